From an optimization exercise on the open Yosys and OpenROAD flow, aimed at small area and a short achievable clock period; shortcuts taken in it are not production practice. Only simulation tests tie the RTL to the original design; equivalence was not proved. Runs are listed by start time; runs that overlapped did not see each other's results, and the first one shown may already differ from the original design. The series may have gaps, and a smaller design here may also do less where the tests do not look.

==> flow/design.v <==
module imm(
  input  [15:0] imm16,
  input  c_imm_zse,
  output [31:0] imm32,
  output [1:0]  lbu_byte
  );
parameter SPR_JRA   = 5'd31;  
parameter SPR_Z     = 5'd0;
parameter ZERO_DATA =   32'd0;
parameter DMEM_READ  = 2'b10;
parameter DMEM_WRITE = 2'b01;
parameter DMEM_NOP   = 2'b00;
parameter MUX_JADDR = 1'd0;
parameter MUX_JRA   = 1'd1;
parameter MUX_RD = 2'd0;
parameter MUX_RT = 2'd1;
parameter MUX_RA = 2'd2;
parameter MUX_DBYTE = 2'd3;
parameter MUX_JALRA = 2'd2;
parameter MUX_DWORD = 2'd1;
parameter MUX_ALU_R = 2'd0;
parameter MUX_IMM = 1'd1;
parameter MUX_RFB = 1'd0;
parameter MUX_ZE = 1'd0;
parameter MUX_SE = 1'd1;
parameter R_TYPE = 6'h00;
parameter J      = 6'h02;
parameter JAL    = 6'h03;
parameter BEQ    = 6'h04;
parameter BNE    = 6'h05;
parameter ADDIU  = 6'h09;
parameter SLTI   = 6'h0a;
parameter SLTIU  = 6'h0b;
parameter ANDI   = 6'h0c;
parameter ORI    = 6'h0d;
parameter LUI    = 6'h0f;
parameter LW     = 6'h23;
parameter LBU    = 6'h24;
parameter SW     = 6'h2b;
parameter SLL    = 6'h00;
parameter SRL    = 6'h02;
parameter SLLV   = 6'h04;
parameter SRLV   = 6'h06;
parameter JR     = 6'h08;
parameter JALR   = 6'h09;
parameter MOVZ   = 6'h0a;
parameter MULLO  = 6'h10;
parameter MULHI  = 6'h11;
parameter ADDU   = 6'h21;
parameter SUBU   = 6'h23;
parameter AND    = 6'h24;
parameter OR     = 6'h25;
parameter XOR    = 6'h26;
parameter NOR    = 6'h27;
parameter SLT    = 6'h2a;
parameter SLTU   = 6'h2b;
parameter F_LSHIFT  = 6'h00;
parameter F_RSHIFT  = 6'h02;
parameter F_LSHIFTV = 6'h04;
parameter F_RSHIFTV = 6'h06;
parameter F_MULLO   = 6'h10;  
parameter F_MULHI   = 6'h11;  
parameter F_ADD     = 6'h21;
parameter F_SUB     = 6'h23;
parameter F_AND     = 6'h24;
parameter F_OR      = 6'h25;
parameter F_XOR     = 6'h26;
parameter F_NOR     = 6'h27;
parameter F_CMP_S   = 6'h2a;  
parameter F_CMP_U   = 6'h2b;  
parameter F_NEQ     = 6'h3a;  
parameter F_EQ      = 6'h3b;  
wire [15:0] extension;
assign extension = (c_imm_zse == MUX_SE) ? {16{imm16[15]}} : 16'b0;
assign imm32 = { extension, imm16 };
assign lbu_byte = imm16[1:0];  
endmodule
module control(
  input       stall,
  input [5:0] opcode,
  input [4:0] shamt,
  input [5:0] func,
  input [4:0] shamtv,
  output       func_movz,
  output [5:0] alu_func,
  output [4:0] alu_shamt,
  output       c_imm_zse, 
  output       c_jjr,     
  output       c_b,       
  output       c_j,       
  output       c_rf_we,   
  output       c_aluy_src,
  output [1:0] c_wb_dest, 
  output [1:0] c_wb_src,  
  output [1:0] c_dmem_rw 
  );
parameter SPR_JRA   = 5'd31;  
parameter SPR_Z     = 5'd0;
parameter ZERO_DATA =   32'd0;
parameter DMEM_READ  = 2'b10;
parameter DMEM_WRITE = 2'b01;
parameter DMEM_NOP   = 2'b00;
parameter MUX_JADDR = 1'd0;
parameter MUX_JRA   = 1'd1;
parameter MUX_RD = 2'd0;
parameter MUX_RT = 2'd1;
parameter MUX_RA = 2'd2;
parameter MUX_DBYTE = 2'd3;
parameter MUX_JALRA = 2'd2;
parameter MUX_DWORD = 2'd1;
parameter MUX_ALU_R = 2'd0;
parameter MUX_IMM = 1'd1;
parameter MUX_RFB = 1'd0;
parameter MUX_ZE = 1'd0;
parameter MUX_SE = 1'd1;
parameter R_TYPE = 6'h00;
parameter J      = 6'h02;
parameter JAL    = 6'h03;
parameter BEQ    = 6'h04;
parameter BNE    = 6'h05;
parameter ADDIU  = 6'h09;
parameter SLTI   = 6'h0a;
parameter SLTIU  = 6'h0b;
parameter ANDI   = 6'h0c;
parameter ORI    = 6'h0d;
parameter LUI    = 6'h0f;
parameter LW     = 6'h23;
parameter LBU    = 6'h24;
parameter SW     = 6'h2b;
parameter SLL    = 6'h00;
parameter SRL    = 6'h02;
parameter SLLV   = 6'h04;
parameter SRLV   = 6'h06;
parameter JR     = 6'h08;
parameter JALR   = 6'h09;
parameter MOVZ   = 6'h0a;
parameter MULLO  = 6'h10;
parameter MULHI  = 6'h11;
parameter ADDU   = 6'h21;
parameter SUBU   = 6'h23;
parameter AND    = 6'h24;
parameter OR     = 6'h25;
parameter XOR    = 6'h26;
parameter NOR    = 6'h27;
parameter SLT    = 6'h2a;
parameter SLTU   = 6'h2b;
parameter F_LSHIFT  = 6'h00;
parameter F_RSHIFT  = 6'h02;
parameter F_LSHIFTV = 6'h04;
parameter F_RSHIFTV = 6'h06;
parameter F_MULLO   = 6'h10;  
parameter F_MULHI   = 6'h11;  
parameter F_ADD     = 6'h21;
parameter F_SUB     = 6'h23;
parameter F_AND     = 6'h24;
parameter F_OR      = 6'h25;
parameter F_XOR     = 6'h26;
parameter F_NOR     = 6'h27;
parameter F_CMP_S   = 6'h2a;  
parameter F_CMP_U   = 6'h2b;  
parameter F_NEQ     = 6'h3a;  
parameter F_EQ      = 6'h3b;  
assign alu_func =
  (opcode==R_TYPE) ?
    ( (func==MOVZ) ? F_OR : func ) :
  (opcode==BEQ   ) ? F_NEQ :
  (opcode==BNE   ) ? F_EQ  :
  (opcode==ADDIU ) ? F_ADD :
  (opcode==SLTI  ) ? F_CMP_S :
  (opcode==SLTIU ) ? F_CMP_U :
  (opcode==ANDI  ) ? F_AND :
  (opcode==ORI   ) ? F_OR :
  (opcode==LUI   ) ? F_LSHIFT :
  (opcode==LW    ) ? F_ADD :
  (opcode==LBU   ) ? F_ADD :
  (opcode==SW    ) ? F_ADD : 
                     F_LSHIFT;
assign alu_shamt =
  (opcode==R_TYPE &&
    (func == SRLV || func == SLLV)) ? shamtv :
  (opcode==LUI) ? 5'd16 :
                  shamt;
assign func_movz = (opcode == R_TYPE && func == MOVZ);
assign c_rf_we =
  ( opcode==J   ||
    opcode==BEQ || 
    opcode==BNE ||
    opcode==SW  || 
    stall ) ? 1'b0
            : 1'b1;
assign c_wb_dest =
  (opcode==JAL   ) ? MUX_RA :
  (opcode==R_TYPE) ? MUX_RD :
                     MUX_RT ;
assign c_imm_zse =
  (opcode==ANDI || 
   opcode==ORI) ? 1'b0 :
                  1'b1 ;
assign c_aluy_src =
  (opcode==R_TYPE || 
   opcode==BEQ   || 
   opcode==BNE)  ? MUX_RFB :
                   MUX_SE  ;
assign c_dmem_rw = 
  (opcode==SW )               ? DMEM_WRITE:
  (opcode==LW || opcode==LBU) ? DMEM_READ:
                                DMEM_NOP;
assign c_wb_src = 
  (opcode==LW   ) ? MUX_DWORD:
  (opcode==JAL || 
    (opcode==R_TYPE && func==JALR)
                ) ? MUX_JALRA:
  (opcode==LBU  ) ? MUX_DBYTE:
                    MUX_ALU_R;
assign c_b = (opcode==BEQ || opcode==BNE);
assign c_j = 
  (opcode==J    ||
   opcode==JAL  || 
    (opcode== R_TYPE && 
      (func==JR || func==JALR)
    )
  );
assign c_jjr =
 (opcode== R_TYPE && 
      (func==JR || func==JALR) ) ? MUX_JRA:
  (opcode==J || opcode==JAL) ? MUX_JADDR : MUX_JADDR; 
endmodule
module alu(
  input  [32-1:0] rfa,
  input  [32-1:0] rfb,
  input  [31:0]        imm32,
  input                c_aluy_src,
  input  [5:0]         alu_func,
  input  [4:0]         alu_shamt,
  output               alu_r_z,
  output [32-1:0] alu_r
  );
parameter SPR_JRA   = 5'd31;  
parameter SPR_Z     = 5'd0;
parameter ZERO_DATA =   32'd0;
parameter DMEM_READ  = 2'b10;
parameter DMEM_WRITE = 2'b01;
parameter DMEM_NOP   = 2'b00;
parameter MUX_JADDR = 1'd0;
parameter MUX_JRA   = 1'd1;
parameter MUX_RD = 2'd0;
parameter MUX_RT = 2'd1;
parameter MUX_RA = 2'd2;
parameter MUX_DBYTE = 2'd3;
parameter MUX_JALRA = 2'd2;
parameter MUX_DWORD = 2'd1;
parameter MUX_ALU_R = 2'd0;
parameter MUX_IMM = 1'd1;
parameter MUX_RFB = 1'd0;
parameter MUX_ZE = 1'd0;
parameter MUX_SE = 1'd1;
parameter R_TYPE = 6'h00;
parameter J      = 6'h02;
parameter JAL    = 6'h03;
parameter BEQ    = 6'h04;
parameter BNE    = 6'h05;
parameter ADDIU  = 6'h09;
parameter SLTI   = 6'h0a;
parameter SLTIU  = 6'h0b;
parameter ANDI   = 6'h0c;
parameter ORI    = 6'h0d;
parameter LUI    = 6'h0f;
parameter LW     = 6'h23;
parameter LBU    = 6'h24;
parameter SW     = 6'h2b;
parameter SLL    = 6'h00;
parameter SRL    = 6'h02;
parameter SLLV   = 6'h04;
parameter SRLV   = 6'h06;
parameter JR     = 6'h08;
parameter JALR   = 6'h09;
parameter MOVZ   = 6'h0a;
parameter MULLO  = 6'h10;
parameter MULHI  = 6'h11;
parameter ADDU   = 6'h21;
parameter SUBU   = 6'h23;
parameter AND    = 6'h24;
parameter OR     = 6'h25;
parameter XOR    = 6'h26;
parameter NOR    = 6'h27;
parameter SLT    = 6'h2a;
parameter SLTU   = 6'h2b;
parameter F_LSHIFT  = 6'h00;
parameter F_RSHIFT  = 6'h02;
parameter F_LSHIFTV = 6'h04;
parameter F_RSHIFTV = 6'h06;
parameter F_MULLO   = 6'h10;  
parameter F_MULHI   = 6'h11;  
parameter F_ADD     = 6'h21;
parameter F_SUB     = 6'h23;
parameter F_AND     = 6'h24;
parameter F_OR      = 6'h25;
parameter F_XOR     = 6'h26;
parameter F_NOR     = 6'h27;
parameter F_CMP_S   = 6'h2a;  
parameter F_CMP_U   = 6'h2b;  
parameter F_NEQ     = 6'h3a;  
parameter F_EQ      = 6'h3b;  
wire  [32-1:0] y;
wire  [32-1:0] x;
wire  signed [63:0] mul64;
assign y = (c_aluy_src==MUX_RFB) ? rfb : imm32;
assign x = rfa;
assign mul64 = $signed(x) * $signed(y);
assign alu_r =
(alu_func==F_LSHIFT ||
 alu_func==F_LSHIFTV) ? y << alu_shamt:
(alu_func==F_RSHIFT ||
 alu_func==F_RSHIFTV) ? y >> alu_shamt:
(alu_func==F_MULLO  ) ? mul64[32-1:0]:
(alu_func==F_MULHI  ) ? mul64[32*2-1:32]:
(alu_func==F_ADD    ) ? x + y:
(alu_func==F_SUB    ) ? x - y:
(alu_func==F_AND    ) ? x & y: 
(alu_func==F_OR     ) ? x | y:
(alu_func==F_XOR    ) ? x ^ y:
(alu_func==F_NOR    ) ? ~( x | y ):
(alu_func==F_CMP_S  ) ? $signed(x) < $signed(y):
(alu_func==F_CMP_U  ) ? x < y:
(alu_func==F_NEQ    ) ? x != y:
(alu_func==F_EQ     ) ? x == y:
                        ZERO_DATA;  
assign alu_r_z = ~|alu_r;
endmodule
module rf(
  input  clk,
  input  func_movz,
  input  [1:0] c_wb_dest,
  input  c_rf_we,
  input  [5-1:0]  rs,
  input  [5-1:0]  rt,
  input  [5-1:0]  rd,
  input  [32-1:0]  wb_data,
  output [32-1:0]  rfa,
  output [32-1:0]  rfb
  );
parameter SPR_JRA   = 5'd31;  
parameter SPR_Z     = 5'd0;
parameter ZERO_DATA =   32'd0;
parameter DMEM_READ  = 2'b10;
parameter DMEM_WRITE = 2'b01;
parameter DMEM_NOP   = 2'b00;
parameter MUX_JADDR = 1'd0;
parameter MUX_JRA   = 1'd1;
parameter MUX_RD = 2'd0;
parameter MUX_RT = 2'd1;
parameter MUX_RA = 2'd2;
parameter MUX_DBYTE = 2'd3;
parameter MUX_JALRA = 2'd2;
parameter MUX_DWORD = 2'd1;
parameter MUX_ALU_R = 2'd0;
parameter MUX_IMM = 1'd1;
parameter MUX_RFB = 1'd0;
parameter MUX_ZE = 1'd0;
parameter MUX_SE = 1'd1;
parameter R_TYPE = 6'h00;
parameter J      = 6'h02;
parameter JAL    = 6'h03;
parameter BEQ    = 6'h04;
parameter BNE    = 6'h05;
parameter ADDIU  = 6'h09;
parameter SLTI   = 6'h0a;
parameter SLTIU  = 6'h0b;
parameter ANDI   = 6'h0c;
parameter ORI    = 6'h0d;
parameter LUI    = 6'h0f;
parameter LW     = 6'h23;
parameter LBU    = 6'h24;
parameter SW     = 6'h2b;
parameter SLL    = 6'h00;
parameter SRL    = 6'h02;
parameter SLLV   = 6'h04;
parameter SRLV   = 6'h06;
parameter JR     = 6'h08;
parameter JALR   = 6'h09;
parameter MOVZ   = 6'h0a;
parameter MULLO  = 6'h10;
parameter MULHI  = 6'h11;
parameter ADDU   = 6'h21;
parameter SUBU   = 6'h23;
parameter AND    = 6'h24;
parameter OR     = 6'h25;
parameter XOR    = 6'h26;
parameter NOR    = 6'h27;
parameter SLT    = 6'h2a;
parameter SLTU   = 6'h2b;
parameter F_LSHIFT  = 6'h00;
parameter F_RSHIFT  = 6'h02;
parameter F_LSHIFTV = 6'h04;
parameter F_RSHIFTV = 6'h06;
parameter F_MULLO   = 6'h10;  
parameter F_MULHI   = 6'h11;  
parameter F_ADD     = 6'h21;
parameter F_SUB     = 6'h23;
parameter F_AND     = 6'h24;
parameter F_OR      = 6'h25;
parameter F_XOR     = 6'h26;
parameter F_NOR     = 6'h27;
parameter F_CMP_S   = 6'h2a;  
parameter F_CMP_U   = 6'h2b;  
parameter F_NEQ     = 6'h3a;  
parameter F_EQ      = 6'h3b;  
reg  [32-1:0] rf [32-1:1];
wire we;                                              
wire [5-1:0] wr;                              
wire rfb_z; 
assign rfb_z = (rt == SPR_Z) ? 1'b1 : ~|rf[rt];                              
assign we = (func_movz ? (rfb_z) : 1) && c_rf_we;     
assign wr =                                           
  (c_wb_dest == MUX_RD) ? rd :                        
  (c_wb_dest == MUX_RT) ? rt :                        
  (c_wb_dest == MUX_RA) ? SPR_JRA :
                          SPR_Z;
assign rfa = (rs == SPR_Z) ? ZERO_DATA : rf[rs];      
assign rfb = (rt == SPR_Z) ? ZERO_DATA : rf[rt];      
always @(negedge clk)
begin
  if (we && wr != SPR_Z)   
  begin                    
    rf[wr] <= wb_data;
  end
end
endmodule
module pc(
  input  clk,
  input                 stall,
  input  [29:0]         imm30,
  input  [32-1:0]  jra,
  input  [26-1:0] jaddr26,
  input  c_jjr,
  input  c_b,
  input  c_j,
  input  alu_r_z,
  output [32-1:0] imem_addr,
  output [32-1:0] jalra,
  input  rst
  );
parameter SPR_JRA   = 5'd31;  
parameter SPR_Z     = 5'd0;
parameter ZERO_DATA =   32'd0;
parameter DMEM_READ  = 2'b10;
parameter DMEM_WRITE = 2'b01;
parameter DMEM_NOP   = 2'b00;
parameter MUX_JADDR = 1'd0;
parameter MUX_JRA   = 1'd1;
parameter MUX_RD = 2'd0;
parameter MUX_RT = 2'd1;
parameter MUX_RA = 2'd2;
parameter MUX_DBYTE = 2'd3;
parameter MUX_JALRA = 2'd2;
parameter MUX_DWORD = 2'd1;
parameter MUX_ALU_R = 2'd0;
parameter MUX_IMM = 1'd1;
parameter MUX_RFB = 1'd0;
parameter MUX_ZE = 1'd0;
parameter MUX_SE = 1'd1;
parameter R_TYPE = 6'h00;
parameter J      = 6'h02;
parameter JAL    = 6'h03;
parameter BEQ    = 6'h04;
parameter BNE    = 6'h05;
parameter ADDIU  = 6'h09;
parameter SLTI   = 6'h0a;
parameter SLTIU  = 6'h0b;
parameter ANDI   = 6'h0c;
parameter ORI    = 6'h0d;
parameter LUI    = 6'h0f;
parameter LW     = 6'h23;
parameter LBU    = 6'h24;
parameter SW     = 6'h2b;
parameter SLL    = 6'h00;
parameter SRL    = 6'h02;
parameter SLLV   = 6'h04;
parameter SRLV   = 6'h06;
parameter JR     = 6'h08;
parameter JALR   = 6'h09;
parameter MOVZ   = 6'h0a;
parameter MULLO  = 6'h10;
parameter MULHI  = 6'h11;
parameter ADDU   = 6'h21;
parameter SUBU   = 6'h23;
parameter AND    = 6'h24;
parameter OR     = 6'h25;
parameter XOR    = 6'h26;
parameter NOR    = 6'h27;
parameter SLT    = 6'h2a;
parameter SLTU   = 6'h2b;
parameter F_LSHIFT  = 6'h00;
parameter F_RSHIFT  = 6'h02;
parameter F_LSHIFTV = 6'h04;
parameter F_RSHIFTV = 6'h06;
parameter F_MULLO   = 6'h10;  
parameter F_MULHI   = 6'h11;  
parameter F_ADD     = 6'h21;
parameter F_SUB     = 6'h23;
parameter F_AND     = 6'h24;
parameter F_OR      = 6'h25;
parameter F_XOR     = 6'h26;
parameter F_NOR     = 6'h27;
parameter F_CMP_S   = 6'h2a;  
parameter F_CMP_U   = 6'h2b;  
parameter F_NEQ     = 6'h3a;  
parameter F_EQ      = 6'h3b;  
reg  [32-1:0] pc;
wire [32-1:0] next_pc;
wire [32-1:0] pc_4;
wire [32-1:0] baddr;
wire [32-1:0] jaddr;
wire [32-1:0] jaddr_concat;
assign pc_4  = pc + 4;
assign jalra = pc + 8;
assign baddr = {imm30, 2'b00} + pc_4;
assign jaddr_concat = {pc_4[31:28], jaddr26, 2'b00};
assign jaddr =
  (c_jjr == MUX_JADDR) ? jaddr_concat:
  (c_jjr == MUX_JRA  ) ? jra :
                         jaddr_concat;
assign next_pc =
  (c_b && alu_r_z) ? baddr :
  (c_j) ? jaddr :
          pc_4  ;
assign imem_addr = pc;
always @(posedge clk or posedge rst)
begin
  if (rst) begin
    pc <= 0;
	 end else if (!stall) begin
    pc <= next_pc;
  end
end
endmodule
module wb(
 input        [32-1:0]     data_word,
 input        [32-1:0]     jalra,
 input        [32-1:0]     alu_r,
 input        [1:0]             lbu_byte,
 input        [1:0]             c_wb_src,
 output        [32-1:0]    wb_data
);
parameter SPR_JRA   = 5'd31;  
parameter SPR_Z     = 5'd0;
parameter ZERO_DATA =   32'd0;
parameter DMEM_READ  = 2'b10;
parameter DMEM_WRITE = 2'b01;
parameter DMEM_NOP   = 2'b00;
parameter MUX_JADDR = 1'd0;
parameter MUX_JRA   = 1'd1;
parameter MUX_RD = 2'd0;
parameter MUX_RT = 2'd1;
parameter MUX_RA = 2'd2;
parameter MUX_DBYTE = 2'd3;
parameter MUX_JALRA = 2'd2;
parameter MUX_DWORD = 2'd1;
parameter MUX_ALU_R = 2'd0;
parameter MUX_IMM = 1'd1;
parameter MUX_RFB = 1'd0;
parameter MUX_ZE = 1'd0;
parameter MUX_SE = 1'd1;
parameter R_TYPE = 6'h00;
parameter J      = 6'h02;
parameter JAL    = 6'h03;
parameter BEQ    = 6'h04;
parameter BNE    = 6'h05;
parameter ADDIU  = 6'h09;
parameter SLTI   = 6'h0a;
parameter SLTIU  = 6'h0b;
parameter ANDI   = 6'h0c;
parameter ORI    = 6'h0d;
parameter LUI    = 6'h0f;
parameter LW     = 6'h23;
parameter LBU    = 6'h24;
parameter SW     = 6'h2b;
parameter SLL    = 6'h00;
parameter SRL    = 6'h02;
parameter SLLV   = 6'h04;
parameter SRLV   = 6'h06;
parameter JR     = 6'h08;
parameter JALR   = 6'h09;
parameter MOVZ   = 6'h0a;
parameter MULLO  = 6'h10;
parameter MULHI  = 6'h11;
parameter ADDU   = 6'h21;
parameter SUBU   = 6'h23;
parameter AND    = 6'h24;
parameter OR     = 6'h25;
parameter XOR    = 6'h26;
parameter NOR    = 6'h27;
parameter SLT    = 6'h2a;
parameter SLTU   = 6'h2b;
parameter F_LSHIFT  = 6'h00;
parameter F_RSHIFT  = 6'h02;
parameter F_LSHIFTV = 6'h04;
parameter F_RSHIFTV = 6'h06;
parameter F_MULLO   = 6'h10;  
parameter F_MULHI   = 6'h11;  
parameter F_ADD     = 6'h21;
parameter F_SUB     = 6'h23;
parameter F_AND     = 6'h24;
parameter F_OR      = 6'h25;
parameter F_XOR     = 6'h26;
parameter F_NOR     = 6'h27;
parameter F_CMP_S   = 6'h2a;  
parameter F_CMP_U   = 6'h2b;  
parameter F_NEQ     = 6'h3a;  
parameter F_EQ      = 6'h3b;  
wire [7:0] data_byte;
wire [32-1:0] data_byte_ze;
assign data_byte =
  (lbu_byte== 2'd0) ? data_word[7:0]:
  (lbu_byte== 2'd1) ? data_word[15:8]:
  (lbu_byte== 2'd2) ? data_word[23:16]:
  (lbu_byte== 2'd3) ? data_word[31:24]:
                      data_word[7:0];
assign data_byte_ze = {24'b0, data_byte};  
assign wb_data =
 (c_wb_src== MUX_DBYTE) ? data_byte_ze:
 (c_wb_src== MUX_JALRA) ? jalra:
 (c_wb_src== MUX_DWORD) ? data_word:
 (c_wb_src== MUX_ALU_R) ? alu_r:
                          ZERO_DATA;
endmodule
module cpu(
  input                clk,
  input                i_cpu_stall,   
  output [32-1:0] o_data_addr,   
  output [32-1:0] o_data,        
  input  [32-1:0] i_data,        
  output [1:0]         o_data_rw,     
  output [32-1:0] o_inst_addr,   
  input  [32-1:0] i_inst,        
  input                rst            
  );
parameter SPR_JRA   = 5'd31;  
parameter SPR_Z     = 5'd0;
parameter ZERO_DATA =   32'd0;
parameter DMEM_READ  = 2'b10;
parameter DMEM_WRITE = 2'b01;
parameter DMEM_NOP   = 2'b00;
parameter MUX_JADDR = 1'd0;
parameter MUX_JRA   = 1'd1;
parameter MUX_RD = 2'd0;
parameter MUX_RT = 2'd1;
parameter MUX_RA = 2'd2;
parameter MUX_DBYTE = 2'd3;
parameter MUX_JALRA = 2'd2;
parameter MUX_DWORD = 2'd1;
parameter MUX_ALU_R = 2'd0;
parameter MUX_IMM = 1'd1;
parameter MUX_RFB = 1'd0;
parameter MUX_ZE = 1'd0;
parameter MUX_SE = 1'd1;
parameter R_TYPE = 6'h00;
parameter J      = 6'h02;
parameter JAL    = 6'h03;
parameter BEQ    = 6'h04;
parameter BNE    = 6'h05;
parameter ADDIU  = 6'h09;
parameter SLTI   = 6'h0a;
parameter SLTIU  = 6'h0b;
parameter ANDI   = 6'h0c;
parameter ORI    = 6'h0d;
parameter LUI    = 6'h0f;
parameter LW     = 6'h23;
parameter LBU    = 6'h24;
parameter SW     = 6'h2b;
parameter SLL    = 6'h00;
parameter SRL    = 6'h02;
parameter SLLV   = 6'h04;
parameter SRLV   = 6'h06;
parameter JR     = 6'h08;
parameter JALR   = 6'h09;
parameter MOVZ   = 6'h0a;
parameter MULLO  = 6'h10;
parameter MULHI  = 6'h11;
parameter ADDU   = 6'h21;
parameter SUBU   = 6'h23;
parameter AND    = 6'h24;
parameter OR     = 6'h25;
parameter XOR    = 6'h26;
parameter NOR    = 6'h27;
parameter SLT    = 6'h2a;
parameter SLTU   = 6'h2b;
parameter F_LSHIFT  = 6'h00;
parameter F_RSHIFT  = 6'h02;
parameter F_LSHIFTV = 6'h04;
parameter F_RSHIFTV = 6'h06;
parameter F_MULLO   = 6'h10;  
parameter F_MULHI   = 6'h11;  
parameter F_ADD     = 6'h21;
parameter F_SUB     = 6'h23;
parameter F_AND     = 6'h24;
parameter F_OR      = 6'h25;
parameter F_XOR     = 6'h26;
parameter F_NOR     = 6'h27;
parameter F_CMP_S   = 6'h2a;  
parameter F_CMP_U   = 6'h2b;  
parameter F_NEQ     = 6'h3a;  
parameter F_EQ      = 6'h3b;  
wire               stall = i_cpu_stall;
wire [32-1:0] dmem_in = i_data;
wire [32-1:0] imem_addr;
wire [31:0]        imm32;
wire [1:0]         lbu_byte;
wire [32-1:0] rfa;
wire [32-1:0] rfb;
wire [32-1:0] alu_r;
wire [4:0]         shamtv;
wire [5:0]         alu_func;
wire [4:0]         alu_shamt;
wire [32-1:0] wb_data;
wire               func_movz;
wire               alu_r_z;
wire [32-1:0] jalra;
wire [5:0]  opcode = i_inst[31:26];
wire [4:0]  rs     = i_inst[25:21];
wire [4:0]  rt     = i_inst[20:16];
wire [4:0]  rd     = i_inst[15:11];
wire [4:0]  shamt  = i_inst[10: 6];
wire [5:0]  func   = i_inst[ 5: 0];
wire [15:0] imm16  = i_inst[15: 0];
wire [25:0] jaddr  = i_inst[25: 0];
wire       c_rf_we;       
wire [1:0] c_wb_dest;     
wire       c_imm_zse;     
wire       c_aluy_src;    
wire [1:0] c_dmem_rw;     
wire       c_jjr;         
wire       c_b;           
wire       c_j;           
wire [1:0] c_wb_src;      
assign shamtv = rfa[4:0];
assign o_inst_addr = imem_addr;
assign o_data_addr = {alu_r[31:2],2'b00};  
assign o_data      = rfb;
assign o_data_rw   = c_dmem_rw;
imm imm(
  .imm16(imm16),
  .c_imm_zse(c_imm_zse),
  .imm32(imm32),
  .lbu_byte(lbu_byte)
  );
control control(
  .stall(stall),
  .opcode(opcode),
  .shamt(shamt),
  .func(func),
  .shamtv(shamtv),
  .alu_func(alu_func),
  .alu_shamt(alu_shamt),
  .func_movz(func_movz),
  .c_rf_we(c_rf_we),
  .c_wb_dest(c_wb_dest),
  .c_imm_zse(c_imm_zse),
  .c_aluy_src(c_aluy_src),
  .c_dmem_rw(c_dmem_rw),
  .c_jjr(c_jjr),
  .c_b(c_b),
  .c_j(c_j),
  .c_wb_src(c_wb_src)
  );
alu alu(
  .rfa(rfa),
  .rfb(rfb),
  .imm32(imm32),
  .c_aluy_src(c_aluy_src),
  .alu_func(alu_func),
  .alu_shamt(alu_shamt),
  .alu_r_z(alu_r_z),
  .alu_r(alu_r)
  );
rf rf(
  .clk(clk),
  .rs(rs),
  .rt(rt),
  .rd(rd),
  .wb_data(wb_data),
  .func_movz(func_movz),
  .c_wb_dest(c_wb_dest),
  .c_rf_we(c_rf_we),
  .rfa(rfa),
  .rfb(rfb)
  );
pc pc(
  .clk(clk),
  .imm30(imm32[29:0]),
  .jra(rfa),
  .jaddr26(jaddr),
  .stall(stall),
  .c_jjr(c_jjr),
  .c_b(c_b),
  .c_j(c_j),
  .alu_r_z(alu_r_z),
  .imem_addr(imem_addr),
  .jalra(jalra),
  .rst(rst)
  );
wb wb(
  .data_word(dmem_in),
  .jalra(jalra),
  .alu_r(alu_r),
  .lbu_byte(lbu_byte),
  .c_wb_src(c_wb_src),
  .wb_data(wb_data)
  );
endmodule
==> flow/run.sh <==
#!/bin/bash
# synth_recipe.tcl (not shown) runs the flow's synth.tcl, then flattens the netlist and writes it again
# the make line also repeats each setting of config.mk as NAME=value (left out here)
make -C /OpenROAD-flow-scripts/flow DESIGN_CONFIG=/design/flow/config.mk WORK_HOME=/design/flow/orfs CLKGATE_MAP_FILE= SYNTH_SCRIPT=/design/flow/synth_recipe.tcl finish
==> flow/config.mk <==
export PLATFORM = sky130hd
export DESIGN_NAME = cpu
export DESIGN_NICKNAME = cpu
export VERILOG_FILES = /design/flow/design.v
export SDC_FILE = /design/flow/constraint.sdc
export NUM_CORES = 4
export LEC_CHECK = 0
export CAP_MARGIN = 20
export CORE_MARGIN = 2
export CORE_UTILIZATION = 40
export SETUP_SLACK_MARGIN = 0.5
export SLEW_MARGIN = 20
==> flow/constraint.sdc <==
create_clock -name core_clock -period 42.0 [get_ports {clk}]
set_input_delay 8.4000 -clock core_clock [delete_from_list [all_inputs] [get_ports {clk}]]
set_output_delay 8.4000 -clock core_clock [all_outputs]
set_load 0.01 [all_outputs]
==> summary.txt, run 1 <==
- The clock tree from TritonCTS is done.
- The aggregate global routing overflow is 0.
- Compared with the post-synthesis result, the final layout area differs by 16.2%.
- Yosys printed 2 warnings.
- The library cell with the largest summed area after synthesis is sky130_fd_sc_hd__edfxtp_1.
- The number of vias in the routed layout is 82100.
- The number of enable-type register cells in the synthesized netlist is 992.
- Setup repair after global routing could not meet its margin everywhere.
- After routing the design area is between 100000 and 150000 um^2.
- STA classifies the critical path endpoint as an output pin.
- The count of port buffers added during placement is 162.
- Dividing the detail-routed via count by the number of cells gives 6.13.
- The worst max-slew margin expressed relative to the limit is 0.168.
- The die outline height is 499 um.
- The setup skew after layout is 86.4 ps.
- The starting utilization of the core area is 0.402.
- The maximum root-to-sink buffer count is 3.
- The overall die area is 249000 um^2.
- Synthesis inferred 1024 register bits.
- Setup violations remaining at the end of the flow were counted as 0.
- After clock tree synthesis, the clock-pin slew on the worst setup and hold paths is 60 ps.
- From left edge to right edge, the die measures 499 um.
- The number of antenna violations at the first check in global routing is 15.
- The proportion of layout cells with a drive suffix above 1 is 0.135.
- For this run, the slowest stage of the critical path takes roughly 600 ps.
- Across the run, the number of max-cap violations was 0.
- The final-report max-slew violation count is 0.
- The fraction of registers with async set/reset is 0.0313.
- The H-tree was split into 3 levels.
- The worst hold path class is register to register.
- Buffers inserted during clock tree synthesis total 110.
- For this design, the slowest cell found on the critical path is sky130_fd_sc_hd__fa_1.
- The floorplan step defined a core boundary enclosing 243000 um^2.
- The share of synthesized area occupied by flip-flops and latches is 0.313.
- Of all nets on the critical path, the largest fanout is 14.
- The number of hold-slack violations in the final timing report is 0.
- The first routing iteration left between 10000 and 15000 violations.
- The critical path in this run is classified as register to output pin.
- The weighted congestion reported at the end of routability-driven placement is 1.10.
- The count of nets left with antenna violations once routing finished came out at 0.
- During I/O placement, the number of pins put on the boundary was 165.
- The combined area of the multi-input logic cells is 60900 um^2.
- The most frequent cell on the critical path is sky130_fd_sc_hd__fa_1.
- The overall track demand over capacity in global routing is 0.349.
- The wire length reported by the detailed router is 440000 um.
- The clock latency reported for the late side of the worst-skew pair is 780 ps.
- The run finished with no timing, DRC or antenna violations.
- Clock tree synthesis selected as its root buffer the cell sky130_fd_sc_hd__clkbuf_16.
- The first global-routing pass estimated 617000 um of wire.
- For the worst setup path, the data arrival time is 32990 ps.
- The filler cell count is roughly 23000.
- The area of all sequential standard cells is 30600 um^2.
- In this run the cell area measured after placement is 106000 um^2.
- Yosys attributes the largest share of cell area to sky130_fd_sc_hd__edfxtp_1 30%, sky130_fd_sc_hd__fa_1 22%, sky130_fd_sc_hd__mux4_2 9.0%, sky130_fd_sc_hd__inv_1 4.4%, sky130_fd_sc_hd__ha_1 3.8%.
- The row count is between 150 and 200.
- The top flip-flop cell by instance count after synthesis is sky130_fd_sc_hd__edfxtp_1.
- A synthesized cell averages 11.0 um^2.
- The half-perimeter wire length after detailed placement is approximately 320000 um.
- The transition time at the pin with the least slew margin is 1250 ps.
- The synthesized area is 97900 um^2.
- The count of nets after finishing is ~12000.
- Once layout is complete, the utilization of the core stands at 0.468.
- The via count of the first global-routing pass was 84800.
- The number of optimization iterations in the first detailed-route pass is 6.
- The area share of the largest cell type after synthesis is 0.304.
- The synthesized netlist contains roughly 120 unique library cells.
- The gate count of the mapped netlist is 8873.
- In the final routed layout, each cell accounts on average for 32.9 um.
- The worst setup path is launched from a register.
- The clock sink count is 1024.
- The pin count of the biggest net entering global routing is 75.
- The required time of the critical path is approximately 34000 ps.
- The residual DRC count is 0.
[worst max-delay path, delay by kind of cell (launching register included)]
family / cells / cell delay [ps]
AO/OA/AOI/OAI: 7 / 1630
adder cells (fa/ha/maj): 9 / 4530
buffers and inverters: 6 / 1740
flip-flops: 1 / 380
multiplexers: 3 / 1550
AND/OR/NAND/NOR: 6 / 1330
[registers in the layout (all words and copies together) (netlist names)]
signal and cells:
pc.pc 32, rf.rf 992
[layout by cell type, fill, tap and decap left out, types with 64 or more instances in the layout]
cell type / instances
sky130_fd_sc_hd__ha_1: 301
sky130_fd_sc_hd__a211oi_1: 110
sky130_fd_sc_hd__clkbuf_16: 110
sky130_fd_sc_hd__buf_4: 490
sky130_fd_sc_hd__nand3_1: 95
sky130_fd_sc_hd__o21ai_0: 175
sky130_fd_sc_hd__inv_1: 2162
sky130_fd_sc_hd__nor3_1: 80
sky130_fd_sc_hd__fa_1: 1085
sky130_fd_sc_hd__xnor2_1: 132
sky130_fd_sc_hd__mux2i_1: 358
sky130_fd_sc_hd__clkdlybuf4s50_1: 152
sky130_fd_sc_hd__a21oi_1: 285
sky130_fd_sc_hd__nor2_1: 895
sky130_fd_sc_hd__a22oi_1: 114
sky130_fd_sc_hd__mux4_2: 390
sky130_fd_sc_hd__o211ai_1: 64
sky130_fd_sc_hd__nand2_1: 838
sky130_fd_sc_hd__o22ai_1: 84
sky130_fd_sc_hd__edfxtp_1: 992
[cell usage after synthesis (26+ instances only)]
cell,n
sky130_fd_sc_hd__a21oi_1,297
sky130_fd_sc_hd__fa_1,1085
sky130_fd_sc_hd__buf_4,55
sky130_fd_sc_hd__o21a_1,30
sky130_fd_sc_hd__o21bai_1,27
sky130_fd_sc_hd__and3_1,38
sky130_fd_sc_hd__a211o_1,34
sky130_fd_sc_hd__nor2_1,953
sky130_fd_sc_hd__nand2_1,839
sky130_fd_sc_hd__nand3_1,95
sky130_fd_sc_hd__nor4_1,27
sky130_fd_sc_hd__inv_1,1147
sky130_fd_sc_hd__buf_1,65
sky130_fd_sc_hd__a22oi_1,114
sky130_fd_sc_hd__nand4_1,51
sky130_fd_sc_hd__mux4_2,390
sky130_fd_sc_hd__a211oi_1,110
sky130_fd_sc_hd__nor3_1,87
sky130_fd_sc_hd__buf_2,88
sky130_fd_sc_hd__or3_1,49
sky130_fd_sc_hd__o22ai_1,85
sky130_fd_sc_hd__xor2_1,49
sky130_fd_sc_hd__o21ai_0,179
sky130_fd_sc_hd__mux2_2,38
sky130_fd_sc_hd__a21o_1,47
sky130_fd_sc_hd__buf_6,31
sky130_fd_sc_hd__a31oi_1,33
sky130_fd_sc_hd__o211ai_1,64
sky130_fd_sc_hd__a221oi_1,33
sky130_fd_sc_hd__or2_2,26
sky130_fd_sc_hd__ha_1,301
sky130_fd_sc_hd__clkbuf_1,345
sky130_fd_sc_hd__dfrtp_1,32
sky130_fd_sc_hd__edfxtp_1,992
sky130_fd_sc_hd__xnor2_1,132
sky130_fd_sc_hd__mux2i_1,360
sky130_fd_sc_hd__a221o_1,37
[worst paths after layout]
path / from / endpoint / slack [ps] / cells past startpoint
worst max-delay path: rf.rf[24][18] / o_data_addr[28] / 610 / 31
worst min-delay path: pc.pc[1] / pc.pc[1] / 650 / 2
worst max register to register: rf.rf[10][11] / pc.pc[25] / 9800 / 35
worst min register to register: pc.pc[1] / pc.pc[1] / 650 / 2
max in group asynchronous: rst / pc.pc[18] / 33560 / 3
min in group asynchronous: rst / pc.pc[16] / 8090 / 3
[cells by family after synthesis]
logic type / after synthesis / synth area share
AOI/OAI and AO/OA: 1373 / 0.0977
and+or+nand+nor: 2340 / 0.104
muxes: 804 / 0.135
xor gates and xnor gates: 181 / 0.0162
buffers and inverters: 1764 / 0.0742
other: 1 / 0.0000383
DFF: 1024 / 0.313
adders and majority gates: 1386 / 0.260
[stage by stage]
stage / hold slack, ps / instances / worst slack [ps] / setup TNS, ps
floorplan: 573 / 8874 / 989 / 0
global placement: 640 / 12200 / -314 / -9700
detailed placement: 659 / 12200 / -327 / -10090
CTS: 662 / 13400 / 621 / 0
global route: 696 / 13400 / 401 / 0
finish: 652 / 13400 / 610 / 0
[final cells by class]
cell class                      count  area share
Clock buffer                      110      0.0242
Tap cell                         3202      0.0352
Inverter                         1173      0.0388
Timing Repair Buffer              705      0.0562
Antenna cell                       14    0.000308
Clock inverter                   1083      0.0414
Multi-Input combinational cell   6086       0.535
Sequential cell                  1024       0.269
[layer usage]
metal | wire (um) | global-route usage | up-vias | part of all wire
met3 | 42700 | 0.0854 | 1188 | 0.097
met2 | 201000 | 0.544 | 5174 | 0.46
met5 | 34 | 0 | - | 0.000077
met1 | 162000 | 0.427 | 42300 | 0.37
met4 | 34500 | 0.244 | 6 | 0.078
li1 | - | - | 33400 | -
[timing repair]
item / in CTS / in global routing
pin swaps: 0 / 1
hold buffers: 0 / 0
setup buffers: 0 / 3
endpoints found under the setup margin: 32 / 43
gates resized for setup: 3 / 15
Power of run 1 is not shown: default switching activity piles up to over one toggle a cycle in this logic, so the estimate is an artifact.
==> run 2: changes to the inputs <==
==> flow/design.v (replaced) <==
module add32(
  input  [31:0] a,
  input  [31:0] b,
  output [31:0] s
  );
assign s = a + b;
endmodule
module add64(
  input  [63:0] a,
  input  [63:0] b,
  output [63:0] s
  );
assign s = a + b;
endmodule
module fa(input a, input b, input c, output s, output co);
assign s = a ^ b ^ c;
assign co = (a & b) | (a & c) | (b & c);
endmodule
module ha(input a, input b, output s, output co);
assign s = a ^ b;
assign co = a & b;
endmodule
module cpu(
  input         clk,
  input         i_cpu_stall,
  output [31:0] o_data_addr,
  output [31:0] o_data,
  input  [31:0] i_data,
  output [1:0]  o_data_rw,
  output [31:0] o_inst_addr,
  input  [31:0] i_inst,
  input         rst
  );
wire [5:0]  opcode = i_inst[31:26];
wire [4:0]  rs     = i_inst[25:21];
wire [4:0]  rt     = i_inst[20:16];
wire [4:0]  rd     = i_inst[15:11];
wire [4:0]  shamt  = i_inst[10:6];
wire [5:0]  func   = i_inst[5:0];
wire [15:0] imm16  = i_inst[15:0];
wire        stall  = i_cpu_stall;
wire r        = (opcode == 6'h00);
wire op_j     = (opcode == 6'h02);
wire op_jal   = (opcode == 6'h03);
wire op_beq   = (opcode == 6'h04);
wire op_bne   = (opcode == 6'h05);
wire op_addiu = (opcode == 6'h09);
wire op_slti  = (opcode == 6'h0a);
wire op_sltiu = (opcode == 6'h0b);
wire op_andi  = (opcode == 6'h0c);
wire op_ori   = (opcode == 6'h0d);
wire op_lui   = (opcode == 6'h0f);
wire op_lw    = (opcode == 6'h23);
wire op_lbu   = (opcode == 6'h24);
wire op_sw    = (opcode == 6'h2b);
wire f_jr   = (func == 6'h08);
wire f_jalr = (func == 6'h09);
wire c_rt_imm  = ~(r | op_beq | op_bne);    
wire c_imm_ze  = op_andi | op_ori;          
wire c_lui     = op_lui;
wire c_shift   = r & (func[5:3] == 3'b000) & ~func[0];
wire c_shift_r = func[1];
wire c_shift_v = func[2];
wire c_mul     = r & (func[5:1] == 5'b01000);
wire c_mul_hi  = func[0];
wire c_add     = op_addiu;
wire c_addu    = r & (func == 6'h21);
wire c_sub     = r & (func == 6'h23);
wire c_slt     = (r & (func == 6'h2a)) | op_slti;
wire c_sltu    = (r & (func == 6'h2b)) | op_sltiu;
wire c_and     = (r & (func == 6'h24)) | op_andi;
wire c_or      = (r & ((func == 6'h25) | (func == 6'h0a))) | op_ori;
wire c_xor     = r & (func == 6'h26);
wire c_nor     = r & (func == 6'h27);
wire c_b       = op_beq | op_bne;
wire c_jr      = r & (f_jr | f_jalr);
wire c_j       = op_j | op_jal;
wire c_jalr    = r & f_jalr;
wire c_movz    = r & (func == 6'h0a);
wire c_we      = ~(op_j | op_beq | op_bne | op_sw | stall);
wire c_wb_link = op_jal | (r & f_jalr);
assign o_data_rw = op_sw ? 2'b01 : (op_lw | op_lbu) ? 2'b10 : 2'b00;
wire [31:0] imm32 = {{16{imm16[15] & ~c_imm_ze}}, imm16};
wire [31:0] rfa, rfb, wb_data;
wire [4:0]  wr = op_jal ? 5'd31 : r ? rd : rt;
wire        we = c_we & (~c_movz | ~|rfb);
wire [32*32-1:0] ta, tb;
assign ta[31:0] = 32'd0;
assign tb[31:0] = 32'd0;
genvar g;
generate for (g = 1; g < 32; g = g + 1) begin : rg
  reg [31:0] q;
  always @(posedge clk)
    if (we && wr == g)
      q <= wb_data;
  assign ta[32*g+31:32*g] = ta[32*g-1:32*g-32] | ({32{rs == g}} & q);
  assign tb[32*g+31:32*g] = tb[32*g-1:32*g-32] | ({32{rt == g}} & q);
end endgenerate
assign rfa = ta[32*31+31:32*31];
assign rfb = tb[32*31+31:32*31];
wire [31:0] addr_sum;
add32 addr_add(.a(rfa), .b(imm32), .s(addr_sum));
assign o_data_addr = {addr_sum[31:2], 2'b00};
assign o_data      = rfb;
wire [31:0] x  = rfa;
wire [31:0] y  = c_rt_imm ? imm32 : rfb;
wire [31:0] xy = x ^ y;
wire        eq = ~|xy;
wire [4:0]  sa = c_shift_v ? x[4:0] : shamt;
reg  [31:0] y_rev, sh_rev;
integer i;
always @* begin
  for (i = 0; i < 32; i = i + 1) y_rev[i] = y[31-i];
end
wire [31:0] sh_in  = c_shift_r ? y_rev : y;
wire [31:0] sh_out = sh_in << sa;
always @* begin
  for (i = 0; i < 32; i = i + 1) sh_rev[i] = sh_out[31-i];
end
wire [31:0] shift_r = c_shift_r ? sh_rev : sh_out;
wire [63:0] mul64;
wire [32:0] m_xe = {x[31], x};
wire [32:0] m_xn = ~m_xe;
wire m_one0 = rfb[0] ^ 1'b0;
wire m_two0 = (rfb[1] & ~rfb[0] & ~1'b0) | (~rfb[1] & rfb[0] & 1'b0);
wire m_neg0 = rfb[1] & ~(rfb[0] & 1'b0);
wire m_p1_0 = m_one0 & ~m_neg0;
wire m_n1_0 = m_one0 & m_neg0;
wire m_p2_0 = m_two0 & ~m_neg0;
wire m_n2_0 = m_two0 & m_neg0;
wire [32:0] m_pp0 = ({33{m_p1_0}} & m_xe) | ({33{m_n1_0}} & m_xn) | ({33{m_p2_0}} & {m_xe[31:0], 1'b0}) | ({33{m_n2_0}} & {m_xn[31:0], 1'b1});
wire m_one1 = rfb[2] ^ rfb[1];
wire m_two1 = (rfb[3] & ~rfb[2] & ~rfb[1]) | (~rfb[3] & rfb[2] & rfb[1]);
wire m_neg1 = rfb[3] & ~(rfb[2] & rfb[1]);
wire m_p1_1 = m_one1 & ~m_neg1;
wire m_n1_1 = m_one1 & m_neg1;
wire m_p2_1 = m_two1 & ~m_neg1;
wire m_n2_1 = m_two1 & m_neg1;
wire [32:0] m_pp1 = ({33{m_p1_1}} & m_xe) | ({33{m_n1_1}} & m_xn) | ({33{m_p2_1}} & {m_xe[31:0], 1'b0}) | ({33{m_n2_1}} & {m_xn[31:0], 1'b1});
wire m_one2 = rfb[4] ^ rfb[3];
wire m_two2 = (rfb[5] & ~rfb[4] & ~rfb[3]) | (~rfb[5] & rfb[4] & rfb[3]);
wire m_neg2 = rfb[5] & ~(rfb[4] & rfb[3]);
wire m_p1_2 = m_one2 & ~m_neg2;
wire m_n1_2 = m_one2 & m_neg2;
wire m_p2_2 = m_two2 & ~m_neg2;
wire m_n2_2 = m_two2 & m_neg2;
wire [32:0] m_pp2 = ({33{m_p1_2}} & m_xe) | ({33{m_n1_2}} & m_xn) | ({33{m_p2_2}} & {m_xe[31:0], 1'b0}) | ({33{m_n2_2}} & {m_xn[31:0], 1'b1});
wire m_one3 = rfb[6] ^ rfb[5];
wire m_two3 = (rfb[7] & ~rfb[6] & ~rfb[5]) | (~rfb[7] & rfb[6] & rfb[5]);
wire m_neg3 = rfb[7] & ~(rfb[6] & rfb[5]);
wire m_p1_3 = m_one3 & ~m_neg3;
wire m_n1_3 = m_one3 & m_neg3;
wire m_p2_3 = m_two3 & ~m_neg3;
wire m_n2_3 = m_two3 & m_neg3;
wire [32:0] m_pp3 = ({33{m_p1_3}} & m_xe) | ({33{m_n1_3}} & m_xn) | ({33{m_p2_3}} & {m_xe[31:0], 1'b0}) | ({33{m_n2_3}} & {m_xn[31:0], 1'b1});
wire m_one4 = rfb[8] ^ rfb[7];
wire m_two4 = (rfb[9] & ~rfb[8] & ~rfb[7]) | (~rfb[9] & rfb[8] & rfb[7]);
wire m_neg4 = rfb[9] & ~(rfb[8] & rfb[7]);
wire m_p1_4 = m_one4 & ~m_neg4;
wire m_n1_4 = m_one4 & m_neg4;
wire m_p2_4 = m_two4 & ~m_neg4;
wire m_n2_4 = m_two4 & m_neg4;
wire [32:0] m_pp4 = ({33{m_p1_4}} & m_xe) | ({33{m_n1_4}} & m_xn) | ({33{m_p2_4}} & {m_xe[31:0], 1'b0}) | ({33{m_n2_4}} & {m_xn[31:0], 1'b1});
wire m_one5 = rfb[10] ^ rfb[9];
wire m_two5 = (rfb[11] & ~rfb[10] & ~rfb[9]) | (~rfb[11] & rfb[10] & rfb[9]);
wire m_neg5 = rfb[11] & ~(rfb[10] & rfb[9]);
wire m_p1_5 = m_one5 & ~m_neg5;
wire m_n1_5 = m_one5 & m_neg5;
wire m_p2_5 = m_two5 & ~m_neg5;
wire m_n2_5 = m_two5 & m_neg5;
wire [32:0] m_pp5 = ({33{m_p1_5}} & m_xe) | ({33{m_n1_5}} & m_xn) | ({33{m_p2_5}} & {m_xe[31:0], 1'b0}) | ({33{m_n2_5}} & {m_xn[31:0], 1'b1});
wire m_one6 = rfb[12] ^ rfb[11];
wire m_two6 = (rfb[13] & ~rfb[12] & ~rfb[11]) | (~rfb[13] & rfb[12] & rfb[11]);
wire m_neg6 = rfb[13] & ~(rfb[12] & rfb[11]);
wire m_p1_6 = m_one6 & ~m_neg6;
wire m_n1_6 = m_one6 & m_neg6;
wire m_p2_6 = m_two6 & ~m_neg6;
wire m_n2_6 = m_two6 & m_neg6;
wire [32:0] m_pp6 = ({33{m_p1_6}} & m_xe) | ({33{m_n1_6}} & m_xn) | ({33{m_p2_6}} & {m_xe[31:0], 1'b0}) | ({33{m_n2_6}} & {m_xn[31:0], 1'b1});
wire m_one7 = rfb[14] ^ rfb[13];
wire m_two7 = (rfb[15] & ~rfb[14] & ~rfb[13]) | (~rfb[15] & rfb[14] & rfb[13]);
wire m_neg7 = rfb[15] & ~(rfb[14] & rfb[13]);
wire m_p1_7 = m_one7 & ~m_neg7;
wire m_n1_7 = m_one7 & m_neg7;
wire m_p2_7 = m_two7 & ~m_neg7;
wire m_n2_7 = m_two7 & m_neg7;
wire [32:0] m_pp7 = ({33{m_p1_7}} & m_xe) | ({33{m_n1_7}} & m_xn) | ({33{m_p2_7}} & {m_xe[31:0], 1'b0}) | ({33{m_n2_7}} & {m_xn[31:0], 1'b1});
wire m_one8 = rfb[16] ^ rfb[15];
wire m_two8 = (rfb[17] & ~rfb[16] & ~rfb[15]) | (~rfb[17] & rfb[16] & rfb[15]);
wire m_neg8 = rfb[17] & ~(rfb[16] & rfb[15]);
wire m_p1_8 = m_one8 & ~m_neg8;
wire m_n1_8 = m_one8 & m_neg8;
wire m_p2_8 = m_two8 & ~m_neg8;
wire m_n2_8 = m_two8 & m_neg8;
wire [32:0] m_pp8 = ({33{m_p1_8}} & m_xe) | ({33{m_n1_8}} & m_xn) | ({33{m_p2_8}} & {m_xe[31:0], 1'b0}) | ({33{m_n2_8}} & {m_xn[31:0], 1'b1});
wire m_one9 = rfb[18] ^ rfb[17];
wire m_two9 = (rfb[19] & ~rfb[18] & ~rfb[17]) | (~rfb[19] & rfb[18] & rfb[17]);
wire m_neg9 = rfb[19] & ~(rfb[18] & rfb[17]);
wire m_p1_9 = m_one9 & ~m_neg9;
wire m_n1_9 = m_one9 & m_neg9;
wire m_p2_9 = m_two9 & ~m_neg9;
wire m_n2_9 = m_two9 & m_neg9;
wire [32:0] m_pp9 = ({33{m_p1_9}} & m_xe) | ({33{m_n1_9}} & m_xn) | ({33{m_p2_9}} & {m_xe[31:0], 1'b0}) | ({33{m_n2_9}} & {m_xn[31:0], 1'b1});
wire m_one10 = rfb[20] ^ rfb[19];
wire m_two10 = (rfb[21] & ~rfb[20] & ~rfb[19]) | (~rfb[21] & rfb[20] & rfb[19]);
wire m_neg10 = rfb[21] & ~(rfb[20] & rfb[19]);
wire m_p1_10 = m_one10 & ~m_neg10;
wire m_n1_10 = m_one10 & m_neg10;
wire m_p2_10 = m_two10 & ~m_neg10;
wire m_n2_10 = m_two10 & m_neg10;
wire [32:0] m_pp10 = ({33{m_p1_10}} & m_xe) | ({33{m_n1_10}} & m_xn) | ({33{m_p2_10}} & {m_xe[31:0], 1'b0}) | ({33{m_n2_10}} & {m_xn[31:0], 1'b1});
wire m_one11 = rfb[22] ^ rfb[21];
wire m_two11 = (rfb[23] & ~rfb[22] & ~rfb[21]) | (~rfb[23] & rfb[22] & rfb[21]);
wire m_neg11 = rfb[23] & ~(rfb[22] & rfb[21]);
wire m_p1_11 = m_one11 & ~m_neg11;
wire m_n1_11 = m_one11 & m_neg11;
wire m_p2_11 = m_two11 & ~m_neg11;
wire m_n2_11 = m_two11 & m_neg11;
wire [32:0] m_pp11 = ({33{m_p1_11}} & m_xe) | ({33{m_n1_11}} & m_xn) | ({33{m_p2_11}} & {m_xe[31:0], 1'b0}) | ({33{m_n2_11}} & {m_xn[31:0], 1'b1});
wire m_one12 = rfb[24] ^ rfb[23];
wire m_two12 = (rfb[25] & ~rfb[24] & ~rfb[23]) | (~rfb[25] & rfb[24] & rfb[23]);
wire m_neg12 = rfb[25] & ~(rfb[24] & rfb[23]);
wire m_p1_12 = m_one12 & ~m_neg12;
wire m_n1_12 = m_one12 & m_neg12;
wire m_p2_12 = m_two12 & ~m_neg12;
wire m_n2_12 = m_two12 & m_neg12;
wire [32:0] m_pp12 = ({33{m_p1_12}} & m_xe) | ({33{m_n1_12}} & m_xn) | ({33{m_p2_12}} & {m_xe[31:0], 1'b0}) | ({33{m_n2_12}} & {m_xn[31:0], 1'b1});
wire m_one13 = rfb[26] ^ rfb[25];
wire m_two13 = (rfb[27] & ~rfb[26] & ~rfb[25]) | (~rfb[27] & rfb[26] & rfb[25]);
wire m_neg13 = rfb[27] & ~(rfb[26] & rfb[25]);
wire m_p1_13 = m_one13 & ~m_neg13;
wire m_n1_13 = m_one13 & m_neg13;
wire m_p2_13 = m_two13 & ~m_neg13;
wire m_n2_13 = m_two13 & m_neg13;
wire [32:0] m_pp13 = ({33{m_p1_13}} & m_xe) | ({33{m_n1_13}} & m_xn) | ({33{m_p2_13}} & {m_xe[31:0], 1'b0}) | ({33{m_n2_13}} & {m_xn[31:0], 1'b1});
wire m_one14 = rfb[28] ^ rfb[27];
wire m_two14 = (rfb[29] & ~rfb[28] & ~rfb[27]) | (~rfb[29] & rfb[28] & rfb[27]);
wire m_neg14 = rfb[29] & ~(rfb[28] & rfb[27]);
wire m_p1_14 = m_one14 & ~m_neg14;
wire m_n1_14 = m_one14 & m_neg14;
wire m_p2_14 = m_two14 & ~m_neg14;
wire m_n2_14 = m_two14 & m_neg14;
wire [32:0] m_pp14 = ({33{m_p1_14}} & m_xe) | ({33{m_n1_14}} & m_xn) | ({33{m_p2_14}} & {m_xe[31:0], 1'b0}) | ({33{m_n2_14}} & {m_xn[31:0], 1'b1});
wire m_one15 = rfb[30] ^ rfb[29];
wire m_two15 = (rfb[31] & ~rfb[30] & ~rfb[29]) | (~rfb[31] & rfb[30] & rfb[29]);
wire m_neg15 = rfb[31] & ~(rfb[30] & rfb[29]);
wire m_p1_15 = m_one15 & ~m_neg15;
wire m_n1_15 = m_one15 & m_neg15;
wire m_p2_15 = m_two15 & ~m_neg15;
wire m_n2_15 = m_two15 & m_neg15;
wire [32:0] m_pp15 = ({33{m_p1_15}} & m_xe) | ({33{m_n1_15}} & m_xn) | ({33{m_p2_15}} & {m_xe[31:0], 1'b0}) | ({33{m_n2_15}} & {m_xn[31:0], 1'b1});
wire m_k1 = ~m_pp10[12];
wire m_k2 = ~m_pp10[12];
wire m_k3 = ~m_pp10[15];
wire m_k4 = ~m_pp10[17];
wire m_k5 = ~m_pp10[19];
wire m_k6 = ~m_pp10[21];
wire m_k7 = ~m_pp10[23];
wire m_k8 = ~m_pp10[25];
wire m_k9 = ~m_pp10[27];
wire m_k10 = ~m_pp10[29];
wire m_k11 = ~m_pp10[31];
wire m_k12 = ~m_pp11[31];
wire m_k13 = ~m_pp12[31];
wire m_k14 = ~m_pp13[31];
wire m_k15 = ~m_pp14[31];
wire m_k16 = ~m_pp15[31];
wire m_s17, m_c18;
ha u_s17 (.a(m_neg12), .b(m_pp0[24]), .s(m_s17), .co(m_c18));
wire m_s19, m_c20;
ha u_s19 (.a(m_pp0[25]), .b(m_pp10[5]), .s(m_s19), .co(m_c20));
wire m_s21, m_c22;
fa u_s21 (.a(m_neg13), .b(m_pp0[26]), .c(m_pp10[6]), .s(m_s21), .co(m_c22));
wire m_s23, m_c24;
ha u_s23 (.a(m_pp11[4]), .b(m_pp12[2]), .s(m_s23), .co(m_c24));
wire m_s25, m_c26;
fa u_s25 (.a(m_pp0[27]), .b(m_pp10[7]), .c(m_pp11[5]), .s(m_s25), .co(m_c26));
wire m_s27, m_c28;
ha u_s27 (.a(m_pp12[3]), .b(m_pp13[1]), .s(m_s27), .co(m_c28));
wire m_s29, m_c30;
fa u_s29 (.a(m_neg14), .b(m_pp0[28]), .c(m_pp10[8]), .s(m_s29), .co(m_c30));
wire m_s31, m_c32;
fa u_s31 (.a(m_pp11[6]), .b(m_pp12[4]), .c(m_pp13[2]), .s(m_s31), .co(m_c32));
wire m_s33, m_c34;
ha u_s33 (.a(m_pp14[0]), .b(m_pp1[26]), .s(m_s33), .co(m_c34));
wire m_s35, m_c36;
fa u_s35 (.a(m_pp0[29]), .b(m_pp10[9]), .c(m_pp11[7]), .s(m_s35), .co(m_c36));
wire m_s37, m_c38;
fa u_s37 (.a(m_pp12[5]), .b(m_pp13[3]), .c(m_pp14[1]), .s(m_s37), .co(m_c38));
wire m_s39, m_c40;
ha u_s39 (.a(m_pp1[27]), .b(m_pp2[25]), .s(m_s39), .co(m_c40));
wire m_s41, m_c42;
fa u_s41 (.a(m_neg15), .b(m_pp0[30]), .c(m_pp10[10]), .s(m_s41), .co(m_c42));
wire m_s43, m_c44;
fa u_s43 (.a(m_pp11[8]), .b(m_pp12[6]), .c(m_pp13[4]), .s(m_s43), .co(m_c44));
wire m_s45, m_c46;
fa u_s45 (.a(m_pp14[2]), .b(m_pp15[0]), .c(m_pp1[28]), .s(m_s45), .co(m_c46));
wire m_s47, m_c48;
ha u_s47 (.a(m_pp2[26]), .b(m_pp3[24]), .s(m_s47), .co(m_c48));
wire m_s49, m_c50;
fa u_s49 (.a(m_pp0[31]), .b(m_pp10[11]), .c(m_pp11[9]), .s(m_s49), .co(m_c50));
wire m_s51, m_c52;
fa u_s51 (.a(m_pp12[7]), .b(m_pp13[5]), .c(m_pp14[3]), .s(m_s51), .co(m_c52));
wire m_s53, m_c54;
fa u_s53 (.a(m_pp15[1]), .b(m_pp1[29]), .c(m_pp2[27]), .s(m_s53), .co(m_c54));
wire m_s55, m_c56;
ha u_s55 (.a(m_pp3[25]), .b(m_pp4[23]), .s(m_s55), .co(m_c56));
wire m_s57, m_c58;
fa u_s57 (.a(m_pp11[10]), .b(m_pp12[8]), .c(m_pp13[6]), .s(m_s57), .co(m_c58));
wire m_s59, m_c60;
fa u_s59 (.a(m_pp14[4]), .b(m_pp15[2]), .c(m_pp1[30]), .s(m_s59), .co(m_c60));
wire m_s61, m_c62;
fa u_s61 (.a(m_pp2[28]), .b(m_pp3[26]), .c(m_pp4[24]), .s(m_s61), .co(m_c62));
wire m_s63, m_c64;
ha u_s63 (.a(m_pp5[22]), .b(m_pp6[20]), .s(m_s63), .co(m_c64));
wire m_s65, m_c66;
fa u_s65 (.a(m_pp10[13]), .b(m_pp11[11]), .c(m_pp12[9]), .s(m_s65), .co(m_c66));
wire m_s67, m_c68;
fa u_s67 (.a(m_pp13[7]), .b(m_pp14[5]), .c(m_pp15[3]), .s(m_s67), .co(m_c68));
wire m_s69, m_c70;
fa u_s69 (.a(m_pp1[31]), .b(m_pp2[29]), .c(m_pp3[27]), .s(m_s69), .co(m_c70));
wire m_s71, m_c72;
ha u_s71 (.a(m_pp4[25]), .b(m_pp5[23]), .s(m_s71), .co(m_c72));
wire m_s73, m_c74;
fa u_s73 (.a(m_pp10[12]), .b(m_pp10[14]), .c(m_pp11[12]), .s(m_s73), .co(m_c74));
wire m_s75, m_c76;
fa u_s75 (.a(m_pp12[10]), .b(m_pp13[8]), .c(m_pp14[6]), .s(m_s75), .co(m_c76));
wire m_s77, m_c78;
fa u_s77 (.a(m_pp15[4]), .b(m_pp2[30]), .c(m_pp3[28]), .s(m_s77), .co(m_c78));
wire m_s79, m_c80;
ha u_s79 (.a(m_pp4[26]), .b(m_pp5[24]), .s(m_s79), .co(m_c80));
wire m_s81, m_c82;
fa u_s81 (.a(m_pp11[13]), .b(m_pp12[11]), .c(m_pp13[9]), .s(m_s81), .co(m_c82));
wire m_s83, m_c84;
fa u_s83 (.a(m_pp14[7]), .b(m_pp15[5]), .c(m_pp2[31]), .s(m_s83), .co(m_c84));
wire m_s85, m_c86;
ha u_s85 (.a(m_pp3[29]), .b(m_pp4[27]), .s(m_s85), .co(m_c86));
wire m_s87, m_c88;
fa u_s87 (.a(m_pp10[15]), .b(m_pp10[16]), .c(m_pp11[14]), .s(m_s87), .co(m_c88));
wire m_s89, m_c90;
fa u_s89 (.a(m_pp12[12]), .b(m_pp13[10]), .c(m_pp14[8]), .s(m_s89), .co(m_c90));
wire m_s91, m_c92;
ha u_s91 (.a(m_pp15[6]), .b(m_pp3[30]), .s(m_s91), .co(m_c92));
wire m_s93, m_c94;
fa u_s93 (.a(m_pp11[15]), .b(m_pp12[13]), .c(m_pp13[11]), .s(m_s93), .co(m_c94));
wire m_s95, m_c96;
ha u_s95 (.a(m_pp14[9]), .b(m_pp15[7]), .s(m_s95), .co(m_c96));
wire m_s97, m_c98;
fa u_s97 (.a(m_pp10[17]), .b(m_pp10[18]), .c(m_pp11[16]), .s(m_s97), .co(m_c98));
wire m_s99, m_c100;
ha u_s99 (.a(m_pp12[14]), .b(m_pp13[12]), .s(m_s99), .co(m_c100));
wire m_s101, m_c102;
ha u_s101 (.a(m_pp11[17]), .b(m_pp12[15]), .s(m_s101), .co(m_c102));
wire m_s103, m_c104;
ha u_s103 (.a(m_pp10[19]), .b(m_pp10[20]), .s(m_s103), .co(m_c104));
wire m_s105, m_c106;
ha u_s105 (.a(m_neg8), .b(m_pp0[16]), .s(m_s105), .co(m_c106));
wire m_s107, m_c108;
ha u_s107 (.a(m_pp0[17]), .b(m_pp1[15]), .s(m_s107), .co(m_c108));
wire m_s109, m_c110;
fa u_s109 (.a(m_neg9), .b(m_pp0[18]), .c(m_pp1[16]), .s(m_s109), .co(m_c110));
wire m_s111, m_c112;
ha u_s111 (.a(m_pp2[14]), .b(m_pp3[12]), .s(m_s111), .co(m_c112));
wire m_s113, m_c114;
fa u_s113 (.a(m_pp0[19]), .b(m_pp1[17]), .c(m_pp2[15]), .s(m_s113), .co(m_c114));
wire m_s115, m_c116;
ha u_s115 (.a(m_pp3[13]), .b(m_pp4[11]), .s(m_s115), .co(m_c116));
wire m_s117, m_c118;
fa u_s117 (.a(m_neg10), .b(m_pp0[20]), .c(m_pp10[0]), .s(m_s117), .co(m_c118));
wire m_s119, m_c120;
fa u_s119 (.a(m_pp1[18]), .b(m_pp2[16]), .c(m_pp3[14]), .s(m_s119), .co(m_c120));
wire m_s121, m_c122;
ha u_s121 (.a(m_pp4[12]), .b(m_pp5[10]), .s(m_s121), .co(m_c122));
wire m_s123, m_c124;
fa u_s123 (.a(m_pp0[21]), .b(m_pp10[1]), .c(m_pp1[19]), .s(m_s123), .co(m_c124));
wire m_s125, m_c126;
fa u_s125 (.a(m_pp2[17]), .b(m_pp3[15]), .c(m_pp4[13]), .s(m_s125), .co(m_c126));
wire m_s127, m_c128;
ha u_s127 (.a(m_pp5[11]), .b(m_pp6[9]), .s(m_s127), .co(m_c128));
wire m_s129, m_c130;
fa u_s129 (.a(m_neg11), .b(m_pp0[22]), .c(m_pp10[2]), .s(m_s129), .co(m_c130));
wire m_s131, m_c132;
fa u_s131 (.a(m_pp11[0]), .b(m_pp1[20]), .c(m_pp2[18]), .s(m_s131), .co(m_c132));
wire m_s133, m_c134;
fa u_s133 (.a(m_pp3[16]), .b(m_pp4[14]), .c(m_pp5[12]), .s(m_s133), .co(m_c134));
wire m_s135, m_c136;
ha u_s135 (.a(m_pp6[10]), .b(m_pp7[8]), .s(m_s135), .co(m_c136));
wire m_s137, m_c138;
fa u_s137 (.a(m_pp0[23]), .b(m_pp10[3]), .c(m_pp11[1]), .s(m_s137), .co(m_c138));
wire m_s139, m_c140;
fa u_s139 (.a(m_pp1[21]), .b(m_pp2[19]), .c(m_pp3[17]), .s(m_s139), .co(m_c140));
wire m_s141, m_c142;
fa u_s141 (.a(m_pp4[15]), .b(m_pp5[13]), .c(m_pp6[11]), .s(m_s141), .co(m_c142));
wire m_s143, m_c144;
ha u_s143 (.a(m_pp7[9]), .b(m_pp8[7]), .s(m_s143), .co(m_c144));
wire m_s145, m_c146;
fa u_s145 (.a(m_pp10[4]), .b(m_pp11[2]), .c(m_pp12[0]), .s(m_s145), .co(m_c146));
wire m_s147, m_c148;
fa u_s147 (.a(m_pp1[22]), .b(m_pp2[20]), .c(m_pp3[18]), .s(m_s147), .co(m_c148));
wire m_s149, m_c150;
fa u_s149 (.a(m_pp4[16]), .b(m_pp5[14]), .c(m_pp6[12]), .s(m_s149), .co(m_c150));
wire m_s151, m_c152;
fa u_s151 (.a(m_pp7[10]), .b(m_pp8[8]), .c(m_pp9[6]), .s(m_s151), .co(m_c152));
wire m_s153, m_c154;
fa u_s153 (.a(m_pp11[3]), .b(m_pp12[1]), .c(m_pp1[23]), .s(m_s153), .co(m_c154));
wire m_s155, m_c156;
fa u_s155 (.a(m_pp2[21]), .b(m_pp3[19]), .c(m_pp4[17]), .s(m_s155), .co(m_c156));
wire m_s157, m_c158;
fa u_s157 (.a(m_pp5[15]), .b(m_pp6[13]), .c(m_pp7[11]), .s(m_s157), .co(m_c158));
wire m_s159, m_c160;
fa u_s159 (.a(m_pp8[9]), .b(m_pp9[7]), .c(m_c18), .s(m_s159), .co(m_c160));
wire m_s161, m_c162;
fa u_s161 (.a(m_pp13[0]), .b(m_pp1[24]), .c(m_pp2[22]), .s(m_s161), .co(m_c162));
wire m_s163, m_c164;
fa u_s163 (.a(m_pp3[20]), .b(m_pp4[18]), .c(m_pp5[16]), .s(m_s163), .co(m_c164));
wire m_s165, m_c166;
fa u_s165 (.a(m_pp6[14]), .b(m_pp7[12]), .c(m_pp8[10]), .s(m_s165), .co(m_c166));
wire m_s167, m_c168;
fa u_s167 (.a(m_pp9[8]), .b(m_c20), .c(m_s23), .s(m_s167), .co(m_c168));
wire m_s169, m_c170;
fa u_s169 (.a(m_pp1[25]), .b(m_pp2[23]), .c(m_pp3[21]), .s(m_s169), .co(m_c170));
wire m_s171, m_c172;
fa u_s171 (.a(m_pp4[19]), .b(m_pp5[17]), .c(m_pp6[15]), .s(m_s171), .co(m_c172));
wire m_s173, m_c174;
fa u_s173 (.a(m_pp7[13]), .b(m_pp8[11]), .c(m_pp9[9]), .s(m_s173), .co(m_c174));
wire m_s175, m_c176;
fa u_s175 (.a(m_c24), .b(m_s27), .c(m_c22), .s(m_s175), .co(m_c176));
wire m_s177, m_c178;
fa u_s177 (.a(m_pp2[24]), .b(m_pp3[22]), .c(m_pp4[20]), .s(m_s177), .co(m_c178));
wire m_s179, m_c180;
fa u_s179 (.a(m_pp5[18]), .b(m_pp6[16]), .c(m_pp7[14]), .s(m_s179), .co(m_c180));
wire m_s181, m_c182;
fa u_s181 (.a(m_pp8[12]), .b(m_pp9[10]), .c(m_c28), .s(m_s181), .co(m_c182));
wire m_s183, m_c184;
fa u_s183 (.a(m_s33), .b(m_c26), .c(m_s29), .s(m_s183), .co(m_c184));
wire m_s185, m_c186;
fa u_s185 (.a(m_pp3[23]), .b(m_pp4[21]), .c(m_pp5[19]), .s(m_s185), .co(m_c186));
wire m_s187, m_c188;
fa u_s187 (.a(m_pp6[17]), .b(m_pp7[15]), .c(m_pp8[13]), .s(m_s187), .co(m_c188));
wire m_s189, m_c190;
fa u_s189 (.a(m_pp9[11]), .b(m_c34), .c(m_s39), .s(m_s189), .co(m_c190));
wire m_s191, m_c192;
fa u_s191 (.a(m_c30), .b(m_c32), .c(m_s35), .s(m_s191), .co(m_c192));
wire m_s193, m_c194;
fa u_s193 (.a(m_pp4[22]), .b(m_pp5[20]), .c(m_pp6[18]), .s(m_s193), .co(m_c194));
wire m_s195, m_c196;
fa u_s195 (.a(m_pp7[16]), .b(m_pp8[14]), .c(m_pp9[12]), .s(m_s195), .co(m_c196));
wire m_s197, m_c198;
fa u_s197 (.a(m_c40), .b(m_s47), .c(m_c36), .s(m_s197), .co(m_c198));
wire m_s199, m_c200;
fa u_s199 (.a(m_c38), .b(m_s41), .c(m_s43), .s(m_s199), .co(m_c200));
wire m_s201, m_c202;
fa u_s201 (.a(m_pp5[21]), .b(m_pp6[19]), .c(m_pp7[17]), .s(m_s201), .co(m_c202));
wire m_s203, m_c204;
fa u_s203 (.a(m_pp8[15]), .b(m_pp9[13]), .c(m_c48), .s(m_s203), .co(m_c204));
wire m_s205, m_c206;
fa u_s205 (.a(m_s55), .b(m_c42), .c(m_c44), .s(m_s205), .co(m_c206));
wire m_s207, m_c208;
fa u_s207 (.a(m_c46), .b(m_s49), .c(m_s51), .s(m_s207), .co(m_c208));
wire m_s209, m_c210;
fa u_s209 (.a(m_pp7[18]), .b(m_pp8[16]), .c(m_pp9[14]), .s(m_s209), .co(m_c210));
wire m_s211, m_c212;
fa u_s211 (.a(~m_pp0[32]), .b(m_k1), .c(m_c56), .s(m_s211), .co(m_c212));
wire m_s213, m_c214;
fa u_s213 (.a(m_s63), .b(m_c50), .c(m_c52), .s(m_s213), .co(m_c214));
wire m_s215, m_c216;
fa u_s215 (.a(m_c54), .b(m_s57), .c(m_s59), .s(m_s215), .co(m_c216));
wire m_s217, m_c218;
fa u_s217 (.a(m_pp6[21]), .b(m_pp7[19]), .c(m_pp8[17]), .s(m_s217), .co(m_c218));
wire m_s219, m_c220;
fa u_s219 (.a(m_pp9[15]), .b(m_k2), .c(m_c64), .s(m_s219), .co(m_c220));
wire m_s221, m_c222;
fa u_s221 (.a(m_s71), .b(m_c58), .c(m_c60), .s(m_s221), .co(m_c222));
wire m_s223, m_c224;
fa u_s223 (.a(m_c62), .b(m_s65), .c(m_s67), .s(m_s223), .co(m_c224));
wire m_s225, m_c226;
fa u_s225 (.a(m_pp6[22]), .b(m_pp7[20]), .c(m_pp8[18]), .s(m_s225), .co(m_c226));
wire m_s227, m_c228;
fa u_s227 (.a(m_pp9[16]), .b(~m_pp1[32]), .c(m_c72), .s(m_s227), .co(m_c228));
wire m_s229, m_c230;
fa u_s229 (.a(m_s79), .b(m_c66), .c(m_c68), .s(m_s229), .co(m_c230));
wire m_s231, m_c232;
fa u_s231 (.a(m_c70), .b(m_s73), .c(m_s75), .s(m_s231), .co(m_c232));
wire m_s233, m_c234;
fa u_s233 (.a(m_pp5[25]), .b(m_pp6[23]), .c(m_pp7[21]), .s(m_s233), .co(m_c234));
wire m_s235, m_c236;
fa u_s235 (.a(m_pp8[19]), .b(m_pp9[17]), .c(m_k3), .s(m_s235), .co(m_c236));
wire m_s237, m_c238;
fa u_s237 (.a(m_c80), .b(m_s85), .c(m_c74), .s(m_s237), .co(m_c238));
wire m_s239, m_c240;
fa u_s239 (.a(m_c76), .b(m_c78), .c(m_s81), .s(m_s239), .co(m_c240));
wire m_s241, m_c242;
fa u_s241 (.a(m_pp4[28]), .b(m_pp5[26]), .c(m_pp6[24]), .s(m_s241), .co(m_c242));
wire m_s243, m_c244;
fa u_s243 (.a(m_pp7[22]), .b(m_pp8[20]), .c(m_pp9[18]), .s(m_s243), .co(m_c244));
wire m_s245, m_c246;
fa u_s245 (.a(~m_pp2[32]), .b(m_c86), .c(m_s91), .s(m_s245), .co(m_c246));
wire m_s247, m_c248;
fa u_s247 (.a(m_c82), .b(m_c84), .c(m_s87), .s(m_s247), .co(m_c248));
wire m_s249, m_c250;
fa u_s249 (.a(m_pp3[31]), .b(m_pp4[29]), .c(m_pp5[27]), .s(m_s249), .co(m_c250));
wire m_s251, m_c252;
fa u_s251 (.a(m_pp6[25]), .b(m_pp7[23]), .c(m_pp8[21]), .s(m_s251), .co(m_c252));
wire m_s253, m_c254;
fa u_s253 (.a(m_pp9[19]), .b(m_k4), .c(m_c92), .s(m_s253), .co(m_c254));
wire m_s255, m_c256;
fa u_s255 (.a(m_s95), .b(m_c88), .c(m_c90), .s(m_s255), .co(m_c256));
wire m_s257, m_c258;
fa u_s257 (.a(m_pp14[10]), .b(m_pp15[8]), .c(m_pp4[30]), .s(m_s257), .co(m_c258));
wire m_s259, m_c260;
fa u_s259 (.a(m_pp5[28]), .b(m_pp6[26]), .c(m_pp7[24]), .s(m_s259), .co(m_c260));
wire m_s261, m_c262;
fa u_s261 (.a(m_pp8[22]), .b(m_pp9[20]), .c(~m_pp3[32]), .s(m_s261), .co(m_c262));
wire m_s263, m_c264;
fa u_s263 (.a(m_c96), .b(m_s99), .c(m_c94), .s(m_s263), .co(m_c264));
wire m_s265, m_c266;
fa u_s265 (.a(m_pp13[13]), .b(m_pp14[11]), .c(m_pp15[9]), .s(m_s265), .co(m_c266));
wire m_s267, m_c268;
fa u_s267 (.a(m_pp4[31]), .b(m_pp5[29]), .c(m_pp6[27]), .s(m_s267), .co(m_c268));
wire m_s269, m_c270;
fa u_s269 (.a(m_pp7[25]), .b(m_pp8[23]), .c(m_pp9[21]), .s(m_s269), .co(m_c270));
wire m_s271, m_c272;
fa u_s271 (.a(m_k5), .b(m_c100), .c(m_s101), .s(m_s271), .co(m_c272));
wire m_s273, m_c274;
fa u_s273 (.a(m_pp11[18]), .b(m_pp12[16]), .c(m_pp13[14]), .s(m_s273), .co(m_c274));
wire m_s275, m_c276;
fa u_s275 (.a(m_pp14[12]), .b(m_pp15[10]), .c(m_pp5[30]), .s(m_s275), .co(m_c276));
wire m_s277, m_c278;
fa u_s277 (.a(m_pp6[28]), .b(m_pp7[26]), .c(m_pp8[24]), .s(m_s277), .co(m_c278));
wire m_s279, m_c280;
fa u_s279 (.a(m_pp9[22]), .b(~m_pp4[32]), .c(m_c102), .s(m_s279), .co(m_c280));
wire m_s281, m_c282;
fa u_s281 (.a(m_pp11[19]), .b(m_pp12[17]), .c(m_pp13[15]), .s(m_s281), .co(m_c282));
wire m_s283, m_c284;
fa u_s283 (.a(m_pp14[13]), .b(m_pp15[11]), .c(m_pp5[31]), .s(m_s283), .co(m_c284));
wire m_s285, m_c286;
fa u_s285 (.a(m_pp6[29]), .b(m_pp7[27]), .c(m_pp8[25]), .s(m_s285), .co(m_c286));
wire m_s287, m_c288;
ha u_s287 (.a(m_pp9[23]), .b(m_k6), .s(m_s287), .co(m_c288));
wire m_s289, m_c290;
fa u_s289 (.a(m_pp10[21]), .b(m_pp10[22]), .c(m_pp11[20]), .s(m_s289), .co(m_c290));
wire m_s291, m_c292;
fa u_s291 (.a(m_pp12[18]), .b(m_pp13[16]), .c(m_pp14[14]), .s(m_s291), .co(m_c292));
wire m_s293, m_c294;
fa u_s293 (.a(m_pp15[12]), .b(m_pp6[30]), .c(m_pp7[28]), .s(m_s293), .co(m_c294));
wire m_s295, m_c296;
ha u_s295 (.a(m_pp8[26]), .b(m_pp9[24]), .s(m_s295), .co(m_c296));
wire m_s297, m_c298;
fa u_s297 (.a(m_pp11[21]), .b(m_pp12[19]), .c(m_pp13[17]), .s(m_s297), .co(m_c298));
wire m_s299, m_c300;
fa u_s299 (.a(m_pp14[15]), .b(m_pp15[13]), .c(m_pp6[31]), .s(m_s299), .co(m_c300));
wire m_s301, m_c302;
ha u_s301 (.a(m_pp7[29]), .b(m_pp8[27]), .s(m_s301), .co(m_c302));
wire m_s303, m_c304;
fa u_s303 (.a(m_pp10[23]), .b(m_pp10[24]), .c(m_pp11[22]), .s(m_s303), .co(m_c304));
wire m_s305, m_c306;
fa u_s305 (.a(m_pp12[20]), .b(m_pp13[18]), .c(m_pp14[16]), .s(m_s305), .co(m_c306));
wire m_s307, m_c308;
ha u_s307 (.a(m_pp15[14]), .b(m_pp7[30]), .s(m_s307), .co(m_c308));
wire m_s309, m_c310;
fa u_s309 (.a(m_pp11[23]), .b(m_pp12[21]), .c(m_pp13[19]), .s(m_s309), .co(m_c310));
wire m_s311, m_c312;
ha u_s311 (.a(m_pp14[17]), .b(m_pp15[15]), .s(m_s311), .co(m_c312));
wire m_s313, m_c314;
fa u_s313 (.a(m_pp10[25]), .b(m_pp10[26]), .c(m_pp11[24]), .s(m_s313), .co(m_c314));
wire m_s315, m_c316;
ha u_s315 (.a(m_pp12[22]), .b(m_pp13[20]), .s(m_s315), .co(m_c316));
wire m_s317, m_c318;
ha u_s317 (.a(m_pp11[25]), .b(m_pp12[23]), .s(m_s317), .co(m_c318));
wire m_s319, m_c320;
ha u_s319 (.a(m_pp10[27]), .b(m_pp10[28]), .s(m_s319), .co(m_c320));
wire m_s321, m_c322;
ha u_s321 (.a(m_neg5), .b(m_pp0[10]), .s(m_s321), .co(m_c322));
wire m_s323, m_c324;
ha u_s323 (.a(m_pp0[11]), .b(m_pp1[9]), .s(m_s323), .co(m_c324));
wire m_s325, m_c326;
fa u_s325 (.a(m_neg6), .b(m_pp0[12]), .c(m_pp1[10]), .s(m_s325), .co(m_c326));
wire m_s327, m_c328;
ha u_s327 (.a(m_pp2[8]), .b(m_pp3[6]), .s(m_s327), .co(m_c328));
wire m_s329, m_c330;
fa u_s329 (.a(m_pp0[13]), .b(m_pp1[11]), .c(m_pp2[9]), .s(m_s329), .co(m_c330));
wire m_s331, m_c332;
ha u_s331 (.a(m_pp3[7]), .b(m_pp4[5]), .s(m_s331), .co(m_c332));
wire m_s333, m_c334;
fa u_s333 (.a(m_neg7), .b(m_pp0[14]), .c(m_pp1[12]), .s(m_s333), .co(m_c334));
wire m_s335, m_c336;
fa u_s335 (.a(m_pp2[10]), .b(m_pp3[8]), .c(m_pp4[6]), .s(m_s335), .co(m_c336));
wire m_s337, m_c338;
ha u_s337 (.a(m_pp5[4]), .b(m_pp6[2]), .s(m_s337), .co(m_c338));
wire m_s339, m_c340;
fa u_s339 (.a(m_pp0[15]), .b(m_pp1[13]), .c(m_pp2[11]), .s(m_s339), .co(m_c340));
wire m_s341, m_c342;
fa u_s341 (.a(m_pp3[9]), .b(m_pp4[7]), .c(m_pp5[5]), .s(m_s341), .co(m_c342));
wire m_s343, m_c344;
ha u_s343 (.a(m_pp6[3]), .b(m_pp7[1]), .s(m_s343), .co(m_c344));
wire m_s345, m_c346;
fa u_s345 (.a(m_pp1[14]), .b(m_pp2[12]), .c(m_pp3[10]), .s(m_s345), .co(m_c346));
wire m_s347, m_c348;
fa u_s347 (.a(m_pp4[8]), .b(m_pp5[6]), .c(m_pp6[4]), .s(m_s347), .co(m_c348));
wire m_s349, m_c350;
fa u_s349 (.a(m_pp7[2]), .b(m_pp8[0]), .c(m_s105), .s(m_s349), .co(m_c350));
wire m_s351, m_c352;
fa u_s351 (.a(m_pp2[13]), .b(m_pp3[11]), .c(m_pp4[9]), .s(m_s351), .co(m_c352));
wire m_s353, m_c354;
fa u_s353 (.a(m_pp5[7]), .b(m_pp6[5]), .c(m_pp7[3]), .s(m_s353), .co(m_c354));
wire m_s355, m_c356;
fa u_s355 (.a(m_pp8[1]), .b(m_c106), .c(m_s107), .s(m_s355), .co(m_c356));
wire m_s357, m_c358;
fa u_s357 (.a(m_pp4[10]), .b(m_pp5[8]), .c(m_pp6[6]), .s(m_s357), .co(m_c358));
wire m_s359, m_c360;
fa u_s359 (.a(m_pp7[4]), .b(m_pp8[2]), .c(m_pp9[0]), .s(m_s359), .co(m_c360));
wire m_s361, m_c362;
fa u_s361 (.a(m_c108), .b(m_s111), .c(m_s109), .s(m_s361), .co(m_c362));
wire m_s363, m_c364;
fa u_s363 (.a(m_pp5[9]), .b(m_pp6[7]), .c(m_pp7[5]), .s(m_s363), .co(m_c364));
wire m_s365, m_c366;
fa u_s365 (.a(m_pp8[3]), .b(m_pp9[1]), .c(m_c112), .s(m_s365), .co(m_c366));
wire m_s367, m_c368;
fa u_s367 (.a(m_s115), .b(m_c110), .c(m_s113), .s(m_s367), .co(m_c368));
wire m_s369, m_c370;
fa u_s369 (.a(m_pp6[8]), .b(m_pp7[6]), .c(m_pp8[4]), .s(m_s369), .co(m_c370));
wire m_s371, m_c372;
fa u_s371 (.a(m_pp9[2]), .b(m_c116), .c(m_s121), .s(m_s371), .co(m_c372));
wire m_s373, m_c374;
fa u_s373 (.a(m_c114), .b(m_s117), .c(m_s119), .s(m_s373), .co(m_c374));
wire m_s375, m_c376;
fa u_s375 (.a(m_pp7[7]), .b(m_pp8[5]), .c(m_pp9[3]), .s(m_s375), .co(m_c376));
wire m_s377, m_c378;
fa u_s377 (.a(m_c122), .b(m_s127), .c(m_c118), .s(m_s377), .co(m_c378));
wire m_s379, m_c380;
fa u_s379 (.a(m_c120), .b(m_s123), .c(m_s125), .s(m_s379), .co(m_c380));
wire m_s381, m_c382;
fa u_s381 (.a(m_pp8[6]), .b(m_pp9[4]), .c(m_c128), .s(m_s381), .co(m_c382));
wire m_s383, m_c384;
fa u_s383 (.a(m_s135), .b(m_c124), .c(m_c126), .s(m_s383), .co(m_c384));
wire m_s385, m_c386;
fa u_s385 (.a(m_s129), .b(m_s131), .c(m_s133), .s(m_s385), .co(m_c386));
wire m_s387, m_c388;
fa u_s387 (.a(m_pp9[5]), .b(m_c136), .c(m_s143), .s(m_s387), .co(m_c388));
wire m_s389, m_c390;
fa u_s389 (.a(m_c130), .b(m_c132), .c(m_c134), .s(m_s389), .co(m_c390));
wire m_s391, m_c392;
fa u_s391 (.a(m_s137), .b(m_s139), .c(m_s141), .s(m_s391), .co(m_c392));
wire m_s393, m_c394;
fa u_s393 (.a(m_c144), .b(m_s17), .c(m_c138), .s(m_s393), .co(m_c394));
wire m_s395, m_c396;
fa u_s395 (.a(m_c140), .b(m_c142), .c(m_s145), .s(m_s395), .co(m_c396));
wire m_s397, m_c398;
fa u_s397 (.a(m_s147), .b(m_s149), .c(m_s151), .s(m_s397), .co(m_c398));
wire m_s399, m_c400;
fa u_s399 (.a(m_s19), .b(m_c146), .c(m_c148), .s(m_s399), .co(m_c400));
wire m_s401, m_c402;
fa u_s401 (.a(m_c150), .b(m_c152), .c(m_s153), .s(m_s401), .co(m_c402));
wire m_s403, m_c404;
fa u_s403 (.a(m_s155), .b(m_s157), .c(m_s159), .s(m_s403), .co(m_c404));
wire m_s405, m_c406;
fa u_s405 (.a(m_c154), .b(m_c156), .c(m_c158), .s(m_s405), .co(m_c406));
wire m_s407, m_c408;
fa u_s407 (.a(m_s161), .b(m_s163), .c(m_s165), .s(m_s407), .co(m_c408));
wire m_s409, m_c410;
fa u_s409 (.a(m_s21), .b(m_c160), .c(m_s167), .s(m_s409), .co(m_c410));
wire m_s411, m_c412;
fa u_s411 (.a(m_c162), .b(m_c164), .c(m_c166), .s(m_s411), .co(m_c412));
wire m_s413, m_c414;
fa u_s413 (.a(m_s169), .b(m_s171), .c(m_s173), .s(m_s413), .co(m_c414));
wire m_s415, m_c416;
fa u_s415 (.a(m_s25), .b(m_c168), .c(m_s175), .s(m_s415), .co(m_c416));
wire m_s417, m_c418;
fa u_s417 (.a(m_c170), .b(m_c172), .c(m_c174), .s(m_s417), .co(m_c418));
wire m_s419, m_c420;
fa u_s419 (.a(m_s177), .b(m_s179), .c(m_s31), .s(m_s419), .co(m_c420));
wire m_s421, m_c422;
fa u_s421 (.a(m_s181), .b(m_c176), .c(m_s183), .s(m_s421), .co(m_c422));
wire m_s423, m_c424;
fa u_s423 (.a(m_c178), .b(m_c180), .c(m_s185), .s(m_s423), .co(m_c424));
wire m_s425, m_c426;
fa u_s425 (.a(m_s187), .b(m_s37), .c(m_c182), .s(m_s425), .co(m_c426));
wire m_s427, m_c428;
fa u_s427 (.a(m_s189), .b(m_c184), .c(m_s191), .s(m_s427), .co(m_c428));
wire m_s429, m_c430;
fa u_s429 (.a(m_c186), .b(m_c188), .c(m_s193), .s(m_s429), .co(m_c430));
wire m_s431, m_c432;
fa u_s431 (.a(m_s195), .b(m_s45), .c(m_c190), .s(m_s431), .co(m_c432));
wire m_s433, m_c434;
fa u_s433 (.a(m_c192), .b(m_s197), .c(m_s199), .s(m_s433), .co(m_c434));
wire m_s435, m_c436;
fa u_s435 (.a(m_c194), .b(m_c196), .c(m_s201), .s(m_s435), .co(m_c436));
wire m_s437, m_c438;
fa u_s437 (.a(m_s53), .b(m_s203), .c(m_c198), .s(m_s437), .co(m_c438));
wire m_s439, m_c440;
fa u_s439 (.a(m_c200), .b(m_s205), .c(m_s207), .s(m_s439), .co(m_c440));
wire m_s441, m_c442;
fa u_s441 (.a(m_c202), .b(m_s209), .c(m_s61), .s(m_s441), .co(m_c442));
wire m_s443, m_c444;
fa u_s443 (.a(m_c204), .b(m_s211), .c(m_c206), .s(m_s443), .co(m_c444));
wire m_s445, m_c446;
fa u_s445 (.a(m_c208), .b(m_s213), .c(m_s215), .s(m_s445), .co(m_c446));
wire m_s447, m_c448;
fa u_s447 (.a(m_c210), .b(m_s217), .c(m_s69), .s(m_s447), .co(m_c448));
wire m_s449, m_c450;
fa u_s449 (.a(m_c212), .b(m_s219), .c(m_c214), .s(m_s449), .co(m_c450));
wire m_s451, m_c452;
fa u_s451 (.a(m_c216), .b(m_s221), .c(m_s223), .s(m_s451), .co(m_c452));
wire m_s453, m_c454;
fa u_s453 (.a(m_c218), .b(m_s225), .c(m_s77), .s(m_s453), .co(m_c454));
wire m_s455, m_c456;
fa u_s455 (.a(m_c220), .b(m_s227), .c(m_c222), .s(m_s455), .co(m_c456));
wire m_s457, m_c458;
fa u_s457 (.a(m_c224), .b(m_s229), .c(m_s231), .s(m_s457), .co(m_c458));
wire m_s459, m_c460;
fa u_s459 (.a(m_c226), .b(m_s233), .c(m_s83), .s(m_s459), .co(m_c460));
wire m_s461, m_c462;
fa u_s461 (.a(m_s235), .b(m_c228), .c(m_c230), .s(m_s461), .co(m_c462));
wire m_s463, m_c464;
fa u_s463 (.a(m_c232), .b(m_s237), .c(m_s239), .s(m_s463), .co(m_c464));
wire m_s465, m_c466;
fa u_s465 (.a(m_c234), .b(m_c236), .c(m_s241), .s(m_s465), .co(m_c466));
wire m_s467, m_c468;
fa u_s467 (.a(m_s243), .b(m_s89), .c(m_s245), .s(m_s467), .co(m_c468));
wire m_s469, m_c470;
fa u_s469 (.a(m_c238), .b(m_c240), .c(m_s247), .s(m_s469), .co(m_c470));
wire m_s471, m_c472;
fa u_s471 (.a(m_c242), .b(m_c244), .c(m_s249), .s(m_s471), .co(m_c472));
wire m_s473, m_c474;
fa u_s473 (.a(m_s251), .b(m_s93), .c(m_c246), .s(m_s473), .co(m_c474));
wire m_s475, m_c476;
fa u_s475 (.a(m_s253), .b(m_c248), .c(m_s255), .s(m_s475), .co(m_c476));
wire m_s477, m_c478;
fa u_s477 (.a(m_c250), .b(m_c252), .c(m_s257), .s(m_s477), .co(m_c478));
wire m_s479, m_c480;
fa u_s479 (.a(m_s259), .b(m_s261), .c(m_s97), .s(m_s479), .co(m_c480));
wire m_s481, m_c482;
fa u_s481 (.a(m_c254), .b(m_c256), .c(m_s263), .s(m_s481), .co(m_c482));
wire m_s483, m_c484;
fa u_s483 (.a(m_c258), .b(m_c260), .c(m_c262), .s(m_s483), .co(m_c484));
wire m_s485, m_c486;
fa u_s485 (.a(m_c98), .b(m_s265), .c(m_s267), .s(m_s485), .co(m_c486));
wire m_s487, m_c488;
fa u_s487 (.a(m_s269), .b(m_s271), .c(m_c264), .s(m_s487), .co(m_c488));
wire m_s489, m_c490;
fa u_s489 (.a(m_s103), .b(m_c266), .c(m_c268), .s(m_s489), .co(m_c490));
wire m_s491, m_c492;
fa u_s491 (.a(m_c270), .b(m_s273), .c(m_s275), .s(m_s491), .co(m_c492));
wire m_s493, m_c494;
fa u_s493 (.a(m_s277), .b(m_c272), .c(m_s279), .s(m_s493), .co(m_c494));
wire m_s495, m_c496;
fa u_s495 (.a(m_c104), .b(m_s287), .c(m_c274), .s(m_s495), .co(m_c496));
wire m_s497, m_c498;
fa u_s497 (.a(m_c276), .b(m_c278), .c(m_s281), .s(m_s497), .co(m_c498));
wire m_s499, m_c500;
fa u_s499 (.a(m_s283), .b(m_s285), .c(m_c280), .s(m_s499), .co(m_c500));
wire m_s501, m_c502;
fa u_s501 (.a(~m_pp5[32]), .b(m_s295), .c(m_c288), .s(m_s501), .co(m_c502));
wire m_s503, m_c504;
fa u_s503 (.a(m_c282), .b(m_c284), .c(m_c286), .s(m_s503), .co(m_c504));
wire m_s505, m_c506;
fa u_s505 (.a(m_s289), .b(m_s291), .c(m_s293), .s(m_s505), .co(m_c506));
wire m_s507, m_c508;
fa u_s507 (.a(m_pp9[25]), .b(m_k7), .c(m_c296), .s(m_s507), .co(m_c508));
wire m_s509, m_c510;
fa u_s509 (.a(m_s301), .b(m_c290), .c(m_c292), .s(m_s509), .co(m_c510));
wire m_s511, m_c512;
fa u_s511 (.a(m_c294), .b(m_s297), .c(m_s299), .s(m_s511), .co(m_c512));
wire m_s513, m_c514;
fa u_s513 (.a(m_pp8[28]), .b(m_pp9[26]), .c(~m_pp6[32]), .s(m_s513), .co(m_c514));
wire m_s515, m_c516;
fa u_s515 (.a(m_c302), .b(m_s307), .c(m_c298), .s(m_s515), .co(m_c516));
wire m_s517, m_c518;
fa u_s517 (.a(m_c300), .b(m_s303), .c(m_s305), .s(m_s517), .co(m_c518));
wire m_s519, m_c520;
fa u_s519 (.a(m_pp7[31]), .b(m_pp8[29]), .c(m_pp9[27]), .s(m_s519), .co(m_c520));
wire m_s521, m_c522;
fa u_s521 (.a(m_k8), .b(m_c308), .c(m_s311), .s(m_s521), .co(m_c522));
wire m_s523, m_c524;
fa u_s523 (.a(m_c304), .b(m_c306), .c(m_s309), .s(m_s523), .co(m_c524));
wire m_s525, m_c526;
fa u_s525 (.a(m_pp14[18]), .b(m_pp15[16]), .c(m_pp8[30]), .s(m_s525), .co(m_c526));
wire m_s527, m_c528;
fa u_s527 (.a(m_pp9[28]), .b(~m_pp7[32]), .c(m_c312), .s(m_s527), .co(m_c528));
wire m_s529, m_c530;
fa u_s529 (.a(m_s315), .b(m_c310), .c(m_s313), .s(m_s529), .co(m_c530));
wire m_s531, m_c532;
fa u_s531 (.a(m_pp13[21]), .b(m_pp14[19]), .c(m_pp15[17]), .s(m_s531), .co(m_c532));
wire m_s533, m_c534;
fa u_s533 (.a(m_pp8[31]), .b(m_pp9[29]), .c(m_k9), .s(m_s533), .co(m_c534));
wire m_s535, m_c536;
fa u_s535 (.a(m_c316), .b(m_s317), .c(m_c314), .s(m_s535), .co(m_c536));
wire m_s537, m_c538;
fa u_s537 (.a(m_pp11[26]), .b(m_pp12[24]), .c(m_pp13[22]), .s(m_s537), .co(m_c538));
wire m_s539, m_c540;
fa u_s539 (.a(m_pp14[20]), .b(m_pp15[18]), .c(m_pp9[30]), .s(m_s539), .co(m_c540));
wire m_s541, m_c542;
fa u_s541 (.a(~m_pp8[32]), .b(m_c318), .c(m_s319), .s(m_s541), .co(m_c542));
wire m_s543, m_c544;
fa u_s543 (.a(m_pp11[27]), .b(m_pp12[25]), .c(m_pp13[23]), .s(m_s543), .co(m_c544));
wire m_s545, m_c546;
fa u_s545 (.a(m_pp14[21]), .b(m_pp15[19]), .c(m_pp9[31]), .s(m_s545), .co(m_c546));
wire m_s547, m_c548;
ha u_s547 (.a(m_k10), .b(m_c320), .s(m_s547), .co(m_c548));
wire m_s549, m_c550;
fa u_s549 (.a(m_pp10[29]), .b(m_pp10[30]), .c(m_pp11[28]), .s(m_s549), .co(m_c550));
wire m_s551, m_c552;
fa u_s551 (.a(m_pp12[26]), .b(m_pp13[24]), .c(m_pp14[22]), .s(m_s551), .co(m_c552));
wire m_s553, m_c554;
ha u_s553 (.a(m_pp15[20]), .b(~m_pp9[32]), .s(m_s553), .co(m_c554));
wire m_s555, m_c556;
fa u_s555 (.a(m_pp11[29]), .b(m_pp12[27]), .c(m_pp13[25]), .s(m_s555), .co(m_c556));
wire m_s557, m_c558;
ha u_s557 (.a(m_pp14[23]), .b(m_pp15[21]), .s(m_s557), .co(m_c558));
wire m_s559, m_c560;
fa u_s559 (.a(m_pp10[31]), .b(m_pp11[30]), .c(m_pp12[28]), .s(m_s559), .co(m_c560));
wire m_s561, m_c562;
ha u_s561 (.a(m_pp13[26]), .b(m_pp14[24]), .s(m_s561), .co(m_c562));
wire m_s563, m_c564;
ha u_s563 (.a(m_pp12[29]), .b(m_pp13[27]), .s(m_s563), .co(m_c564));
wire m_s565, m_c566;
ha u_s565 (.a(m_pp11[31]), .b(m_pp12[30]), .s(m_s565), .co(m_c566));
wire m_s567, m_c568;
ha u_s567 (.a(m_neg3), .b(m_pp0[6]), .s(m_s567), .co(m_c568));
wire m_s569, m_c570;
ha u_s569 (.a(m_pp0[7]), .b(m_pp1[5]), .s(m_s569), .co(m_c570));
wire m_s571, m_c572;
fa u_s571 (.a(m_neg4), .b(m_pp0[8]), .c(m_pp1[6]), .s(m_s571), .co(m_c572));
wire m_s573, m_c574;
ha u_s573 (.a(m_pp2[4]), .b(m_pp3[2]), .s(m_s573), .co(m_c574));
wire m_s575, m_c576;
fa u_s575 (.a(m_pp0[9]), .b(m_pp1[7]), .c(m_pp2[5]), .s(m_s575), .co(m_c576));
wire m_s577, m_c578;
ha u_s577 (.a(m_pp3[3]), .b(m_pp4[1]), .s(m_s577), .co(m_c578));
wire m_s579, m_c580;
fa u_s579 (.a(m_pp1[8]), .b(m_pp2[6]), .c(m_pp3[4]), .s(m_s579), .co(m_c580));
wire m_s581, m_c582;
fa u_s581 (.a(m_pp4[2]), .b(m_pp5[0]), .c(m_s321), .s(m_s581), .co(m_c582));
wire m_s583, m_c584;
fa u_s583 (.a(m_pp2[7]), .b(m_pp3[5]), .c(m_pp4[3]), .s(m_s583), .co(m_c584));
wire m_s585, m_c586;
fa u_s585 (.a(m_pp5[1]), .b(m_c322), .c(m_s323), .s(m_s585), .co(m_c586));
wire m_s587, m_c588;
fa u_s587 (.a(m_pp4[4]), .b(m_pp5[2]), .c(m_pp6[0]), .s(m_s587), .co(m_c588));
wire m_s589, m_c590;
fa u_s589 (.a(m_c324), .b(m_s327), .c(m_s325), .s(m_s589), .co(m_c590));
wire m_s591, m_c592;
fa u_s591 (.a(m_pp5[3]), .b(m_pp6[1]), .c(m_c328), .s(m_s591), .co(m_c592));
wire m_s593, m_c594;
fa u_s593 (.a(m_s331), .b(m_c326), .c(m_s329), .s(m_s593), .co(m_c594));
wire m_s595, m_c596;
fa u_s595 (.a(m_pp7[0]), .b(m_c332), .c(m_s337), .s(m_s595), .co(m_c596));
wire m_s597, m_c598;
fa u_s597 (.a(m_c330), .b(m_s333), .c(m_s335), .s(m_s597), .co(m_c598));
wire m_s599, m_c600;
fa u_s599 (.a(m_c338), .b(m_s343), .c(m_c334), .s(m_s599), .co(m_c600));
wire m_s601, m_c602;
fa u_s601 (.a(m_c336), .b(m_s339), .c(m_s341), .s(m_s601), .co(m_c602));
wire m_s603, m_c604;
fa u_s603 (.a(m_c344), .b(m_c340), .c(m_c342), .s(m_s603), .co(m_c604));
wire m_s605, m_c606;
fa u_s605 (.a(m_s345), .b(m_s347), .c(m_s349), .s(m_s605), .co(m_c606));
wire m_s607, m_c608;
fa u_s607 (.a(m_c346), .b(m_c348), .c(m_s351), .s(m_s607), .co(m_c608));
wire m_s609, m_c610;
fa u_s609 (.a(m_s353), .b(m_c350), .c(m_s355), .s(m_s609), .co(m_c610));
wire m_s611, m_c612;
fa u_s611 (.a(m_c352), .b(m_c354), .c(m_s357), .s(m_s611), .co(m_c612));
wire m_s613, m_c614;
fa u_s613 (.a(m_s359), .b(m_c356), .c(m_s361), .s(m_s613), .co(m_c614));
wire m_s615, m_c616;
fa u_s615 (.a(m_c358), .b(m_c360), .c(m_s363), .s(m_s615), .co(m_c616));
wire m_s617, m_c618;
fa u_s617 (.a(m_s365), .b(m_c362), .c(m_s367), .s(m_s617), .co(m_c618));
wire m_s619, m_c620;
fa u_s619 (.a(m_c364), .b(m_s369), .c(m_c366), .s(m_s619), .co(m_c620));
wire m_s621, m_c622;
fa u_s621 (.a(m_s371), .b(m_c368), .c(m_s373), .s(m_s621), .co(m_c622));
wire m_s623, m_c624;
fa u_s623 (.a(m_c370), .b(m_s375), .c(m_c372), .s(m_s623), .co(m_c624));
wire m_s625, m_c626;
fa u_s625 (.a(m_c374), .b(m_s377), .c(m_s379), .s(m_s625), .co(m_c626));
wire m_s627, m_c628;
fa u_s627 (.a(m_c376), .b(m_s381), .c(m_c378), .s(m_s627), .co(m_c628));
wire m_s629, m_c630;
fa u_s629 (.a(m_c380), .b(m_s383), .c(m_s385), .s(m_s629), .co(m_c630));
wire m_s631, m_c632;
fa u_s631 (.a(m_c382), .b(m_s387), .c(m_c384), .s(m_s631), .co(m_c632));
wire m_s633, m_c634;
fa u_s633 (.a(m_c386), .b(m_s389), .c(m_s391), .s(m_s633), .co(m_c634));
wire m_s635, m_c636;
fa u_s635 (.a(m_c388), .b(m_c390), .c(m_c392), .s(m_s635), .co(m_c636));
wire m_s637, m_c638;
fa u_s637 (.a(m_s393), .b(m_s395), .c(m_s397), .s(m_s637), .co(m_c638));
wire m_s639, m_c640;
fa u_s639 (.a(m_c394), .b(m_c396), .c(m_c398), .s(m_s639), .co(m_c640));
wire m_s641, m_c642;
fa u_s641 (.a(m_s399), .b(m_s401), .c(m_s403), .s(m_s641), .co(m_c642));
wire m_s643, m_c644;
fa u_s643 (.a(m_c400), .b(m_c402), .c(m_s405), .s(m_s643), .co(m_c644));
wire m_s645, m_c646;
fa u_s645 (.a(m_s407), .b(m_c404), .c(m_s409), .s(m_s645), .co(m_c646));
wire m_s647, m_c648;
fa u_s647 (.a(m_c406), .b(m_c408), .c(m_s411), .s(m_s647), .co(m_c648));
wire m_s649, m_c650;
fa u_s649 (.a(m_s413), .b(m_c410), .c(m_s415), .s(m_s649), .co(m_c650));
wire m_s651, m_c652;
fa u_s651 (.a(m_c412), .b(m_c414), .c(m_s417), .s(m_s651), .co(m_c652));
wire m_s653, m_c654;
fa u_s653 (.a(m_s419), .b(m_c416), .c(m_s421), .s(m_s653), .co(m_c654));
wire m_s655, m_c656;
fa u_s655 (.a(m_c418), .b(m_c420), .c(m_s423), .s(m_s655), .co(m_c656));
wire m_s657, m_c658;
fa u_s657 (.a(m_s425), .b(m_c422), .c(m_s427), .s(m_s657), .co(m_c658));
wire m_s659, m_c660;
fa u_s659 (.a(m_c424), .b(m_c426), .c(m_s429), .s(m_s659), .co(m_c660));
wire m_s661, m_c662;
fa u_s661 (.a(m_s431), .b(m_c428), .c(m_s433), .s(m_s661), .co(m_c662));
wire m_s663, m_c664;
fa u_s663 (.a(m_c430), .b(m_s435), .c(m_c432), .s(m_s663), .co(m_c664));
wire m_s665, m_c666;
fa u_s665 (.a(m_s437), .b(m_c434), .c(m_s439), .s(m_s665), .co(m_c666));
wire m_s667, m_c668;
fa u_s667 (.a(m_c436), .b(m_s441), .c(m_c438), .s(m_s667), .co(m_c668));
wire m_s669, m_c670;
fa u_s669 (.a(m_s443), .b(m_c440), .c(m_s445), .s(m_s669), .co(m_c670));
wire m_s671, m_c672;
fa u_s671 (.a(m_c442), .b(m_s447), .c(m_c444), .s(m_s671), .co(m_c672));
wire m_s673, m_c674;
fa u_s673 (.a(m_s449), .b(m_c446), .c(m_s451), .s(m_s673), .co(m_c674));
wire m_s675, m_c676;
fa u_s675 (.a(m_c448), .b(m_s453), .c(m_c450), .s(m_s675), .co(m_c676));
wire m_s677, m_c678;
fa u_s677 (.a(m_s455), .b(m_c452), .c(m_s457), .s(m_s677), .co(m_c678));
wire m_s679, m_c680;
fa u_s679 (.a(m_c454), .b(m_s459), .c(m_c456), .s(m_s679), .co(m_c680));
wire m_s681, m_c682;
fa u_s681 (.a(m_s461), .b(m_c458), .c(m_s463), .s(m_s681), .co(m_c682));
wire m_s683, m_c684;
fa u_s683 (.a(m_c460), .b(m_s465), .c(m_c462), .s(m_s683), .co(m_c684));
wire m_s685, m_c686;
fa u_s685 (.a(m_s467), .b(m_c464), .c(m_s469), .s(m_s685), .co(m_c686));
wire m_s687, m_c688;
fa u_s687 (.a(m_c466), .b(m_s471), .c(m_c468), .s(m_s687), .co(m_c688));
wire m_s689, m_c690;
fa u_s689 (.a(m_s473), .b(m_c470), .c(m_s475), .s(m_s689), .co(m_c690));
wire m_s691, m_c692;
fa u_s691 (.a(m_c472), .b(m_s477), .c(m_s479), .s(m_s691), .co(m_c692));
wire m_s693, m_c694;
fa u_s693 (.a(m_c474), .b(m_c476), .c(m_s481), .s(m_s693), .co(m_c694));
wire m_s695, m_c696;
fa u_s695 (.a(m_c478), .b(m_c480), .c(m_s483), .s(m_s695), .co(m_c696));
wire m_s697, m_c698;
fa u_s697 (.a(m_s485), .b(m_c482), .c(m_s487), .s(m_s697), .co(m_c698));
wire m_s699, m_c700;
fa u_s699 (.a(m_c484), .b(m_c486), .c(m_s489), .s(m_s699), .co(m_c700));
wire m_s701, m_c702;
fa u_s701 (.a(m_s491), .b(m_s493), .c(m_c488), .s(m_s701), .co(m_c702));
wire m_s703, m_c704;
fa u_s703 (.a(m_c490), .b(m_c492), .c(m_s495), .s(m_s703), .co(m_c704));
wire m_s705, m_c706;
fa u_s705 (.a(m_s497), .b(m_c494), .c(m_s499), .s(m_s705), .co(m_c706));
wire m_s707, m_c708;
fa u_s707 (.a(m_s501), .b(m_c496), .c(m_c498), .s(m_s707), .co(m_c708));
wire m_s709, m_c710;
fa u_s709 (.a(m_s503), .b(m_c500), .c(m_s505), .s(m_s709), .co(m_c710));
wire m_s711, m_c712;
fa u_s711 (.a(m_c502), .b(m_s507), .c(m_c504), .s(m_s711), .co(m_c712));
wire m_s713, m_c714;
fa u_s713 (.a(m_c506), .b(m_s509), .c(m_s511), .s(m_s713), .co(m_c714));
wire m_s715, m_c716;
fa u_s715 (.a(m_s513), .b(m_c508), .c(m_c510), .s(m_s715), .co(m_c716));
wire m_s717, m_c718;
fa u_s717 (.a(m_c512), .b(m_s515), .c(m_s517), .s(m_s717), .co(m_c718));
wire m_s719, m_c720;
fa u_s719 (.a(m_c514), .b(m_s519), .c(m_s521), .s(m_s719), .co(m_c720));
wire m_s721, m_c722;
fa u_s721 (.a(m_c516), .b(m_c518), .c(m_s523), .s(m_s721), .co(m_c722));
wire m_s723, m_c724;
fa u_s723 (.a(m_c520), .b(m_s525), .c(m_c522), .s(m_s723), .co(m_c724));
wire m_s725, m_c726;
fa u_s725 (.a(m_s527), .b(m_c524), .c(m_s529), .s(m_s725), .co(m_c726));
wire m_s727, m_c728;
fa u_s727 (.a(m_c526), .b(m_s531), .c(m_s533), .s(m_s727), .co(m_c728));
wire m_s729, m_c730;
fa u_s729 (.a(m_c528), .b(m_c530), .c(m_s535), .s(m_s729), .co(m_c730));
wire m_s731, m_c732;
fa u_s731 (.a(m_c532), .b(m_c534), .c(m_s537), .s(m_s731), .co(m_c732));
wire m_s733, m_c734;
fa u_s733 (.a(m_s539), .b(m_s541), .c(m_c536), .s(m_s733), .co(m_c734));
wire m_s735, m_c736;
fa u_s735 (.a(m_c538), .b(m_c540), .c(m_s547), .s(m_s735), .co(m_c736));
wire m_s737, m_c738;
fa u_s737 (.a(m_s543), .b(m_s545), .c(m_c542), .s(m_s737), .co(m_c738));
wire m_s739, m_c740;
fa u_s739 (.a(m_s553), .b(m_c544), .c(m_c546), .s(m_s739), .co(m_c740));
wire m_s741, m_c742;
fa u_s741 (.a(m_c548), .b(m_s549), .c(m_s551), .s(m_s741), .co(m_c742));
wire m_s743, m_c744;
fa u_s743 (.a(m_k11), .b(m_c554), .c(m_s557), .s(m_s743), .co(m_c744));
wire m_s745, m_c746;
fa u_s745 (.a(m_c550), .b(m_c552), .c(m_s555), .s(m_s745), .co(m_c746));
wire m_s747, m_c748;
fa u_s747 (.a(m_pp15[22]), .b(~m_pp10[32]), .c(m_c558), .s(m_s747), .co(m_c748));
wire m_s749, m_c750;
fa u_s749 (.a(m_s561), .b(m_c556), .c(m_s559), .s(m_s749), .co(m_c750));
wire m_s751, m_c752;
fa u_s751 (.a(m_pp14[25]), .b(m_pp15[23]), .c(m_k12), .s(m_s751), .co(m_c752));
wire m_s753, m_c754;
fa u_s753 (.a(m_c562), .b(m_s563), .c(m_c560), .s(m_s753), .co(m_c754));
wire m_s755, m_c756;
fa u_s755 (.a(m_pp13[28]), .b(m_pp14[26]), .c(m_pp15[24]), .s(m_s755), .co(m_c756));
wire m_s757, m_c758;
fa u_s757 (.a(~m_pp11[32]), .b(m_c564), .c(m_s565), .s(m_s757), .co(m_c758));
wire m_s759, m_c760;
fa u_s759 (.a(m_pp13[29]), .b(m_pp14[27]), .c(m_pp15[25]), .s(m_s759), .co(m_c760));
wire m_s761, m_c762;
ha u_s761 (.a(m_k13), .b(m_c566), .s(m_s761), .co(m_c762));
wire m_s763, m_c764;
fa u_s763 (.a(m_pp12[31]), .b(m_pp13[30]), .c(m_pp14[28]), .s(m_s763), .co(m_c764));
wire m_s765, m_c766;
ha u_s765 (.a(m_pp15[26]), .b(~m_pp12[32]), .s(m_s765), .co(m_c766));
wire m_s767, m_c768;
ha u_s767 (.a(m_pp14[29]), .b(m_pp15[27]), .s(m_s767), .co(m_c768));
wire m_s769, m_c770;
ha u_s769 (.a(m_pp13[31]), .b(m_pp14[30]), .s(m_s769), .co(m_c770));
wire m_s771, m_c772;
ha u_s771 (.a(m_neg2), .b(m_pp0[4]), .s(m_s771), .co(m_c772));
wire m_s773, m_c774;
ha u_s773 (.a(m_pp0[5]), .b(m_pp1[3]), .s(m_s773), .co(m_c774));
wire m_s775, m_c776;
fa u_s775 (.a(m_pp1[4]), .b(m_pp2[2]), .c(m_pp3[0]), .s(m_s775), .co(m_c776));
wire m_s777, m_c778;
fa u_s777 (.a(m_pp2[3]), .b(m_pp3[1]), .c(m_c568), .s(m_s777), .co(m_c778));
wire m_s779, m_c780;
fa u_s779 (.a(m_pp4[0]), .b(m_c570), .c(m_s573), .s(m_s779), .co(m_c780));
wire m_s781, m_c782;
fa u_s781 (.a(m_c574), .b(m_s577), .c(m_c572), .s(m_s781), .co(m_c782));
wire m_s783, m_c784;
fa u_s783 (.a(m_c578), .b(m_c576), .c(m_s579), .s(m_s783), .co(m_c784));
wire m_s785, m_c786;
fa u_s785 (.a(m_c580), .b(m_s583), .c(m_c582), .s(m_s785), .co(m_c786));
wire m_s787, m_c788;
fa u_s787 (.a(m_c584), .b(m_s587), .c(m_c586), .s(m_s787), .co(m_c788));
wire m_s789, m_c790;
fa u_s789 (.a(m_c588), .b(m_s591), .c(m_c590), .s(m_s789), .co(m_c790));
wire m_s791, m_c792;
fa u_s791 (.a(m_c592), .b(m_s595), .c(m_c594), .s(m_s791), .co(m_c792));
wire m_s793, m_c794;
fa u_s793 (.a(m_c596), .b(m_c598), .c(m_s599), .s(m_s793), .co(m_c794));
wire m_s795, m_c796;
fa u_s795 (.a(m_c600), .b(m_c602), .c(m_s603), .s(m_s795), .co(m_c796));
wire m_s797, m_c798;
fa u_s797 (.a(m_c604), .b(m_s607), .c(m_c606), .s(m_s797), .co(m_c798));
wire m_s799, m_c800;
fa u_s799 (.a(m_c608), .b(m_s611), .c(m_c610), .s(m_s799), .co(m_c800));
wire m_s801, m_c802;
fa u_s801 (.a(m_c612), .b(m_s615), .c(m_c614), .s(m_s801), .co(m_c802));
wire m_s803, m_c804;
fa u_s803 (.a(m_c616), .b(m_s619), .c(m_c618), .s(m_s803), .co(m_c804));
wire m_s805, m_c806;
fa u_s805 (.a(m_c620), .b(m_s623), .c(m_c622), .s(m_s805), .co(m_c806));
wire m_s807, m_c808;
fa u_s807 (.a(m_c624), .b(m_s627), .c(m_c626), .s(m_s807), .co(m_c808));
wire m_s809, m_c810;
fa u_s809 (.a(m_c628), .b(m_s631), .c(m_c630), .s(m_s809), .co(m_c810));
wire m_s811, m_c812;
fa u_s811 (.a(m_c632), .b(m_c634), .c(m_s635), .s(m_s811), .co(m_c812));
wire m_s813, m_c814;
fa u_s813 (.a(m_c636), .b(m_c638), .c(m_s639), .s(m_s813), .co(m_c814));
wire m_s815, m_c816;
fa u_s815 (.a(m_c640), .b(m_s643), .c(m_c642), .s(m_s815), .co(m_c816));
wire m_s817, m_c818;
fa u_s817 (.a(m_c644), .b(m_s647), .c(m_c646), .s(m_s817), .co(m_c818));
wire m_s819, m_c820;
fa u_s819 (.a(m_c648), .b(m_s651), .c(m_c650), .s(m_s819), .co(m_c820));
wire m_s821, m_c822;
fa u_s821 (.a(m_c652), .b(m_s655), .c(m_c654), .s(m_s821), .co(m_c822));
wire m_s823, m_c824;
fa u_s823 (.a(m_c656), .b(m_s659), .c(m_c658), .s(m_s823), .co(m_c824));
wire m_s825, m_c826;
fa u_s825 (.a(m_c660), .b(m_s663), .c(m_c662), .s(m_s825), .co(m_c826));
wire m_s827, m_c828;
fa u_s827 (.a(m_c664), .b(m_s667), .c(m_c666), .s(m_s827), .co(m_c828));
wire m_s829, m_c830;
fa u_s829 (.a(m_c668), .b(m_s671), .c(m_c670), .s(m_s829), .co(m_c830));
wire m_s831, m_c832;
fa u_s831 (.a(m_c672), .b(m_s675), .c(m_c674), .s(m_s831), .co(m_c832));
wire m_s833, m_c834;
fa u_s833 (.a(m_c676), .b(m_s679), .c(m_c678), .s(m_s833), .co(m_c834));
wire m_s835, m_c836;
fa u_s835 (.a(m_c680), .b(m_s683), .c(m_c682), .s(m_s835), .co(m_c836));
wire m_s837, m_c838;
fa u_s837 (.a(m_c684), .b(m_s687), .c(m_c686), .s(m_s837), .co(m_c838));
wire m_s839, m_c840;
fa u_s839 (.a(m_s691), .b(m_c688), .c(m_c690), .s(m_s839), .co(m_c840));
wire m_s841, m_c842;
fa u_s841 (.a(m_c692), .b(m_s695), .c(m_c694), .s(m_s841), .co(m_c842));
wire m_s843, m_c844;
fa u_s843 (.a(m_c696), .b(m_s699), .c(m_c698), .s(m_s843), .co(m_c844));
wire m_s845, m_c846;
fa u_s845 (.a(m_c700), .b(m_s703), .c(m_c702), .s(m_s845), .co(m_c846));
wire m_s847, m_c848;
fa u_s847 (.a(m_c704), .b(m_s707), .c(m_c706), .s(m_s847), .co(m_c848));
wire m_s849, m_c850;
fa u_s849 (.a(m_c708), .b(m_s711), .c(m_c710), .s(m_s849), .co(m_c850));
wire m_s851, m_c852;
fa u_s851 (.a(m_c712), .b(m_s715), .c(m_c714), .s(m_s851), .co(m_c852));
wire m_s853, m_c854;
fa u_s853 (.a(m_c716), .b(m_s719), .c(m_c718), .s(m_s853), .co(m_c854));
wire m_s855, m_c856;
fa u_s855 (.a(m_c720), .b(m_s723), .c(m_c722), .s(m_s855), .co(m_c856));
wire m_s857, m_c858;
fa u_s857 (.a(m_c724), .b(m_s727), .c(m_c726), .s(m_s857), .co(m_c858));
wire m_s859, m_c860;
fa u_s859 (.a(m_c728), .b(m_s731), .c(m_c730), .s(m_s859), .co(m_c860));
wire m_s861, m_c862;
fa u_s861 (.a(m_c732), .b(m_s735), .c(m_s737), .s(m_s861), .co(m_c862));
wire m_s863, m_c864;
fa u_s863 (.a(m_c736), .b(m_s739), .c(m_s741), .s(m_s863), .co(m_c864));
wire m_s865, m_c866;
fa u_s865 (.a(m_s743), .b(m_c740), .c(m_c742), .s(m_s865), .co(m_c866));
wire m_s867, m_c868;
fa u_s867 (.a(m_c744), .b(m_s747), .c(m_c746), .s(m_s867), .co(m_c868));
wire m_s869, m_c870;
fa u_s869 (.a(m_s751), .b(m_c748), .c(m_c750), .s(m_s869), .co(m_c870));
wire m_s871, m_c872;
fa u_s871 (.a(m_c752), .b(m_s755), .c(m_s757), .s(m_s871), .co(m_c872));
wire m_s873, m_c874;
fa u_s873 (.a(m_c756), .b(m_s761), .c(m_s759), .s(m_s873), .co(m_c874));
wire m_s875, m_c876;
fa u_s875 (.a(m_s765), .b(m_c760), .c(m_c762), .s(m_s875), .co(m_c876));
wire m_s877, m_c878;
fa u_s877 (.a(m_k14), .b(m_c766), .c(m_s767), .s(m_s877), .co(m_c878));
wire m_s879, m_c880;
fa u_s879 (.a(m_pp15[28]), .b(~m_pp13[32]), .c(m_c768), .s(m_s879), .co(m_c880));
wire m_s881, m_c882;
ha u_s881 (.a(m_pp15[29]), .b(m_k15), .s(m_s881), .co(m_c882));
wire m_s883, m_c884;
ha u_s883 (.a(m_pp14[31]), .b(m_pp15[30]), .s(m_s883), .co(m_c884));
wire m_s885, m_c886;
ha u_s885 (.a(m_neg1), .b(m_pp0[2]), .s(m_s885), .co(m_c886));
wire m_s887, m_c888;
ha u_s887 (.a(m_pp0[3]), .b(m_pp1[1]), .s(m_s887), .co(m_c888));
wire m_s889, m_c890;
fa u_s889 (.a(m_pp1[2]), .b(m_pp2[0]), .c(m_s771), .s(m_s889), .co(m_c890));
wire m_s891, m_c892;
fa u_s891 (.a(m_pp2[1]), .b(m_c772), .c(m_s773), .s(m_s891), .co(m_c892));
wire m_s893, m_c894;
fa u_s893 (.a(m_c774), .b(m_s567), .c(m_s775), .s(m_s893), .co(m_c894));
wire m_s895, m_c896;
fa u_s895 (.a(m_s569), .b(m_c776), .c(m_s777), .s(m_s895), .co(m_c896));
wire m_s897, m_c898;
fa u_s897 (.a(m_s571), .b(m_c778), .c(m_s779), .s(m_s897), .co(m_c898));
wire m_s899, m_c900;
fa u_s899 (.a(m_s575), .b(m_c780), .c(m_s781), .s(m_s899), .co(m_c900));
wire m_s901, m_c902;
fa u_s901 (.a(m_s581), .b(m_c782), .c(m_s783), .s(m_s901), .co(m_c902));
wire m_s903, m_c904;
fa u_s903 (.a(m_s585), .b(m_c784), .c(m_s785), .s(m_s903), .co(m_c904));
wire m_s905, m_c906;
fa u_s905 (.a(m_s589), .b(m_c786), .c(m_s787), .s(m_s905), .co(m_c906));
wire m_s907, m_c908;
fa u_s907 (.a(m_s593), .b(m_c788), .c(m_s789), .s(m_s907), .co(m_c908));
wire m_s909, m_c910;
fa u_s909 (.a(m_s597), .b(m_c790), .c(m_s791), .s(m_s909), .co(m_c910));
wire m_s911, m_c912;
fa u_s911 (.a(m_s601), .b(m_c792), .c(m_s793), .s(m_s911), .co(m_c912));
wire m_s913, m_c914;
fa u_s913 (.a(m_s605), .b(m_c794), .c(m_s795), .s(m_s913), .co(m_c914));
wire m_s915, m_c916;
fa u_s915 (.a(m_s609), .b(m_c796), .c(m_s797), .s(m_s915), .co(m_c916));
wire m_s917, m_c918;
fa u_s917 (.a(m_s613), .b(m_c798), .c(m_s799), .s(m_s917), .co(m_c918));
wire m_s919, m_c920;
fa u_s919 (.a(m_s617), .b(m_c800), .c(m_s801), .s(m_s919), .co(m_c920));
wire m_s921, m_c922;
fa u_s921 (.a(m_s621), .b(m_c802), .c(m_s803), .s(m_s921), .co(m_c922));
wire m_s923, m_c924;
fa u_s923 (.a(m_s625), .b(m_c804), .c(m_s805), .s(m_s923), .co(m_c924));
wire m_s925, m_c926;
fa u_s925 (.a(m_s629), .b(m_c806), .c(m_s807), .s(m_s925), .co(m_c926));
wire m_s927, m_c928;
fa u_s927 (.a(m_s633), .b(m_c808), .c(m_s809), .s(m_s927), .co(m_c928));
wire m_s929, m_c930;
fa u_s929 (.a(m_s637), .b(m_c810), .c(m_s811), .s(m_s929), .co(m_c930));
wire m_s931, m_c932;
fa u_s931 (.a(m_s641), .b(m_c812), .c(m_s813), .s(m_s931), .co(m_c932));
wire m_s933, m_c934;
fa u_s933 (.a(m_s645), .b(m_c814), .c(m_s815), .s(m_s933), .co(m_c934));
wire m_s935, m_c936;
fa u_s935 (.a(m_s649), .b(m_c816), .c(m_s817), .s(m_s935), .co(m_c936));
wire m_s937, m_c938;
fa u_s937 (.a(m_s653), .b(m_c818), .c(m_s819), .s(m_s937), .co(m_c938));
wire m_s939, m_c940;
fa u_s939 (.a(m_s657), .b(m_c820), .c(m_s821), .s(m_s939), .co(m_c940));
wire m_s941, m_c942;
fa u_s941 (.a(m_s661), .b(m_c822), .c(m_s823), .s(m_s941), .co(m_c942));
wire m_s943, m_c944;
fa u_s943 (.a(m_s665), .b(m_c824), .c(m_s825), .s(m_s943), .co(m_c944));
wire m_s945, m_c946;
fa u_s945 (.a(m_s669), .b(m_c826), .c(m_s827), .s(m_s945), .co(m_c946));
wire m_s947, m_c948;
fa u_s947 (.a(m_s673), .b(m_c828), .c(m_s829), .s(m_s947), .co(m_c948));
wire m_s949, m_c950;
fa u_s949 (.a(m_s677), .b(m_c830), .c(m_s831), .s(m_s949), .co(m_c950));
wire m_s951, m_c952;
fa u_s951 (.a(m_s681), .b(m_c832), .c(m_s833), .s(m_s951), .co(m_c952));
wire m_s953, m_c954;
fa u_s953 (.a(m_s685), .b(m_c834), .c(m_s835), .s(m_s953), .co(m_c954));
wire m_s955, m_c956;
fa u_s955 (.a(m_s689), .b(m_c836), .c(m_s837), .s(m_s955), .co(m_c956));
wire m_s957, m_c958;
fa u_s957 (.a(m_s693), .b(m_c838), .c(m_s839), .s(m_s957), .co(m_c958));
wire m_s959, m_c960;
fa u_s959 (.a(m_s697), .b(m_c840), .c(m_s841), .s(m_s959), .co(m_c960));
wire m_s961, m_c962;
fa u_s961 (.a(m_s701), .b(m_c842), .c(m_s843), .s(m_s961), .co(m_c962));
wire m_s963, m_c964;
fa u_s963 (.a(m_s705), .b(m_c844), .c(m_s845), .s(m_s963), .co(m_c964));
wire m_s965, m_c966;
fa u_s965 (.a(m_s709), .b(m_c846), .c(m_s847), .s(m_s965), .co(m_c966));
wire m_s967, m_c968;
fa u_s967 (.a(m_s713), .b(m_c848), .c(m_s849), .s(m_s967), .co(m_c968));
wire m_s969, m_c970;
fa u_s969 (.a(m_s717), .b(m_c850), .c(m_s851), .s(m_s969), .co(m_c970));
wire m_s971, m_c972;
fa u_s971 (.a(m_s721), .b(m_c852), .c(m_s853), .s(m_s971), .co(m_c972));
wire m_s973, m_c974;
fa u_s973 (.a(m_s725), .b(m_c854), .c(m_s855), .s(m_s973), .co(m_c974));
wire m_s975, m_c976;
fa u_s975 (.a(m_s729), .b(m_c856), .c(m_s857), .s(m_s975), .co(m_c976));
wire m_s977, m_c978;
fa u_s977 (.a(m_s733), .b(m_c858), .c(m_s859), .s(m_s977), .co(m_c978));
wire m_s979, m_c980;
fa u_s979 (.a(m_c734), .b(m_s861), .c(m_c860), .s(m_s979), .co(m_c980));
wire m_s981, m_c982;
fa u_s981 (.a(m_c738), .b(m_s863), .c(m_c862), .s(m_s981), .co(m_c982));
wire m_s983, m_c984;
fa u_s983 (.a(m_s745), .b(m_c864), .c(m_s865), .s(m_s983), .co(m_c984));
wire m_s985, m_c986;
fa u_s985 (.a(m_s749), .b(m_c866), .c(m_s867), .s(m_s985), .co(m_c986));
wire m_s987, m_c988;
fa u_s987 (.a(m_s753), .b(m_c868), .c(m_s869), .s(m_s987), .co(m_c988));
wire m_s989, m_c990;
fa u_s989 (.a(m_c754), .b(m_s871), .c(m_c870), .s(m_s989), .co(m_c990));
wire m_s991, m_c992;
fa u_s991 (.a(m_c758), .b(m_s873), .c(m_c872), .s(m_s991), .co(m_c992));
wire m_s993, m_c994;
fa u_s993 (.a(m_s763), .b(m_c874), .c(m_s875), .s(m_s993), .co(m_c994));
wire m_s995, m_c996;
fa u_s995 (.a(m_c764), .b(m_s877), .c(m_c876), .s(m_s995), .co(m_c996));
wire m_s997, m_c998;
fa u_s997 (.a(m_s769), .b(m_c878), .c(m_s879), .s(m_s997), .co(m_c998));
wire m_s999, m_c1000;
fa u_s999 (.a(m_c770), .b(m_s881), .c(m_c880), .s(m_s999), .co(m_c1000));
wire m_s1001, m_c1002;
fa u_s1001 (.a(~m_pp14[32]), .b(m_s883), .c(m_c882), .s(m_s1001), .co(m_c1002));
wire m_s1003, m_c1004;
ha u_s1003 (.a(m_k16), .b(m_c884), .s(m_s1003), .co(m_c1004));
wire m_s1005, m_c1006;
ha u_s1005 (.a(m_pp15[31]), .b(~m_pp15[32]), .s(m_s1005), .co(m_c1006));
wire [63:0] m_r0;
wire [63:0] m_r1;
assign m_r0[0] = m_neg0;
assign m_r1[0] = m_pp0[0];
assign m_r0[1] = m_pp0[1];
assign m_r1[1] = 1'b0;
assign m_r0[2] = m_pp1[0];
assign m_r1[2] = m_s885;
assign m_r0[3] = m_s887;
assign m_r1[3] = m_c886;
assign m_r0[4] = m_s889;
assign m_r1[4] = m_c888;
assign m_r0[5] = m_s891;
assign m_r1[5] = m_c890;
assign m_r0[6] = m_s893;
assign m_r1[6] = m_c892;
assign m_r0[7] = m_s895;
assign m_r1[7] = m_c894;
assign m_r0[8] = m_s897;
assign m_r1[8] = m_c896;
assign m_r0[9] = m_s899;
assign m_r1[9] = m_c898;
assign m_r0[10] = m_s901;
assign m_r1[10] = m_c900;
assign m_r0[11] = m_s903;
assign m_r1[11] = m_c902;
assign m_r0[12] = m_s905;
assign m_r1[12] = m_c904;
assign m_r0[13] = m_s907;
assign m_r1[13] = m_c906;
assign m_r0[14] = m_s909;
assign m_r1[14] = m_c908;
assign m_r0[15] = m_s911;
assign m_r1[15] = m_c910;
assign m_r0[16] = m_s913;
assign m_r1[16] = m_c912;
assign m_r0[17] = m_s915;
assign m_r1[17] = m_c914;
assign m_r0[18] = m_s917;
assign m_r1[18] = m_c916;
assign m_r0[19] = m_s919;
assign m_r1[19] = m_c918;
assign m_r0[20] = m_s921;
assign m_r1[20] = m_c920;
assign m_r0[21] = m_s923;
assign m_r1[21] = m_c922;
assign m_r0[22] = m_s925;
assign m_r1[22] = m_c924;
assign m_r0[23] = m_s927;
assign m_r1[23] = m_c926;
assign m_r0[24] = m_s929;
assign m_r1[24] = m_c928;
assign m_r0[25] = m_s931;
assign m_r1[25] = m_c930;
assign m_r0[26] = m_s933;
assign m_r1[26] = m_c932;
assign m_r0[27] = m_s935;
assign m_r1[27] = m_c934;
assign m_r0[28] = m_s937;
assign m_r1[28] = m_c936;
assign m_r0[29] = m_s939;
assign m_r1[29] = m_c938;
assign m_r0[30] = m_s941;
assign m_r1[30] = m_c940;
assign m_r0[31] = m_s943;
assign m_r1[31] = m_c942;
assign m_r0[32] = m_s945;
assign m_r1[32] = m_c944;
assign m_r0[33] = m_s947;
assign m_r1[33] = m_c946;
assign m_r0[34] = m_s949;
assign m_r1[34] = m_c948;
assign m_r0[35] = m_s951;
assign m_r1[35] = m_c950;
assign m_r0[36] = m_s953;
assign m_r1[36] = m_c952;
assign m_r0[37] = m_s955;
assign m_r1[37] = m_c954;
assign m_r0[38] = m_s957;
assign m_r1[38] = m_c956;
assign m_r0[39] = m_s959;
assign m_r1[39] = m_c958;
assign m_r0[40] = m_s961;
assign m_r1[40] = m_c960;
assign m_r0[41] = m_s963;
assign m_r1[41] = m_c962;
assign m_r0[42] = m_s965;
assign m_r1[42] = m_c964;
assign m_r0[43] = m_s967;
assign m_r1[43] = m_c966;
assign m_r0[44] = m_s969;
assign m_r1[44] = m_c968;
assign m_r0[45] = m_s971;
assign m_r1[45] = m_c970;
assign m_r0[46] = m_s973;
assign m_r1[46] = m_c972;
assign m_r0[47] = m_s975;
assign m_r1[47] = m_c974;
assign m_r0[48] = m_s977;
assign m_r1[48] = m_c976;
assign m_r0[49] = m_s979;
assign m_r1[49] = m_c978;
assign m_r0[50] = m_s981;
assign m_r1[50] = m_c980;
assign m_r0[51] = m_s983;
assign m_r1[51] = m_c982;
assign m_r0[52] = m_s985;
assign m_r1[52] = m_c984;
assign m_r0[53] = m_s987;
assign m_r1[53] = m_c986;
assign m_r0[54] = m_s989;
assign m_r1[54] = m_c988;
assign m_r0[55] = m_s991;
assign m_r1[55] = m_c990;
assign m_r0[56] = m_s993;
assign m_r1[56] = m_c992;
assign m_r0[57] = m_s995;
assign m_r1[57] = m_c994;
assign m_r0[58] = m_s997;
assign m_r1[58] = m_c996;
assign m_r0[59] = m_s999;
assign m_r1[59] = m_c998;
assign m_r0[60] = m_s1001;
assign m_r1[60] = m_c1000;
assign m_r0[61] = m_s1003;
assign m_r1[61] = m_c1002;
assign m_r0[62] = m_s1005;
assign m_r1[62] = m_c1004;
assign m_r0[63] = 1'b1;
assign m_r1[63] = m_c1006;
add64 mul_add(.a(m_r0), .b(m_r1), .s(mul64));
wire [31:0] mul_r = c_mul_hi ? mul64[63:32] : mul64[31:0];
wire        neg  = c_sub | c_slt | c_sltu;
wire [32:0] diff = {1'b0, x} + {1'b0, y ^ {32{neg}}} + {32'b0, neg};
wire lt_u = ~diff[32];
wire lt_s = (x[31] ^ y[31]) ? x[31] : diff[31];
wire [31:0] alu_r =
  ({32{c_shift}}         & shift_r) |
  ({32{c_mul}}           & mul_r) |
  ({32{c_add}}           & addr_sum) |
  ({32{c_addu | c_sub}}  & diff[31:0]) |
  ({32{c_slt}}           & {31'b0, lt_s}) |
  ({32{c_sltu}}          & {31'b0, lt_u}) |
  ({32{c_and}}           & (x & y)) |
  ({32{c_or}}            & (x | y)) |
  ({32{c_xor}}           & xy) |
  ({32{c_nor}}           & ~(x | y)) |
  ({32{c_lui}}           & {imm16, 16'b0});
reg  [31:0] pc_r;
wire [31:0] pc4, pc8;
wire [28:0] inc3;
wire [29:0] ic;
assign ic[0] = 1'b1;
generate for (g = 0; g < 29; g = g + 1) begin : g_inc
  assign inc3[g]  = pc_r[g+3] ^ ic[g];
  assign ic[g+1]  = pc_r[g+3] & ic[g];
end endgenerate
assign pc4 = pc_r[2] ? {inc3, 1'b0, pc_r[1:0]} : {pc_r[31:3], 1'b1, pc_r[1:0]};
assign pc8 = {inc3, pc_r[2:0]};
wire [15:0] bl;
wire [16:0] bc;
assign bc[0] = 1'b1;
generate for (g = 0; g < 16; g = g + 1) begin : g_bl
  assign bl[g]   = pc_r[g+2] ^ imm16[g] ^ bc[g];
  assign bc[g+1] = (pc_r[g+2] & imm16[g]) | (pc_r[g+2] & bc[g]) | (imm16[g] & bc[g]);
end endgenerate
wire [13:0] hp, hm;
wire [14:0] hpc, hmc;
assign hpc[0] = 1'b1;
assign hmc[0] = 1'b1;
generate for (g = 0; g < 14; g = g + 1) begin : g_bh
  assign hp[g]    = pc_r[g+18] ^ hpc[g];
  assign hpc[g+1] = pc_r[g+18] & hpc[g];
  assign hm[g]    = pc_r[g+18] ^ hmc[g];
  assign hmc[g+1] = ~pc_r[g+18] & hmc[g];
end endgenerate
wire [13:0] bh = (bc[16] == imm16[15]) ? pc_r[31:18] :
                 bc[16]                ? hp : hm;
wire [31:0] baddr = {bh, bl, pc_r[1:0]};
wire taken     = c_b & (eq ^ op_bne);
wire jalr_self = c_jalr & (rd == rs) & (rd != 5'd0);
wire [31:0] next_pc =
  taken     ? baddr :
  c_j       ? {pc4[31:28], i_inst[25:0], 2'b00} :
  jalr_self ? pc8 :
  c_jr      ? rfa :
              pc4;
assign o_inst_addr = pc_r;
always @(posedge clk or posedge rst)
begin
  if (rst)
    pc_r <= 32'd0;
  else if (!stall)
    pc_r <= next_pc;
end
wire [7:0] data_byte = i_data >> {imm16[1:0], 3'b000};
assign wb_data = op_lw     ? i_data :
                 op_lbu    ? {24'b0, data_byte} :
                 c_wb_link ? pc8 :
                             alu_r;
endmodule
==> flow/flow/run.sh (new file) <==
#!/bin/bash
set -euo pipefail
bash standard.sh SETUP_SLACK_MARGIN=21 "BUFFER_PORTS_ARGS=-buffer_cell sky130_fd_sc_hd__buf_4" finish > standard_finish.log 2>&1
==> flow/standard.sh (new file) <==
#!/bin/bash
# synth_recipe.tcl (not shown) runs the flow's synth.tcl, then flattens the netlist and writes it again
# the make line also repeats each setting of config.mk as NAME=value (left out here)
make -C /OpenROAD-flow-scripts/flow DESIGN_CONFIG=/design/flow/config.mk WORK_HOME=/design/flow/orfs CLKGATE_MAP_FILE= SYNTH_SCRIPT=/design/flow/synth_recipe.tcl "${@:-finish}"
==> flow/config.mk (replaced) <==
export PLATFORM = sky130hd
export DESIGN_NAME = cpu
export DESIGN_NICKNAME = cpu
export VERILOG_FILES = /design/flow/design.v
export SDC_FILE = /design/flow/constraint.sdc
export NUM_CORES = 4
export LEC_CHECK = 0
export CAP_MARGIN = 35
export CORE_MARGIN = 2
export CORE_UTILIZATION = 50
export CTS_BUF_LIST = sky130_fd_sc_hd__clkbuf_8
export CTS_CLUSTER_SIZE = 24
export SLEW_MARGIN = 35
export SYNTH_HIERARCHICAL = 1
export SYNTH_MINIMUM_KEEP_SIZE = 0
removed: flow/run.sh
==> run 2 against run 1 <==
Critical path depth increased by 6. Clock skew is 15 ps lower. Global-route usage increased by 19 points. Core utilization is 9.8 points higher. Sequential share of layout area rose by 6.4 points. Critical path type is now input port to register. Critical endpoint is now rg[5].q[8]. Largest cell class unchanged. Highest routed layer unchanged.
==> summary.txt, run 2 <==
- STA classifies the critical path startpoint as an input port.
- The TritonCTS buffer count is 160 (+45%).
- The overall track demand over capacity in global routing is 0.538 (+0.188).
- The die outline height is 408 um (-18%).
- The number of enable-type register cells in the synthesized netlist is 992 (unchanged).
- The worst register-to-register path ends at rg[5].q[8].
- The residual DRC count was 0 (unchanged).
- The cell depth of the worst setup path was 37 (+19%).
- The most frequent cell on the critical path is sky130_fd_sc_hd__fa_1.
- The starting utilization of the core area is 0.502 (+0.0999).
- By area the synthesized netlist is led by sky130_fd_sc_hd__edfxtp_1 37%, sky130_fd_sc_hd__fa_1 11%, sky130_fd_sc_hd__xnor2_1 6.0%, sky130_fd_sc_hd__a22oi_1 5.5%, sky130_fd_sc_hd__ha_1 4.5%.
- sky130_fd_sc_hd__edfxtp_1 takes more of the synthesized area than any other cell.
- The filler cell count was 14000 (-38%).
- The arithmetic-cell share of the synthesized area counting full adders, half adders and majority gates is 0.156 (-0.104).
- The overall die area is 166000 um^2 (-33%).
- The via count of the first global-routing pass is 75800 (-11%).
- The chip width is 408 um (-18%).
- The proportion of layout cells with a drive suffix above 1 is 0.159 (+0.0241).
- The synthesized area was 81500 um^2 (-17%).
- The run finished with no timing, DRC or antenna violations.
- The post-synthesis compound-gate area fraction is 0.203 (+0.106).
- The count of cells along the worst register-to-register path was 32 (-8.6%).
- The average size of a mapped cell is 10.5 um^2 (-4.4%).
- The library cell used most frequently in the layout, excluding fill and tap cells, is sky130_fd_sc_hd__edfxtp_1.
- The cell at the slowest stage of the critical path is sky130_fd_sc_hd__o21ai_0.
- The number of antenna violations at the first check in global routing is 46 (+31).
- The finished layout cell area was 91800 um^2 (-19%).
- The combined area of the multi-input logic cells is 49300 um^2 (-19%).
- Setup repair after global routing could not meet its margin everywhere.
- The number of hold-slack violations in the final timing report was 0 (unchanged).
- The transition time at the pin with the least slew margin was 1090 ps (-160 ps).
- In the layout the commonest cells are 992 x sky130_fd_sc_hd__edfxtp_1, 580 x sky130_fd_sc_hd__a22oi_1, 554 x sky130_fd_sc_hd__xnor2_1.
- The number of vias in the routed layout came to 81100 (-1.2%).
- The global-route wire length before repair was 620000 um (+0.52%).
- The number of placed cells counting well taps came to 9724 (-20%).
- The aggregate global routing overflow came to 0 (unchanged).
- The number of ports placed on the die boundary is 165 (unchanged).
- The weighted congestion reported at the end of routability-driven placement was 1.05 (-4.4%).
- The final-report max-slew violation count is 0 (unchanged).
- By area, the combinational part of the netlist is dominated by compound AO/OA/AOI/OAI gates.
- The most critical setup path has its startpoint at i_inst[17].
- The number of nets with antenna violations after detailed routing is 0 (unchanged).
- The number of non-filler instances in the completed layout is 10100 (-24%).
- The clock transition at the register clock pins on the worst setup and hold paths after CTS was 60 ps (about the same).
- The fraction of registers with async set/reset was 0.0313 (unchanged).
- Ranked by instance count, the synthesized netlist is headed by 992 x sky130_fd_sc_hd__edfxtp_1, 592 x sky130_fd_sc_hd__a22oi_1, 556 x sky130_fd_sc_hd__xnor2_1.
- The unique cell type count in the Yosys netlist is 130 (+6.6%).
- Static timing analysis puts the maximum clock frequency at 47.0 MHz.
- rg.q holds more flip-flops than any other register.
- The total negative setup slack came to 0 ps (unchanged).
- The xor and xnor area share after synthesis was 0.0682 (+0.0521).
- The setup skew after layout came to 71.3 ps (-15.1 ps).
- The standard cell core area is 162000 um^2 (-33%).
- The count of maximum capacitance violations is 0 (unchanged).
- The row count is 148 (-18%).
- The largest registers in the layout are rg.q x992, pc_r x32.
- The fraction of synthesized area in multiplexers is 0.0277 (-0.107).
- The pin count of the biggest net entering global routing is 64 (-15%).
- The wire length reported by the detailed router was 462000 um (+5.0%).
- The count of nets after finishing was 8613 (-25%).
- The DRC violation total after the first TritonRoute iteration is 17300 (+65%).
- Among all flip-flop cells after synthesis, the most frequent one is sky130_fd_sc_hd__edfxtp_1.
- From synthesis to final layout, the design area changed by 12.7%.
- The most frequently used cell type in the post-synthesis netlist is sky130_fd_sc_hd__edfxtp_1.
- The half-perimeter wire length after detailed placement came to 299000 um (-7.8%).
- The area share of the largest cell type after synthesis is 0.366 (+0.0612).
- The kind of capture point of the worst setup path is a register.
- The total of endpoints with negative setup slack in the final report is 0 (unchanged).
- The period utilization is 0.506.
- The flip-flop and latch count after synthesis was 1024 (unchanged).
- The share of synthesized area occupied by flip-flops and latches is 0.375 (+0.0629).
- The startpoint of the worst register-to-register path is rg[6].q[1].
- The simple-gate area share of the yosys netlist was 0.125 (+0.0204).
- The number of optimization iterations in the first detailed-route pass is 11 (+5).
- The worst max-slew margin expressed relative to the limit is 0.270 (+0.101).
- The count of port buffers added during placement is 162 (unchanged).
- The critical path in this run is classified as input port to register.
- The slack of the worst reg-to-reg path is 29780 ps (+19980 ps).
- The data arrival time of the worst path is 21870 ps (-11120 ps).
- The area of all sequential standard cells is 30600 um^2 (unchanged).
- The required time of the critical path came to 42600 ps (+9000 ps).
- The biggest fanout along the worst timing path is 40 (+26).
- The flip-flop count of the largest register, all copies and words added is 992 (unchanged).
- The clock tree from TritonCTS is done.
- The number of warnings printed during yosys synthesis was 7 (+5).
- The clock sink count is 1024 (unchanged).
- The count of H-tree levels built during CTS is 4 (+1).
- The number of vias per cell after detailed routing is 7.99 (+30%).
- The count of buffering cells on the critical path with inverters included is 7 (+1).
- The worst hold path begins at pc_r[6].
- The post-detailed-placement cell area was 86300 um^2 (-19%).
- The clock latency reported for the late side of the worst-skew pair is 950 ps (+170 ps).
- In this run the worst hold path is classified as register to register.
- Broken down by cell family, the worst path's largest delay share belongs to compound AO/OA/AOI/OAI gates.
- Counting I/O delays and the setup requirement, the final critical path takes between 20000 and 25000 ps.
- The critical path ends at rg[5].q[8].
- The root buffer selected by CTS is sky130_fd_sc_hd__clkbuf_8.
- The maximum root-to-sink buffer count is 3 (unchanged).
- The routed wire length per instance is 45.6 um (+39%).
- The gate count of the mapped netlist came to 7730 (-13%).
- The largest stage delay on the critical path is 750 ps (+160 ps).
==> run 2: cell count changes after synthesis, sizes merged, moves of 381 or more <==
cell,before,now
inv,1158,206
fa,1085,452
nor2,956,355
a22oi,114,593
nand2,840,416
xnor2,132,556
o22ai,85,466
==> run 2: final cells by class <==
cell class | instances | area share
Clock inverter | 127 | 0.00989
Tap cell | 2175 | 0.0296
Antenna cell | 44 | 0.00120
Clock buffer | 161 | 0.0241
Inverter | 211 | 0.00887
Sequential cell | 1024 | 0.333
Multi-Input combinational cell | 5828 | 0.536
Timing Repair Buffer | 576 | 0.0569
==> run 2: per-layer routing <==
layer,vias up,GRT usage,routed length [um]
met5,-,0.0152,695
met4,40,0.432,50400
met3,2914,0.280,81300
met2,9128,0.736,182000
met1,38900,0.623,148000
li1,30100,-,-
==> run 2: through the flow <==
stage / hold WS, ps / worst slack (ps) / utilization
2_1_floorplan: 546 / 21010 / -
3_3_place_gp: 597 / 18640 / 0.531
3_5_place_dp: 593 / 19000 / 0.532
4_1_cts: 608 / 20920 / 0.558
5_1_grt: 651 / 20950 / 0.566
6_report: 637 / 20730 / 0.566
==> run 2: worst reg2reg max path: cells and delay by family (launching register included) <==
family | cells | cell delay, ps
simple gates | 8 | 2060
buf+inv | 3 | 940
xor+xnor | 1 | 260
fa+ha+maj | 7 | 3370
compound gates | 12 | 4460
mux | 1 | 330
flops | 1 | 470
==> run 2: how the worst min path moves through the flow <==
stage / slack [ps] / cells after the start / to
after floorplan: 550 / 1 / pc_r[0]
final: 640 / 2 / pc_r[6]
after detailed placement: 590 / 1 / pc_r[0]
after CTS: 610 / 1 / pc_r[0]
after global routing: 650 / 1 / pc_r[0]
after global placement: 600 / 1 / pc_r[0]
==> run 2: logic make-up after synthesis <==
family          after synthesis
compound gates             2351
simple gates               1919
flops                      1024
buf+inv                     881
fa+ha+maj                   745
xor+xnor                    635
mux                         173
other cells                   2
==> run 2: repair_timing <==
| action | in CTS | in global routing |
|---|---|---|
| pin swaps | 21 | 43 |
| resized for setup | 151 | 123 |
| hold endpoints to repair | 0 | 0 |
| endpoints found under the setup margin | 31 | 362 |
| hold buffers | 0 | 0 |
| cloned | 3 | 4 |
| buffers inserted | 48 | 28 |
==> run 2: per-module statistics from Yosys, one instance, submodules excluded <==
module	times used	cell area (um^2)	cells	flip-flops and latches
cpu	1	66400	6415	1024
add64	1	3900	579	0
add32	1	1740	241	0
fa	434	20.0	1	0
ha	61	12.5	1	0
Power of run 2 is left out for the same reason.
==> run 3: changes to the inputs <==
--- a/flow/design.v
+++ b/flow/design.v
@@ -20,6 +20,15 @@
 assign s = a ^ b;
 assign co = a & b;
 endmodule
+module dec32(
+  input  [4:0]  a,
+  output [31:0] y
+  );
+genvar g;
+generate for (g = 0; g < 32; g = g + 1) begin : d
+  assign y[g] = (a == g);
+end endgenerate
+endmodule
 module cpu(
   input         clk,
   input         i_cpu_stall,
@@ -84,6 +93,9 @@
 wire [31:0] rfa, rfb, wb_data;
 wire [4:0]  wr = op_jal ? 5'd31 : r ? rd : rt;
 wire        we = c_we & (~c_movz | ~|rfb);
+wire [31:0] sel_a, sel_b;
+dec32 dec_a(.a(rs), .y(sel_a));
+dec32 dec_b(.a(rt), .y(sel_b));
 wire [32*32-1:0] ta, tb;
 assign ta[31:0] = 32'd0;
 assign tb[31:0] = 32'd0;
@@ -93,8 +105,8 @@
   always @(posedge clk)
     if (we && wr == g)
       q <= wb_data;
-  assign ta[32*g+31:32*g] = ta[32*g-1:32*g-32] | ({32{rs == g}} & q);
-  assign tb[32*g+31:32*g] = tb[32*g-1:32*g-32] | ({32{rt == g}} & q);
+  assign ta[32*g+31:32*g] = ta[32*g-1:32*g-32] | ({32{sel_a[g]}} & q);
+  assign tb[32*g+31:32*g] = tb[32*g-1:32*g-32] | ({32{sel_b[g]}} & q);
 end endgenerate
 assign rfa = ta[32*31+31:32*31];
 assign rfb = tb[32*31+31:32*31];
==> run 3 against run 2 <==
Still clean. Count of clock-buffer cells in the layout rose by 5. First-iteration DRC count fell by 2.6%. Hold slack got worse by 8.4 ps. Synthesized cell count fell by 6.8%. Critical path type is now input port to output pin. Critical endpoint is now o_data_addr[31]. Highest routed layer unchanged.
==> summary.txt, run 3 <==
- The run finished with no timing, DRC or antenna violations.
- The worst hold path class is register to register.
- The capturing point of the worst reg2reg path is rg[24].q[19].
- The average size of a mapped cell is 11.0 um^2 (+4.3%).
- The upper clock frequency limit is 47.5 MHz (+1.1%).
- The biggest fanout along the worst timing path was 10 (-75%).
- The proportion of layout cells with a drive suffix above 1 was 0.162 (+0.00322).
- The number of placed cells counting well taps is 9096 (-6.5%).
- The most numerous cell type found on the critical path is sky130_fd_sc_hd__buf_4.
- The aggregate global routing overflow is 0 (unchanged).
- The weighted congestion reported at the end of routability-driven placement was 1.07 (+2.1%).
- The number of ports placed on the die boundary is 165 (unchanged).
- The worst max-slew margin expressed relative to the limit is 0.255 (-0.0147).
- The count of H-tree levels built during CTS is 4 (unchanged).
- The gate count of the mapped netlist is 7206 (-6.8%).
- Leaving out fill and tap cells, the most frequent cells in the layout are 992 x sky130_fd_sc_hd__edfxtp_1, 648 x sky130_fd_sc_hd__a22oi_1, 577 x sky130_fd_sc_hd__xnor2_1.
- The overall track demand over capacity in global routing is 0.533 (-0.00442).
- The TritonCTS buffer count came to 166 (+3.8%).
- The count of buffering cells on the critical path with inverters included is 6 (-1).
- The number of warnings printed during yosys synthesis is 7 (unchanged).
- The filler cell count is 13300 (-4.7%).
- The maximum root-to-sink buffer count was 3 (unchanged).
- The period utilization is 0.501 (-0.00538).
- The number of nets with antenna violations after detailed routing was 0 (unchanged).
- The pin count of the biggest net entering global routing is 56 (-13%).
- The row count is 146 (-1.4%).
- The startpoint of the worst register-to-register path is rg[5].q[6].
- The layout overhead on the synthesized area is 13.8%.
- The number of hold-slack violations in the final timing report is 0 (unchanged).
- Setup repair after global routing could not meet its margin everywhere.
- The cell depth of the worst setup path came to 18 (-51%).
- The number of vias in the routed layout was 77300 (-4.7%).
- The nature of the critical path startpoint is an input port.
- The worst setup path category is input port to output pin.
- The number of optimization iterations in the first detailed-route pass is 16 (+5).
- The root buffer selected by CTS is sky130_fd_sc_hd__clkbuf_8.
- The die outline height is 402 um (-1.4%).
- The routed wire length per instance is 46.7 um (+2.5%).
- The final-report max-slew violation count came to 0 (unchanged).
- The total of endpoints with negative setup slack in the final report is 0 (unchanged).
- The kind of capture point of the worst setup path is an output pin.
- The total negative setup slack is 0 ps (unchanged).
- The synthesized area was 79200 um^2 (-2.8%).
- The number of vias per cell after detailed routing came to 8.11 (+1.5%).
- The number of antenna violations at the first check in global routing is 31 (-33%).
- The residual DRC count came to 0 (unchanged).
- The count of cells along the worst register-to-register path is 30 (-6.3%).
- The required time of the critical path is 33600 ps (-9000 ps).
- The standard cell core area is 158000 um^2 (-2.7%).
- The largest register by flop count is rg.q.
- The via count of the first global-routing pass is 72000 (-5.1%).
- The clock latency reported for the late side of the worst-skew pair is 980 ps (+30 ps).
- The slack of the worst reg-to-reg path is 29770 ps (about the same).
- The data arrival time of the worst path is 12640 ps (-9230 ps).
- The count of port buffers added during placement came to 162 (unchanged).
- The critical path starts at i_inst[25].
- The clock transition at the register clock pins on the worst setup and hold paths after CTS was 50 ps (about the same).
- The largest registers in the layout are rg.q x992, pc_r x32.
- Broken down by cell family, the worst path's largest delay share belongs to simple AND/OR/NAND/NOR gates.
- The count of maximum capacitance violations is 0 (unchanged).
- The setup skew after layout was 97.5 ps (+26.2 ps).
- The shortest clock period the worst path allows after layout is 21040 ps (-226 ps).
- The destination of the critical timing path is o_data_addr[31].
- The number of non-filler instances in the completed layout is 9527 (-6.1%).
- The starting utilization of the core area is 0.502 (about the same).
- The cell at the slowest stage of the critical path is sky130_fd_sc_hd__or4_4.
- The clock tree from TritonCTS is done.
- The DRC violation total after the first TritonRoute iteration was 16800 (-2.6%).
- The overall die area is 162000 um^2 (-2.7%).
- The library cell used most frequently in the layout, excluding fill and tap cells, is sky130_fd_sc_hd__edfxtp_1.
- The wire length reported by the detailed router is 445000 um (-3.8%).
- The critical path goes through buf_6 -> nand2b_4 -> buf_4 -> nor2_4 -> buf_4 -> buf_16 -> a221oi_1 -> nand3_1 -> or4_4 -> buf_12 -> ha_2 -> a21o_1 -> a21o_1 -> a22o_1 -> a311oi_4 -> nor4_1 -> or3_4 -> buf_4.
- The largest stage delay on the critical path is 640 ps (-110 ps).
- The global-route wire length before repair is 595000 um (-4.0%).
- The share of the core filled with cells came to 0.571 (+0.00503).
- The flip-flop count of the largest register, all copies and words added is 992 (unchanged).
- The half-perimeter wire length after detailed placement was 277000 um (-7.4%).
- The chip width is 402 um (-1.4%).
- The transition time at the pin with the least slew margin is 1120 ps (+29.8 ps).
- The count of nets after finishing is 8116 (-5.8%).
- The clock sink count was 1024 (unchanged).
==> run 3: how the worst min path moves through the flow <==
stage | startpoint | end | slack, ps | cells past startpoint
after floorplan | pc_r[0] | pc_r[0] | 560 | 2
after global placement | pc_r[0] | pc_r[0] | 600 | 2
after detailed placement | pc_r[0] | pc_r[0] | 610 | 2
after CTS | pc_r[7] | pc_r[7] | 630 | 2
after global routing | pc_r[6] | pc_r[6] | 670 | 2
final | pc_r[7] | pc_r[7] | 630 | 2
==> run 3: layout make-up <==
class / count / area (um^2) / area share
diodes: 24 / 60.1 / 0.000666
clock buffers: 166 / 2280 / 0.0253
well taps: 2072 / 2590 / 0.0288
repair buffers: 557 / 5470 / 0.0607
flip-flops and latches: 1024 / 30600 / 0.339
clock inverters: 129 / 1050 / 0.0117
multi-input cells: 5375 / 47400 / 0.526
inverters: 180 / 683 / 0.00758
==> run 3: metrics by stage <==
stage	area [um^2]	hold WS [ps]	worst slack [ps]
finish	90200	629	20960
global route	90100	666	20960
CTS	89100	633	21000
detailed placement	84000	613	19620
global placement	83800	603	19650
floorplan	79300	565	21000
==> run 3: worst min-delay path, delay by kind of cell, from the launching register on <==
family             cells  cell delay (ps)
and+or+nand+nor        1              120
DFF                    1              430
AOI/OAI and AO/OA      1               50
==> run 3: layer usage <==
metal / GRT usage / share of wire / up-vias
met5: 0.0190 / 0.0013 / -
li1: - / - / 28600
met2: 0.721 / 0.39 / 8651
met3: 0.262 / 0.17 / 2668
met4: 0.428 / 0.11 / 42
met1: 0.637 / 0.33 / 37300
==> run 3: what timing repair did <==
item | in CTS | in global routing
resized for setup | 220 | 91
pin swaps | 33 | 45
buffers inserted | 57 | 36
setup endpoints to repair | 30 | 19
gates cloned | 10 | 2
hold buffers | 0 | 0
Power of run 3 is left out for the same reason.
==> run 4: changes to the inputs <==
--- a/flow/design.v
+++ b/flow/design.v
@@ -29,6 +29,35 @@
   assign y[g] = (a == g);
 end endgenerate
 endmodule
+module shift32(
+  input  [31:0] y,
+  input  [4:0]  sa,
+  input         right,
+  output [31:0] r
+  );
+reg  [31:0] y_rev, sh_rev;
+integer i;
+always @* begin
+  for (i = 0; i < 32; i = i + 1) y_rev[i] = y[31-i];
+end
+wire [31:0] sh_in  = right ? y_rev : y;
+wire [31:0] sh_out = sh_in << sa;
+always @* begin
+  for (i = 0; i < 32; i = i + 1) sh_rev[i] = sh_out[31-i];
+end
+assign r = right ? sh_rev : sh_out;
+endmodule
+module wbsel(
+  input  [31:0] lo,
+  input  [31:0] hi,
+  input  [31:0] other,
+  input         sel_lo,
+  input         sel_hi,
+  input         sel_other,
+  output [31:0] d
+  );
+assign d = ({32{sel_lo}} & lo) | ({32{sel_hi}} & hi) | ({32{sel_other}} & other);
+endmodule
 module cpu(
   input         clk,
   input         i_cpu_stall,
@@ -119,17 +148,8 @@
 wire [31:0] xy = x ^ y;
 wire        eq = ~|xy;
 wire [4:0]  sa = c_shift_v ? x[4:0] : shamt;
-reg  [31:0] y_rev, sh_rev;
-integer i;
-always @* begin
-  for (i = 0; i < 32; i = i + 1) y_rev[i] = y[31-i];
-end
-wire [31:0] sh_in  = c_shift_r ? y_rev : y;
-wire [31:0] sh_out = sh_in << sa;
-always @* begin
-  for (i = 0; i < 32; i = i + 1) sh_rev[i] = sh_out[31-i];
-end
-wire [31:0] shift_r = c_shift_r ? sh_rev : sh_out;
+wire [31:0] shift_r;
+shift32 shifter(.y(y), .sa(sa), .right(c_shift_r), .r(shift_r));
 wire [63:0] mul64;
 wire [32:0] m_xe = {x[31], x};
 wire [32:0] m_xn = ~m_xe;
@@ -1398,14 +1418,12 @@
 assign m_r0[63] = 1'b1;
 assign m_r1[63] = m_c1006;
 add64 mul_add(.a(m_r0), .b(m_r1), .s(mul64));
-wire [31:0] mul_r = c_mul_hi ? mul64[63:32] : mul64[31:0];
 wire        neg  = c_sub | c_slt | c_sltu;
 wire [32:0] diff = {1'b0, x} + {1'b0, y ^ {32{neg}}} + {32'b0, neg};
 wire lt_u = ~diff[32];
 wire lt_s = (x[31] ^ y[31]) ? x[31] : diff[31];
 wire [31:0] alu_r =
   ({32{c_shift}}         & shift_r) |
-  ({32{c_mul}}           & mul_r) |
   ({32{c_add}}           & addr_sum) |
   ({32{c_addu | c_sub}}  & diff[31:0]) |
   ({32{c_slt}}           & {31'b0, lt_s}) |
@@ -1463,8 +1481,11 @@
     pc_r <= next_pc;
 end
 wire [7:0] data_byte = i_data >> {imm16[1:0], 3'b000};
-assign wb_data = op_lw     ? i_data :
-                 op_lbu    ? {24'b0, data_byte} :
-                 c_wb_link ? pc8 :
-                             alu_r;
+wire [31:0] wb_other = op_lw     ? i_data :
+                      op_lbu    ? {24'b0, data_byte} :
+                      c_wb_link ? pc8 :
+                                  alu_r;
+wbsel wbsel(.lo(mul64[31:0]), .hi(mul64[63:32]), .other(wb_other),
+            .sel_lo(c_mul & ~c_mul_hi), .sel_hi(c_mul & c_mul_hi), .sel_other(~c_mul),
+            .d(wb_data));
 endmodule
==> flow/flow/run.sh (replaced) <==
#!/bin/bash
set -euo pipefail
bash standard.sh SETUP_SLACK_MARGIN=21 "BUFFER_PORTS_ARGS=-buffer_cell sky130_fd_sc_hd__buf_2" finish > standard_finish.log 2>&1
==> run 4 against run 3 <==
Still clean on timing, DRC and antenna. Maximum frequency about the same. Non-clock buffer count increased by 13. Wire length decreased by 4.7%. Core utilization decreased by 0.65 points. Die area decreased by 1.2%. Hold slack improved by 18 ps. Global-route usage decreased by 1.5 points. Sequential share of layout area increased by 0.83 points. Sequential cell count unchanged. Design area decreased by 2.4%. Worst setup slack got worse by 16 ps. Largest cell class unchanged.
==> summary.txt, run 4 <==
- The chip width was 400 um (-0.59%).
- The number of hold-repair buffers added at the cts stage is 0 (unchanged).
- The final-report max-slew violation count is 0 (unchanged).
- The via count of the first global-routing pass is 70600 (-1.9%).
- The startpoint of the worst register-to-register path is rg[2].q[30].
- The number of antenna violations at the first check in global routing is 29 (-6.5%).
- The die outline height came to 400 um (-0.59%).
- The total of endpoints with negative setup slack in the final report is 0 (unchanged).
- The weighted congestion reported at the end of routability-driven placement is 1.08 (+0.86%).
- The endpoint identified for the worst register-to-register timing path is rg[7].q[24].
- The aggregate global routing overflow is 0 (unchanged).
- The residual DRC count is 0 (unchanged).
- The worst max-slew margin expressed relative to the limit is 0.277 (+0.0221).
- The clock transition at the register clock pins on the worst setup and hold paths after CTS is 60 ps (about the same).
- The number of placed cells counting well taps is 8985 (-1.2%).
- The average size of a mapped cell was 11.0 um^2 (+0.22%).
- The number of optimization iterations in the first detailed-route pass was 14 (-2).
- The clock latency reported for the late side of the worst-skew pair was 900 ps (-80 ps).
- The flip-flop count of the largest register, all copies and words added is 992 (unchanged).
- The number of non-filler instances in the completed layout is 9397 (-1.4%).
- The count of nets after finishing is 8019 (-1.2%).
- The worst setup path category is input port to output pin.
- The biggest fanout along the worst timing path is 32 (+22).
- The global-route wire length before repair came to 571000 um (-4.0%).
- The number of vias in the routed layout came to 74700 (-3.3%).
- The data arrival time of the worst path is 12660 ps (+20 ps).
- The gate count of the mapped netlist came to 7104 (-1.4%).
- The wire length reported by the detailed router is 424000 um (-4.7%).
- The number of warnings printed during yosys synthesis is 8 (+1).
- The upper clock frequency limit is 47.5 MHz (about the same).
- The overall track demand over capacity in global routing was 0.518 (-0.0154).
- The filler cell count came to 13300 (-0.58%).
- The number of ports placed on the die boundary is 165 (unchanged).
- The largest registers in the layout are rg.q x992, pc_r x32.
- The area growth from synthesis to layout is 12.4%.
- The top cell types in the final layout, fill and taps aside, are 992 x sky130_fd_sc_hd__edfxtp_1, 724 x sky130_fd_sc_hd__a22oi_1, 578 x sky130_fd_sc_hd__xnor2_1.
- The overall die area was 160000 um^2 (-1.2%).
- The standard cell core area is 156000 um^2 (-1.3%).
- The count of H-tree levels built during CTS is 4 (unchanged).
- The number of stages on the worst hold path is 1 (-1).
- The slack of the worst reg-to-reg path came to 30700 ps (+930 ps).
- The required time of the critical path is 33600 ps (about the same).
- Setup repair after global routing could not meet its margin everywhere.
- The largest register by flop count is rg.q.
- The proportion of layout cells with a drive suffix above 1 is 0.162 (-0.000315).
- The worst setup path is captured at an output pin.
- The TritonCTS buffer count was 142 (-14%).
- The maximum root-to-sink buffer count is 3 (unchanged).
- The root buffer selected by CTS is sky130_fd_sc_hd__clkbuf_8.
- The half-perimeter wire length after detailed placement is 272000 um (-1.8%).
- The length of routed wiring on met1 is 140000 um (-4.8%).
- In this run the most critical hold path is launched from pc_r[26].
- The wire length on met2 is 175000 um (+1.6%).
- The worst hold path class is register to register.
- The synthesized area is 78300 um^2 (-1.2%).
- The routed wire length per instance is 45.1 um (-3.4%).
- The pin count of the biggest net entering global routing came to 61 (+8.9%).
- The DRC violation total after the first TritonRoute iteration is 15700 (-7.0%).
- STA classifies the critical path startpoint as an input port.
- The count of port buffers added during placement came to 162 (unchanged).
- The run finished with no timing, DRC or antenna violations.
- The count of maximum capacitance violations was 0 (unchanged).
- The number of hold-slack violations in the final timing report was 0 (unchanged).
- The number of nets with antenna violations after detailed routing is 0 (unchanged).
- The shortest clock period the worst path allows after layout is 21060 ps (+15.8 ps).
- The clock sink count is 1024 (unchanged).
- The total negative setup slack is 0 ps (unchanged).
- The uppermost signal routing layer after detailed routing is met5.
- The sum of met3 wire segment lengths after detailed routing was 65600 um (-14%).
- The transition time at the pin with the least slew margin is 1080 ps (-33.2 ps).
- The number of vias per cell after detailed routing is 7.95 (-2.0%).
- The count of cells along the worst register-to-register path was 27 (-10%).
- The setup skew after layout is 46.1 ps (-51.4 ps).
- The period utilization is 0.501 (about the same).
- The worst min-delay path endpoint is pc_r[26].
- The row count came to 145 (-0.68%).
- The leading cell type in the layout, fill and taps excluded is sky130_fd_sc_hd__edfxtp_1.
- The clock tree from TritonCTS is done.
- The starting utilization of the core area was 0.502 (about the same).
-- run 4: cell count changes in the layout (fill, tap and decap cells not counted), sizes merged, moves of 44 or more --
cell    delta
o22ai     +69
nand3     +44
a221oi    -48
mux2i     -64
a22oi     +71
a22o      -78
a21oi     -47
-- run 4: through the flow --
| step | setup WS, ps | utilization | area, um^2 | hold WS, ps |
|---|---|---|---|---|
| finish | 20940 | 0.565 | 88000 | 647 |
| global placement | 19270 | 0.527 | 82100 | 621 |
| floorplan | 21010 | - | 78300 | 551 |
| global route | 20980 | 0.564 | 88000 | 672 |
| detailed placement | 19270 | 0.528 | 82300 | 627 |
| CTS | 21000 | 0.559 | 87100 | 640 |
-- run 4: critical path, stage by stage --
cell	delay, ps
sky130_fd_sc_hd__buf_8	130
sky130_fd_sc_hd__nand2b_4	220
sky130_fd_sc_hd__buf_4	140
sky130_fd_sc_hd__nor2_4	40
sky130_fd_sc_hd__buf_12	170
sky130_fd_sc_hd__a222oi_1	440
sky130_fd_sc_hd__nand3_1	120
sky130_fd_sc_hd__or4_4	640
sky130_fd_sc_hd__buf_12	200
sky130_fd_sc_hd__ha_4	310
sky130_fd_sc_hd__o211ai_1	110
sky130_fd_sc_hd__o21ai_2	210
sky130_fd_sc_hd__o21bai_4	120
sky130_fd_sc_hd__a22oi_4	260
sky130_fd_sc_hd__a311oi_4	150
sky130_fd_sc_hd__o311a_1	310
sky130_fd_sc_hd__or3_4	410
sky130_fd_sc_hd__buf_6	130
-- run 4: worst max path at each step --
stage	from	endpoint	slack (ps)	cells past startpoint
floorplan	i_inst[24]	o_data_addr[31]	21010	18
global placement	i_inst[23]	o_data_addr[30]	19270	17
detailed placement	i_inst[23]	o_data_addr[30]	19270	17
CTS	i_inst[23]	o_data_addr[18]	21000	19
global route	i_inst[23]	o_data_addr[31]	20980	20
finish	i_inst[25]	o_data_addr[31]	20940	18
-- run 4: area by class of cell --
cell class | instances | area (um^2) | area share
timing repair buffer | 570 | 4880 | 0.0555
tap | 2058 | 2570 | 0.0293
multi-input combinational | 5236 | 46100 | 0.524
clock inverter | 113 | 896 | 0.0102
clock buffer | 146 | 2010 | 0.0228
sequential | 1024 | 30600 | 0.348
antenna | 17 | 42.5 | 0.000483
inverter | 233 | 875 | 0.00994
-- run 4: timing repair --
item                       in CTS  in global routing
setup endpoints to repair      30                 19
pin swaps                      37                 54
cloned                          9                  3
gates resized for setup       206                 78
setup buffers                  84                 30
-- run 4: per-layer routing --
metal | up-vias | global-route usage
met4 | 28 | 0.389
met3 | 2424 | 0.204
li1 | 28100 | -
met1 | 36400 | 0.623
met2 | 7744 | 0.747
met5 | - | 0.00151
Power of run 4 is left out for the same reason.

==> what the ideal ports hide <==
In the flow no input, the clock included, has a driving cell. The finished layouts below were timed again as built, in two steps. Step 1 assumes that a clkbuf_16 drives the clock port and a buf_2 every other input. Step 2 times the ports against the registers' clock, not the clock port: input delays grow and output delays shrink by t, the midpoint of the rising clock arrivals with the driver on. a / b / c = ideal ports / drivers / drivers and shift; a / b = the first two.
run | t, ns | slack for setup (ns) | worst setup path at the end | latest minus earliest clock arrival (ns) | worst slew at a driven data input, ns
run 2 | 0.994 | 20.735 / 20.790 / 19.796 | input to register | 0.071 / 0.071 | 0.19
run 3 | 1.010 | 20.961 / 20.921 / 20.112 | input to register | 0.098 / 0.098 | 0.05
run 4 | 0.935 | 20.945 / 20.894 / 20.894 | input to output | 0.047 / 0.046 | 0.07
After both steps setup and hold are still met in every run listed. The setup slack of run 2, which loses most, moves by +0.055 ns with the drivers and by -0.939 ns with both steps.
